Source: an optimization exercise on an open RTL-to-GDS flow (aim: small area). Production flows keep margins and buffers that such runs may drop. Where RTL was checked, it was by simulation tests only, not by an equivalence proof against the original. Order is by start time. A run may have started before the one above it ended, and the first run may already hold edits. Not every run is shown, and edits may drop behaviour that the tests do not exercise. Function not checked in runs 2, 3, 16, 18, 19, 22, 23 and 26: the RTL went through the layout flow alone. The clock cells of runs 14 to 26 come from the design's own scripts or RTL, not from TritonCTS. The flow treats the clock pin as an ideal source. Dropping or thinning the clock tree relies on that and would not hold on a real chip. Power figures rest on the tool's default switching activity, not on a simulated workload.

File: run.sh
#!/bin/bash
# synth_recipe.tcl (not shown) runs the flow's synth.tcl, then flattens the netlist and writes it again
# the make line also repeats each setting of config.mk as NAME=value (left out here)
make -C /OpenROAD-flow-scripts/flow DESIGN_CONFIG=/design/flow/config.mk WORK_HOME=/design/flow/orfs CLKGATE_MAP_FILE= SYNTH_SCRIPT=/design/flow/synth_recipe.tcl finish
File: config.mk
export PLATFORM = sky130hd
export DESIGN_NAME = MemoryGameTopLvl
export DESIGN_NICKNAME = MemoryGameTopLvl
export VERILOG_FILES = /design/flow/design.v
export SDC_FILE = /design/flow/constraint.sdc
export NUM_CORES = 4
export LEC_CHECK = 0
export CAP_MARGIN = 20
export CORE_MARGIN = 2
export CORE_UTILIZATION = 40
export SLEW_MARGIN = 20
File: constraint.sdc
create_clock -name core_clock -period 10.0 [get_ports {i_clk}]
set_input_delay 2.0000 -clock core_clock [delete_from_list [all_inputs] [get_ports {i_clk}]]
set_output_delay 2.0000 -clock core_clock [all_outputs]
set_load 0.01 [all_outputs]
File: design.v
module Lfsr22(
	input i_clk,
	input i_rst,
	output reg [21:0] o_data);
	wire w_xnor;
	always @(posedge i_clk)
		if (i_rst)
			o_data <= 22'h3A5C96;
		else
			o_data <= {o_data[20:0], w_xnor};
	assign w_xnor = o_data[21] ^~ o_data[20];
endmodule
module CountAndToggle #(parameter COUNT_LIMIT = 1000000)(
	input i_clk,
	input i_rst,
	input i_en,
	output reg o_toggle);
	reg [$clog2(COUNT_LIMIT):0] r_count;
	always @(posedge i_clk)
	begin
		if (i_rst)
		begin
			r_count <= 0;
			o_toggle <= 1'b0;
		end
		else if (i_en)
		begin
			if (r_count < COUNT_LIMIT)
				r_count <= r_count + 1;
			else
				begin
					o_toggle <= ~o_toggle;
					r_count <= 0;
				end
		end
		else
			r_count <= 0;
	end
endmodule
module DebounceFilter #(parameter DEBOUNCE_LIMIT = 5000000)(
	input i_clk,
	input i_rst,
	input i_bouncy,
	output o_debounced);
	reg [$clog2(DEBOUNCE_LIMIT):0] r_count;
	reg r_state;
	always @(posedge i_clk)
	begin
		if (i_rst)
		begin
			r_count <= 0;
			r_state <= 1'b0;
		end
		else if (i_bouncy != r_state && r_count < DEBOUNCE_LIMIT - 1)
			r_count <= r_count + 1;
		else if (r_count == DEBOUNCE_LIMIT - 1)
		begin
			r_state <= i_bouncy;
			r_count <= 0;
		end
		else
			r_count <= 0;
	end
	assign o_debounced = r_state;
endmodule
module BinaryToSevSeg(
	input i_clk,
	input i_rst,
	input [3:0] i_bin_num,
	output reg [6:0] o_sevseg);
	always @(posedge i_clk)
	begin
		if (i_rst)
			o_sevseg <= ~(7'b0000000);
		else
		case (i_bin_num)
		4'd0:
			o_sevseg <= ~(7'b0111111);
		4'd1:
			o_sevseg <= ~(7'b0000110);
		4'd2:
			o_sevseg <= ~(7'b1011011);
		4'd3:
			o_sevseg <= ~(7'b1001111);
		4'd4:
			o_sevseg <= ~(7'b1100110);
		4'd5:
			o_sevseg <= ~(7'b1101101);
		4'd6:
			o_sevseg <= ~(7'b1111101);
		4'd7:
			o_sevseg <= ~(7'b0000111);
		4'd8:
			o_sevseg <= ~(7'b1111111);
		4'd9:
			o_sevseg <= ~(7'b1101111);
		4'hA:
			o_sevseg <= ~(7'b1110111);
		4'hF:
			o_sevseg <= ~(7'b1110001);
		default:
			o_sevseg <= ~(7'b0000000);
		endcase
	end
endmodule
module StateMachineGame #(parameter CLK_PER_SEC = 50000000, parameter GAME_LIMIT = 7)(
	input i_clk,
	input i_rst,
	input [4:0] i_sw,
	output [3:0] o_led,
	output reg [3:0] o_score);
	localparam START = 3'd0;
	localparam PATTERN_OFF = 3'd1;
	localparam SHOW_STEP = 3'd2;
	localparam WAIT_PLAYER = 3'd3;
	localparam LOSE = 3'd4;
	localparam WIN = 3'd5;
	reg [2:0] r_state;
	reg r_toggle, r_dv;
	reg [4:0] r_sw;
	reg [1:0] r_pattern [10:0];
	wire [21:0] w_lfsr;
	reg [$clog2(GAME_LIMIT):0] r_step_index;
	reg [1:0] r_sw_id;
	wire w_count_en, w_toggle;
	always @(posedge i_clk)
	begin
		if (i_rst)
		begin
			r_state <= START;
			o_score <= 0;
			r_step_index <= 0;
		end
		else if (i_sw[4])
			r_state <= START;
		else
		begin
			case (r_state)
			START:
			begin
				r_state <= PATTERN_OFF;
				o_score <= 0;
				r_step_index <= 0;
			end
			PATTERN_OFF:
			begin
				if (r_toggle & !w_toggle)
					r_state <= SHOW_STEP;
			end
			SHOW_STEP:
			begin
				if (r_toggle & !w_toggle)
				begin
					if (o_score == r_step_index)
					begin
						r_state <= WAIT_PLAYER;
						r_step_index <= 0;
					end
					else
					begin
						r_step_index <= r_step_index  + 1;
						r_state <= PATTERN_OFF;
					end
				end
			end
			WAIT_PLAYER:
			begin
				if (r_dv)
				begin
					if (r_sw_id != r_pattern[r_step_index])
						r_state <= LOSE;
					else if (o_score == r_step_index)
					begin
						r_state <= PATTERN_OFF;
						if (o_score == GAME_LIMIT)
							r_state <= WIN;
						else
						begin
							o_score <= o_score + 1;
							r_step_index <= 0;
						end
					end
					else
						r_step_index <= r_step_index + 1;
				end
			end
			LOSE:
				o_score <= 4'hF;
			WIN:
				o_score <= 4'hA;
			default:
				r_state <= START;
			endcase
		end
	end
	integer i;
	always @(posedge i_clk)
	begin
		if (r_state == START)
		begin
		for (i = 0; i < 2 * (GAME_LIMIT + 1); i = i + 2)
			r_pattern[i / 2] <= {w_lfsr[i], w_lfsr[i + 1]};
		end
	end
	always @(posedge i_clk)
	begin
		if (i_rst)
		begin
			r_toggle <= 1'b0;
			r_sw <= 5'b0;
			r_dv <= 1'b0;
			r_sw_id <= 2'b00;
		end
		else
		begin
		r_toggle <= w_toggle;
		r_sw[0] <= i_sw[0];
		r_sw[1] <= i_sw[1];
		r_sw[2] <= i_sw[2];
		r_sw[3] <= i_sw[3];
		r_sw[4] <= i_sw[4];
		if (!i_sw[0] & r_sw[0])
		begin
			r_dv <= 1'b1;
			r_sw_id <= 2'b00;
		end
		else if (!i_sw[1] & r_sw[1])
		begin
			r_dv <= 1'b1;
			r_sw_id <= 2'b01;
		end
		else if (!i_sw[2] & r_sw[2])
		begin
			r_dv <= 1'b1;
			r_sw_id <= 2'b10;
		end
		else if (!i_sw[3] & r_sw[3])
		begin
			r_dv <= 1'b1;
			r_sw_id <= 2'b11;
		end
		else
			r_dv <= 1'b0;
		end
	end
	assign w_count_en = (r_state == PATTERN_OFF || r_state == SHOW_STEP );
	CountAndToggle #(.COUNT_LIMIT(CLK_PER_SEC/4)) cat_inst(
		.i_clk(i_clk),
		.i_rst(i_rst),
		.i_en(w_count_en),
		.o_toggle(w_toggle));
	Lfsr22 lfsr_inst(
		.i_clk(i_clk),
		.i_rst(i_rst),
		.o_data(w_lfsr));
	assign o_led[0] = (SHOW_STEP == r_state && r_pattern[r_step_index] == 2'b00) ? 1'b1 : i_sw[0];
	assign o_led[1] = (SHOW_STEP == r_state && r_pattern[r_step_index] == 2'b01) ? 1'b1 : i_sw[1];
	assign o_led[2] = (SHOW_STEP == r_state && r_pattern[r_step_index] == 2'b10) ? 1'b1 : i_sw[2];
	assign o_led[3] = (SHOW_STEP == r_state && r_pattern[r_step_index] == 2'b11) ? 1'b1 : i_sw[3]; 	
endmodule
module MemoryGameTopLvl(
	input i_clk,
	input i_rst,
	input [4:0] i_sw,
	output [3:0] o_led,
	output [6:0] o_sevseg);
	localparam GAME_LIMIT = 7;
	localparam CLK_PER_SEC = 50000;
	localparam DEBOUNCE_LIMIT = 5000;
	wire [4:0] w_sw;
	wire [6:0] w_sevseg;
	wire [3:0] w_score;
	DebounceFilter #(.DEBOUNCE_LIMIT(DEBOUNCE_LIMIT)) debounce_sw0(
		.i_clk(i_clk),
		.i_rst(i_rst),
		.i_bouncy(i_sw[0]),
		.o_debounced(w_sw[0]));
	DebounceFilter #(.DEBOUNCE_LIMIT(DEBOUNCE_LIMIT)) debounce_sw1(
		.i_clk(i_clk),
		.i_rst(i_rst),
		.i_bouncy(i_sw[1]),
		.o_debounced(w_sw[1]));
	DebounceFilter #(.DEBOUNCE_LIMIT(DEBOUNCE_LIMIT)) debounce_sw2(
		.i_clk(i_clk),
		.i_rst(i_rst),
		.i_bouncy(i_sw[2]),
		.o_debounced(w_sw[2]));
	DebounceFilter #(.DEBOUNCE_LIMIT(DEBOUNCE_LIMIT)) debounce_sw3(
		.i_clk(i_clk),
		.i_rst(i_rst),
		.i_bouncy(i_sw[3]),
		.o_debounced(w_sw[3]));
	DebounceFilter #(.DEBOUNCE_LIMIT(DEBOUNCE_LIMIT)) debounce_sw4(
		.i_clk(i_clk),
		.i_rst(i_rst),
		.i_bouncy(i_sw[4]),
		.o_debounced(w_sw[4]));
	StateMachineGame #(.CLK_PER_SEC(CLK_PER_SEC), .GAME_LIMIT(GAME_LIMIT)) state_machine_inst(
		.i_clk(i_clk),
		.i_rst(i_rst),
		.i_sw(w_sw),
		.o_led(o_led),
		.o_score(w_score));
	BinaryToSevSeg sevseg_inst(
		.i_clk(i_clk),
		.i_rst(i_rst),
		.i_bin_num(w_score),
		.o_sevseg(w_sevseg));
	assign o_sevseg[0] = w_sevseg[0];
	assign o_sevseg[1] = w_sevseg[1];
	assign o_sevseg[2] = w_sevseg[2];
	assign o_sevseg[3] = w_sevseg[3];
	assign o_sevseg[4] = w_sevseg[4];
	assign o_sevseg[5] = w_sevseg[5];
	assign o_sevseg[6] = w_sevseg[6];
endmodule
==> impl_metrics.toml, run 1 <==
[power_and_ir_drop]
cell_internal_pwr_mw = 1.17
ir_drop_mv = 0.126
power_density_mw_per_mm2 = 203
clockPowerShare = 0.443
combPwrFrac = 0.094
p_leak_nw = 2.74
p_seq_frac = 0.462
finalPower_mw = 1.54
swShare = 0.237
switchingPower_mw = 0.364

[setup_path]
cp_data_arrival_time_ns = 2.88
worstSetupPathType = "flop to output port"
critPathMaxStageDelay_ns = 0.56
endpoint = "o_led[0]"
r2r_slack_ns = 7.19
r2r_start = "state_machine_inst.r_step_index[0]$_SDFFE_PP0P_"
crit_required_ns = 8.00
reg2reg_depth = 9
crit_start = "state_machine_inst.r_step_index[0]$_SDFFE_PP0P_"
cp-end-kind = "output port"
cp-start-kind = "flop"
crit_fanout = 7
slowest_stage = "clkdlybuf4s50_1"
reg2reg_to = "state_machine_inst.o_score[3]$_SDFFE_PP0P_"
crit_chain = "inv_1, ha_1, a222oi_1, nor2b_1, or3_1, and2_1, nand2_1, o21ai_0, clkdlybuf4s50_1"

[cts]
cts_sinks = 155
hold_buffers = 0
cts.path.max_buffers = 2
cts.clk_slew.worst_paths_ns = 0.06
cts_resized = 0
cts_made_buffers = 17
cts_tree = "yes"
worstSkewPairLatency_ns = 0.42
ctsRootBufferMaster = "clkbuf_16"
post_cts_buffers = 0
h-tree-depth = 4

[grt]
grt_start_max_net_pins = 49
grt_antenna_before_repair = 0
grt_pass1_vias = 4652
grt_overflow = 0
track_usage = 0.148
grt_pass1_wl_mm = 21.1

[detailed_routing]
wl_mm = 12.3
dr.pass1.iters = 4
drtAntennaViolNets = 0
drcViolationCount = 0
vias = 4852
viasPerCell = 5.02
drt_iter0_markers = 230
routed_wire_length_per_instance_microns = 12.8

[flow_run]
max_cap_viol_count = 0

[layout]
fin_area_sq_mm = 0.00755
post-route-util = 0.474
nets = 761
n_antenna_cell = 0
drive_gt1_frac = 0.0640
syn_to_final_growth_pct = 15.5

[sta]
fin_tns_setup_ns = 0
report.final.slew_viol_count = 0
grt_setup_unrepaired = "no"
worstMarginPinSlew_ns = 0.873
whs_ns = 0.414
min_period_over_period = 0.488
hold_viol = 0
finalClockSkew_ns = 0.00931
setup_viol = 0
relSlewSlack = 0.414
period_needed_ns = 4.88
max_freq_mhz = 205

[yosys]
ys_types = 58
synth_seq_area_share = 0.499
yosys.area_share.simple = 0.240
yosys.area_share.xor_xnor = 0.103
syn_area_per_cell_sq_um = 9.12
synth_cells = 717
ys_ff_latch = 155
synthArstFlopShare = 0
synth_compound_area_frac = 0.0936
synth_area_sq_mm = 0.00654
synth_enable_flop_cells = 16
yosysWarnings = 12
synthAdderAreaFrac = 0.0325
synth_top_family_by_area = "simple AND/OR/NAND/NOR gates"
synthMuxAreaShare = 0.00765
synth_ff_type = "dfxtp_1"

[placed_design]
place_area_sq_mm = 0.00693
portBuffers = 17
place.gp.congestion = 0.773
hpwl_mm = 8.52

[floorplan]
ios = 18
row_count = 46
core_sq_mm = 0.0159
initial_core_util = 0.410
die_area_sq_mm = 0.0174
chipWidth_microns = 132
dieHeight_microns = 132

[min_path]
min_path_type = "flop to flop"
hp-start = "state_machine_inst.lfsr_inst.o_data[18]$_SDFF_PP0_"

[run_status]
status = "no timing/DRC/antenna violations"
==> cell usage after synthesis (8+ instances only) <==
cell type    n  area (sq um)
a21oi_1     20           100
and3_1      14          87.6
clkbuf_1    18          67.6
dfxtp_1    139          2780
edfxtp_1    16           480
ha_1        17           213
inv_1       18          67.6
nand2_1     73           274
nand2b_1     9          56.3
nand3_1     39           195
nand4_1     13          81.3
nor2_1     124           465
nor2b_1     16           100
nor3_1      14          70.1
o21ai_0      8          40.0
or2_2       13          81.3
xnor2_1     37           324
xor2_1      40           350
==> layer usage <==
layer  track usage  share of wire  up-vias
met4        0.0761          0.018        0
met1         0.175           0.46     2285
met3        0.0346          0.024       18
li1              -              -     2480
met2         0.250           0.50       69
met5             0              0        -
==> worst min path at each step <==
| stage | depth (start not counted) | to |
|---|---|---|
| after floorplan | 1 | state_machine_inst.lfsr_inst.o_data[17]$_SDFF_PP1_ |
| after global placement | 1 | state_machine_inst.lfsr_inst.o_data[20]$_SDFF_PP1_ |
| after detailed placement | 1 | state_machine_inst.lfsr_inst.o_data[17]$_SDFF_PP1_ |
| after CTS | 0 | state_machine_inst.r_pattern[6][1]$_DFFE_PP_ |
| after global routing | 1 | state_machine_inst.lfsr_inst.o_data[20]$_SDFF_PP1_ |
| final | 1 | state_machine_inst.lfsr_inst.o_data[19]$_SDFF_PP1_ |
==> worst max-delay path, delay by kind of cell, from the launching register on <==
kind | cells | cell delay [ns]
AO/OA/AOI/OAI | 2 | 0.41
AND/OR/NAND/NOR | 4 | 0.65
adder cells (fa/ha/maj) | 1 | 0.27
buffers and inverters | 2 | 0.68
flip-flops | 1 | 0.46
==> flip-flops by register name (all words and copies together) (netlist names), 2 cells and up <==
register and count:
state_machine_inst.o_score 4, debounce_sw0.r_count 14, debounce_sw2.r_count 14, state_machine_inst.r_pattern 16
state_machine_inst.lfsr_inst.o_data 22, debounce_sw1.r_count 14, debounce_sw3.r_count 14, state_machine_inst.r_sw_id 2
state_machine_inst.r_step_index 4, state_machine_inst.cat_inst.r_count 15, state_machine_inst.r_state 3, sevseg_inst.o_sevseg 7
state_machine_inst.r_sw 4, debounce_sw4.r_count 14
==> logic make-up after synthesis <==
logic type	Yosys count
AOI/OAI and AO/OA	86
DFF	155
adders and majority gates	17
xor gates and xnor gates	77
other	1
buffers and inverters	40
muxes	5
and+or+nand+nor	336
==> power groups by stage <==
stage / Clock (mW) / Combinational [mW] / Sequential, mW
2_1_floorplan: 0 / 0.108 / 0.709
3_3_place_gp: 0 / 0.139 / 0.723
3_5_place_dp: 0 / 0.145 / 0.724
4_1_cts: 0.698 / 0.145 / 0.710
5_1_grt: 0.723 / 0.161 / 0.715
6_report: 0.681 / 0.145 / 0.710
==> layout make-up <==
class                   count  area, sq um
fillers                  1507         8390
flip-flops and latches    155         3260
multi-input cells         527         3150
clock buffers              21          462
well taps                 216          270
repair buffers             18          173
clock inverters            11          166
inverters                  18         67.6
==> layout by cell type, fill, tap and decap left out, types with 3 or more instances in the layout <==
cell,n
mux2i_1,5
nand3_1,39
clkbuf_1,3
edfxtp_1,16
nor2_1,124
a22oi_1,3
nand2b_1,9
xor2_1,40
or3_1,6
nand4_1,13
dfxtp_1,139
clkbuf_16,18
conb_1,6
a21oi_1,20
o21ai_0,8
inv_1,18
a211o_1,4
nor3_1,13
and3_1,14
xnor2_1,37
or2_2,13
o21ai_1,6
a2111oi_0,5
nor2b_1,16
ha_1,17
a21o_1,3
o211ai_1,6
a31oi_1,6
nand2_1,73
nor4b_1,4
clkdlybuf4s50_1,16
bufinv_16,4
==> per-stage QoR <==
| stage | worst slack (ns) | std cells |
|---|---|---|
| 2_1_floorplan | 6.20 | 722 |
| 3_3_place_gp | 5.65 | 934 |
| 3_5_place_dp | 5.55 | 934 |
| 4_1_cts | 5.10 | 966 |
| 5_1_grt | 4.85 | 966 |
| 6_report | 5.12 | 966 |
==> run 2, diff against run 1 <==
==> design.v (replaced) <==
module Lfsr22(
	input i_clk,
	input i_rst,
	output [21:0] o_data);
	localparam [21:0] POL = 22'b1010101010101010101010;
	localparam [21:0] INIT = 22'h3A5C96;
	reg [21:0] r_data;
	wire [21:0] w_q = r_data ^ POL;
	always @(posedge i_clk)
		if (i_rst)
			r_data <= INIT ^ POL;
		else
			r_data <= {w_q[20:0], w_q[21] ~^ w_q[20]} ^ POL;
	assign o_data = r_data;
endmodule
module CountAndToggle(
	input i_clk,
	input i_rst,
	input i_en,
	output o_fall);
	localparam [13:0] Z     = 14'b11101011011100;
	localparam [13:0] TMASK = 14'b00011111111111;
	localparam [13:0] T     = 14'b00000011100011;
	reg [13:0] r_count;
	reg r_toggle, r_toggle_d;
	wire w_det = ((r_count & TMASK) == T);
	always @(posedge i_clk)
	begin
		if (!i_en | w_det)
			r_count <= Z;
		else
			r_count <= {~r_count[12:0], r_count[0] ^ r_count[4] ^ r_count[13]};
		if (i_rst)
			r_toggle <= 1'b0;
		else if (i_en & w_det)
			r_toggle <= ~r_toggle;
		r_toggle_d <= r_toggle;
	end
	assign o_fall = r_toggle_d & ~r_toggle;
endmodule
module DebounceFilter(
	input i_clk,
	input i_rst,
	input i_bouncy,
	output o_debounced,
	output o_fall);
	localparam [12:0] Z     = 13'b0101011010111;
	localparam [12:0] TMASK = 13'b0101110011111;
	localparam [12:0] T     = 13'b0101100011100;
	reg [12:0] r_count;
	reg r_state;
	wire w_det = ((r_count & TMASK) == T);
	wire w_clr = i_rst | (i_bouncy == r_state) | w_det;
	always @(posedge i_clk)
	begin
		if (w_clr)
			r_count <= Z;
		else
			r_count <= {~r_count[11:0], r_count[9] ^ r_count[12]};
		if (i_rst)
			r_state <= 1'b0;
		else if (w_det)
			r_state <= i_bouncy;
	end
	assign o_debounced = r_state;
	assign o_fall = r_state & w_det & ~i_bouncy;
endmodule
module BinaryToSevSeg(
	input [3:0] i_code,
	output reg [6:0] o_sevseg);
	always @(*)
		case (i_code)
		4'd0: o_sevseg = ~(7'b0111111);
		4'd1: o_sevseg = ~(7'b0000110);
		4'd2: o_sevseg = ~(7'b1011011);
		4'd3: o_sevseg = ~(7'b1001111);
		4'd4: o_sevseg = ~(7'b1100110);
		4'd5: o_sevseg = ~(7'b1101101);
		4'd6: o_sevseg = ~(7'b1111101);
		4'd7: o_sevseg = ~(7'b0000111);
		4'b1010: o_sevseg = ~(7'b1110111);
		4'b1111: o_sevseg = ~(7'b1110001);
		4'b1000: o_sevseg = ~(7'b0000000);
		default: o_sevseg = 7'bxxxxxxx;
		endcase
endmodule
module StateMachineGame(
	input i_clk,
	input i_rst,
	input [4:0] i_sw,
	input [3:0] i_fall,
	input i_tfall,
	input [21:0] i_lfsr,
	output o_count_en,
	output [3:0] o_led,
	output [3:0] o_disp);
	localparam START = 3'd0;
	localparam PATTERN_OFF = 3'd1;
	localparam SHOW_STEP = 3'd2;
	localparam WAIT_PLAYER = 3'd3;
	localparam LOSE = 3'd4;
	localparam WIN = 3'd5;
	localparam [3:0] D_F = 4'b1111;
	localparam [3:0] D_A = 4'b1010;
	localparam [3:0] D_BLANK = 4'b1000;
	reg [2:0] r_state;
	reg [2:0] r_step;
	reg [3:0] r_disp;
	reg r_wr;
	reg r_pdv, r_dv;
	reg [1:0] r_pid, r_id;
	reg [15:0] r_pattern;
	wire [2:0] w_score = r_disp[2:0];
	wire w_start = (r_state == START);
	wire w_show = (r_state == SHOW_STEP);
	wire w_off = (r_state == PATTERN_OFF);
	wire w_wait = (r_state == WAIT_PLAYER);
	wire w_lose = (r_state == LOSE);
	wire w_win = (r_state == WIN);
	reg [1:0] w_entry;
	always @(*)
		case (r_step)
		3'd0: w_entry = {r_pattern[0], ~r_pattern[1]};
		3'd1: w_entry = {r_pattern[2], ~r_pattern[3]};
		3'd2: w_entry = {r_pattern[4], ~r_pattern[5]};
		3'd3: w_entry = {r_pattern[6], ~r_pattern[7]};
		3'd4: w_entry = {r_pattern[8], ~r_pattern[9]};
		3'd5: w_entry = {r_pattern[10], ~r_pattern[11]};
		3'd6: w_entry = {r_pattern[12], ~r_pattern[13]};
		default: w_entry = {r_pattern[14], ~r_pattern[15]};
		endcase
	wire w_last = (w_score == r_step);
	wire w_correct = (r_id == w_entry);
	always @(posedge i_clk)
	begin
		if (i_rst)
			r_state <= START;
		else if (i_sw[4])
			r_state <= START;
		else
			case (r_state)
			START: r_state <= PATTERN_OFF;
			PATTERN_OFF: if (i_tfall) r_state <= SHOW_STEP;
			SHOW_STEP: if (i_tfall) r_state <= w_last ? WAIT_PLAYER : PATTERN_OFF;
			WAIT_PLAYER:
				if (r_dv)
				begin
					if (!w_correct)
						r_state <= LOSE;
					else if (w_last)
						r_state <= (w_score == 3'd7) ? WIN : PATTERN_OFF;
				end
			LOSE: r_state <= LOSE;
			WIN: r_state <= WIN;
			default: r_state <= 3'bxxx;
			endcase
		if (i_rst)
			r_wr <= 1'b1;
		else if (i_sw[4])
			r_wr <= 1'b0;
		else
			r_wr <= w_start | w_lose | w_win |
				(w_wait & r_dv & w_correct & w_last & (w_score != 3'd7));
		if (i_rst)
			r_disp <= D_BLANK;
		else if (r_wr)
			r_disp <= w_lose ? D_F : w_win ? D_A : {1'b0, r_step + 3'd1};
		if (i_rst | w_start)
			r_step <= 3'd7;
		else if (w_off & r_wr)
			r_step <= 3'd0;
		else if (w_show & i_tfall)
			r_step <= w_last ? 3'd0 : r_step + 3'd1;
		else if (w_wait & r_dv & w_correct & !w_last)
			r_step <= r_step + 3'd1;
		if (w_start)
			r_pattern <= i_lfsr[15:0];
		r_pdv <= |i_fall;
		r_pid <= i_fall[0] ? 2'd0 : i_fall[1] ? 2'd1 : i_fall[2] ? 2'd2 : 2'd3;
		r_dv <= r_pdv;
		r_id <= r_pid;
	end
	assign o_count_en = w_off | w_show;
	assign o_led[0] = (w_show & (w_entry == 2'd0)) | i_sw[0];
	assign o_led[1] = (w_show & (w_entry == 2'd1)) | i_sw[1];
	assign o_led[2] = (w_show & (w_entry == 2'd2)) | i_sw[2];
	assign o_led[3] = (w_show & (w_entry == 2'd3)) | i_sw[3];
	assign o_disp = r_disp;
endmodule
module MemoryGameTopLvl(
	input i_clk,
	input i_rst,
	input [4:0] i_sw,
	output [3:0] o_led,
	output [6:0] o_sevseg);
	wire [4:0] w_sw;
	wire [4:0] w_fall;
	wire [21:0] w_lfsr;
	wire [3:0] w_disp;
	wire w_count_en, w_tfall;
	genvar g;
	generate
		for (g = 0; g < 5; g = g + 1)
		begin : debounce
			DebounceFilter debounce_sw(
				.i_clk(i_clk),
				.i_rst(i_rst),
				.i_bouncy(i_sw[g]),
				.o_debounced(w_sw[g]),
				.o_fall(w_fall[g]));
		end
	endgenerate
	Lfsr22 lfsr_inst(
		.i_clk(i_clk),
		.i_rst(i_rst),
		.o_data(w_lfsr));
	CountAndToggle cat_inst(
		.i_clk(i_clk),
		.i_rst(i_rst),
		.i_en(w_count_en),
		.o_fall(w_tfall));
	StateMachineGame state_machine_inst(
		.i_clk(i_clk),
		.i_rst(i_rst),
		.i_sw(w_sw),
		.i_fall(w_fall[3:0]),
		.i_tfall(w_tfall),
		.i_lfsr(w_lfsr),
		.o_count_en(w_count_en),
		.o_led(o_led),
		.o_disp(w_disp));
	BinaryToSevSeg sevseg_inst(
		.i_code(w_disp),
		.o_sevseg(o_sevseg));
endmodule
==> impl_metrics.toml, run 2 <==
[detailed_routing]
drcViolationCount = 0
viasPerCell = 4.75
routed_wire_length_per_instance_microns = 12.5
dr.pass1.iters = 4
wl_mm = 8.56
drt_iter0_markers = 129
drtAntennaViolNets = 0
vias = 3248

[yosys]
synth_area_sq_mm = 0.00505
syn_area_per_cell_sq_um = 10.7
synth_enable_flop_cells = 16
synth_top_area_share = 0.523
ys_ff_latch = 148
synth_top_area_cell = "dfxtp_1"
yosys.cell_count.top_type = "dfxtp_1"
ys_types = 65
synthTopCellsByCount = "dfxtp_1, nor2_1, nand2_1"
synth_cells = 472
synth_seq_area_share = 0.618
synth_ff_type = "dfxtp_1"
synthArstFlopShare = 0
yosysWarnings = 5
synth_area_leaders = "dfxtp_1, edfxtp_1, nor2_1"

[layout]
n_antenna_cell = 0
multi_input_area_sq_mm = 0.00183
instances_no_fill = 684
fill_cells = 1164
largest_reg_flops = 65
biggestRegsByFlops = "debounce.debounce_sw.r_count x65, lfsr_inst.r_data x22, state_machine_inst.r_pattern x16"
ff_latch_area_sq_mm = 0.00312
final_cell_mix = "dfxtp_1, nor2_1, nand2_1, clkbuf_16, clkdlybuf4s50_1"
nets = 516
largest_register = "debounce.debounce_sw.r_count"
drive_gt1_frac = 0.0996
mostFrequentLayoutCell = "dfxtp_1"
post-route-util = 0.479
syn_to_final_growth_pct = 18.2

[setup_path]
crit_fanout = 9
critPathMaxStageDelay_ns = 0.59
crit_buf_inv = 2
cp-end-kind = "output port"
worstSetupPathType = "flop to output port"
critPathTopFamily = "simple AND/OR/NAND/NOR gates"
cp-start-kind = "flop"
crit_chain = "inv_1, ha_1, or4_1, nor2_2, a21oi_1, o31ai_1, clkdlybuf4s50_1"
crit_required_ns = 8.00
slowest_stage = "or4_1"
cp_data_arrival_time_ns = 3.11

[run_status]
status = "no timing/DRC/antenna violations"

[grt]
grt_overflow = 0
grt_pass1_vias = 3181
grt_pass1_wl_mm = 14.4
grt_start_max_net_pins = 48
grt_antenna_before_repair = 0
track_usage = 0.140

[floorplan]
core_sq_mm = 0.0125
chipWidth_microns = 116
ios = 18
row_count = 41
die_area_sq_mm = 0.0135
dieHeight_microns = 116
initial_core_util = 0.405

[power_and_ir_drop]
p_leak_nw = 2.28
power_density_mw_per_mm2 = 219
ir_drop_mv = 0.115

[sta]
hold_viol = 0
setup_viol = 0
relSlewSlack = 0.440
min_period_over_period = 0.511
fin_tns_setup_ns = 0
max_freq_mhz = 196
period_needed_ns = 5.11
finalClockSkew_ns = 0.00609
worstMarginPinSlew_ns = 0.834
report.final.slew_viol_count = 0
grt_setup_unrepaired = "no"

[placed_design]
portBuffers = 17
hpwl_mm = 5.87
place_inst = 652
place.gp.congestion = 0.808

[cts]
hold_buffers = 0
cts_made_buffers = 17
post_cts_buffers = 0
cts.clk_slew.worst_paths_ns = 0.06
cts_tree = "yes"
worstSkewPairLatency_ns = 0.41
h-tree-depth = 4
cts_resized = 0
ctsRootBufferMaster = "clkbuf_16"
cts_sinks = 148
cts.path.max_buffers = 2

[flow_run]
max_cap_viol_count = 0

[min_path]
min_path_type = "flop to flop"
run 2: changes by cell type in the layout (fill, tap and decap cells not counted), sizes merged, moves of 8 or more:
cell / previous run / this run
nor2: 124 / 68
xor2: 40 / 6
nand3: 39 / 8
xnor2: 37 / 12
and3: 14 / 1
a21oi: 21 / 9
nand4: 13 / 2
nor2b: 16 / 5
mux2i: 5 / 15
or2: 13 / 3
nand2: 73 / 65
run 2: through the flow:
step | power (mW) | setup slack (ns) | cell area [sq um] | hold slack, ns
2_1_floorplan | 0.702 | 6.02 | 5050 | 0.310
6_report | 1.31 | 4.89 | 5970 | 0.333
3_5_place_dp | 0.729 | 5.35 | 5410 | 0.325
4_1_cts | 1.32 | 4.86 | 5970 | 0.337
5_1_grt | 1.36 | 4.73 | 5970 | 0.336
3_3_place_gp | 0.727 | 5.42 | 5410 | 0.314
run 2: layer usage:
layer	global-route usage	up-vias	wire length (microns)
li1	-	1659	-
met3	0.0555	16	292
met1	0.168	1530	4100
met5	0	-	0
met4	0.0722	0	184
met2	0.217	43	3980
run 2: cell type report:
| type | instances | area share |
|---|---|---|
| clock buffer | 20 | 0.0767 |
| clock inverter | 12 | 0.0176 |
| inverter | 14 | 0.00880 |
| multi-input combinational | 298 | 0.306 |
| sequential | 148 | 0.523 |
| tap | 172 | 0.0360 |
| timing repair buffer | 20 | 0.0323 |
run 2: path summary, 6_finish.rpt:
kind	cells past startpoint	startpoint	slack [ns]	to
setup reg to reg	8	state_machine_inst.r_step[2]$_SDFFE_PP1P_	7.39	state_machine_inst.r_wr$_SDFF_PP1_
hold / removal	0	state_machine_inst.r_pid[1]$_SDFF_PP0_	0.33	state_machine_inst.r_id[1]$_DFF_P_
setup / recovery	7	state_machine_inst.r_step[2]$_SDFFE_PP1P_	4.89	o_led[1]
hold reg to reg	0	state_machine_inst.r_pid[1]$_SDFF_PP0_	0.33	state_machine_inst.r_id[1]$_DFF_P_
run 2: cells by family (layout without fill, tap and decap cells):
family / after synthesis / count (layout) / synth area share
simple gates: 201 / 201 / 0.189
compound gates: 53 / 53 / 0.0840
xor+xnor: 18 / 18 / 0.0312
buf+inv: 26 / 66 / 0.0213
mux: 16 / 16 / 0.0320
fa+ha+maj: 10 / 10 / 0.0248
flops: 148 / 148 / 0.618
run 2: power by group:
| group | internal, mW | total [mW] | switching [mW] |
|---|---|---|---|
| Combinational | 0.0344 | 0.0761 | 0.0417 |
| Sequential | 0.626 | 0.640 | 0.0136 |
| Clock | 0.356 | 0.591 | 0.235 |
| Total | 1.02 | 1.31 | 0.290 |
==> run 3, diff against run 2 <==
--- a/config.mk
+++ b/config.mk
@@ -9,3 +9,6 @@
 export CORE_MARGIN = 2
 export CORE_UTILIZATION = 40
+export CTS_BUF_LIST = sky130_fd_sc_hd__clkbuf_8
+export CTS_CLUSTER_DIAMETER = 100
+export CTS_CLUSTER_SIZE = 30
 export SLEW_MARGIN = 20
==> impl_metrics.toml, run 3 <==
[cts]
h-tree-depth = 4
cts.clk_slew.worst_paths_ns = 0.08
cts_sinks = 148
hold_buffers = 0
cts.path.max_buffers = 2
cts_resized = 0
cts_tree = "yes"
post_cts_buffers = 0
ctsRootBufferMaster = "clkbuf_8"
cts_made_buffers = 17
worstSkewPairLatency_ns = 0.44

[placed_design]
place_area_sq_mm = 0.00541
hpwl_mm = 5.87
portBuffers = 17
place.gp.congestion = 0.808

[yosys]
synth_top_area_share = 0.523
synthTopCellsByCount = "dfxtp_1, nor2_1, nand2_1"
ys_ff_latch = 148
yosys.cell_count.top_type = "dfxtp_1"
synth_ff_type = "dfxtp_1"
syn_area_per_cell_sq_um = 10.7
synth_area_sq_mm = 0.00505
yosysWarnings = 5
synth_enable_flop_cells = 16
ys_types = 65
synth_seq_area_share = 0.618
synth_cells = 472
synthArstFlopShare = 0
synth_top_area_cell = "dfxtp_1"
synth_area_leaders = "dfxtp_1, edfxtp_1, nor2_1"

[setup_path]
crit_required_ns = 8.00
critPathTopFamily = "simple AND/OR/NAND/NOR gates"
slowest_stage = "or4_1"
r2r_start = "state_machine_inst.r_step[2]$_SDFFE_PP1P_"
cp-start-kind = "flop"
crit_chain = "inv_1, ha_1, or4_1, nor2_2, a21oi_1, o31ai_1, clkdlybuf4s50_1"
cp_data_arrival_time_ns = 3.16
crit_fanout = 9
worstSetupPathType = "flop to output port"
crit_start = "state_machine_inst.r_step[2]$_SDFFE_PP1P_"
critPathMaxStageDelay_ns = 0.59
cp-end-kind = "output port"
crit_buf_inv = 2

[floorplan]
core_sq_mm = 0.0125
dieHeight_microns = 116
row_count = 41
initial_core_util = 0.405
chipWidth_microns = 116
ios = 18
die_area_sq_mm = 0.0135

[layout]
mostFrequentLayoutCell = "dfxtp_1"
largest_reg_flops = 65
fill_cells = 1186
final_cell_mix = "dfxtp_1, nor2_1, nand2_1, clkbuf_8, clkdlybuf4s50_1"
syn_to_final_growth_pct = 14.5
drive_gt1_frac = 0.0996
largest_register = "debounce.debounce_sw.r_count"
biggestRegsByFlops = "debounce.debounce_sw.r_count x65, lfsr_inst.r_data x22, state_machine_inst.r_pattern x16"
post-route-util = 0.464
n_antenna_cell = 0
fin_area_sq_mm = 0.00579
nets = 516

[sta]
setup_viol = 0
grt_setup_unrepaired = "no"
min_period_over_period = 0.516
fin_tns_setup_ns = 0
worstMarginPinSlew_ns = 0.831
period_needed_ns = 5.16
finalClockSkew_ns = 0.00556
hold_viol = 0
report.final.slew_viol_count = 0
max_freq_mhz = 194
whs_ns = 0.335
relSlewSlack = 0.441

[grt]
grt_start_max_net_pins = 48
grt_pass1_vias = 3167
grt_pass1_wl_mm = 14.2
grt_antenna_before_repair = 0
grt_overflow = 0
track_usage = 0.138

[detailed_routing]
drt_iter0_markers = 102
viasPerCell = 4.74
drcViolationCount = 0
vias = 3242
routed_wire_length_per_instance_microns = 12.4
wl_mm = 8.49
dr.pass1.iters = 5
drtAntennaViolNets = 0

[power_and_ir_drop]
power_density_mw_per_mm2 = 198
p_leak_nw = 2.20
ir_drop_mv = 0.121

[min_path]
min_path_type = "flop to flop"
hp-start = "state_machine_inst.r_pdv$_DFF_P_"

[run_status]
status = "no timing/DRC/antenna violations"

[flow_run]
max_cap_viol_count = 0
run 3: cell counts after synthesis:
Identical to the previous run, type by type.
run 3: layer usage:
layer	share of wire	up-vias	track usage
li1	-	1656	-
met1	0.47	1525	0.164
met2	0.47	41	0.219
met3	0.033	20	0.0472
met4	0.029	0	0.0786
met5	0	-	0
run 3: final cells by class:
type                            instances  area, sq um  area share
Clock buffer                           17          234      0.0404
Tap cell                              172          215      0.0372
Clock inverter                         15          143      0.0247
Inverter                               14         52.6     0.00908
Timing Repair Buffer                   20          193      0.0333
Multi-Input combinational cell        298         1830       0.316
Sequential cell                       148         3120       0.540
run 3: cell families after synthesis:
group,Yosys count,share of synthesized area
compound gates,53,0.0840
flops,148,0.618
buf+inv,26,0.0213
fa+ha+maj,10,0.0248
xor+xnor,18,0.0312
simple gates,201,0.189
mux,16,0.0320
run 3: path summary, 6_finish.rpt:
kind,slack (ns),depth (start not counted),to
max,4.84,7,o_led[1]
max reg2reg,7.38,8,state_machine_inst.r_wr$_SDFF_PP1_
min,0.33,0,state_machine_inst.r_dv$_DFF_P_
min reg2reg,0.33,0,state_machine_inst.r_dv$_DFF_P_
run 3: power by group:
part	internal, mW	switching, mW
Clock	0.218	0.213
Combinational	0.0344	0.0418
Sequential	0.625	0.0137
run 3: worst reg2reg max path: stages (launching register included):
cell	delay, ns
dfxtp_1	0.57
inv_1	0.12
ha_1	0.27
nor4_4	0.43
a2111oi_0	0.16
a31oi_2	0.25
o311ai_4	0.19
or3_4	0.44
o21ai_2	0.13
run 3: stage by stage:
step                power, mW  instances  setup WS (ns)
global route             1.20        684           4.67
global placement        0.727        652           5.42
finish                   1.15        684           4.84
detailed placement      0.729        652           5.35
floorplan               0.702        472           6.02
CTS                      1.16        684           4.82
==> run 4, diff against run 3 <==
--- a/design.v
+++ b/design.v
@@ -68,20 +68,12 @@
 module BinaryToSevSeg(
 	input [3:0] i_code,
-	output reg [6:0] o_sevseg);
-	always @(*)
-		case (i_code)
-		4'd0: o_sevseg = ~(7'b0111111);
-		4'd1: o_sevseg = ~(7'b0000110);
-		4'd2: o_sevseg = ~(7'b1011011);
-		4'd3: o_sevseg = ~(7'b1001111);
-		4'd4: o_sevseg = ~(7'b1100110);
-		4'd5: o_sevseg = ~(7'b1101101);
-		4'd6: o_sevseg = ~(7'b1111101);
-		4'd7: o_sevseg = ~(7'b0000111);
-		4'b1010: o_sevseg = ~(7'b1110111);
-		4'b1111: o_sevseg = ~(7'b1110001);
-		4'b1000: o_sevseg = ~(7'b0000000);
-		default: o_sevseg = 7'bxxxxxxx;
-		endcase
+	output [6:0] o_sevseg);
+	assign o_sevseg[0] = (~i_code[0] & ~i_code[1] & i_code[2]) | (i_code[0] & ~i_code[1] & ~i_code[2]);
+	assign o_sevseg[1] = (~i_code[0] & i_code[1] & i_code[2] & ~i_code[3]) | (i_code[0] & ~i_code[1] & i_code[2]) | (~i_code[2] & i_code[3]);
+	assign o_sevseg[2] = (~i_code[0] & i_code[1] & ~i_code[2]) | (i_code[0] & i_code[3]);
+	assign o_sevseg[3] = (~i_code[0] & ~i_code[1] & i_code[2]) | (i_code[0] & ~i_code[1] & ~i_code[2]) | (i_code[0] & i_code[1] & i_code[2]) | (i_code[3]);
+	assign o_sevseg[4] = (i_code[0]) | (~i_code[1] & i_code[2]);
+	assign o_sevseg[5] = (i_code[0] & i_code[1]) | (i_code[0] & ~i_code[2]) | (i_code[1] & ~i_code[2] & ~i_code[3]);
+	assign o_sevseg[6] = (i_code[0] & i_code[1] & i_code[2]) | (~i_code[1] & ~i_code[2]);
 endmodule
 module StateMachineGame(
@@ -101,7 +93,7 @@
 	localparam LOSE = 3'd4;
 	localparam WIN = 3'd5;
-	localparam [3:0] D_F = 4'b1111;
-	localparam [3:0] D_A = 4'b1010;
-	localparam [3:0] D_BLANK = 4'b1000;
+	localparam [3:0] D_F = 4'b1010;
+	localparam [3:0] D_A = 4'b1110;
+	localparam [3:0] D_BLANK = 4'b1001;
 	reg [2:0] r_state;
 	reg [2:0] r_step;
--- a/config.mk
+++ b/config.mk
@@ -9,6 +9,6 @@
 export CORE_MARGIN = 2
 export CORE_UTILIZATION = 40
-export CTS_BUF_LIST = sky130_fd_sc_hd__clkbuf_8
-export CTS_CLUSTER_DIAMETER = 100
-export CTS_CLUSTER_SIZE = 30
+export CTS_BUF_LIST = sky130_fd_sc_hd__clkbuf_16
+export CTS_CLUSTER_DIAMETER = 200
+export CTS_CLUSTER_SIZE = 50
 export SLEW_MARGIN = 20
==> impl_metrics.toml, run 4 <==
[sta]
max_freq_mhz = 191
min_period_over_period = 0.525
period_needed_ns = 5.25
setup_viol = 0
relSlewSlack = 0.430
worstMarginPinSlew_ns = 0.849
finalClockSkew_ns = 0.0216
report.final.slew_viol_count = 0
fin_tns_setup_ns = 0
grt_setup_unrepaired = "no"
hold_viol = 0

[min_path]
hold_depth = 0
min_path_type = "flop to flop"
hp-start = "state_machine_inst.r_pid[1]$_SDFF_PP0_"
holdPathEnd = "state_machine_inst.r_id[1]$_DFF_P_"

[layout]
fill_cells = 1071
largest_reg_flops = 65
syn_to_final_growth_pct = 18.7
n_antenna_cell = 0
nets = 475
mostFrequentLayoutCell = "dfxtp_1"
biggestRegsByFlops = "debounce.debounce_sw.r_count x65, lfsr_inst.r_data x22, state_machine_inst.r_pattern x16"
final_cell_mix = "dfxtp_1, nor2_1, nand2_1, nand2b_1"
largest_register = "debounce.debounce_sw.r_count"
drive_gt1_frac = 0.0966

[yosys]
synth_cells = 438
yosys.area_share.simple = 0.207
ys_types = 49
synthArstFlopShare = 0
synthAdderAreaFrac = 0.0134
yosysWarnings = 4
syn_area_per_cell_sq_um = 10.7
ys_ff_latch = 141
synth_area_sq_mm = 0.00467
synth_area_leaders = "dfxtp_1, edfxtp_1, nor2_1"
synthTopCellsByCount = "dfxtp_1, nor2_1, nand2_1"
synthMuxAreaShare = 0.0220
synth_compound_area_frac = 0.0597
synth_top_area_share = 0.536
synth_ff_type = "dfxtp_1"
synth_top_family_by_area = "simple AND/OR/NAND/NOR gates"
yosys.area_share.xor_xnor = 0.0391
synth_enable_flop_cells = 16
yosys.cell_count.top_type = "dfxtp_1"
synth_seq_area_share = 0.639
synth_top_area_cell = "dfxtp_1"

[cts]
hold_buffers = 0
h-tree-depth = 4
cts.clk_slew.worst_paths_ns = 0.06
ctsRootBufferMaster = "clkbuf_16"
cts.path.max_buffers = 2
cts_resized = 0
worstSkewPairLatency_ns = 0.42
cts_made_buffers = 17
post_cts_buffers = 0
cts_tree = "yes"
cts_sinks = 141

[floorplan]
row_count = 39
dieHeight_microns = 112
die_area_sq_mm = 0.0126
core_sq_mm = 0.0114
initial_core_util = 0.409
chipWidth_microns = 112
ios = 18

[grt]
track_usage = 0.134
grt_pass1_vias = 2877
grt_pass1_wl_mm = 13.2
grt_antenna_before_repair = 0
grt_overflow = 0
grt_start_max_net_pins = 46

[setup_path]
critPathTopFamily = "simple AND/OR/NAND/NOR gates"
reg2reg_depth = 9
r2r_start = "state_machine_inst.r_step[2]$_SDFFE_PP1P_"
crit_required_ns = 8.00
crit_buf_inv = 2
crit_start = "state_machine_inst.r_step[2]$_SDFFE_PP1P_"
r2r_slack_ns = 7.03
worstSetupPathType = "flop to output port"
slowest_stage = "nor4_2"
critPathMaxStageDelay_ns = 0.56
crit_chain = "inv_1, ha_1, nor4_2, a21oi_1, a32oi_1, nand2_1, o21bai_1, clkdlybuf4s50_1"
cp-end-kind = "output port"
reg2reg_to = "state_machine_inst.r_step[2]$_SDFFE_PP1P_"
cp_data_arrival_time_ns = 3.25
cp-start-kind = "flop"
crit_fanout = 11

[detailed_routing]
drt_iter0_markers = 171
routed-wl-met2_mm = 3.53
dr.pass1.iters = 5
drcViolationCount = 0
viasPerCell = 4.81
wl_met3_microns = 290
met1_length_mm = 3.84
dr.max_layer_used = "met4"
drtAntennaViolNets = 0
wl_mm = 7.72
routed_wire_length_per_instance_microns = 12.5
vias = 2980

[placed_design]
hpwl_mm = 5.22
place.gp.congestion = 0.784
portBuffers = 17

[power_and_ir_drop]
p_leak_nw = 2.11
finalPower_mw = 1.26
power_density_mw_per_mm2 = 226
ir_drop_mv = 0.159

[run_status]
status = "no timing/DRC/antenna violations"

[flow_run]
max_cap_viol_count = 0
run 4: cells by family (layout without fill, tap and decap cells):
kind of cell / Yosys count / after routing
adder cells (fa/ha/maj): 5 / 5
multiplexers: 10 / 10
XOR/XNOR: 20 / 20
AO/OA/AOI/OAI: 37 / 37
AND/OR/NAND/NOR: 202 / 202
buffers and inverters: 23 / 61
flip-flops: 141 / 141
run 4: power by group:
group / leakage, nW / internal [mW] / switching [mW]
Combinational: 0.662 / 0.0282 / 0.0311
Clock: 0.273 / 0.345 / 0.243
Sequential: 1.18 / 0.594 / 0.0145
run 4: stage by stage:
stage | std cells | setup slack [ns] | util | area (sq um) | hold WS, ns
after floorplan | 438 | 6.05 | - | 4670 | 0.310
after global placement | 587 | 5.41 | 0.436 | 4980 | 0.315
after detailed placement | 587 | 5.24 | 0.436 | 4980 | 0.316
after CTS | 619 | 4.77 | 0.486 | 5550 | 0.328
after global routing | 619 | 4.59 | 0.486 | 5550 | 0.331
final | 619 | 4.75 | 0.486 | 5550 | 0.327
run 4: per-layer routing:
metal  up-vias  global-route usage
met5         -                   0
met4         0              0.0634
met3         5              0.0508
met2        57               0.201
met1      1401               0.172
li1       1517                   -
run 4: worst max-delay path by stage:
stage               endpoint  slack [ns]  cells past startpoint
global placement    o_led[2]        5.41                      8
detailed placement  o_led[3]        5.24                      8
floorplan           o_led[0]        6.05                      7
global route        o_led[3]        4.59                      8
CTS                 o_led[3]        4.77                      8
finish              o_led[3]        4.75                      8
run 4: cell type report:
type	count	area [sq um]	share of cell area
sequential	141	2980	0.538
multi-input combinational	274	1600	0.288
clock buffer	17	425	0.0767
timing repair buffer	19	185	0.0334
tap	143	179	0.0323
clock inverter	15	136	0.0246
inverter	10	37.5	0.00677
==> run 5, diff against run 4 <==
==> flow/run.sh (new file) <==
#!/bin/bash
# Standard ORFS layout with port buffers of the smallest buffer and a clock
# tree without dummy loads; each tool's output is in ORFS's logs, make's in
# standard.log.
export BUFFER_PORTS_ARGS="-buffer_cell sky130_fd_sc_hd__buf_1"
export CTS_ARGS="-sink_clustering_enable -repair_clock_nets -dont_use_dummy_load -buf_list sky130_fd_sc_hd__clkbuf_4 -sink_clustering_size 20 -sink_clustering_max_diameter 60"
bash standard.sh > standard.log 2>&1
==> standard.sh (new file) <==
#!/bin/bash
# synth_recipe.tcl (not shown) runs the flow's synth.tcl, then flattens the netlist and writes it again
# the make line also repeats each setting of config.mk as NAME=value (left out here)
make -C /OpenROAD-flow-scripts/flow DESIGN_CONFIG=/design/flow/config.mk WORK_HOME=/design/flow/orfs CLKGATE_MAP_FILE= SYNTH_SCRIPT=/design/flow/synth_recipe.tcl "${@:-finish}"
--- a/config.mk
+++ b/config.mk
@@ -9,6 +9,3 @@
 export CORE_MARGIN = 2
 export CORE_UTILIZATION = 40
-export CTS_BUF_LIST = sky130_fd_sc_hd__clkbuf_16
-export CTS_CLUSTER_DIAMETER = 200
-export CTS_CLUSTER_SIZE = 50
 export SLEW_MARGIN = 20
removed: run.sh
==> impl_metrics.toml, run 5 <==
[detailed_routing]
viasPerCell = 4.82
drtAntennaViolNets = 0
vias = 2911
drt_iter0_markers = 146
routed_wire_length_per_instance_microns = 12.0
drcViolationCount = 0
dr.pass1.iters = 5
wl_mm = 7.27

[sta]
min_period_over_period = 0.483
relSlewSlack = 0.426
period_needed_ns = 4.83
grt_setup_unrepaired = "no"
worstMarginPinSlew_ns = 0.855
hold_viol = 0
max_freq_mhz = 207
fin_tns_setup_ns = 0
setup_viol = 0
finalClockSkew_ns = 0.0518
report.final.slew_viol_count = 0
whs_ns = 0.341

[grt]
grt_pass1_wl_mm = 12.7
grt_overflow = 0
grt_antenna_before_repair = 0
grt_pass1_vias = 2821
track_usage = 0.128
grt_start_max_net_pins = 46

[placed_design]
hpwl_mm = 5.11
place.gp.congestion = 0.765
portBuffers = 17

[setup_path]
critPathMaxStageDelay_ns = 0.54
slowest_stage = "dfxtp_1"
cp_data_arrival_time_ns = 2.83
crit_buf_inv = 2
crit_chain = "inv_1, ha_1, nor4_2, a21oi_1, a32oi_1, nand2_1, o21bai_1, buf_1"
cp-start-kind = "flop"
crit_fanout = 11
cp-end-kind = "output port"
crit_required_ns = 8.00
worstSetupPathType = "flop to output port"
critPathTopFamily = "simple AND/OR/NAND/NOR gates"

[layout]
fill_cells = 1121
biggestRegsByFlops = "debounce.debounce_sw.r_count x65, lfsr_inst.r_data x22, state_machine_inst.r_pattern x16"
final_cell_mix = "dfxtp_1, nor2_1, nand2_1, nand2b_1, clkbuf_4"
n_antenna_cell = 0
mostFrequentLayoutCell = "dfxtp_1"
drive_gt1_frac = 0.0694
nets = 475
syn_to_final_growth_pct = 7.18
largest_reg_flops = 65
post-route-util = 0.438
largest_register = "debounce.debounce_sw.r_count"

[power_and_ir_drop]
cell_internal_pwr_mw = 0.693
power_density_mw_per_mm2 = 178
p_leak_nw = 1.87
switchingPower_mw = 0.200
clockPowerShare = 0.260
combPwrFrac = 0.059
ir_drop_mv = 0.0919
swShare = 0.224
p_seq_frac = 0.680

[yosys]
synth_area_leaders = "dfxtp_1, edfxtp_1, nor2_1"
synth_ff_type = "dfxtp_1"
synth_area_sq_mm = 0.00467
ys_ff_latch = 141
synthArstFlopShare = 0
syn_area_per_cell_sq_um = 10.7
synth_enable_flop_cells = 16
yosys.cell_count.top_type = "dfxtp_1"
yosysWarnings = 4
synth_seq_area_share = 0.639
synthTopCellsByCount = "dfxtp_1, nor2_1, nand2_1"
ys_types = 49
synth_top_area_cell = "dfxtp_1"
synth_cells = 438
synth_top_area_share = 0.536

[cts]
cts_sinks = 141
ctsRootBufferMaster = "clkbuf_4"
cts_resized = 0
cts.path.max_buffers = 2
hold_buffers = 0
worstSkewPairLatency_ns = 0.53
post_cts_buffers = 0
cts_tree = "yes"
cts.clk_slew.worst_paths_ns = 0.09
cts_made_buffers = 17
h-tree-depth = 4

[floorplan]
dieHeight_microns = 112
row_count = 39
initial_core_util = 0.409
core_sq_mm = 0.0114
die_area_sq_mm = 0.0126
chipWidth_microns = 112
ios = 18

[min_path]
min_path_type = "flop to flop"

[flow_run]
max_cap_viol_count = 0

[run_status]
status = "no timing/DRC/antenna violations"
==> run 5: final timing paths <==
kind                                             start                                        end  slack (ns)  cells after the start
max          state_machine_inst.r_step[2]$_SDFFE_PP1P_                                   o_led[2]        5.17                      8
min reg2reg     state_machine_inst.r_pid[0]$_SDFF_PP0_         state_machine_inst.r_id[0]$_DFF_P_        0.34                      0
min             state_machine_inst.r_pid[0]$_SDFF_PP0_         state_machine_inst.r_id[0]$_DFF_P_        0.34                      0
max reg2reg  state_machine_inst.r_step[2]$_SDFFE_PP1P_  state_machine_inst.r_step[2]$_SDFFE_PP1P_        7.09                      9
==> run 5: metal layers <==
layer / wire length, microns / global-route usage / share of wire / up-vias
met5: 0 / 0 / 0 / -
met4: 149 / 0.0683 / 0.020 / 0
met3: 338 / 0.0443 / 0.046 / 12
met2: 3160 / 0.192 / 0.43 / 40
met1: 3620 / 0.165 / 0.50 / 1347
li1: - / - / - / 1512
==> run 5: final cells by class <==
| cell class | instances | area [sq um] | share of cell area |
|---|---|---|---|
| sequential | 141 | 2980 | 0.596 |
| tap | 143 | 179 | 0.0357 |
| multi-input combinational | 274 | 1600 | 0.319 |
| inverter | 10 | 37.5 | 0.00750 |
| timing repair buffer | 19 | 80.1 | 0.0160 |
| clock buffer | 17 | 128 | 0.0255 |
==> run 5: kinds of logic after synthesis <==
| family | synth area share |
|---|---|
| simple gates | 0.207 |
| flops | 0.639 |
| compound gates | 0.0597 |
| buf+inv | 0.0201 |
| xor+xnor | 0.0391 |
| mux | 0.0220 |
| fa+ha+maj | 0.0134 |
==> run 5: power by group through the flow <==
stage                     Combinational [mW]  Sequential (mW)  Clock (mW)
after global routing                  0.0603            0.611       0.266
after CTS                             0.0538            0.608       0.244
final                                 0.0529            0.607       0.232
after global placement                0.0523            0.620           0
after floorplan                       0.0445            0.613           0
after detailed placement              0.0535            0.621           0
==> run 5: per-stage QoR <==
step	area (sq um)	power (mW)	setup WS (ns)	std cells
5_1_grt	5010	0.937	4.92	604
3_3_place_gp	4880	0.673	5.79	587
3_5_place_dp	4880	0.674	5.67	587
2_1_floorplan	4670	0.658	6.05	438
4_1_cts	5010	0.906	5.11	604
6_report	5010	0.893	5.17	604
==> run 6, diff against run 5 <==
==> flow/run.sh (replaced) <==
#!/bin/bash
# Standard ORFS layout with port buffers of the smallest buffer and a clock
# tree without dummy loads; each tool's output is in ORFS's logs, make's in
# standard.log.
export BUFFER_PORTS_ARGS="-buffer_cell sky130_fd_sc_hd__buf_1"
export CTS_ARGS="-sink_clustering_enable -repair_clock_nets -dont_use_dummy_load -buf_list sky130_fd_sc_hd__clkbuf_8 -sink_clustering_size 30 -sink_clustering_max_diameter 100"
bash standard.sh > standard.log 2>&1
==> impl_metrics.toml, run 6 <==
[setup_path]
crit_required_ns = 8.00
crit_fanout = 11
cp-end-kind = "output port"
r2r_slack_ns = 7.07
cp-start-kind = "flop"
worstSetupPathType = "flop to output port"
reg2reg_depth = 9
reg2reg_to = "state_machine_inst.r_step[2]$_SDFFE_PP1P_"
r2r_start = "state_machine_inst.r_step[2]$_SDFFE_PP1P_"
cp_data_arrival_time_ns = 2.78

[detailed_routing]
routed_wire_length_per_instance_microns = 12.1
drcViolationCount = 0
drtAntennaViolNets = 0
dr.pass1.iters = 4
viasPerCell = 4.83
vias = 2915
wl_mm = 7.32
drt_iter0_markers = 148

[yosys]
synth_top_area_share = 0.536
synthArstFlopShare = 0
syn_area_per_cell_sq_um = 10.7
synth_area_leaders = "dfxtp_1, edfxtp_1, nor2_1"
yosys.cell_count.top_type = "dfxtp_1"
ys_types = 49
yosysWarnings = 4
synth_ff_type = "dfxtp_1"
ys_ff_latch = 141
synthTopCellsByCount = "dfxtp_1, nor2_1, nand2_1"
synth_enable_flop_cells = 16
synth_area_sq_mm = 0.00467
synth_cells = 438
synth_top_area_cell = "dfxtp_1"
synth_seq_area_share = 0.639

[layout]
n_antenna_cell = 0
largest_reg_flops = 65
syn_to_final_growth_pct = 9.46
final_cell_mix = "dfxtp_1, nor2_1, nand2_1, nand2b_1, clkbuf_8"
fill_cells = 1122
nets = 475
mostFrequentLayoutCell = "dfxtp_1"
drive_gt1_frac = 0.0694
largest_register = "debounce.debounce_sw.r_count"
biggestRegsByFlops = "debounce.debounce_sw.r_count x65, lfsr_inst.r_data x22, state_machine_inst.r_pattern x16"
fin_area_sq_mm = 0.00511

[min_path]
holdPathEnd = "state_machine_inst.r_id[0]$_DFF_P_"
min_path_type = "flop to flop"
hold_depth = 0
hp-start = "state_machine_inst.r_pid[0]$_SDFF_PP0_"

[power_and_ir_drop]
p_leak_nw = 1.92
power_density_mw_per_mm2 = 191
ir_drop_mv = 0.106

[floorplan]
die_area_sq_mm = 0.0126
row_count = 39
ios = 18
initial_core_util = 0.409
dieHeight_microns = 112
chipWidth_microns = 112
core_sq_mm = 0.0114

[grt]
grt_start_max_net_pins = 46
track_usage = 0.130
grt_pass1_wl_mm = 12.8
grt_overflow = 0
grt_antenna_before_repair = 0
grt_pass1_vias = 2840

[run_status]
status = "no timing/DRC/antenna violations"

[sta]
fin_tns_setup_ns = 0
period_needed_ns = 4.78
worstMarginPinSlew_ns = 0.843
hold_viol = 0
grt_setup_unrepaired = "no"
relSlewSlack = 0.434
max_freq_mhz = 209
report.final.slew_viol_count = 0
finalClockSkew_ns = 0.0290
setup_viol = 0
min_period_over_period = 0.478

[cts]
cts_resized = 0
h-tree-depth = 4
cts_tree = "yes"
cts_made_buffers = 17
cts_sinks = 141
ctsRootBufferMaster = "clkbuf_8"
hold_buffers = 0
cts.clk_slew.worst_paths_ns = 0.06
worstSkewPairLatency_ns = 0.44
post_cts_buffers = 0
cts.path.max_buffers = 2

[placed_design]
place.gp.congestion = 0.765
place_area_sq_mm = 0.00488
portBuffers = 17
hpwl_mm = 5.11

[flow_run]
max_cap_viol_count = 0
run 6: cell counts after synthesis:
No cell type changed its count.
run 6: per-stage QoR:
step / cells / worst slack [ns] / total power, mW / utilization / hold slack (ns)
2_1_floorplan: 438 / 6.05 / 0.658 / - / 0.310
3_3_place_gp: 587 / 5.79 / 0.673 / 0.427 / 0.312
3_5_place_dp: 587 / 5.67 / 0.674 / 0.427 / 0.320
4_1_cts: 604 / 5.20 / 0.992 / 0.448 / 0.334
5_1_grt: 604 / 5.02 / 1.02 / 0.448 / 0.335
6_report: 604 / 5.22 / 0.975 / 0.448 / 0.330
run 6: critical path, cell delays in order (launching register included):
cell and delay (ns):
dfxtp_1 0.53, inv_1 0.11, ha_1 0.24, nor4_2 0.55, a21oi_1 0.09, a32oi_1 0.40
nand2_1 0.12, o21bai_1 0.16, buf_1 0.17
run 6: logic make-up (layout without fill, tap and decap cells):
kind of cell / count (synthesis) / count (layout) / share of synthesized area
AOI/OAI and AO/OA: 37 / 37 / 0.0597
xor gates and xnor gates: 20 / 20 / 0.0391
adders and majority gates: 5 / 5 / 0.0134
buffers and inverters: 23 / 46 / 0.0201
DFF: 141 / 141 / 0.639
muxes: 10 / 10 / 0.0220
and+or+nand+nor: 202 / 202 / 0.207
run 6: how the worst max path moves through the flow:
stage | depth (start not counted) | slack, ns | endpoint | start
after detailed placement | 8 | 5.67 | o_led[2] | state_machine_inst.r_step[2]$_SDFFE_PP1P_
final | 8 | 5.22 | o_led[2] | state_machine_inst.r_step[2]$_SDFFE_PP1P_
after global placement | 8 | 5.79 | o_led[2] | state_machine_inst.r_step[2]$_SDFFE_PP1P_
after floorplan | 7 | 6.05 | o_led[0] | state_machine_inst.r_step[1]$_SDFFE_PP1P_
after global routing | 8 | 5.02 | o_led[2] | state_machine_inst.r_step[2]$_SDFFE_PP1P_
after CTS | 8 | 5.20 | o_led[2] | state_machine_inst.r_step[2]$_SDFFE_PP1P_
run 6: final cells by class:
class | count | area [sq um] | share of cell area
Clock buffer | 17 | 234 | 0.0458
Timing Repair Buffer | 19 | 80.1 | 0.0157
Sequential cell | 141 | 2980 | 0.583
Inverter | 10 | 37.5 | 0.00734
Multi-Input combinational cell | 274 | 1600 | 0.313
Tap cell | 143 | 179 | 0.0350
run 6: per-layer routing:
metal | global-route usage | up-vias | part of all wire
li1 | - | 1508 | -
met1 | 0.166 | 1349 | 0.49
met2 | 0.192 | 45 | 0.44
met3 | 0.0475 | 13 | 0.047
met4 | 0.0707 | 0 | 0.019
met5 | 0 | - | 0
run 6: where the power goes:
part | internal [mW] | leakage [nW] | switching, mW
Sequential | 0.594 | 1.18 | 0.0141
Clock | 0.149 | 0.122 | 0.165
Combinational | 0.0222 | 0.620 | 0.0308
Total | 0.765 | 1.92 | 0.210
==> run 7, diff against run 6 <==
==> flow/run.sh (replaced) <==
#!/bin/bash
export BUFFER_PORTS_ARGS="-buffer_cell sky130_fd_sc_hd__buf_1"
export CTS_ARGS="-sink_clustering_enable -repair_clock_nets -dont_use_dummy_load -buf_list sky130_fd_sc_hd__clkbuf_8 -sink_clustering_size 50 -sink_clustering_max_diameter 300"
bash standard.sh > standard.log 2>&1
==> impl_metrics.toml, run 7 <==
[run_status]
status = "no timing/DRC/antenna violations"

[cts]
cts_tree = "yes"
worstSkewPairLatency_ns = 0.44
hold_buffers = 0
cts_resized = 0
ctsRootBufferMaster = "clkbuf_8"
cts.path.max_buffers = 2
cts_made_buffers = 17
cts_sinks = 141
post_cts_buffers = 0
h-tree-depth = 4
cts.clk_slew.worst_paths_ns = 0.06

[detailed_routing]
drcViolationCount = 0
drtAntennaViolNets = 0
wl_mm = 7.32
dr.pass1.iters = 4
drt_iter0_markers = 148
routed_wire_length_per_instance_microns = 12.1
viasPerCell = 4.83
vias = 2915

[power_and_ir_drop]
ir_drop_mv = 0.106
switchingPower_mw = 0.210
cell_internal_pwr_mw = 0.765
p_seq_frac = 0.624
clockPowerShare = 0.322
swShare = 0.215
finalPower_mw = 0.975
power_density_mw_per_mm2 = 191
combPwrFrac = 0.054
p_leak_nw = 1.92

[layout]
post-route-util = 0.448
biggestRegsByFlops = "debounce.debounce_sw.r_count x65, lfsr_inst.r_data x22, state_machine_inst.r_pattern x16"
final_cell_mix = "dfxtp_1, nor2_1, nand2_1, nand2b_1, clkbuf_8"
syn_to_final_growth_pct = 9.46
fin_area_sq_mm = 0.00511
largest_register = "debounce.debounce_sw.r_count"
instances_no_fill = 604
nets = 475
mostFrequentLayoutCell = "dfxtp_1"
n_antenna_cell = 0
drive_gt1_frac = 0.0694
largest_reg_flops = 65

[floorplan]
row_count = 39
chipWidth_microns = 112
ios = 18
die_area_sq_mm = 0.0126
dieHeight_microns = 112
initial_core_util = 0.409
core_sq_mm = 0.0114

[setup_path]
cp_data_arrival_time_ns = 2.78
slowest_stage = "nor4_2"
critPathTopFamily = "simple AND/OR/NAND/NOR gates"
cp-start-kind = "flop"
crit_required_ns = 8.00
crit_buf_inv = 2
critPathMaxStageDelay_ns = 0.55
crit_chain = "inv_1, ha_1, nor4_2, a21oi_1, a32oi_1, nand2_1, o21bai_1, buf_1"
worstSetupPathType = "flop to output port"
cp-end-kind = "output port"
crit_fanout = 11

[sta]
hold_viol = 0
finalClockSkew_ns = 0.0290
relSlewSlack = 0.434
report.final.slew_viol_count = 0
setup_viol = 0
period_needed_ns = 4.78
worstMarginPinSlew_ns = 0.843
grt_setup_unrepaired = "no"
fin_tns_setup_ns = 0
min_period_over_period = 0.478
max_freq_mhz = 209
layout_setup_ws_ns = 5.22
whs_ns = 0.330

[placed_design]
pre_cts_ws_ns = 5.67
portBuffers = 17
place_inst = 587
place.gp.congestion = 0.765
place_area_sq_mm = 0.00488
hpwl_mm = 5.11

[yosys]
ys_types = 49
synth_top_area_cell = "dfxtp_1"
ys_ff_latch = 141
yosysWarnings = 4
synthTopCellsByCount = "dfxtp_1, nor2_1, nand2_1"
synth_enable_flop_cells = 16
yosys.cell_count.top_type = "dfxtp_1"
synth_seq_area_share = 0.639
synth_area_sq_mm = 0.00467
synth_cells = 438
synth_ff_type = "dfxtp_1"
synth_area_leaders = "dfxtp_1, edfxtp_1, nor2_1"
syn_area_per_cell_sq_um = 10.7
synth_top_area_share = 0.536
synthArstFlopShare = 0

[grt]
grt_pass1_vias = 2840
grt_start_max_net_pins = 46
track_usage = 0.130
grt_pass1_wl_mm = 12.8
grt_antenna_before_repair = 0
grt_overflow = 0

[min_path]
min_path_type = "flop to flop"

[flow_run]
max_cap_viol_count = 0
==> run 7: cell counts in the layout (fill, tap and decap cells not counted) <==
Identical to the previous run, type by type.
==> run 7: worst paths after layout <==
kind / slack, ns / from / cells after the start / to
worst min register to register: 0.33 / state_machine_inst.r_pid[0]$_SDFF_PP0_ / 0 / state_machine_inst.r_id[0]$_DFF_P_
worst max register to register: 7.07 / state_machine_inst.r_step[2]$_SDFFE_PP1P_ / 9 / state_machine_inst.r_step[2]$_SDFFE_PP1P_
worst max-delay path: 5.22 / state_machine_inst.r_step[2]$_SDFFE_PP1P_ / 8 / o_led[2]
worst min-delay path: 0.33 / state_machine_inst.r_pid[0]$_SDFF_PP0_ / 0 / state_machine_inst.r_id[0]$_DFF_P_
==> run 7: worst register-to-register path, delay by kind of cell (launching register included) <==
kind                       cells  cell delay [ns]
AOI/OAI and AO/OA              3             0.72
xor gates and xnor gates       1             0.23
adders and majority gates      1             0.24
buffers and inverters          1             0.11
DFF                            1             0.53
and+or+nand+nor                3             1.03
==> run 7: layer usage <==
metal  part of all wire  up-vias  global-route usage
li1                   -     1508                   -
met1               0.49     1349               0.166
met2               0.44       45               0.192
met3              0.047       13              0.0475
met4              0.019        0              0.0707
met5                  0        -                   0
==> run 7: kinds of logic after synthesis <==
logic type / synth area share
simple gates: 0.207
flops: 0.639
mux: 0.0220
buf+inv: 0.0201
fa+ha+maj: 0.0134
xor+xnor: 0.0391
compound gates: 0.0597
==> run 7: power by group through the flow <==
stage,sequential [mW],combinational [mW],clock (mW)
floorplan,0.613,0.0445,0
global route,0.611,0.0603,0.352
CTS,0.608,0.0538,0.330
finish,0.608,0.0530,0.314
detailed placement,0.621,0.0535,0
global placement,0.620,0.0523,0
==> run 7: final cells by class <==
class,instances,area (sq um)
Fill cell,1122,6310
Sequential cell,141,2980
Multi-Input combinational cell,274,1600
Clock buffer,17,234
Tap cell,143,179
Timing Repair Buffer,19,80.1
Inverter,10,37.5
==> run 8, diff against run 7 <==
==> flow/run.sh (replaced) <==
#!/bin/bash
export BUFFER_PORTS_ARGS="-buffer_cell sky130_fd_sc_hd__buf_1"
export CTS_ARGS="-sink_clustering_enable -repair_clock_nets -dont_use_dummy_load -buf_list sky130_fd_sc_hd__clkbuf_4 -sink_clustering_size 40 -sink_clustering_max_diameter 200"
bash standard.sh > standard.log 2>&1
==> impl_metrics.toml, run 8 <==
[flow_run]
max_cap_viol_count = 0

[floorplan]
dieHeight_microns = 112
core_sq_mm = 0.0114
row_count = 39
chipWidth_microns = 112
initial_core_util = 0.409
die_area_sq_mm = 0.0126
ios = 18

[layout]
syn_to_final_growth_pct = 7.18
drive_gt1_frac = 0.0694
nets = 475
mostFrequentLayoutCell = "dfxtp_1"
biggestRegsByFlops = "debounce.debounce_sw.r_count x65, lfsr_inst.r_data x22, state_machine_inst.r_pattern x16"
fill_cells = 1121
largest_register = "debounce.debounce_sw.r_count"
fin_area_sq_mm = 0.00501
largest_reg_flops = 65
n_antenna_cell = 0
final_cell_mix = "dfxtp_1, nor2_1, nand2_1, nand2b_1, clkbuf_4"

[detailed_routing]
vias = 2911
dr.pass1.iters = 5
routed_wire_length_per_instance_microns = 12.0
drcViolationCount = 0
drtAntennaViolNets = 0
wl_mm = 7.27
viasPerCell = 4.82
drt_iter0_markers = 146

[yosys]
synth_ff_type = "dfxtp_1"
ys_types = 49
yosys.cell_count.top_type = "dfxtp_1"
yosys.area_share.xor_xnor = 0.0391
synth_seq_area_share = 0.639
synth_top_area_cell = "dfxtp_1"
synth_top_family_by_area = "simple AND/OR/NAND/NOR gates"
ys_ff_latch = 141
synth_area_sq_mm = 0.00467
synth_area_leaders = "dfxtp_1, edfxtp_1, nor2_1"
synth_cells = 438
synth_enable_flop_cells = 16
synthArstFlopShare = 0
synthMuxAreaShare = 0.0220
synth_compound_area_frac = 0.0597
synthAdderAreaFrac = 0.0134
syn_area_per_cell_sq_um = 10.7
yosys.area_share.simple = 0.207
yosysWarnings = 4
synth_top_area_share = 0.536
synthTopCellsByCount = "dfxtp_1, nor2_1, nand2_1"

[placed_design]
portBuffers = 17
place.gp.congestion = 0.765
hpwl_mm = 5.11
place_area_sq_mm = 0.00488

[cts]
worstSkewPairLatency_ns = 0.53
cts_made_buffers = 17
cts.clk_slew.worst_paths_ns = 0.09
cts.path.max_buffers = 2
cts_sinks = 141
post_cts_buffers = 0
ctsRootBufferMaster = "clkbuf_4"
h-tree-depth = 4
cts_resized = 0
hold_buffers = 0
cts_tree = "yes"

[sta]
period_needed_ns = 4.83
relSlewSlack = 0.426
min_period_over_period = 0.483
max_freq_mhz = 207
fin_tns_setup_ns = 0
setup_viol = 0
finalClockSkew_ns = 0.0518
worstMarginPinSlew_ns = 0.855
report.final.slew_viol_count = 0
grt_setup_unrepaired = "no"
hold_viol = 0

[setup_path]
cp_data_arrival_time_ns = 2.83
worstSetupPathType = "flop to output port"
reg2reg_depth = 9
cp-start-kind = "flop"
cp-end-kind = "output port"
crit_required_ns = 8.00
crit_fanout = 11

[grt]
grt_antenna_before_repair = 0
grt_overflow = 0
grt_start_max_net_pins = 46
track_usage = 0.128
grt_pass1_wl_mm = 12.7
grt_pass1_vias = 2821

[run_status]
status = "no timing/DRC/antenna violations"

[power_and_ir_drop]
ir_drop_mv = 0.0919
p_leak_nw = 1.87
power_density_mw_per_mm2 = 178

[min_path]
min_path_type = "flop to flop"
hold_depth = 0
## run 8: cell counts after synthesis
No cell type changed its count.
## run 8: cells by family after synthesis
| logic type | Yosys count |
|---|---|
| xor gates and xnor gates | 20 |
| DFF | 141 |
| buffers and inverters | 23 |
| muxes | 10 |
| AOI/OAI and AO/OA | 37 |
| and+or+nand+nor | 202 |
| adders and majority gates | 5 |
## run 8: layer usage
metal | part of all wire | wire [microns] | track usage
met1 | 0.50 | 3620 | 0.165
met2 | 0.43 | 3160 | 0.192
met3 | 0.046 | 338 | 0.0443
met4 | 0.020 | 149 | 0.0683
met5 | 0 | 0 | 0
## run 8: through the flow
stage | hold slack, ns | util | power, mW | std cells | worst slack [ns]
finish | 0.341 | 0.438 | 0.893 | 604 | 5.17
global route | 0.347 | 0.438 | 0.937 | 604 | 4.92
CTS | 0.339 | 0.438 | 0.906 | 604 | 5.11
detailed placement | 0.320 | 0.427 | 0.674 | 587 | 5.67
global placement | 0.312 | 0.427 | 0.673 | 587 | 5.79
floorplan | 0.310 | - | 0.658 | 438 | 6.05
## run 8: cell type report
type                       count  area, sq um  area share
tap                          143          179      0.0357
clock buffer                  17          128      0.0255
inverter                      10         37.5     0.00750
sequential                   141         2980       0.596
timing repair buffer          19         80.1      0.0160
multi-input combinational    274         1600       0.319
## run 8: final timing paths
path | slack (ns) | end | startpoint
setup / recovery | 5.17 | o_led[2] | state_machine_inst.r_step[2]$_SDFFE_PP1P_
hold / removal | 0.34 | state_machine_inst.r_id[0]$_DFF_P_ | state_machine_inst.r_pid[0]$_SDFF_PP0_
setup reg to reg | 7.09 | state_machine_inst.r_step[2]$_SDFFE_PP1P_ | state_machine_inst.r_step[2]$_SDFFE_PP1P_
hold reg to reg | 0.34 | state_machine_inst.r_id[0]$_DFF_P_ | state_machine_inst.r_pid[0]$_SDFF_PP0_
## run 8: worst max-delay path: stages (launching register included)
cell and delay, ns:
dfxtp_1 0.54, inv_1 0.11, ha_1 0.24, nor4_2 0.54
a21oi_1 0.09, a32oi_1 0.39, nand2_1 0.12, o21bai_1 0.15
buf_1 0.17
## run 8: report_power, final
| group | internal [mW] | total [mW] | switching (mW) |
|---|---|---|---|
| logic | 0.0222 | 0.0529 | 0.0307 |
| registers | 0.593 | 0.607 | 0.0142 |
| clock network | 0.0777 | 0.232 | 0.155 |
==> run 9, diff against run 8 <==
==> flow/run.sh (replaced) <==
#!/bin/bash
export BUFFER_PORTS_ARGS="-buffer_cell sky130_fd_sc_hd__buf_1"
export CTS_ARGS="-sink_clustering_enable -repair_clock_nets -dont_use_dummy_load -root_buf sky130_fd_sc_hd__clkbuf_8 -buf_list sky130_fd_sc_hd__clkbuf_4 -sink_clustering_size 25 -sink_clustering_max_diameter 150"
bash standard.sh > standard.log 2>&1
==> impl_metrics.toml, run 9 <==
[setup_path]
critPathMaxStageDelay_ns = 0.55
critPathTopFamily = "simple AND/OR/NAND/NOR gates"
crit_chain = "inv_1, ha_1, nor4_2, a21oi_1, a32oi_1, nand2_1, o21bai_1, buf_1"
crit_fanout = 11
crit_required_ns = 8.00
worstSetupPathType = "flop to output port"
cp-start-kind = "flop"
cp-end-kind = "output port"
crit_buf_inv = 2
cp_data_arrival_time_ns = 2.74
slowest_stage = "dfxtp_1"

[grt]
grt_start_max_net_pins = 46
grt_pass1_vias = 2829
grt_pass1_wl_mm = 12.7
grt_antenna_before_repair = 0
grt_overflow = 0
track_usage = 0.129

[floorplan]
chipWidth_microns = 112
dieHeight_microns = 112
initial_core_util = 0.409
row_count = 39
ios = 18
core_sq_mm = 0.0114
die_area_sq_mm = 0.0126

[layout]
final_cell_mix = "dfxtp_1, nor2_1, nand2_1, nand2b_1"
syn_to_final_growth_pct = 7.31
multi_input_area_sq_mm = 0.00160
ff_latch_area_sq_mm = 0.00298
n_antenna_cell = 0
drive_gt1_frac = 0.0694
largest_register = "debounce.debounce_sw.r_count"
post-route-util = 0.439
nets = 475
biggestRegsByFlops = "debounce.debounce_sw.r_count x65, lfsr_inst.r_data x22, state_machine_inst.r_pattern x16"
mostFrequentLayoutCell = "dfxtp_1"
instances_no_fill = 604
fill_cells = 1123
largest_reg_flops = 65

[yosys]
synth_seq_area_share = 0.639
synth_top_area_cell = "dfxtp_1"
syn_area_per_cell_sq_um = 10.7
synth_compound_area_frac = 0.0597
ys_ff_latch = 141
yosysWarnings = 4
yosys.area_share.simple = 0.207
synth_cells = 438
synth_area_leaders = "dfxtp_1, edfxtp_1, nor2_1"
synth_enable_flop_cells = 16
synthMuxAreaShare = 0.0220
synthArstFlopShare = 0
yosys.area_share.xor_xnor = 0.0391
synth_area_sq_mm = 0.00467
synth_top_area_share = 0.536
synthAdderAreaFrac = 0.0134
synth_top_family_by_area = "simple AND/OR/NAND/NOR gates"
yosys.cell_count.top_type = "dfxtp_1"
ys_types = 49
synth_ff_type = "dfxtp_1"
synthTopCellsByCount = "dfxtp_1, nor2_1, nand2_1"

[sta]
min_period_over_period = 0.474
whs_ns = 0.341
grt_setup_unrepaired = "no"
period_needed_ns = 4.74
fin_tns_setup_ns = 0
setup_viol = 0
finalClockSkew_ns = 0.0517
report.final.slew_viol_count = 0
hold_viol = 0
relSlewSlack = 0.426
max_freq_mhz = 211
worstMarginPinSlew_ns = 0.854

[cts]
post_cts_buffers = 0
ctsRootBufferMaster = "clkbuf_8"
cts_resized = 0
worstSkewPairLatency_ns = 0.42
cts.path.max_buffers = 2
cts_tree = "yes"
hold_buffers = 0
cts_made_buffers = 17
cts_sinks = 141
h-tree-depth = 4
cts.clk_slew.worst_paths_ns = 0.10

[detailed_routing]
viasPerCell = 4.80
dr.pass1.iters = 5
wl_mm = 7.24
drcViolationCount = 0
routed_wire_length_per_instance_microns = 12.0
vias = 2901
drt_iter0_markers = 139
drtAntennaViolNets = 0

[flow_run]
max_cap_viol_count = 0

[placed_design]
hpwl_mm = 5.11
place.gp.congestion = 0.765
place_inst = 587
portBuffers = 17

[power_and_ir_drop]
ir_drop_mv = 0.0922
p_leak_nw = 1.88
finalPower_mw = 0.898
power_density_mw_per_mm2 = 179

[min_path]
min_path_type = "flop to flop"

[run_status]
status = "no timing/DRC/antenna violations"
-- run 9: cell counts after synthesis --
Identical to the previous run, type by type.
-- run 9: per-stage QoR --
step | area (sq um) | setup WS, ns
finish | 5010 | 5.26
CTS | 5010 | 5.24
global placement | 4880 | 5.79
floorplan | 4670 | 6.05
global route | 5010 | 5.04
detailed placement | 4880 | 5.67
-- run 9: cells by family (layout without fill, tap and decap cells) --
family	count (synthesis)	count (layout)
DFF	141	141
AOI/OAI and AO/OA	37	37
adders and majority gates	5	5
muxes	10	10
buffers and inverters	23	46
xor gates and xnor gates	20	20
and+or+nand+nor	202	202
-- run 9: metal layers --
| metal | global-route usage | vias to the layer above | routed length (microns) |
|---|---|---|---|
| met5 | 0 | - | 0 |
| met4 | 0.0732 | 0 | 138 |
| met3 | 0.0427 | 9 | 306 |
| met2 | 0.192 | 41 | 3180 |
| met1 | 0.165 | 1338 | 3610 |
| li1 | - | 1513 | - |
-- run 9: layout make-up --
class | instances | share of cell area
clock buffer | 17 | 0.0267
inverter | 10 | 0.00749
multi-input combinational | 274 | 0.319
sequential | 141 | 0.595
tap | 143 | 0.0357
timing repair buffer | 19 | 0.0160
-- run 9: where the power goes --
| group | internal, mW | leakage [nW] | total, mW | switching (mW) |
|---|---|---|---|---|
| registers | 0.593 | 1.18 | 0.607 | 0.0142 |
| clock network | 0.0834 | 0.0808 | 0.238 | 0.155 |
| logic | 0.0222 | 0.620 | 0.0527 | 0.0305 |
| total | 0.699 | 1.88 | 0.898 | 0.199 |
-- run 9: path summary, 6_finish.rpt --
| path | to | cells after the start | slack (ns) | startpoint |
|---|---|---|---|---|
| max | o_led[2] | 8 | 5.26 | state_machine_inst.r_step[2]$_SDFFE_PP1P_ |
| min | cat_inst.r_count[13]$_SDFF_PP1_ | 1 | 0.34 | cat_inst.r_count[12]$_SDFF_PP1_ |
| max reg2reg | state_machine_inst.r_step[2]$_SDFFE_PP1P_ | 9 | 7.09 | state_machine_inst.r_step[2]$_SDFFE_PP1P_ |
| min reg2reg | cat_inst.r_count[13]$_SDFF_PP1_ | 1 | 0.34 | cat_inst.r_count[12]$_SDFF_PP1_ |
==> run 10, diff against run 9 <==
==> flow/run.sh (replaced) <==
#!/bin/bash
# Layout flow: the standard ORFS flow (standard.sh) with three changes:
#  - synthesis maps the logic with an area-oriented ABC script (the same
#    Yosys script otherwise, so the registers are the standard ones);
#  - ports are buffered with the smallest buffer;
#  - the clock tree uses small buffers and no dummy loads.
# make's output goes to standard.log, each tool's to ORFS's logs/.
set -e
H=$(pwd)
cp flow/abc_area.script "$H/abc_area.script"
{
  echo "proc abc {args} {"
  echo "  set i [lsearch -exact \$args -script]"
  echo "  if {\$i >= 0} { lset args [expr {\$i + 1}] $H/abc_area.script }"
  echo "  yosys abc {*}\$args"
  echo "}"
  cat synth_recipe.tcl
} > my_synth.tcl
sed "s#SYNTH_SCRIPT=[^ ]*#SYNTH_SCRIPT=$H/my_synth.tcl#" standard.sh > my_standard.sh
export BUFFER_PORTS_ARGS="-buffer_cell sky130_fd_sc_hd__buf_1"
export CTS_ARGS="$(cat flow/cts_args.txt)"
bash my_standard.sh > standard.log 2>&1
==> flow/abc_area.script (new file) <==
&get -n
&st
&if -K 6 -a
&mfs
&st
&dch -f
&nf -a -R 1000
&put
&get -n
&st
&dch -f
&nf -a -R 1000
&put
==> flow/cts_args.txt (new file) <==
-sink_clustering_enable -repair_clock_nets -dont_use_dummy_load -root_buf sky130_fd_sc_hd__clkbuf_16 -buf_list sky130_fd_sc_hd__clkbuf_4
==> impl_metrics.toml, run 10 <==
[min_path]
hold_depth = 0
min_path_type = "flop to flop"

[cts]
h-tree-depth = 4
cts_tree = "yes"
worstSkewPairLatency_ns = 0.35
cts_sinks = 141
hold_buffers = 0
post_cts_buffers = 0
cts.path.max_buffers = 2
cts.clk_slew.worst_paths_ns = 0.08
cts_made_buffers = 17
ctsRootBufferMaster = "clkbuf_16"
cts_resized = 0

[setup_path]
cp_data_arrival_time_ns = 2.75
crit_required_ns = 8.00
cp-end-kind = "output port"
crit_fanout = 8
r2r_slack_ns = 6.55
reg2reg_depth = 13
worstSetupPathType = "flop to output port"
cp-start-kind = "flop"

[yosys]
yosys.area_share.simple = 0.197
ys_ff_latch = 141
synthArstFlopShare = 0
synth_enable_flop_cells = 16
synth_area_leaders = "dfxtp_1, edfxtp_1, nand2_1"
synth_ff_type = "dfxtp_1"
syn_area_per_cell_sq_um = 10.6
synth_seq_area_share = 0.668
yosys.cell_count.top_type = "dfxtp_1"
synthAdderAreaFrac = 0.0140
synth_top_family_by_area = "simple AND/OR/NAND/NOR gates"
synth_top_area_share = 0.560
synth_compound_area_frac = 0.0751
ys_types = 39
yosys.area_share.xor_xnor = 0.0353
synth_area_sq_mm = 0.00447
synth_top_area_cell = "dfxtp_1"
synthMuxAreaShare = 0
synthTopCellsByCount = "dfxtp_1, nand2_1, nor2_1"
synth_cells = 421
yosysWarnings = 4

[placed_design]
hpwl_mm = 5.03
place_area_sq_mm = 0.00473
portBuffers = 17
pre_cts_ws_ns = 5.61
place.gp.congestion = 0.876

[sta]
fin_tns_setup_ns = 0
finalClockSkew_ns = 0.0481
setup_viol = 0
period_needed_ns = 4.75
max_freq_mhz = 211
min_period_over_period = 0.475
layout_setup_ws_ns = 5.25
hold_viol = 0
grt_setup_unrepaired = "no"
worstMarginPinSlew_ns = 0.846
relSlewSlack = 0.432
report.final.slew_viol_count = 0

[power_and_ir_drop]
finalPower_mw = 0.937
ir_drop_mv = 0.105
p_leak_nw = 1.76
power_density_mw_per_mm2 = 192

[floorplan]
core_sq_mm = 0.0109
initial_core_util = 0.410
chipWidth_microns = 110
dieHeight_microns = 110
ios = 18
row_count = 38
die_area_sq_mm = 0.0120

[layout]
biggestRegsByFlops = "debounce.debounce_sw.r_count x65, lfsr_inst.r_data x22, state_machine_inst.r_pattern x16"
largest_register = "debounce.debounce_sw.r_count"
drive_gt1_frac = 0.0460
largest_reg_flops = 65
fill_cells = 1053
final_cell_mix = "dfxtp_1, nand2_1, nor2_1, nor3_1"
ff_latch_area_sq_mm = 0.00298
fin_area_sq_mm = 0.00487
syn_to_final_growth_pct = 9.08
n_antenna_cell = 0
nets = 471
mostFrequentLayoutCell = "dfxtp_1"
multi_input_area_sq_mm = 0.00144

[grt]
grt_antenna_before_repair = 0
track_usage = 0.136
grt_use_met3 = 0.0569
use_met2 = 0.212
grt_pass1_vias = 2806
groute.layer.met1.usage = 0.162
grt_overflow = 0
grt_pass1_wl_mm = 12.4
grt_start_max_net_pins = 48
grt_busiest_layer = "met2"

[detailed_routing]
drt_iter0_markers = 99
wl_mm = 7.12
drcViolationCount = 0
dr.pass1.iters = 4
viasPerCell = 4.82
vias = 2876
routed_wire_length_per_instance_microns = 11.9
drtAntennaViolNets = 0

[run_status]
status = "no timing/DRC/antenna violations"

[flow_run]
max_cap_viol_count = 0
==> run 10: cell count changes after synthesis, moves of 5 or more <==
cell | previous run | this run
nor2_1 | 63 | 58
clkinv_1 | 0 | 13
o21ai_0 | 5 | 10
nand2b_1 | 21 | 13
clkbuf_1 | 11 | 0
mux2i_1 | 8 | 0
nor3_1 | 8 | 19
inv_1 | 10 | 0
==> run 10: worst paths after layout <==
path | endpoint | from
max | o_led[0] | state_machine_inst.r_step[2]$_SDFFE_PP1P_
min | state_machine_inst.r_dv$_DFF_P_ | state_machine_inst.r_pdv$_DFF_P_
max reg2reg | state_machine_inst.r_step[0]$_SDFFE_PP1P_ | state_machine_inst.r_step[2]$_SDFFE_PP1P_
min reg2reg | state_machine_inst.r_dv$_DFF_P_ | state_machine_inst.r_pdv$_DFF_P_
==> run 10: per-layer routing <==
| layer | share of wire | vias to the layer above |
|---|---|---|
| met5 | 0 | - |
| met4 | 0.024 | 0 |
| met3 | 0.045 | 15 |
| met2 | 0.44 | 44 |
| met1 | 0.49 | 1314 |
| li1 | - | 1503 |
==> run 10: final cells by class <==
class	count	area share
Sequential cell	141	0.612
Multi-Input combinational cell	267	0.295
Tap cell	140	0.0360
Clock buffer	17	0.0298
Timing Repair Buffer	19	0.0164
Inverter	13	0.0100
==> run 10: power breakdown <==
part	leakage, nW	internal, mW	switching [mW]
registers	1.18	0.603	0.0184
logic	0.495	0.0267	0.0429
clock network	0.0859	0.0928	0.153
==> run 10: through the flow <==
| stage | hold WS (ns) | util | std cells |
|---|---|---|---|
| 5_1_grt | 0.352 | 0.447 | 597 |
| 3_5_place_dp | 0.312 | 0.434 | 580 |
| 2_1_floorplan | 0.310 | - | 421 |
| 4_1_cts | 0.332 | 0.447 | 597 |
| 6_report | 0.331 | 0.447 | 597 |
| 3_3_place_gp | 0.312 | 0.434 | 580 |
==> run 10: critical path, stage by stage (launching register included) <==
cell and delay, ns:
dfxtp_1 0.48, clkinv_1 0.18, ha_1 0.24, or4_1 0.59
o21ai_0 0.11, nor3_1 0.06, a21oi_1 0.36, nor2_1 0.10
a21o_1 0.19, buf_1 0.12
==> run 10: logic make-up after synthesis <==
logic type               after synthesis
AO/OA/AOI/OAI                         52
XOR/XNOR                              18
adder cells (fa/ha/maj)                5
buffers and inverters                 13
flip-flops                           141
AND/OR/NAND/NOR                      192
==> run 11, diff against run 10 <==
--- a/design.v
+++ b/design.v
@@ -3,5 +3,5 @@
 	input i_rst,
 	output [21:0] o_data);
-	localparam [21:0] POL = 22'b1010101010101010101010;
+	localparam [21:0] POL = 22'h2A5494;
 	localparam [21:0] INIT = 22'h3A5C96;
 	reg [21:0] r_data;
@@ -70,9 +70,9 @@
 	output [6:0] o_sevseg);
 	assign o_sevseg[0] = (~i_code[0] & ~i_code[1] & i_code[2]) | (i_code[0] & ~i_code[1] & ~i_code[2]);
-	assign o_sevseg[1] = (~i_code[0] & i_code[1] & i_code[2] & ~i_code[3]) | (i_code[0] & ~i_code[1] & i_code[2]) | (~i_code[2] & i_code[3]);
-	assign o_sevseg[2] = (~i_code[0] & i_code[1] & ~i_code[2]) | (i_code[0] & i_code[3]);
+	assign o_sevseg[1] = ~((~i_code[0] & ~i_code[1]) | (i_code[0] & i_code[1]) | (~i_code[2] & ~i_code[3]));
+	assign o_sevseg[2] = (~i_code[0] & i_code[1] & ~i_code[2]) | (~i_code[1] & i_code[3]);
 	assign o_sevseg[3] = (~i_code[0] & ~i_code[1] & i_code[2]) | (i_code[0] & ~i_code[1] & ~i_code[2]) | (i_code[0] & i_code[1] & i_code[2]) | (i_code[3]);
-	assign o_sevseg[4] = (i_code[0]) | (~i_code[1] & i_code[2]);
-	assign o_sevseg[5] = (i_code[0] & i_code[1]) | (i_code[0] & ~i_code[2]) | (i_code[1] & ~i_code[2] & ~i_code[3]);
+	assign o_sevseg[4] = (i_code[0] & ~i_code[1]) | (i_code[0] & ~i_code[3]) | (~i_code[1] & i_code[2]);
+	assign o_sevseg[5] = (i_code[0] & ~i_code[1] & ~i_code[2]) | (i_code[0] & i_code[1] & i_code[2]) | (i_code[1] & ~i_code[2] & ~i_code[3]);
 	assign o_sevseg[6] = (i_code[0] & i_code[1] & i_code[2]) | (~i_code[1] & ~i_code[2]);
 endmodule
@@ -88,12 +88,12 @@
 	output [3:0] o_disp);
 	localparam START = 3'd0;
-	localparam PATTERN_OFF = 3'd1;
-	localparam SHOW_STEP = 3'd2;
-	localparam WAIT_PLAYER = 3'd3;
+	localparam PATTERN_OFF = 3'd7;
+	localparam SHOW_STEP = 3'd3;
+	localparam WAIT_PLAYER = 3'd1;
 	localparam LOSE = 3'd4;
 	localparam WIN = 3'd5;
-	localparam [3:0] D_F = 4'b1010;
-	localparam [3:0] D_A = 4'b1110;
-	localparam [3:0] D_BLANK = 4'b1001;
+	localparam [3:0] D_F = 4'd10;
+	localparam [3:0] D_A = 4'd11;
+	localparam [3:0] D_BLANK = 4'd9;
 	reg [2:0] r_state;
 	reg [2:0] r_step;
@@ -104,21 +104,23 @@
 	reg [15:0] r_pattern;
 	wire [2:0] w_score = r_disp[2:0];
-	wire w_start = (r_state == START);
-	wire w_show = (r_state == SHOW_STEP);
-	wire w_off = (r_state == PATTERN_OFF);
-	wire w_wait = (r_state == WAIT_PLAYER);
-	wire w_lose = (r_state == LOSE);
-	wire w_win = (r_state == WIN);
+	wire w_start = (~r_state[0] & ~r_state[2]);
+	wire w_off = (r_state[1] & r_state[2]);
+	wire w_show = (r_state[1] & ~r_state[2]);
+	wire w_wait = (r_state[0] & ~r_state[1] & ~r_state[2]);
+	wire w_lose = (~r_state[0] & r_state[2]);
+	wire w_win = (r_state[0] & ~r_state[1] & r_state[2]);
+	localparam [15:0] PPOL = 16'h5494;
+	wire [15:0] w_pat = r_pattern ^ PPOL;
 	reg [1:0] w_entry;
 	always @(*)
 		case (r_step)
-		3'd0: w_entry = {r_pattern[0], ~r_pattern[1]};
-		3'd1: w_entry = {r_pattern[2], ~r_pattern[3]};
-		3'd2: w_entry = {r_pattern[4], ~r_pattern[5]};
-		3'd3: w_entry = {r_pattern[6], ~r_pattern[7]};
-		3'd4: w_entry = {r_pattern[8], ~r_pattern[9]};
-		3'd5: w_entry = {r_pattern[10], ~r_pattern[11]};
-		3'd6: w_entry = {r_pattern[12], ~r_pattern[13]};
-		default: w_entry = {r_pattern[14], ~r_pattern[15]};
+		3'd0: w_entry = {w_pat[0], w_pat[1]};
+		3'd1: w_entry = {w_pat[2], w_pat[3]};
+		3'd2: w_entry = {w_pat[4], w_pat[5]};
+		3'd3: w_entry = {w_pat[6], w_pat[7]};
+		3'd4: w_entry = {w_pat[8], w_pat[9]};
+		3'd5: w_entry = {w_pat[10], w_pat[11]};
+		3'd6: w_entry = {w_pat[12], w_pat[13]};
+		default: w_entry = {w_pat[14], w_pat[15]};
 		endcase
 	wire w_last = (w_score == r_step);
@@ -145,5 +147,5 @@
 			LOSE: r_state <= LOSE;
 			WIN: r_state <= WIN;
-			default: r_state <= 3'bxxx;
+			default: r_state <= START;
 			endcase
 		if (i_rst)
@@ -157,12 +159,10 @@
 			r_disp <= D_BLANK;
 		else if (r_wr)
-			r_disp <= w_lose ? D_F : w_win ? D_A : {1'b0, r_step + 3'd1};
-		if (i_rst | w_start)
-			r_step <= 3'd7;
-		else if (w_off & r_wr)
+			r_disp <= w_lose ? D_F : w_win ? D_A : {1'b0, r_step};
+		if (i_rst | w_start | (w_off & r_wr))
 			r_step <= 3'd0;
 		else if (w_show & i_tfall)
 			r_step <= w_last ? 3'd0 : r_step + 3'd1;
-		else if (w_wait & r_dv & w_correct & !w_last)
+		else if (w_wait & r_dv & w_correct)
 			r_step <= r_step + 3'd1;
 		if (w_start)
@@ -173,5 +173,5 @@
 		r_id <= r_pid;
 	end
-	assign o_count_en = w_off | w_show;
+	assign o_count_en = (r_state[1]);
 	assign o_led[0] = (w_show & (w_entry == 2'd0)) | i_sw[0];
 	assign o_led[1] = (w_show & (w_entry == 2'd1)) | i_sw[1];
--- a/flow/run.sh
+++ b/flow/run.sh
@@ -1,6 +1,7 @@
 #!/bin/bash
 # Layout flow: the standard ORFS flow (standard.sh) with three changes:
-#  - synthesis maps the logic with an area-oriented ABC script (the same
-#    Yosys script otherwise, so the registers are the standard ones);
+#  - synthesis maps the logic with an area-oriented ABC script and without
+#    ORFS's half/full adder extraction (the same Yosys script otherwise, so
+#    the registers are the standard ones);
 #  - ports are buffered with the smallest buffer;
 #  - the clock tree uses small buffers and no dummy loads.
@@ -17,5 +18,5 @@
   cat synth_recipe.tcl
 } > my_synth.tcl
-sed "s#SYNTH_SCRIPT=[^ ]*#SYNTH_SCRIPT=$H/my_synth.tcl#" standard.sh > my_standard.sh
+sed "s#SYNTH_SCRIPT=[^ ]*#SYNTH_SCRIPT=$H/my_synth.tcl ADDER_MAP_FILE=#" standard.sh > my_standard.sh
 export BUFFER_PORTS_ARGS="-buffer_cell sky130_fd_sc_hd__buf_1"
 export CTS_ARGS="$(cat flow/cts_args.txt)"
==> flow/abc_area.script (replaced) <==
&get -n
&st
&synch2
&if -K 6 -a
&mfs
&st
&dch -f
&nf -a -R 1000
&put
&get -n
&st
&dch -f
&nf -a -R 1000
&put
==> impl_metrics.toml, run 11 <==
[run_status]
status = "no timing/DRC/antenna violations"

[power_and_ir_drop]
cell_internal_pwr_mw = 0.792
combPwrFrac = 0.137
ir_drop_mv = 0.112
switchingPower_mw = 0.297
p_seq_frac = 0.635
p_leak_nw = 1.71
clockPowerShare = 0.228
swShare = 0.273
power_density_mw_per_mm2 = 228

[detailed_routing]
drcViolationCount = 0
vias = 2869
viasPerCell = 4.86
wl_mm = 7.44
dr.pass1.iters = 4
drtAntennaViolNets = 0
drt_iter0_markers = 147
routed_wire_length_per_instance_microns = 12.6

[cts]
cts.path.max_buffers = 2
post_cts_buffers = 0
cts.clk_slew.worst_paths_ns = 0.10
hold_buffers = 0
cts_made_buffers = 17
ctsRootBufferMaster = "clkbuf_16"
h-tree-depth = 4
cts_sinks = 141
cts_resized = 0
cts_tree = "yes"
worstSkewPairLatency_ns = 0.36

[placed_design]
hpwl_mm = 5.07
place.gp.congestion = 0.880
portBuffers = 17
pre_cts_ws_ns = 6.02

[setup_path]
crit_buf_inv = 2
cp.depth = 9
worstSetupPathType = "flop to output port"
crit_fanout = 9
crit_required_ns = 8.00
slowest_stage = "dfxtp_1"
critPathMaxStageDelay_ns = 0.51
cp-end-kind = "output port"
critPathTopFamily = "compound AO/OA/AOI/OAI gates"
cp-start-kind = "flop"
cp_data_arrival_time_ns = 2.35
crit_chain = "clkinv_1, nor2_1, a22o_1, a21oi_1, o21ai_0, o21ai_0, nor2_1, a31o_1, buf_1"
reg2reg_depth = 13

[yosys]
synth_top_area_cell = "dfxtp_1"
synth_area_leaders = "dfxtp_1, edfxtp_1, nor2_1"
ys_types = 39
syn_area_per_cell_sq_um = 10.6
synth_cells = 414
yosysWarnings = 4
ys_ff_latch = 141
synth_top_area_share = 0.573
synth_area_sq_mm = 0.00437
synth_enable_flop_cells = 16
yosys.cell_count.top_type = "dfxtp_1"
synth_seq_area_share = 0.683
synth_ff_type = "dfxtp_1"
synthArstFlopShare = 0
synthTopCellsByCount = "dfxtp_1, nor2_1, nand2_1"

[sta]
setup_viol = 0
max_freq_mhz = 230
layout_setup_ws_ns = 5.65
report.final.slew_viol_count = 0
period_needed_ns = 4.35
fin_tns_setup_ns = 0
grt_setup_unrepaired = "no"
min_period_over_period = 0.435
finalClockSkew_ns = 0.0401
relSlewSlack = 0.461
worstMarginPinSlew_ns = 0.802
hold_viol = 0

[grt]
track_usage = 0.143
groute.layer.met1.usage = 0.185
grt_pass1_wl_mm = 12.9
grt_antenna_before_repair = 0
use_met2 = 0.218
grt_use_met3 = 0.0518
grt_busiest_layer = "met2"
grt_start_max_net_pins = 42
grt_overflow = 0
grt_pass1_vias = 2759

[floorplan]
ios = 18
dieHeight_microns = 109
chipWidth_microns = 109
core_sq_mm = 0.0107
die_area_sq_mm = 0.0118
row_count = 38
initial_core_util = 0.407

[flow_run]
max_cap_viol_count = 0

[layout]
syn_to_final_growth_pct = 9.16
mostFrequentLayoutCell = "dfxtp_1"
post-route-util = 0.444
final_cell_mix = "dfxtp_1, nor2_1, nand2_1"
biggestRegsByFlops = "debounce.debounce_sw.r_count x65, lfsr_inst.r_data x22, state_machine_inst.r_pattern x16"
nets = 459
drive_gt1_frac = 0.0444
largest_reg_flops = 65
largest_register = "debounce.debounce_sw.r_count"
n_antenna_cell = 0

[min_path]
min_path_type = "flop to flop"
hold_depth = 0
run 11: cell count changes after synthesis, sizes merged, moves of 8 or more:
cell,change
nor2,+9
nand2b,-11
clkinv,-8
nand3,+8
run 11: power groups by stage:
stage | sequential (mW) | combinational, mW | clock (mW)
2_1_floorplan | 0.686 | 0.110 | 0
5_1_grt | 0.700 | 0.173 | 0.284
3_3_place_gp | 0.702 | 0.147 | 0
6_report | 0.692 | 0.149 | 0.248
4_1_cts | 0.691 | 0.150 | 0.262
3_5_place_dp | 0.704 | 0.149 | 0
run 11: final timing paths:
kind                                             startpoint                                         to  slack, ns
setup / recovery  state_machine_inst.r_step[1]$_SDFFE_PP0P_                                   o_led[3]       5.65
hold / removal       state_machine_inst.r_pid[1]$_SDFF_PP0_         state_machine_inst.r_id[1]$_DFF_P_       0.34
setup reg to reg  state_machine_inst.r_step[1]$_SDFFE_PP0P_  state_machine_inst.r_step[1]$_SDFFE_PP0P_       7.01
hold reg to reg      state_machine_inst.r_pid[1]$_SDFF_PP0_         state_machine_inst.r_id[1]$_DFF_P_       0.34
run 11: per-stage QoR:
stage	power, mW	instance area [sq um]	cells	hold slack [ns]
4_1_cts	1.10	4770	590	0.336
6_report	1.09	4770	590	0.336
3_5_place_dp	0.853	4630	573	0.313
5_1_grt	1.16	4770	590	0.353
3_3_place_gp	0.849	4630	573	0.313
2_1_floorplan	0.796	4370	414	0.310
run 11: kinds of logic (layout without fill, tap and decap cells):
| logic type | Yosys count | count (layout) | synth area share |
|---|---|---|---|
| and+or+nand+nor | 195 | 195 | 0.197 |
| DFF | 141 | 141 | 0.683 |
| AOI/OAI and AO/OA | 55 | 55 | 0.0799 |
| xor gates and xnor gates | 16 | 16 | 0.0321 |
| buffers and inverters | 5 | 41 | 0.00429 |
| muxes | 2 | 2 | 0.00458 |
run 11: area by class of cell:
cell class | instances | area, sq um
Fill cell | 1062 | 5970
Sequential cell | 141 | 2980
Inverter | 5 | 18.8
Tap cell | 140 | 175
Timing Repair Buffer | 19 | 80.1
Clock buffer | 17 | 145
Multi-Input combinational cell | 268 | 1370
run 11: metal layers:
metal	up-vias	routed length, microns	share of wire
li1	1494	-	-
met1	1335	3740	0.50
met2	34	3360	0.45
met3	6	246	0.033
met4	0	102	0.014
met5	-	0	0
run 11: worst register-to-register path: cells and delay by family (launching register included):
kind / cells / cell delay (ns)
compound gates: 10 / 1.93
flops: 1 / 0.51
simple gates: 2 / 0.24
buf+inv: 1 / 0.18
==> run 12, diff against run 11 <==
==> flow/cts_args.txt (replaced) <==
-sink_clustering_enable -repair_clock_nets -dont_use_dummy_load -root_buf sky130_fd_sc_hd__clkbuf_8 -buf_list sky130_fd_sc_hd__clkbuf_4
==> impl_metrics.toml, run 12 <==
[placed_design]
pre_cts_ws_ns = 6.02
portBuffers = 17
place.gp.congestion = 0.880
hpwl_mm = 5.07

[layout]
fill_cells = 1064
biggestRegsByFlops = "debounce.debounce_sw.r_count x65, lfsr_inst.r_data x22, state_machine_inst.r_pattern x16"
mostFrequentLayoutCell = "dfxtp_1"
final_cell_mix = "dfxtp_1, nor2_1, nand2_1"
n_antenna_cell = 0
drive_gt1_frac = 0.0444
multi_input_area_sq_mm = 0.00137
syn_to_final_growth_pct = 8.90
ff_latch_area_sq_mm = 0.00298
nets = 459
largest_register = "debounce.debounce_sw.r_count"
largest_reg_flops = 65

[floorplan]
ios = 18
die_area_sq_mm = 0.0118
core_sq_mm = 0.0107
row_count = 38
dieHeight_microns = 109
initial_core_util = 0.407
chipWidth_microns = 109

[power_and_ir_drop]
cell_internal_pwr_mw = 0.783
swShare = 0.275
p_leak_nw = 1.70
ir_drop_mv = 0.112
power_density_mw_per_mm2 = 227
clockPowerShare = 0.221
switchingPower_mw = 0.297
p_seq_frac = 0.641
combPwrFrac = 0.138

[sta]
setup_viol = 0
hold_viol = 0
layout_setup_ws_ns = 5.59
report.final.slew_viol_count = 0
relSlewSlack = 0.461
finalClockSkew_ns = 0.0393
fin_tns_setup_ns = 0
grt_setup_unrepaired = "no"
max_freq_mhz = 227
min_period_over_period = 0.441
period_needed_ns = 4.41
worstMarginPinSlew_ns = 0.802

[cts]
worstSkewPairLatency_ns = 0.40
cts_sinks = 141
ctsRootBufferMaster = "clkbuf_8"
h-tree-depth = 4
cts.path.max_buffers = 2
cts.clk_slew.worst_paths_ns = 0.10
hold_buffers = 0
cts_made_buffers = 17
cts_tree = "yes"
post_cts_buffers = 0
cts_resized = 0

[setup_path]
crit_fanout = 9
cp-start-kind = "flop"
cp_data_arrival_time_ns = 2.41
crit_required_ns = 8.00
worstSetupPathType = "flop to output port"
cp-end-kind = "output port"

[detailed_routing]
drtAntennaViolNets = 0
routed_wire_length_per_instance_microns = 12.6
vias = 2874
drt_iter0_markers = 148
drcViolationCount = 0
wl_mm = 7.46
dr.pass1.iters = 5
viasPerCell = 4.87

[run_status]
status = "no timing/DRC/antenna violations"

[grt]
grt_overflow = 0
grt_pass1_vias = 2761
grt_antenna_before_repair = 0
grt_pass1_wl_mm = 12.9
grt_start_max_net_pins = 42
track_usage = 0.143

[yosys]
synth_area_sq_mm = 0.00437
yosys.cell_count.top_type = "dfxtp_1"
syn_area_per_cell_sq_um = 10.6
ys_ff_latch = 141
synth_ff_type = "dfxtp_1"
synth_enable_flop_cells = 16
synthArstFlopShare = 0
ys_types = 39
synth_cells = 414
synth_top_area_cell = "dfxtp_1"
synth_seq_area_share = 0.683
synth_top_area_share = 0.573
synth_area_leaders = "dfxtp_1, edfxtp_1, nor2_1"
synthTopCellsByCount = "dfxtp_1, nor2_1, nand2_1"
yosysWarnings = 4

[flow_run]
max_cap_viol_count = 0

[min_path]
min_path_type = "flop to flop"
[run 12: cell count changes in the layout (fill, tap and decap cells not counted)]
cell       change
clkbuf_8       +1
clkbuf_16      -1
[run 12: area by class of cell]
class / count / area share
Clock buffer: 17 / 0.0281
Inverter: 5 / 0.00394
Multi-Input combinational cell: 268 / 0.288
Sequential cell: 141 / 0.627
Tap cell: 140 / 0.0368
Timing Repair Buffer: 19 / 0.0168
[run 12: cell families (layout without fill, tap and decap cells)]
| group | after synthesis | count (layout) | synth area share |
|---|---|---|---|
| flip-flops | 141 | 141 | 0.683 |
| AND/OR/NAND/NOR | 195 | 195 | 0.197 |
| buffers and inverters | 5 | 41 | 0.00429 |
| AO/OA/AOI/OAI | 55 | 55 | 0.0799 |
| XOR/XNOR | 16 | 16 | 0.0321 |
| multiplexers | 2 | 2 | 0.00458 |
[run 12: power by group through the flow]
stage / sequential, mW / clock [mW] / combinational, mW
3_3_place_gp: 0.702 / 0 / 0.147
5_1_grt: 0.700 / 0.275 / 0.173
2_1_floorplan: 0.686 / 0 / 0.110
6_report: 0.692 / 0.239 / 0.149
4_1_cts: 0.691 / 0.252 / 0.150
3_5_place_dp: 0.704 / 0 / 0.149
[run 12: worst paths after layout]
check | start | end | slack, ns | depth (start not counted)
min | state_machine_inst.r_pid[1]$_SDFF_PP0_ | state_machine_inst.r_id[1]$_DFF_P_ | 0.34 | 0
max reg2reg | state_machine_inst.r_step[1]$_SDFFE_PP0P_ | state_machine_inst.r_step[1]$_SDFFE_PP0P_ | 6.99 | 13
max | state_machine_inst.r_step[1]$_SDFFE_PP0P_ | o_led[3] | 5.59 | 9
min reg2reg | state_machine_inst.r_pid[1]$_SDFF_PP0_ | state_machine_inst.r_id[1]$_DFF_P_ | 0.34 | 0
[run 12: stage by stage]
stage / hold slack [ns] / total power [mW] / area, sq um / instances / utilization
finish: 0.336 / 1.08 / 4760 / 590 / 0.443
floorplan: 0.310 / 0.796 / 4370 / 414 / -
global route: 0.353 / 1.15 / 4760 / 590 / 0.443
global placement: 0.313 / 0.849 / 4630 / 573 / 0.430
CTS: 0.336 / 1.09 / 4760 / 590 / 0.443
detailed placement: 0.313 / 0.853 / 4630 / 573 / 0.430
[run 12: routing by layer]
layer | wire length [microns] | vias to the layer above | global-route usage
met1 | 3770 | 1339 | 0.185
li1 | - | 1494 | -
met3 | 245 | 6 | 0.0536
met5 | 0 | - | 0
met2 | 3340 | 35 | 0.218
met4 | 104 | 0 | 0.0549
[run 12: critical path, stage by stage (launching register included)]
cell	delay, ns
dfxtp_1	0.53
clkinv_1	0.18
nor2_1	0.17
a22o_1	0.16
a21oi_1	0.06
o21ai_0	0.11
o21ai_0	0.27
nor2_1	0.21
a31o_1	0.19
buf_1	0.16
==> run 13, diff against run 12 <==
==> flow/cts_args.txt (replaced) <==
-sink_clustering_enable -repair_clock_nets -dont_use_dummy_load -root_buf sky130_fd_sc_hd__clkbuf_16 -buf_list {sky130_fd_sc_hd__clkbuf_2 sky130_fd_sc_hd__clkbuf_4 sky130_fd_sc_hd__clkbuf_8}
==> impl_metrics.toml, run 13 <==
[floorplan]
core_sq_mm = 0.0107
row_count = 38
chipWidth_microns = 109
dieHeight_microns = 109
ios = 18
initial_core_util = 0.407
die_area_sq_mm = 0.0118

[placed_design]
portBuffers = 17
place_inst = 573
place.gp.congestion = 0.880
hpwl_mm = 5.07

[cts]
post_cts_buffers = 0
worstSkewPairLatency_ns = 0.36
cts.path.max_buffers = 2
cts_sinks = 141
ctsRootBufferMaster = "clkbuf_16"
hold_buffers = 0
h-tree-depth = 4
cts_resized = 0
cts.clk_slew.worst_paths_ns = 0.06
cts_tree = "yes"
cts_made_buffers = 17

[yosys]
synth_cells = 414
synth_seq_area_share = 0.683
ys_ff_latch = 141
yosys.cell_count.top_type = "dfxtp_1"
synthTopCellsByCount = "dfxtp_1, nor2_1, nand2_1"
synth_enable_flop_cells = 16
synth_top_area_share = 0.573
synth_top_area_cell = "dfxtp_1"
synth_area_leaders = "dfxtp_1, edfxtp_1, nor2_1"
syn_area_per_cell_sq_um = 10.6
synthArstFlopShare = 0
synth_ff_type = "dfxtp_1"
synth_area_sq_mm = 0.00437
ys_types = 39
yosysWarnings = 4

[detailed_routing]
dr.pass1.iters = 4
vias = 2870
drt_iter0_markers = 143
routed_wire_length_per_instance_microns = 12.7
viasPerCell = 4.86
drcViolationCount = 0
wl_mm = 7.49
drtAntennaViolNets = 0

[sta]
worstMarginPinSlew_ns = 0.797
min_period_over_period = 0.436
setup_viol = 0
finalClockSkew_ns = 0.0237
whs_ns = 0.327
hold_viol = 0
period_needed_ns = 4.36
grt_setup_unrepaired = "no"
fin_tns_setup_ns = 0
max_freq_mhz = 229
relSlewSlack = 0.465
report.final.slew_viol_count = 0

[min_path]
min_path_type = "flop to flop"
hold_depth = 0

[setup_path]
reg2reg_depth = 13
worstSetupPathType = "flop to output port"
crit_fanout = 9
cp-end-kind = "output port"
cp_data_arrival_time_ns = 2.36
cp-start-kind = "flop"
crit_required_ns = 8.00

[flow_run]
max_cap_viol_count = 0

[grt]
grt_antenna_before_repair = 0
track_usage = 0.146
grt_pass1_vias = 2764
grt_pass1_wl_mm = 13.0
grt_start_max_net_pins = 42
grt_overflow = 0

[power_and_ir_drop]
clockPowerShare = 0.280
p_leak_nw = 1.75
ir_drop_mv = 0.108
combPwrFrac = 0.128
p_seq_frac = 0.593
switchingPower_mw = 0.309
power_density_mw_per_mm2 = 240
cell_internal_pwr_mw = 0.860
swShare = 0.265

[layout]
largest_register = "debounce.debounce_sw.r_count"
multi_input_area_sq_mm = 0.00137
nets = 459
mostFrequentLayoutCell = "dfxtp_1"
drive_gt1_frac = 0.0444
largest_reg_flops = 65
ff_latch_area_sq_mm = 0.00298
biggestRegsByFlops = "debounce.debounce_sw.r_count x65, lfsr_inst.r_data x22, state_machine_inst.r_pattern x16"
syn_to_final_growth_pct = 11.5
fill_cells = 1048
instances_no_fill = 590
n_antenna_cell = 0
final_cell_mix = "dfxtp_1, nor2_1, nand2_1"

[run_status]
status = "no timing/DRC/antenna violations"
## run 13: cell count changes in the layout (fill, tap and decap cells not counted)
cell       before  now
clkbuf_16       0    1
clkbuf_4       16    0
clkbuf_8        1   16
## run 13: per-layer routing
| layer | global-route usage | part of all wire | up-vias | routed length, microns |
|---|---|---|---|---|
| li1 | - | - | 1490 | - |
| met1 | 0.186 | 0.50 | 1346 | 3750 |
| met2 | 0.218 | 0.46 | 30 | 3420 |
| met3 | 0.0609 | 0.035 | 4 | 265 |
| met4 | 0.0577 | 0.0085 | 0 | 64 |
| met5 | 0 | 0 | - | 0 |
## run 13: worst paths after layout
path | slack (ns) | from | end
worst max-delay path | 5.64 | state_machine_inst.r_step[1]$_SDFFE_PP0P_ | o_led[3]
worst min-delay path | 0.33 | state_machine_inst.r_pid[0]$_SDFF_PP0_ | state_machine_inst.r_id[0]$_DFF_P_
worst max register to register | 6.99 | state_machine_inst.r_step[1]$_SDFFE_PP0P_ | state_machine_inst.r_step[1]$_SDFFE_PP0P_
worst min register to register | 0.33 | state_machine_inst.r_pid[0]$_SDFF_PP0_ | state_machine_inst.r_id[0]$_DFF_P_
## run 13: critical path, stage by stage, from the launching register on
cell	delay, ns
dfxtp_1	0.51
clkinv_1	0.18
nor2_1	0.17
a22o_1	0.16
a21oi_1	0.06
o21ai_0	0.11
o21ai_0	0.27
nor2_1	0.21
a31o_1	0.19
buf_1	0.16
## run 13: layout make-up
type                            instances  area share
Tap cell                              140      0.0360
Timing Repair Buffer                   19      0.0164
Clock buffer                           17      0.0503
Inverter                                5     0.00385
Multi-Input combinational cell        268       0.281
Sequential cell                       141       0.612
## run 13: cell families after synthesis
group           share of synthesized area
mux                               0.00458
buf+inv                           0.00429
simple gates                        0.197
xor+xnor                           0.0321
flops                               0.683
compound gates                     0.0799
## run 13: power groups by stage
| stage | registers (mW) | clock network [mW] | logic [mW] |
|---|---|---|---|
| 2_1_floorplan | 0.686 | 0 | 0.110 |
| 3_3_place_gp | 0.702 | 0 | 0.147 |
| 3_5_place_dp | 0.704 | 0 | 0.149 |
| 4_1_cts | 0.692 | 0.341 | 0.150 |
| 5_1_grt | 0.701 | 0.364 | 0.173 |
| 6_report | 0.693 | 0.327 | 0.149 |
## run 13: metrics by stage
stage / worst slack, ns / util / cell area, sq um / power, mW
after floorplan: 6.48 / - / 4370 / 0.796
after global placement: 6.18 / 0.430 / 4630 / 0.849
after detailed placement: 6.02 / 0.430 / 4630 / 0.853
after CTS: 5.66 / 0.453 / 4870 / 1.18
after global routing: 5.37 / 0.453 / 4870 / 1.24
final: 5.64 / 0.453 / 4870 / 1.17
==> run 14, diff against run 13 <==
==> flow/run.sh (replaced) <==
#!/bin/bash
# Layout flow: the standard ORFS flow (standard.sh) with these changes:
#  - synthesis maps the logic with an area-oriented ABC script and without
#    ORFS's half/full adder extraction (the same Yosys script otherwise, so
#    the registers are the standard ones);
#  - ports are buffered with the smallest buffer;
#  - the clock tree is built by cts_manual.tcl (a few clock buffers, one per
#    group of nearby flip-flops) instead of TritonCTS.
# make's output goes to standard.log and finish.log, the clock tree step's
# to cts_manual.log, each ORFS tool's to ORFS's logs/.
set -e
H=$(pwd)
cp flow/abc_area.script "$H/abc_area.script"
{
  echo "proc abc {args} {"
  echo "  set i [lsearch -exact \$args -script]"
  echo "  if {\$i >= 0} { lset args [expr {\$i + 1}] $H/abc_area.script }"
  echo "  yosys abc {*}\$args"
  echo "}"
  cat synth_recipe.tcl
} > my_synth.tcl
sed "s#SYNTH_SCRIPT=[^ ]*#SYNTH_SCRIPT=$H/my_synth.tcl ADDER_MAP_FILE=#" standard.sh > my_standard.sh
export BUFFER_PORTS_ARGS="-buffer_cell sky130_fd_sc_hd__buf_1"
bash my_standard.sh place > standard.log 2>&1
RESULTS=$H/orfs/results/sky130hd/MemoryGameTopLvl/base PLATFORM_DIR=$FLOW_HOME/platforms/sky130hd \
  NCLUSTER=$(cat flow/ncluster.txt) CLKBUF=$(cat flow/clkbuf.txt) CLKPORT=i_clk \
  openroad -no_init -exit flow/cts_manual.tcl > cts_manual.log 2>&1
bash my_standard.sh finish > finish.log 2>&1
==> flow/clkbuf.txt (new file) <==
sky130_fd_sc_hd__clkbuf_16
==> flow/cts_manual.tcl (new file) <==
# Clock tree for a small design: the flip-flops are split into NCLUSTER
# groups of equal size by position (k-means), each driven by one clock buffer placed at
# the group's centre; the clock port drives the group buffers directly.
# Reads 3_place.odb, writes 4_1_cts.odb and 4_cts.sdc like ORFS's cts step.
set R $::env(RESULTS)
set P $::env(PLATFORM_DIR)
read_lef $P/lef/sky130_fd_sc_hd.tlef
read_lef $P/lef/sky130_fd_sc_hd_merged.lef
read_liberty $P/lib/sky130_fd_sc_hd__tt_025C_1v80.lib
read_db $R/3_place.odb
read_sdc $R/3_place.sdc
source $P/setRC.tcl

set k $::env(NCLUSTER)
set bufname $::env(CLKBUF)
set block [ord::get_db_block]
set clknet [$block findNet $::env(CLKPORT)]
set sinks {}
foreach it [$clknet getITerms] {
  set inst [$it getInst]
  lassign [$inst getLocation] x y
  set m [$inst getMaster]
  lappend sinks [list $it [expr {$x + [$m getWidth] / 2}] [expr {$y + [$m getHeight] / 2}]]
}
set n [llength $sinks]
puts "manual cts: $n sinks, $k clusters of $bufname"

# k-means on sink positions, seeded deterministically along the sorted x order
set sorted [lsort -real -index 1 $sinks]
set cent {}
for {set c 0} {$c < $k} {incr c} {
  set s [lindex $sorted [expr {int(($c + 0.5) * $n / $k)}]]
  lappend cent [list [lindex $s 1] [lindex $s 2]]
}
# capacity-limited k-means: every group gets at most ceil(n / k) sinks
set cap [expr {($n + $k - 1) / $k}]
for {set iter 0} {$iter < 50} {incr iter} {
  set pairs {}
  for {set i 0} {$i < $n} {incr i} {
    set s [lindex $sinks $i]
    for {set c 0} {$c < $k} {incr c} {
      lassign [lindex $cent $c] cx cy
      lappend pairs [list [expr {abs([lindex $s 1] - $cx) + abs([lindex $s 2] - $cy)}] $i $c]
    }
  }
  set pairs [lsort -real -index 0 $pairs]
  set assigned [lrepeat $n -1]
  set count [lrepeat $k 0]
  foreach p $pairs {
    lassign $p d i c
    if {[lindex $assigned $i] >= 0 || [lindex $count $c] >= $cap} continue
    lset assigned $i $c
    lset count $c [expr {[lindex $count $c] + 1}]
  }
  set groups {}
  for {set c 0} {$c < $k} {incr c} { lappend groups {} }
  for {set i 0} {$i < $n} {incr i} {
    set c [lindex $assigned $i]
    lset groups $c [concat [lindex $groups $c] [list [lindex $sinks $i]]]
  }
  set new {}
  for {set c 0} {$c < $k} {incr c} {
    set g [lindex $groups $c]
    if {[llength $g] == 0} { lappend new [lindex $cent $c]; continue }
    set sx 0; set sy 0
    foreach s $g { set sx [expr {$sx + [lindex $s 1]}]; set sy [expr {$sy + [lindex $s 2]}] }
    lappend new [list [expr {$sx / [llength $g]}] [expr {$sy / [llength $g]}]]
  }
  if {$new eq $cent} break
  set cent $new
}
set master [[ord::get_db] findMaster $bufname]
for {set c 0} {$c < $k} {incr c} {
  set g [lindex $groups $c]
  if {[llength $g] == 0} continue
  set buf [odb::dbInst_create $block $master "clkbuf_manual_$c"]
  set net [odb::dbNet_create $block "clknet_manual_$c"]
  $net setSigType CLOCK
  lassign [lindex $cent $c] cx cy
  $buf setLocation [expr {int($cx)}] [expr {int($cy)}]
  $buf setPlacementStatus PLACED
  [$buf findITerm A] connect $clknet
  [$buf findITerm X] connect $net
  foreach s $g {
    set it [lindex $s 0]
    $it disconnect
    $it connect $net
  }
  puts "cluster $c: [llength $g] sinks at ([expr {int($cx)}], [expr {int($cy)}])"
}
$clknet setSigType CLOCK

detailed_placement
set_propagated_clock [all_clocks]
estimate_parasitics -placement
report_clock_skew
repair_timing -hold -verbose
detailed_placement
check_placement -verbose
estimate_parasitics -placement
report_worst_slack -min
report_worst_slack -max
write_db $R/4_1_cts.odb
write_sdc $R/4_cts.sdc
==> flow/ncluster.txt (new file) <==
4
--- a/config.mk
+++ b/config.mk
@@ -8,4 +8,4 @@
 export CAP_MARGIN = 20
 export CORE_MARGIN = 2
-export CORE_UTILIZATION = 40
+export CORE_UTILIZATION = 70
 export SLEW_MARGIN = 20
removed: flow/cts_args.txt
==> impl_metrics.toml, run 14 <==
[layout]
n_antenna_cell = 0
final_cell_mix = "dfxtp_1, nor2_1, nand2_1"
largest_reg_flops = 65
syn_to_final_growth_pct = 6.10
nets = 445
post-route-util = 0.774
mostFrequentLayoutCell = "dfxtp_1"
biggestRegsByFlops = "debounce.debounce_sw.r_count x65, lfsr_inst.r_data x22, state_machine_inst.r_pattern x16"
largest_register = "debounce.debounce_sw.r_count"
drive_gt1_frac = 0.0138

[yosys]
yosys.cell_count.top_type = "dfxtp_1"
synth_top_area_cell = "dfxtp_1"
ys_types = 39
syn_area_per_cell_sq_um = 10.6
synthTopCellsByCount = "dfxtp_1, nor2_1, nand2_1"
synth_seq_area_share = 0.683
synth_enable_flop_cells = 16
synth_area_leaders = "dfxtp_1, edfxtp_1, nor2_1"
synth_ff_type = "dfxtp_1"
synth_area_sq_mm = 0.00437
ys_ff_latch = 141
synthArstFlopShare = 0
synth_top_area_share = 0.573
synth_cells = 414
yosysWarnings = 4

[floorplan]
row_count = 28
core_sq_mm = 0.00599
initial_core_util = 0.730
dieHeight_microns = 83.0
die_area_sq_mm = 0.00689
chipWidth_microns = 83.0
ios = 18

[power_and_ir_drop]
power_density_mw_per_mm2 = 225
p_leak_nw = 1.66
ir_drop_mv = 0.165
finalPower_mw = 1.04

[setup_path]
cp_data_arrival_time_ns = 2.12
crit_chain = "clkinv_1, nor2_1, a22o_1, a21oi_1, o21ai_0, o21ai_0, nor2_1, a31o_1, buf_1"
r2r_slack_ns = 7.17
critPathMaxStageDelay_ns = 0.53
slowest_stage = "dfxtp_1"
worstSetupPathType = "flop to output port"
crit_fanout = 9
crit_required_ns = 8.00
cp-end-kind = "output port"
cp-start-kind = "flop"

[detailed_routing]
drt_iter0_markers = 166
drtAntennaViolNets = 0
viasPerCell = 5.57
vias = 2844
drcViolationCount = 0
wl_mm = 7.12
dr.pass1.iters = 4
routed_wire_length_per_instance_microns = 13.9

[sta]
relSlewSlack = 0.445
setup_viol = 0
report.final.slew_viol_count = 0
hold_viol = 0
worstMarginPinSlew_ns = 0.826
period_needed_ns = 4.12
max_freq_mhz = 243
grt_setup_unrepaired = "no"
fin_tns_setup_ns = 0
min_period_over_period = 0.412
finalClockSkew_ns = 0.00958

[cts]
worstSkewPairLatency_ns = 0.18
cts.clk_slew.worst_paths_ns = 0.12

[min_path]
min_path_type = "flop to flop"

[placed_design]
hpwl_mm = 4.86
portBuffers = 17
place.gp.congestion = 0.786

[grt]
track_usage = 0.204
grt_overflow = 0
grt_pass1_wl_mm = 12.0
grt_pass1_vias = 2616
grt_start_max_net_pins = 42
grt_antenna_before_repair = 0

[run_status]
status = "no timing/DRC/antenna violations"

[flow_run]
max_cap_viol_count = 0
-- run 14: cell count changes in the layout (fill, tap and decap cells not counted) --
cell       previous run  this run
clkbuf_8             16         0
clkbuf_16             1         4
buf_4                 2         1
-- run 14: worst paths after layout --
check                                            startpoint                                        end  cells past startpoint
setup reg to reg  state_machine_inst.r_step[1]$_SDFFE_PP0P_  state_machine_inst.r_step[2]$_SDFFE_PP0P_                     14
hold reg to reg      state_machine_inst.r_pid[1]$_SDFF_PP0_         state_machine_inst.r_id[1]$_DFF_P_                      0
hold / removal       state_machine_inst.r_pid[1]$_SDFF_PP0_         state_machine_inst.r_id[1]$_DFF_P_                      0
setup / recovery  state_machine_inst.r_step[1]$_SDFFE_PP0P_                                   o_led[3]                      9
-- run 14: cell type report --
cell class	instances	area (sq um)
Buffer	4	100
Fill cell	406	1350
Inverter	5	18.8
Multi-Input combinational cell	268	1370
Sequential cell	141	2980
Tap cell	75	93.8
Timing Repair Buffer	18	72.6
-- run 14: kinds of logic (layout without fill, tap and decap cells) --
| kind of cell | Yosys count | count (layout) | synth area share |
|---|---|---|---|
| AO/OA/AOI/OAI | 55 | 55 | 0.0799 |
| XOR/XNOR | 16 | 16 | 0.0321 |
| buffers and inverters | 5 | 27 | 0.00429 |
| flip-flops | 141 | 141 | 0.683 |
| multiplexers | 2 | 2 | 0.00458 |
| AND/OR/NAND/NOR | 195 | 195 | 0.197 |
-- run 14: critical path, delay by kind of cell, from the launching register on --
kind	cells	cell delay, ns
flops	1	0.53
simple gates	2	0.36
compound gates	5	0.73
buf+inv	2	0.33
-- run 14: power by group --
part / internal (mW) / total (mW) / switching [mW]
Clock: 0.0750 / 0.207 / 0.132
Sequential: 0.640 / 0.689 / 0.0488
Combinational: 0.0582 / 0.149 / 0.0904
-- run 14: metal layers --
layer / vias up / GRT usage / part of all wire
li1: 1469 / - / -
met1: 1316 / 0.305 / 0.48
met2: 49 / 0.339 / 0.47
met3: 10 / 0.0129 / 0.032
met4: 0 / 0.0298 / 0.018
met5: - / 0 / 0
-- run 14: per-stage QoR --
stage,worst slack [ns],area [sq um],cells,hold WS (ns)
after floorplan,6.48,4370,414,0.310
after global placement,6.16,4540,507,0.310
after detailed placement,6.13,4540,507,0.312
after global routing,5.64,4640,511,0.333
final,5.88,4640,511,0.329
==> run 15, diff against run 14 <==
--- a/config.mk
+++ b/config.mk
@@ -8,4 +8,4 @@
 export CAP_MARGIN = 20
 export CORE_MARGIN = 2
-export CORE_UTILIZATION = 70
+export CORE_UTILIZATION = 60
 export SLEW_MARGIN = 20
==> impl_metrics.toml, run 15 <==
[yosys]
synth_area_sq_mm = 0.00437
ys_ff_latch = 141
synth_top_area_cell = "dfxtp_1"
synth_enable_flop_cells = 16
yosysWarnings = 4
yosys.cell_count.top_type = "dfxtp_1"
synth_seq_area_share = 0.683
synth_area_leaders = "dfxtp_1, edfxtp_1, nor2_1"
synth_ff_type = "dfxtp_1"
syn_area_per_cell_sq_um = 10.6
synthTopCellsByCount = "dfxtp_1, nor2_1, nand2_1"
ys_types = 39
synth_cells = 414
synthArstFlopShare = 0
synth_top_area_share = 0.573

[setup_path]
cp-end-kind = "output port"
crit_buf_inv = 2
crit_required_ns = 8.00
worstSetupPathType = "flop to output port"
crit_chain = "clkinv_1, nor2_1, a22o_1, a21oi_1, o21ai_0, o21ai_0, nor2_1, a31o_1, buf_1"
slowest_stage = "dfxtp_1"
critPathTopFamily = "compound AO/OA/AOI/OAI gates"
cp-start-kind = "flop"
critPathMaxStageDelay_ns = 0.52
cp_data_arrival_time_ns = 2.10
crit_fanout = 9

[sta]
period_needed_ns = 4.10
fin_tns_setup_ns = 0
min_period_over_period = 0.410
layout_setup_ws_ns = 5.90
report.final.slew_viol_count = 0
hold_viol = 0
max_freq_mhz = 244
relSlewSlack = 0.427
grt_setup_unrepaired = "no"
finalClockSkew_ns = 0.00760
setup_viol = 0
worstMarginPinSlew_ns = 0.853
whs_ns = 0.341

[layout]
post-route-util = 0.654
mostFrequentLayoutCell = "dfxtp_1"
drive_gt1_frac = 0.0138
syn_to_final_growth_pct = 6.79
largest_register = "debounce.debounce_sw.r_count"
ff_latch_area_sq_mm = 0.00298
biggestRegsByFlops = "debounce.debounce_sw.r_count x65, lfsr_inst.r_data x22, state_machine_inst.r_pattern x16"
nets = 445
fill_cells = 628
n_antenna_cell = 0
multi_input_area_sq_mm = 0.00137
final_cell_mix = "dfxtp_1, nor2_1, nand2_1"
largest_reg_flops = 65

[placed_design]
place.gp.congestion = 0.835
portBuffers = 17
hpwl_mm = 4.83
pre_cts_ws_ns = 6.08

[floorplan]
ios = 18
dieHeight_microns = 89.3
row_count = 31
chipWidth_microns = 89.3
initial_core_util = 0.612
die_area_sq_mm = 0.00798
core_sq_mm = 0.00714

[power_and_ir_drop]
p_leak_nw = 1.66
ir_drop_mv = 0.165
power_density_mw_per_mm2 = 224
finalPower_mw = 1.04

[run_status]
status = "no timing/DRC/antenna violations"

[detailed_routing]
drcViolationCount = 0
dr.pass1.iters = 4
wl_mm = 6.85
drtAntennaViolNets = 0
routed_wire_length_per_instance_microns = 12.8
viasPerCell = 5.27
drt_iter0_markers = 72
vias = 2817

[grt]
grt_pass1_vias = 2604
grt_pass1_wl_mm = 11.5
grt_start_max_net_pins = 42
grt_antenna_before_repair = 0
track_usage = 0.175
grt_overflow = 0

[cts]
cts.clk_slew.worst_paths_ns = 0.12
worstSkewPairLatency_ns = 0.18

[flow_run]
max_cap_viol_count = 0

[min_path]
min_path_type = "flop to flop"
[run 15: cell counts after synthesis]
Identical to the previous run, type by type.
[run 15: power breakdown]
part / total (mW) / internal, mW / switching [mW]
clock: 0.209 / 0.0751 / 0.134
combinational: 0.147 / 0.0581 / 0.0886
sequential: 0.689 / 0.640 / 0.0483
[run 15: layout make-up]
cell class	instances	area share
sequential	141	0.639
tap	99	0.0265
buffer	4	0.0214
inverter	5	0.00402
multi-input combinational	268	0.293
timing repair buffer	18	0.0155
[run 15: routing by layer]
layer  up-vias  track usage  wire (microns)
met4         0       0.0244              78
li1       1472            -               -
met5         -            0               0
met1      1314        0.246            3410
met3         7       0.0185             172
met2        24        0.304            3190
[run 15: worst paths after layout]
path	startpoint	to	slack, ns	cells after the start
max	state_machine_inst.r_step[1]$_SDFFE_PP0P_	o_led[3]	5.90	9
min	state_machine_inst.r_pid[0]$_SDFF_PP0_	state_machine_inst.r_id[0]$_DFF_P_	0.34	0
max reg2reg	state_machine_inst.r_step[1]$_SDFFE_PP0P_	state_machine_inst.r_step[1]$_SDFFE_PP0P_	7.19	13
min reg2reg	state_machine_inst.r_pid[0]$_SDFF_PP0_	state_machine_inst.r_id[0]$_DFF_P_	0.34	0
[run 15: logic make-up after synthesis]
group                  after synthesis  share of synthesized area
AND/OR/NAND/NOR                    195                      0.197
flip-flops                         141                      0.683
AO/OA/AOI/OAI                       55                     0.0799
XOR/XNOR                            16                     0.0321
buffers and inverters                5                    0.00429
multiplexers                         2                    0.00458
[run 15: per-stage QoR]
| stage | std cells | area (sq um) |
|---|---|---|
| 2_1_floorplan | 414 | 4370 |
| 3_3_place_gp | 531 | 4570 |
| 3_5_place_dp | 531 | 4570 |
| 5_1_grt | 535 | 4670 |
| 6_report | 535 | 4670 |
==> run 16, diff against run 15 <==
--- a/design.v
+++ b/design.v
@@ -69,11 +69,11 @@
 	input [3:0] i_code,
 	output [6:0] o_sevseg);
-	assign o_sevseg[0] = (~i_code[0] & ~i_code[1] & i_code[2]) | (i_code[0] & ~i_code[1] & ~i_code[2]);
-	assign o_sevseg[1] = ~((~i_code[0] & ~i_code[1]) | (i_code[0] & i_code[1]) | (~i_code[2] & ~i_code[3]));
-	assign o_sevseg[2] = (~i_code[0] & i_code[1] & ~i_code[2]) | (~i_code[1] & i_code[3]);
-	assign o_sevseg[3] = (~i_code[0] & ~i_code[1] & i_code[2]) | (i_code[0] & ~i_code[1] & ~i_code[2]) | (i_code[0] & i_code[1] & i_code[2]) | (i_code[3]);
-	assign o_sevseg[4] = (i_code[0] & ~i_code[1]) | (i_code[0] & ~i_code[3]) | (~i_code[1] & i_code[2]);
-	assign o_sevseg[5] = (i_code[0] & ~i_code[1] & ~i_code[2]) | (i_code[0] & i_code[1] & i_code[2]) | (i_code[1] & ~i_code[2] & ~i_code[3]);
-	assign o_sevseg[6] = (i_code[0] & i_code[1] & i_code[2]) | (~i_code[1] & ~i_code[2]);
+	assign o_sevseg[0] = ~((i_code[1]) | (~i_code[2] & ~i_code[3]));
+	assign o_sevseg[1] = (~i_code[0] & i_code[1]) | (~i_code[1] & i_code[3]);
+	assign o_sevseg[2] = (~i_code[0] & i_code[3]) | (i_code[0] & i_code[1] & i_code[2]) | (~i_code[1] & i_code[3]);
+	assign o_sevseg[3] = ~((~i_code[0] & ~i_code[1] & ~i_code[2]) | (i_code[1] & ~i_code[3]));
+	assign o_sevseg[4] = (~i_code[0] & i_code[2]) | (i_code[0] & ~i_code[1]) | (i_code[0] & ~i_code[2] & ~i_code[3]);
+	assign o_sevseg[5] = ~((~i_code[0]) | (i_code[1] & i_code[3]));
+	assign o_sevseg[6] = ~((~i_code[0] & i_code[2]) | (i_code[1]));
 endmodule
 module StateMachineGame(
@@ -93,4 +93,12 @@
 	localparam LOSE = 3'd4;
 	localparam WIN = 3'd5;
+	localparam [2:0] E0 = 3'd0;
+	localparam [2:0] E1 = 3'd5;
+	localparam [2:0] E2 = 3'd7;
+	localparam [2:0] E3 = 3'd3;
+	localparam [2:0] E4 = 3'd4;
+	localparam [2:0] E5 = 3'd6;
+	localparam [2:0] E6 = 3'd2;
+	localparam [2:0] E7 = 3'd1;
 	localparam [3:0] D_F = 4'd10;
 	localparam [3:0] D_A = 4'd11;
@@ -115,13 +123,17 @@
 	always @(*)
 		case (r_step)
-		3'd0: w_entry = {w_pat[0], w_pat[1]};
-		3'd1: w_entry = {w_pat[2], w_pat[3]};
-		3'd2: w_entry = {w_pat[4], w_pat[5]};
-		3'd3: w_entry = {w_pat[6], w_pat[7]};
-		3'd4: w_entry = {w_pat[8], w_pat[9]};
-		3'd5: w_entry = {w_pat[10], w_pat[11]};
-		3'd6: w_entry = {w_pat[12], w_pat[13]};
+		E0: w_entry = {w_pat[0], w_pat[1]};
+		E1: w_entry = {w_pat[2], w_pat[3]};
+		E2: w_entry = {w_pat[4], w_pat[5]};
+		E3: w_entry = {w_pat[6], w_pat[7]};
+		E4: w_entry = {w_pat[8], w_pat[9]};
+		E5: w_entry = {w_pat[10], w_pat[11]};
+		E6: w_entry = {w_pat[12], w_pat[13]};
 		default: w_entry = {w_pat[14], w_pat[15]};
 		endcase
+	wire [2:0] w_step_inc;
+	assign w_step_inc[0] = (~r_step[0] & ~r_step[2]) | (r_step[0] & r_step[2]);
+	assign w_step_inc[1] = (r_step[2]);
+	assign w_step_inc[2] = (~r_step[0] & ~r_step[1]) | (r_step[0] & r_step[1] & ~r_step[2]) | (~r_step[1] & r_step[2]);
 	wire w_last = (w_score == r_step);
 	wire w_correct = (r_id == w_entry);
@@ -143,5 +155,5 @@
 						r_state <= LOSE;
 					else if (w_last)
-						r_state <= (w_score == 3'd7) ? WIN : PATTERN_OFF;
+						r_state <= (w_score == E7) ? WIN : PATTERN_OFF;
 				end
 			LOSE: r_state <= LOSE;
@@ -155,5 +167,5 @@
 		else
 			r_wr <= w_start | w_lose | w_win |
-				(w_wait & r_dv & w_correct & w_last & (w_score != 3'd7));
+				(w_wait & r_dv & w_correct & w_last & (w_score != E7));
 		if (i_rst)
 			r_disp <= D_BLANK;
@@ -161,9 +173,9 @@
 			r_disp <= w_lose ? D_F : w_win ? D_A : {1'b0, r_step};
 		if (i_rst | w_start | (w_off & r_wr))
-			r_step <= 3'd0;
+			r_step <= E0;
 		else if (w_show & i_tfall)
-			r_step <= w_last ? 3'd0 : r_step + 3'd1;
+			r_step <= w_last ? E0 : w_step_inc;
 		else if (w_wait & r_dv & w_correct)
-			r_step <= r_step + 3'd1;
+			r_step <= w_step_inc;
 		if (w_start)
 			r_pattern <= i_lfsr[15:0];
==> impl_metrics.toml, run 16 <==
[run_status]
status = "no timing/DRC/antenna violations"

[setup_path]
critPathMaxStageDelay_ns = 0.60
cp_data_arrival_time_ns = 2.25
reg2reg_depth = 12
crit_fanout = 12
cp-start-kind = "flop"
cp-end-kind = "output port"
slowest_stage = "dfxtp_1"
crit_chain = "nand2_1, o21ai_0, a21oi_1, a21oi_1, clkinv_1, a31o_1, buf_1"
crit_required_ns = 8.00
worstSetupPathType = "flop to output port"
cpMostUsedCell = "a21oi_1"

[yosys]
synthAdderAreaFrac = 0
synth_top_area_cell = "dfxtp_1"
synthTopCellsByCount = "dfxtp_1, nor2_1, nand2_1"
synth_ff_type = "dfxtp_1"
synth_compound_area_frac = 0.0745
synth_top_family_by_area = "simple AND/OR/NAND/NOR gates"
syn_area_per_cell_sq_um = 10.7
synth_seq_area_share = 0.683
yosys.area_share.xor_xnor = 0.0361
yosysWarnings = 4
synthArstFlopShare = 0
ys_types = 39
synthMuxAreaShare = 0.0103
synth_area_leaders = "dfxtp_1, edfxtp_1, nor2_1"
synth_top_area_share = 0.573
synth_cells = 408
ys_ff_latch = 141
yosys.area_share.simple = 0.190
synth_area_sq_mm = 0.00436
yosys.cell_count.top_type = "dfxtp_1"
synth_enable_flop_cells = 16

[detailed_routing]
dr.max_layer_used = "met4"
routed-wl-met2_mm = 3.23
drtAntennaViolNets = 0
wl_met3_microns = 202
dr.pass1.iters = 4
viasPerCell = 5.17
drcViolationCount = 0
drt_iter0_markers = 62
vias = 2734
met1_length_mm = 3.34
routed_wire_length_per_instance_microns = 12.9
wl_mm = 6.82

[layout]
syn_to_final_growth_pct = 6.79
largest_reg_flops = 65
fill_cells = 626
n_antenna_cell = 0
nets = 439
final_cell_mix = "dfxtp_1, nor2_1, nand2_1, nor3_1"
mostFrequentLayoutCell = "dfxtp_1"
fin_area_sq_mm = 0.00466
drive_gt1_frac = 0.0163
largest_register = "debounce.debounce_sw.r_count"
biggestRegsByFlops = "debounce.debounce_sw.r_count x65, lfsr_inst.r_data x22, state_machine_inst.r_pattern x16"

[sta]
fin_tns_setup_ns = 0
min_period_over_period = 0.425
setup_viol = 0
grt_setup_unrepaired = "no"
report.final.slew_viol_count = 0
layout_setup_ws_ns = 5.75
period_needed_ns = 4.25
max_freq_mhz = 235
hold_viol = 0
worstMarginPinSlew_ns = 0.847
finalClockSkew_ns = 0.0113
relSlewSlack = 0.431

[floorplan]
dieHeight_microns = 89.3
ios = 18
die_area_sq_mm = 0.00797
initial_core_util = 0.612
chipWidth_microns = 89.3
core_sq_mm = 0.00714
row_count = 31

[grt]
track_usage = 0.172
grt_antenna_before_repair = 0
grt_overflow = 0
grt_pass1_wl_mm = 11.3
grt_start_max_net_pins = 43
grt_pass1_vias = 2464

[power_and_ir_drop]
p_leak_nw = 1.67
combPwrFrac = 0.149
ir_drop_mv = 0.111
switchingPower_mw = 0.272
cell_internal_pwr_mw = 0.777
p_seq_frac = 0.657
swShare = 0.259
power_density_mw_per_mm2 = 225
finalPower_mw = 1.05
clockPowerShare = 0.195

[placed_design]
pre_cts_ws_ns = 5.96
portBuffers = 17
hpwl_mm = 4.82
place.gp.congestion = 0.847
place_area_sq_mm = 0.00456

[flow_run]
max_cap_viol_count = 0

[min_path]
hold_depth = 0
min_path_type = "flop to flop"

[cts]
cts.clk_slew.worst_paths_ns = 0.11
worstSkewPairLatency_ns = 0.18
==> run 16: changes by cell type in the layout (fill, tap and decap cells not counted), moves of 3 or more <==
cell	previous run	this run
a211oi_1	1	4
a21oi_1	16	12
nand2_1	66	62
nand3_1	12	3
nor2_1	67	71
nor2b_1	10	13
nor3_1	14	18
nor4_1	6	3
o21ai_0	15	12
xnor2_1	15	12
xor2_1	1	6
==> run 16: power groups by stage <==
| stage | combinational [mW] | sequential (mW) | clock, mW |
|---|---|---|---|
| 2_1_floorplan | 0.116 | 0.685 | 0 |
| 6_report | 0.156 | 0.688 | 0.204 |
| 3_5_place_dp | 0.157 | 0.701 | 0 |
| 3_3_place_gp | 0.154 | 0.702 | 0 |
| 5_1_grt | 0.180 | 0.697 | 0.226 |
==> run 16: logic make-up (layout without fill, tap and decap cells) <==
kind of cell              count (synthesis)  count (layout)
buffers and inverters                     7              29
AOI/OAI and AO/OA                        50              50
and+or+nand+nor                         189             189
DFF                                     141             141
xor gates and xnor gates                 18              18
muxes                                     3               3
==> run 16: path summary, 6_finish.rpt <==
path,end,slack [ns],startpoint
setup / recovery,o_led[2],5.75,state_machine_inst.r_step[0]$_SDFFE_PP0P_
hold / removal,state_machine_inst.r_id[1]$_DFF_P_,0.34,state_machine_inst.r_pid[1]$_SDFF_PP0_
hold reg to reg,state_machine_inst.r_id[1]$_DFF_P_,0.34,state_machine_inst.r_pid[1]$_SDFF_PP0_
setup reg to reg,state_machine_inst.r_state[2]$_SDFFE_PP0P_,7.22,state_machine_inst.r_step[0]$_SDFFE_PP0P_
==> run 16: layout make-up <==
type | instances | area, sq um | area share
well taps | 99 | 124 | 0.0266
flip-flops and latches | 141 | 2980 | 0.640
plain buffers | 4 | 100 | 0.0215
repair buffers | 18 | 72.6 | 0.0156
multi-input cells | 260 | 1360 | 0.291
inverters | 7 | 26.3 | 0.00564
==> run 16: worst max-delay path, delay by kind of cell, from the launching register on <==
family / cells / cell delay [ns]
AOI/OAI and AO/OA: 4 / 1.03
DFF: 1 / 0.60
buffers and inverters: 2 / 0.26
and+or+nand+nor: 1 / 0.19
==> run 16: per-stage QoR <==
stage,cells,hold slack (ns),util
floorplan,408,0.310,-
global placement,525,0.314,0.639
detailed placement,525,0.318,0.639
global route,529,0.352,0.653
finish,529,0.341,0.653
==> run 16: metal layers <==
layer | track usage | up-vias
met5 | 0 | -
li1 | - | 1427
met3 | 0.0203 | 5
met4 | 0.0149 | 0
met1 | 0.237 | 1277
met2 | 0.307 | 25
==> run 17, diff against run 16 <==
--- a/design.v
+++ b/design.v
@@ -88,9 +88,11 @@
 	output [3:0] o_disp);
 	localparam START = 3'd0;
-	localparam PATTERN_OFF = 3'd7;
-	localparam SHOW_STEP = 3'd3;
-	localparam WAIT_PLAYER = 3'd1;
-	localparam LOSE = 3'd4;
-	localparam WIN = 3'd5;
+	localparam START_W = 3'd1;
+	localparam PATTERN_OFF_W = 3'd3;
+	localparam PATTERN_OFF = 3'd6;
+	localparam SHOW_STEP = 3'd4;
+	localparam WAIT_PLAYER = 3'd5;
+	localparam END = 3'd7;
+	localparam END_W = 3'd2;
 	localparam [2:0] E0 = 3'd0;
 	localparam [2:0] E1 = 3'd5;
@@ -107,15 +109,16 @@
 	reg [2:0] r_step;
 	reg [3:0] r_disp;
-	reg r_wr;
 	reg r_pdv, r_dv;
 	reg [1:0] r_pid, r_id;
 	reg [15:0] r_pattern;
 	wire [2:0] w_score = r_disp[2:0];
-	wire w_start = (~r_state[0] & ~r_state[2]);
-	wire w_off = (r_state[1] & r_state[2]);
-	wire w_show = (r_state[1] & ~r_state[2]);
-	wire w_wait = (r_state[0] & ~r_state[1] & ~r_state[2]);
-	wire w_lose = (~r_state[0] & r_state[2]);
-	wire w_win = (r_state[0] & ~r_state[1] & r_state[2]);
+	wire w_start = (~r_state[0] & ~r_state[1] & ~r_state[2]);
+	wire w_start_w = (r_state[0] & ~r_state[1] & ~r_state[2]);
+	wire w_off_w = (r_state[0] & r_state[1] & ~r_state[2]);
+	wire w_off = (~r_state[0] & r_state[1] & r_state[2]);
+	wire w_show = (~r_state[0] & ~r_state[1] & r_state[2]);
+	wire w_wait = (r_state[0] & ~r_state[1] & r_state[2]);
+	wire w_end = (r_state[0] & r_state[1] & r_state[2]);
+	wire w_end_w = (~r_state[0] & r_state[1] & ~r_state[2]);
 	localparam [15:0] PPOL = 16'h5494;
 	wire [15:0] w_pat = r_pattern ^ PPOL;
@@ -136,4 +139,5 @@
 	assign w_step_inc[1] = (r_step[2]);
 	assign w_step_inc[2] = (~r_step[0] & ~r_step[1]) | (r_step[0] & r_step[1] & ~r_step[2]) | (~r_step[1] & r_step[2]);
+	localparam [2:0] MARK = E0 ^ 3'd1;
 	wire w_last = (w_score == r_step);
 	wire w_correct = (r_id == w_entry);
@@ -141,10 +145,12 @@
 	begin
 		if (i_rst)
-			r_state <= START;
+			r_state <= START_W;
 		else if (i_sw[4])
 			r_state <= START;
 		else
 			case (r_state)
-			START: r_state <= PATTERN_OFF;
+			START: r_state <= PATTERN_OFF_W;
+			START_W: r_state <= PATTERN_OFF_W;
+			PATTERN_OFF_W: r_state <= PATTERN_OFF;
 			PATTERN_OFF: if (i_tfall) r_state <= SHOW_STEP;
 			SHOW_STEP: if (i_tfall) r_state <= w_last ? WAIT_PLAYER : PATTERN_OFF;
@@ -153,30 +159,24 @@
 				begin
 					if (!w_correct)
-						r_state <= LOSE;
+						r_state <= END;
 					else if (w_last)
-						r_state <= (w_score == E7) ? WIN : PATTERN_OFF;
+						r_state <= (w_score == E7) ? END : PATTERN_OFF_W;
 				end
-			LOSE: r_state <= LOSE;
-			WIN: r_state <= WIN;
-			default: r_state <= START;
+			END: r_state <= END_W;
+			default: r_state <= END_W;
 			endcase
 		if (i_rst)
-			r_wr <= 1'b1;
-		else if (i_sw[4])
-			r_wr <= 1'b0;
-		else
-			r_wr <= w_start | w_lose | w_win |
-				(w_wait & r_dv & w_correct & w_last & (w_score != E7));
-		if (i_rst)
 			r_disp <= D_BLANK;
-		else if (r_wr)
-			r_disp <= w_lose ? D_F : w_win ? D_A : {1'b0, r_step};
-		if (i_rst | w_start | (w_off & r_wr))
+		else if (w_start_w | w_off_w)
+			r_disp <= {1'b0, r_step};
+		else if (w_end_w)
+			r_disp <= (r_step[0] == E0[0]) ? D_A : D_F;
+		if (i_rst | w_start | w_start_w | w_off_w)
 			r_step <= E0;
 		else if (w_show & i_tfall)
 			r_step <= w_last ? E0 : w_step_inc;
-		else if (w_wait & r_dv & w_correct)
-			r_step <= w_step_inc;
-		if (w_start)
+		else if (w_wait & r_dv)
+			r_step <= w_correct ? w_step_inc : MARK;
+		if (w_start | w_start_w)
 			r_pattern <= i_lfsr[15:0];
 		r_pdv <= |i_fall;
@@ -185,5 +185,5 @@
 		r_id <= r_pid;
 	end
-	assign o_count_en = (r_state[1]);
+	assign o_count_en = (~r_state[0] & r_state[2]) | (r_state[0] & r_state[1] & ~r_state[2]);
 	assign o_led[0] = (w_show & (w_entry == 2'd0)) | i_sw[0];
 	assign o_led[1] = (w_show & (w_entry == 2'd1)) | i_sw[1];
==> impl_metrics.toml, run 17 <==
[layout]
mostFrequentLayoutCell = "dfxtp_1"
final_cell_mix = "dfxtp_1, nor2_1, nand2_1, nor3_1"
largest_reg_flops = 65
ff_latch_area_sq_mm = 0.00296
multi_input_area_sq_mm = 0.00138
drive_gt1_frac = 0.0212
nets = 433
biggestRegsByFlops = "debounce.debounce_sw.r_count x65, lfsr_inst.r_data x22, state_machine_inst.r_pattern x16"
largest_register = "debounce.debounce_sw.r_count"
n_antenna_cell = 0
syn_to_final_growth_pct = 6.98
fill_cells = 621

[grt]
groute.layer.met1.usage = 0.245
grt_overflow = 0
grt_busiest_layer = "met2"
track_usage = 0.174
grt_start_max_net_pins = 47
grt_antenna_before_repair = 0
grt_pass1_wl_mm = 11.3
use_met2 = 0.307
grt_use_met3 = 0.0102
grt_pass1_vias = 2464

[sta]
report.final.slew_viol_count = 0
hold_viol = 0
worstMarginPinSlew_ns = 0.834
setup_viol = 0
layout_setup_ws_ns = 5.88
fin_tns_setup_ns = 0
finalClockSkew_ns = 0.0171
relSlewSlack = 0.440
period_needed_ns = 4.12
grt_setup_unrepaired = "no"
max_freq_mhz = 242
min_period_over_period = 0.412

[yosys]
yosys.cell_count.top_type = "dfxtp_1"
synth_seq_area_share = 0.680
synth_area_sq_mm = 0.00435
synth_ff_type = "dfxtp_1"
synth_enable_flop_cells = 16
synthArstFlopShare = 0
synth_cells = 401
yosysWarnings = 4
synthTopCellsByCount = "dfxtp_1, nor2_1, nand2_1"
ys_types = 36
synth_area_leaders = "dfxtp_1, edfxtp_1, nor2_1"
syn_area_per_cell_sq_um = 10.9
ys_ff_latch = 140
synth_top_area_share = 0.570
synth_top_area_cell = "dfxtp_1"

[detailed_routing]
routed_wire_length_per_instance_microns = 13.1
viasPerCell = 5.13
drt_iter0_markers = 92
drtAntennaViolNets = 0
dr.pass1.iters = 4
vias = 2685
wl_mm = 6.83
drcViolationCount = 0

[floorplan]
initial_core_util = 0.610
ios = 18
dieHeight_microns = 89.2
chipWidth_microns = 89.2
core_sq_mm = 0.00714
die_area_sq_mm = 0.00795
row_count = 31

[min_path]
min_path_type = "flop to flop"

[setup_path]
crit_fanout = 10
crit_required_ns = 8.00
worstSetupPathType = "flop to output port"
cp-start-kind = "flop"
crit_start = "state_machine_inst.r_step[1]$_SDFFE_PP0P_"
cp_data_arrival_time_ns = 2.12
endpoint = "o_led[3]"
reg2reg_to = "state_machine_inst.r_state[2]$_SDFFE_PP0P_"
cp-end-kind = "output port"
r2r_slack_ns = 7.56
r2r_start = "state_machine_inst.r_step[2]$_SDFFE_PP0P_"
reg2reg_depth = 9

[placed_design]
pre_cts_ws_ns = 6.06
hpwl_mm = 4.90
portBuffers = 17
place.gp.congestion = 0.790

[power_and_ir_drop]
ir_drop_mv = 0.136
p_leak_nw = 1.69
power_density_mw_per_mm2 = 190

[run_status]
status = "no timing/DRC/antenna violations"

[flow_run]
max_cap_viol_count = 0

[cts]
worstSkewPairLatency_ns = 0.19
cts.clk_slew.worst_paths_ns = 0.12
[run 17: how the worst min path moves through the flow]
stage | start | end | slack [ns] | cells past startpoint
6_report | state_machine_inst.r_pid[0]$_SDFF_PP0_ | state_machine_inst.r_id[0]$_DFF_P_ | 0.32 | 0
5_1_grt | state_machine_inst.r_pid[0]$_SDFF_PP0_ | state_machine_inst.r_id[0]$_DFF_P_ | 0.33 | 0
3_5_place_dp | state_machine_inst.r_pid[1]$_SDFF_PP0_ | state_machine_inst.r_id[1]$_DFF_P_ | 0.31 | 0
3_3_place_gp | state_machine_inst.r_pid[1]$_SDFF_PP0_ | state_machine_inst.r_id[1]$_DFF_P_ | 0.31 | 0
2_1_floorplan | state_machine_inst.r_pdv$_DFF_P_ | state_machine_inst.r_dv$_DFF_P_ | 0.31 | 0
[run 17: cell families (layout without fill, tap and decap cells)]
kind of cell,Yosys count,in the layout,synth area share
buf+inv,4,27,0.00345
simple gates,193,193,0.198
compound gates,36,36,0.0540
mux,7,7,0.0221
flops,140,140,0.680
xor+xnor,21,21,0.0422
[run 17: worst max-delay path: stages (launching register included)]
cell and delay [ns]:
dfxtp_1 0.56, mux4_2 0.55, mux2i_1 0.31, clkinv_1 0.14, a41o_1 0.26, buf_1 0.13
[run 17: area by class of cell]
| class | count | share of cell area |
|---|---|---|
| repair buffers | 19 | 0.0172 |
| well taps | 99 | 0.0266 |
| inverters | 4 | 0.00322 |
| plain buffers | 4 | 0.0215 |
| flip-flops and latches | 140 | 0.636 |
| multi-input cells | 257 | 0.295 |
[run 17: layer usage]
layer	up-vias	part of all wire
li1	1403	-
met5	-	0
met1	1247	0.49
met2	27	0.47
met3	8	0.019
met4	0	0.015
[run 17: through the flow]
stage               hold WS [ns]  area (sq um)  total power [mW]  cells   util
global placement           0.314          4560             0.693    519  0.639
finish                     0.324          4660             0.887    523  0.653
floorplan                  0.310          4350             0.671    401      -
global route               0.328          4660             0.925    523  0.653
detailed placement         0.314          4560             0.695    519  0.639
[run 17: power breakdown]
| part | internal [mW] | leakage, nW | switching [mW] |
|---|---|---|---|
| logic | 0.0249 | 0.473 | 0.0382 |
| registers | 0.599 | 1.17 | 0.0192 |
| clock network | 0.0749 | 0.0493 | 0.130 |
==> run 18, diff against run 17 <==
--- a/design.v
+++ b/design.v
@@ -90,7 +90,7 @@
 	localparam START_W = 3'd1;
 	localparam PATTERN_OFF_W = 3'd3;
-	localparam PATTERN_OFF = 3'd6;
+	localparam PATTERN_OFF = 3'd5;
 	localparam SHOW_STEP = 3'd4;
-	localparam WAIT_PLAYER = 3'd5;
+	localparam WAIT_PLAYER = 3'd6;
 	localparam END = 3'd7;
 	localparam END_W = 3'd2;
@@ -116,7 +116,7 @@
 	wire w_start_w = (r_state[0] & ~r_state[1] & ~r_state[2]);
 	wire w_off_w = (r_state[0] & r_state[1] & ~r_state[2]);
-	wire w_off = (~r_state[0] & r_state[1] & r_state[2]);
+	wire w_off = (r_state[0] & ~r_state[1] & r_state[2]);
 	wire w_show = (~r_state[0] & ~r_state[1] & r_state[2]);
-	wire w_wait = (r_state[0] & ~r_state[1] & r_state[2]);
+	wire w_wait = (~r_state[0] & r_state[1] & r_state[2]);
 	wire w_end = (r_state[0] & r_state[1] & r_state[2]);
 	wire w_end_w = (~r_state[0] & r_state[1] & ~r_state[2]);
@@ -185,5 +185,5 @@
 		r_id <= r_pid;
 	end
-	assign o_count_en = (~r_state[0] & r_state[2]) | (r_state[0] & r_state[1] & ~r_state[2]);
+	assign o_count_en = (r_state[0] & r_state[1] & ~r_state[2]) | (~r_state[1] & r_state[2]);
 	assign o_led[0] = (w_show & (w_entry == 2'd0)) | i_sw[0];
 	assign o_led[1] = (w_show & (w_entry == 2'd1)) | i_sw[1];
==> impl_metrics.toml, run 18 <==
[run_status]
status = "no timing/DRC/antenna violations"

[grt]
grt_overflow = 0
grt_start_max_net_pins = 47
grt_pass1_wl_mm = 11.6
grt_antenna_before_repair = 0
grt_pass1_vias = 2520
track_usage = 0.177

[yosys]
synth_ff_type = "dfxtp_1"
synth_seq_area_share = 0.677
synth_area_leaders = "dfxtp_1, edfxtp_1, nor2_1"
ys_types = 36
synth_area_sq_mm = 0.00438
yosys.area_share.simple = 0.198
synthMuxAreaShare = 0.00714
synthArstFlopShare = 0
synth_top_area_share = 0.567
synthTopCellsByCount = "dfxtp_1, nor2_1, nand2_1"
yosysWarnings = 4
synth_top_area_cell = "dfxtp_1"
synth_cells = 417
ys_ff_latch = 140
yosys.area_share.xor_xnor = 0.0360
syn_area_per_cell_sq_um = 10.5
synth_top_family_by_area = "simple AND/OR/NAND/NOR gates"
yosys.cell_count.top_type = "dfxtp_1"
synthAdderAreaFrac = 0
synth_enable_flop_cells = 16
synth_compound_area_frac = 0.0760

[sta]
worstMarginPinSlew_ns = 0.822
max_freq_mhz = 237
report.final.slew_viol_count = 0
fin_tns_setup_ns = 0
relSlewSlack = 0.448
grt_setup_unrepaired = "no"
min_period_over_period = 0.421
finalClockSkew_ns = 0.00999
setup_viol = 0
period_needed_ns = 4.21
hold_viol = 0

[layout]
syn_to_final_growth_pct = 6.94
largest_register = "debounce.debounce_sw.r_count"
largest_reg_flops = 65
drive_gt1_frac = 0.0159
instances_no_fill = 539
final_cell_mix = "dfxtp_1, nor2_1, nand2_1, nor3_1, xnor2_1"
n_antenna_cell = 0
nets = 449
mostFrequentLayoutCell = "dfxtp_1"
biggestRegsByFlops = "debounce.debounce_sw.r_count x65, lfsr_inst.r_data x22, state_machine_inst.r_pattern x16"
fill_cells = 567

[setup_path]
cp-start-kind = "flop"
crit_start = "state_machine_inst.r_step[2]$_SDFFE_PP0P_"
crit_buf_inv = 2
cp-end-kind = "output port"
critPathTopFamily = "compound AO/OA/AOI/OAI gates"
critPathMaxStageDelay_ns = 0.60
cp_data_arrival_time_ns = 2.21
r2r_slack_ns = 7.31
crit_chain = "clkinv_1, o21ai_0, o211ai_1, o32a_1, o41ai_1, buf_1"
crit_fanout = 12
worstSetupPathType = "flop to output port"
r2r_start = "state_machine_inst.r_step[2]$_SDFFE_PP0P_"
reg2reg_depth = 12
crit_required_ns = 8.00
slowest_stage = "dfxtp_1"
reg2reg_to = "state_machine_inst.r_state[0]$_SDFFE_PP1P_"

[power_and_ir_drop]
p_seq_frac = 0.694
ir_drop_mv = 0.132
clockPowerShare = 0.222
cell_internal_pwr_mw = 0.714
switchingPower_mw = 0.200
power_density_mw_per_mm2 = 195
finalPower_mw = 0.914
swShare = 0.219
combPwrFrac = 0.083
p_leak_nw = 1.69

[placed_design]
place_inst = 535
place.gp.congestion = 0.882
portBuffers = 17
hpwl_mm = 4.94

[detailed_routing]
drt_iter0_markers = 54
wl_mm = 7.01
viasPerCell = 5.25
dr.pass1.iters = 4
drcViolationCount = 0
routed_wire_length_per_instance_microns = 13.0
drtAntennaViolNets = 0
vias = 2831

[floorplan]
ios = 18
die_area_sq_mm = 0.00800
chipWidth_microns = 89.4
initial_core_util = 0.610
row_count = 31
dieHeight_microns = 89.4
core_sq_mm = 0.00718

[min_path]
holdPathEnd = "state_machine_inst.r_id[0]$_DFF_P_"
hold_depth = 0
hp-start = "state_machine_inst.r_pid[0]$_SDFF_PP0_"
min_path_type = "flop to flop"

[cts]
cts.clk_slew.worst_paths_ns = 0.12
worstSkewPairLatency_ns = 0.18

[flow_run]
max_cap_viol_count = 0
==> run 18: cell types whose count changed after synthesis, sizes merged, moves of 3 or more <==
cell,delta
a21o,+3
clkinv,+3
nand2b,+6
nor2,+4
nor2b,-3
o21ai,+4
xor2,-5
==> run 18: layer usage <==
metal  global-route usage  vias to the layer above  wire length, microns
met4               0.0204                        0                    84
met3               0.0129                        9                   173
li1                     -                     1453                     -
met1                0.248                     1337                  3470
met5                    0                        -                     0
met2                0.313                       32                  3280
==> run 18: how the worst max path moves through the flow <==
stage          endpoint  slack [ns]  depth (start not counted)
2_1_floorplan  o_led[0]        6.28                          5
3_3_place_gp   o_led[0]        6.17                          6
3_5_place_dp   o_led[0]        6.07                          6
5_1_grt        o_led[0]        5.56                          7
6_report       o_led[0]        5.79                          6
==> run 18: cells by family after synthesis <==
logic type | Yosys count
DFF | 140
AOI/OAI and AO/OA | 52
muxes | 3
xor gates and xnor gates | 18
and+or+nand+nor | 197
buffers and inverters | 7
==> run 18: power by group through the flow <==
stage	Sequential, mW	Clock [mW]	Combinational [mW]
6_report	0.635	0.203	0.0761
5_1_grt	0.640	0.226	0.0873
3_5_place_dp	0.647	0	0.0772
3_3_place_gp	0.647	0	0.0754
2_1_floorplan	0.639	0	0.0558
==> run 18: final cells by class <==
| cell class | count | area, sq um | area share |
|---|---|---|---|
| multi-input cells | 270 | 1390 | 0.297 |
| inverters | 7 | 26.3 | 0.00561 |
| well taps | 99 | 124 | 0.0265 |
| repair buffers | 19 | 80.1 | 0.0171 |
| plain buffers | 4 | 100 | 0.0214 |
| flip-flops and latches | 140 | 2960 | 0.633 |
==> run 18: worst register-to-register path: stages, from the launching register on <==
cell and delay [ns]:
dfxtp_1 0.60, clkinv_1 0.27, nand2_1 0.21, nor2_1 0.08, a22oi_1 0.43, xnor2_1 0.21, nand3_1 0.12, a21oi_1 0.16
a21oi_1 0.10, nor2_1 0.12, a21oi_1 0.07, o21ai_0 0.16, o21bai_1 0.07
==> run 18: metrics by stage <==
step	util	setup WS [ns]	cell area, sq um	hold slack [ns]
after floorplan	-	6.28	4380	0.310
after global placement	0.639	6.17	4580	0.312
after detailed placement	0.639	6.07	4580	0.314
after global routing	0.652	5.56	4680	0.339
final	0.652	5.79	4680	0.336
==> run 19, diff against run 18 <==
--- a/config.mk
+++ b/config.mk
@@ -6,6 +6,6 @@
 export NUM_CORES = 4
 export LEC_CHECK = 0
-export CAP_MARGIN = 20
+export CAP_MARGIN = 0
 export CORE_MARGIN = 2
 export CORE_UTILIZATION = 60
-export SLEW_MARGIN = 20
+export SLEW_MARGIN = 0
==> impl_metrics.toml, run 19 <==
[run_status]
status = "no timing/DRC/antenna violations"

[layout]
ff_latch_area_sq_mm = 0.00296
n_antenna_cell = 0
multi_input_area_sq_mm = 0.00139
fill_cells = 567
biggestRegsByFlops = "debounce.debounce_sw.r_count x65, lfsr_inst.r_data x22, state_machine_inst.r_pattern x16"
final_cell_mix = "dfxtp_1, nor2_1, nand2_1, nor3_1, xnor2_1"
largest_reg_flops = 65
mostFrequentLayoutCell = "dfxtp_1"
nets = 449
syn_to_final_growth_pct = 6.94
drive_gt1_frac = 0.0159
largest_register = "debounce.debounce_sw.r_count"

[grt]
grt_use_met3 = 0.0129
groute.layer.met1.usage = 0.248
grt_overflow = 0
grt_start_max_net_pins = 47
use_met2 = 0.313
grt_antenna_before_repair = 0
track_usage = 0.177
grt_busiest_layer = "met2"
grt_pass1_vias = 2520
grt_pass1_wl_mm = 11.6

[power_and_ir_drop]
combPwrFrac = 0.083
clockPowerShare = 0.222
p_seq_frac = 0.694
ir_drop_mv = 0.132
swShare = 0.219
finalPower_mw = 0.914
switchingPower_mw = 0.200
cell_internal_pwr_mw = 0.714
power_density_mw_per_mm2 = 195
p_leak_nw = 1.69

[sta]
hold_viol = 0
worstMarginPinSlew_ns = 0.822
setup_viol = 0
min_period_over_period = 0.421
report.final.slew_viol_count = 0
relSlewSlack = 0.448
fin_tns_setup_ns = 0
grt_setup_unrepaired = "no"
period_needed_ns = 4.21
finalClockSkew_ns = 0.00999
max_freq_mhz = 237

[detailed_routing]
drcViolationCount = 0
dr.pass1.iters = 4
vias = 2831
routed_wire_length_per_instance_microns = 13.0
drt_iter0_markers = 54
drtAntennaViolNets = 0
viasPerCell = 5.25
wl_mm = 7.01

[yosys]
yosys.area_share.xor_xnor = 0.0360
ys_types = 36
yosys.cell_count.top_type = "dfxtp_1"
yosysWarnings = 4
synth_cells = 417
synth_area_sq_mm = 0.00438
synth_compound_area_frac = 0.0760
synth_top_family_by_area = "simple AND/OR/NAND/NOR gates"
synth_top_area_cell = "dfxtp_1"
synth_enable_flop_cells = 16
synthAdderAreaFrac = 0
synth_ff_type = "dfxtp_1"
synthMuxAreaShare = 0.00714
synth_seq_area_share = 0.677
syn_area_per_cell_sq_um = 10.5
synth_area_leaders = "dfxtp_1, edfxtp_1, nor2_1"
synth_top_area_share = 0.567
ys_ff_latch = 140
synthArstFlopShare = 0
synthTopCellsByCount = "dfxtp_1, nor2_1, nand2_1"
yosys.area_share.simple = 0.198

[setup_path]
worstSetupPathType = "flop to output port"
crit_fanout = 12
cp_data_arrival_time_ns = 2.21
cp-start-kind = "flop"
crit_required_ns = 8.00
cp-end-kind = "output port"

[cts]
worstSkewPairLatency_ns = 0.18
cts.clk_slew.worst_paths_ns = 0.12

[floorplan]
die_area_sq_mm = 0.00800
ios = 18
dieHeight_microns = 89.4
initial_core_util = 0.610
chipWidth_microns = 89.4
core_sq_mm = 0.00718
row_count = 31

[placed_design]
place.gp.congestion = 0.882
hpwl_mm = 4.94
portBuffers = 17

[min_path]
min_path_type = "flop to flop"

[flow_run]
max_cap_viol_count = 0
==> run 19: cell counts after synthesis <==
No cell type changed its count.
==> run 19: worst max-delay path, stage by stage (launching register included) <==
cell,delay [ns]
dfxtp_1,0.60
clkinv_1,0.26
o21ai_0,0.24
o211ai_1,0.13
o32a_1,0.26
o41ai_1,0.35
buf_1,0.19
==> run 19: worst paths after layout <==
check | endpoint | slack, ns | startpoint | depth (start not counted)
setup / recovery | o_led[0] | 5.79 | state_machine_inst.r_step[2]$_SDFFE_PP0P_ | 6
hold / removal | state_machine_inst.r_id[0]$_DFF_P_ | 0.34 | state_machine_inst.r_pid[0]$_SDFF_PP0_ | 0
setup reg to reg | state_machine_inst.r_state[0]$_SDFFE_PP1P_ | 7.31 | state_machine_inst.r_step[2]$_SDFFE_PP0P_ | 12
hold reg to reg | state_machine_inst.r_id[0]$_DFF_P_ | 0.34 | state_machine_inst.r_pid[0]$_SDFF_PP0_ | 0
==> run 19: stage by stage <==
stage | instances | area, sq um | utilization | hold slack (ns) | setup slack, ns
after floorplan | 417 | 4380 | - | 0.310 | 6.28
after global placement | 535 | 4580 | 0.639 | 0.312 | 6.17
after detailed placement | 535 | 4580 | 0.639 | 0.314 | 6.07
after global routing | 539 | 4680 | 0.652 | 0.339 | 5.56
final | 539 | 4680 | 0.652 | 0.336 | 5.79
==> run 19: area by class of cell <==
| class | instances | share of cell area |
|---|---|---|
| buffer | 4 | 0.0214 |
| sequential | 140 | 0.633 |
| inverter | 7 | 0.00561 |
| multi-input combinational | 270 | 0.297 |
| tap | 99 | 0.0265 |
| timing repair buffer | 19 | 0.0171 |
==> run 19: cell families (layout without fill, tap and decap cells) <==
family	count (synthesis)	after routing
compound gates	52	52
flops	140	140
xor+xnor	18	18
mux	3	3
buf+inv	7	30
simple gates	197	197
==> run 19: power groups by stage <==
stage	registers, mW	logic [mW]	clock network (mW)
after floorplan	0.639	0.0558	0
after global placement	0.647	0.0754	0
after detailed placement	0.647	0.0772	0
after global routing	0.640	0.0873	0.226
final	0.635	0.0761	0.203
==> run 19: per-layer routing <==
metal / part of all wire / vias up
met5: 0 / -
met4: 0.012 / 0
met3: 0.025 / 9
met2: 0.47 / 32
met1: 0.50 / 1337
li1: - / 1453
==> run 20, diff against run 19 <==
--- a/design.v
+++ b/design.v
@@ -90,7 +90,7 @@
 	localparam START_W = 3'd1;
 	localparam PATTERN_OFF_W = 3'd3;
-	localparam PATTERN_OFF = 3'd5;
+	localparam PATTERN_OFF = 3'd6;
 	localparam SHOW_STEP = 3'd4;
-	localparam WAIT_PLAYER = 3'd6;
+	localparam WAIT_PLAYER = 3'd5;
 	localparam END = 3'd7;
 	localparam END_W = 3'd2;
@@ -116,7 +116,7 @@
 	wire w_start_w = (r_state[0] & ~r_state[1] & ~r_state[2]);
 	wire w_off_w = (r_state[0] & r_state[1] & ~r_state[2]);
-	wire w_off = (r_state[0] & ~r_state[1] & r_state[2]);
+	wire w_off = (~r_state[0] & r_state[1] & r_state[2]);
 	wire w_show = (~r_state[0] & ~r_state[1] & r_state[2]);
-	wire w_wait = (~r_state[0] & r_state[1] & r_state[2]);
+	wire w_wait = (r_state[0] & ~r_state[1] & r_state[2]);
 	wire w_end = (r_state[0] & r_state[1] & r_state[2]);
 	wire w_end_w = (~r_state[0] & r_state[1] & ~r_state[2]);
@@ -185,5 +185,5 @@
 		r_id <= r_pid;
 	end
-	assign o_count_en = (r_state[0] & r_state[1] & ~r_state[2]) | (~r_state[1] & r_state[2]);
+	assign o_count_en = (~r_state[0] & r_state[2]) | (r_state[0] & r_state[1] & ~r_state[2]);
 	assign o_led[0] = (w_show & (w_entry == 2'd0)) | i_sw[0];
 	assign o_led[1] = (w_show & (w_entry == 2'd1)) | i_sw[1];
==> impl_metrics.toml, run 20 <==
[layout]
mostFrequentLayoutCell = "dfxtp_1"
biggestRegsByFlops = "debounce.debounce_sw.r_count x65, lfsr_inst.r_data x22, state_machine_inst.r_pattern x16"
n_antenna_cell = 0
nets = 433
post-route-util = 0.653
drive_gt1_frac = 0.0212
final_cell_mix = "dfxtp_1, nor2_1, nand2_1, nor3_1"
largest_register = "debounce.debounce_sw.r_count"
syn_to_final_growth_pct = 6.98
largest_reg_flops = 65
instances_no_fill = 523
fill_cells = 621

[yosys]
yosys.area_share.xor_xnor = 0.0422
synth_area_leaders = "dfxtp_1, edfxtp_1, nor2_1"
synth_area_sq_mm = 0.00435
synth_top_family_by_area = "simple AND/OR/NAND/NOR gates"
synthArstFlopShare = 0
synth_top_area_cell = "dfxtp_1"
yosys.cell_count.top_type = "dfxtp_1"
yosys.area_share.simple = 0.198
synth_top_area_share = 0.570
synth_enable_flop_cells = 16
synth_compound_area_frac = 0.0540
synth_cells = 401
ys_types = 36
syn_area_per_cell_sq_um = 10.9
synthAdderAreaFrac = 0
synth_ff_type = "dfxtp_1"
ys_ff_latch = 140
synthTopCellsByCount = "dfxtp_1, nor2_1, nand2_1"
yosysWarnings = 4
synthMuxAreaShare = 0.0221
synth_seq_area_share = 0.680

[grt]
track_usage = 0.174
grt_pass1_vias = 2464
grt_start_max_net_pins = 47
grt_pass1_wl_mm = 11.3
grt_overflow = 0
grt_antenna_before_repair = 0

[min_path]
hold_depth = 0
min_path_type = "flop to flop"

[setup_path]
crit_fanout = 10
critPathTopFamily = "multiplexers"
cp_data_arrival_time_ns = 2.12
cp.depth = 5
slowest_stage = "dfxtp_1"
cp-start-kind = "flop"
reg2reg_depth = 9
worstSetupPathType = "flop to output port"
critPathMaxStageDelay_ns = 0.56
cp-end-kind = "output port"
crit_required_ns = 8.00
crit_buf_inv = 2
crit_chain = "mux4_2, mux2i_1, clkinv_1, a41o_1, buf_1"

[detailed_routing]
routed_wire_length_per_instance_microns = 13.1
wl_mm = 6.83
dr.pass1.iters = 4
viasPerCell = 5.13
drt_iter0_markers = 92
drtAntennaViolNets = 0
vias = 2685
drcViolationCount = 0

[placed_design]
portBuffers = 17
place.gp.congestion = 0.790
hpwl_mm = 4.90
place_inst = 519

[power_and_ir_drop]
swShare = 0.212
clockPowerShare = 0.231
p_seq_frac = 0.698
power_density_mw_per_mm2 = 190
p_leak_nw = 1.69
switchingPower_mw = 0.188
combPwrFrac = 0.071
ir_drop_mv = 0.136
cell_internal_pwr_mw = 0.699
finalPower_mw = 0.887

[sta]
max_freq_mhz = 242
whs_ns = 0.324
period_needed_ns = 4.12
grt_setup_unrepaired = "no"
worstMarginPinSlew_ns = 0.834
setup_viol = 0
min_period_over_period = 0.412
relSlewSlack = 0.440
fin_tns_setup_ns = 0
hold_viol = 0
finalClockSkew_ns = 0.0171
report.final.slew_viol_count = 0

[floorplan]
ios = 18
row_count = 31
chipWidth_microns = 89.2
core_sq_mm = 0.00714
initial_core_util = 0.610
dieHeight_microns = 89.2
die_area_sq_mm = 0.00795

[flow_run]
max_cap_viol_count = 0

[cts]
worstSkewPairLatency_ns = 0.19
cts.clk_slew.worst_paths_ns = 0.12

[run_status]
status = "no timing/DRC/antenna violations"
[run 20: cell types whose count changed in the layout (fill, tap and decap cells not counted), moves of 3 or more]
cell      before  now
nand2b_1       9    3
nor2b_1        8   11
o21ai_0       10    6
nor2_1        76   72
clkinv_1       7    4
a21o_1         3    0
xor2_1         1    6
[run 20: power groups by stage]
stage,Combinational (mW),Sequential [mW],Clock [mW]
detailed placement,0.0638,0.632,0
global placement,0.0626,0.631,0
finish,0.0631,0.619,0.205
floorplan,0.0459,0.625,0
global route,0.0719,0.623,0.230
[run 20: final timing paths]
check,slack [ns],start,endpoint
hold / removal,0.32,state_machine_inst.r_pid[0]$_SDFF_PP0_,state_machine_inst.r_id[0]$_DFF_P_
setup reg to reg,7.56,state_machine_inst.r_step[2]$_SDFFE_PP0P_,state_machine_inst.r_state[2]$_SDFFE_PP0P_
setup / recovery,5.88,state_machine_inst.r_step[1]$_SDFFE_PP0P_,o_led[3]
hold reg to reg,0.32,state_machine_inst.r_pid[0]$_SDFF_PP0_,state_machine_inst.r_id[0]$_DFF_P_
[run 20: cell type report]
class	count	area (sq um)	share of cell area
flip-flops and latches	140	2960	0.636
multi-input cells	257	1380	0.295
well taps	99	124	0.0266
plain buffers	4	100	0.0215
repair buffers	19	80.1	0.0172
inverters	4	15.0	0.00322
[run 20: worst reg2reg max path, delay by kind of cell, from the launching register on]
kind / cells / cell delay, ns
AO/OA/AOI/OAI: 4 / 0.88
XOR/XNOR: 1 / 0.13
flip-flops: 1 / 0.63
AND/OR/NAND/NOR: 3 / 0.48
multiplexers: 1 / 0.24
[run 20: cells by family (layout without fill, tap and decap cells)]
kind of cell | after synthesis | count (layout)
XOR/XNOR | 21 | 21
flip-flops | 140 | 140
multiplexers | 7 | 7
AND/OR/NAND/NOR | 193 | 193
AO/OA/AOI/OAI | 36 | 36
buffers and inverters | 4 | 27
[run 20: per-stage QoR]
| step | setup slack [ns] | cell area [sq um] |
|---|---|---|
| floorplan | 6.30 | 4350 |
| global placement | 6.04 | 4560 |
| detailed placement | 6.06 | 4560 |
| global route | 5.68 | 4660 |
| finish | 5.88 | 4660 |
[run 20: routing by layer]
metal  track usage  wire (microns)  vias to the layer above
met2         0.307            3230                       27
met3        0.0102             129                        8
met4        0.0231             105                        0
li1              -               -                     1403
met5             0               0                        -
met1         0.245            3370                     1247
==> run 21, diff against run 20 <==
--- a/config.mk
+++ b/config.mk
@@ -6,6 +6,7 @@
 export NUM_CORES = 4
 export LEC_CHECK = 0
-export CAP_MARGIN = 0
+export CAP_MARGIN = 20
 export CORE_MARGIN = 2
 export CORE_UTILIZATION = 60
-export SLEW_MARGIN = 0
+export PLACE_DENSITY = 0.9
+export SLEW_MARGIN = 20
==> impl_metrics.toml, run 21 <==
[min_path]
holdPathEnd = "state_machine_inst.r_dv$_DFF_P_"
min_path_type = "flop to flop"
hold_depth = 0
hp-start = "state_machine_inst.r_pdv$_DFF_P_"

[grt]
grt_pass1_wl_mm = 11.4
grt_pass1_vias = 2550
grt_overflow = 0
track_usage = 0.175
grt_antenna_before_repair = 0
grt_start_max_net_pins = 47

[floorplan]
ios = 18
initial_core_util = 0.610
chipWidth_microns = 89.2
dieHeight_microns = 89.2
core_sq_mm = 0.00714
die_area_sq_mm = 0.00795
row_count = 31

[detailed_routing]
routed_wire_length_per_instance_microns = 13.2
drt_iter0_markers = 136
wl_mm = 6.92
viasPerCell = 5.26
drcViolationCount = 0
vias = 2745
dr.pass1.iters = 4
drtAntennaViolNets = 0

[sta]
hold_viol = 0
whs_ns = 0.335
report.final.slew_viol_count = 0
min_period_over_period = 0.418
period_needed_ns = 4.18
grt_setup_unrepaired = "no"
fin_tns_setup_ns = 0
setup_viol = 0
max_freq_mhz = 239
finalClockSkew_ns = 0.00988
worstMarginPinSlew_ns = 0.843
relSlewSlack = 0.438

[setup_path]
critPathMaxStageDelay_ns = 0.67
crit_fanout = 13
r2r_slack_ns = 7.39
worstSetupPathType = "flop to output port"
slowest_stage = "dfxtp_1"
cp-start-kind = "flop"
r2r_start = "state_machine_inst.r_step[2]$_SDFFE_PP0P_"
reg2reg_depth = 9
reg2reg_to = "state_machine_inst.r_state[2]$_SDFFE_PP0P_"
crit_chain = "mux2i_1, a21oi_1, o21ai_0, nor3_1, a31o_1, buf_1"
cp-end-kind = "output port"
crit_required_ns = 8.00
cp_data_arrival_time_ns = 2.18

[layout]
mostFrequentLayoutCell = "dfxtp_1"
syn_to_final_growth_pct = 6.81
fill_cells = 558
largest_register = "debounce.debounce_sw.r_count"
final_cell_mix = "dfxtp_1, nor2_1, nand2_1, nor3_1"
n_antenna_cell = 0
biggestRegsByFlops = "debounce.debounce_sw.r_count x65, lfsr_inst.r_data x22, state_machine_inst.r_pattern x16"
largest_reg_flops = 65
nets = 432
drive_gt1_frac = 0.0189

[cts]
worstSkewPairLatency_ns = 0.18
cts.clk_slew.worst_paths_ns = 0.12

[yosys]
yosys.cell_count.top_type = "dfxtp_1"
synth_compound_area_frac = 0.0540
synthArstFlopShare = 0
synth_top_area_share = 0.570
ys_types = 36
synth_top_family_by_area = "simple AND/OR/NAND/NOR gates"
synth_area_leaders = "dfxtp_1, edfxtp_1, nor2_1"
synth_enable_flop_cells = 16
synthTopCellsByCount = "dfxtp_1, nor2_1, nand2_1"
synth_ff_type = "dfxtp_1"
synthAdderAreaFrac = 0
syn_area_per_cell_sq_um = 10.9
synth_cells = 401
ys_ff_latch = 140
synth_area_sq_mm = 0.00435
yosysWarnings = 4
synth_top_area_cell = "dfxtp_1"
yosys.area_share.simple = 0.198
yosys.area_share.xor_xnor = 0.0422
synth_seq_area_share = 0.680
synthMuxAreaShare = 0.0221

[power_and_ir_drop]
p_leak_nw = 1.69
ir_drop_mv = 0.110
power_density_mw_per_mm2 = 191

[placed_design]
hpwl_mm = 4.85
place.gp.congestion = 0.846
portBuffers = 17

[flow_run]
max_cap_viol_count = 0

[run_status]
status = "no timing/DRC/antenna violations"
[run 21: cell counts after synthesis]
Identical to the previous run, type by type.
[run 21: worst max-delay path by stage]
stage | start | endpoint | slack, ns | cells past startpoint
detailed placement | state_machine_inst.r_step[1]$_SDFFE_PP0P_ | o_led[3] | 6.05 | 5
global route | state_machine_inst.r_step[2]$_SDFFE_PP0P_ | o_led[1] | 5.63 | 6
finish | state_machine_inst.r_step[2]$_SDFFE_PP0P_ | o_led[0] | 5.82 | 6
floorplan | state_machine_inst.r_step[1]$_SDFFE_PP0P_ | o_led[3] | 6.30 | 4
global placement | state_machine_inst.r_step[1]$_SDFFE_PP0P_ | o_led[3] | 6.12 | 5
[run 21: metrics by stage]
step / cell area [sq um] / worst slack (ns) / power, mW / util / std cells
finish: 4650 / 5.82 / 0.889 / 0.652 / 522
global placement: 4550 / 6.12 / 0.692 / 0.638 / 518
global route: 4650 / 5.63 / 0.926 / 0.652 / 522
floorplan: 4350 / 6.30 / 0.671 / - / 401
detailed placement: 4550 / 6.05 / 0.696 / 0.638 / 518
[run 21: metal layers]
| metal | up-vias | track usage | share of wire |
|---|---|---|---|
| li1 | 1398 | - | - |
| met1 | 1276 | 0.254 | 0.48 |
| met2 | 66 | 0.294 | 0.46 |
| met3 | 5 | 0.0129 | 0.048 |
| met4 | 0 | 0.0299 | 0.0081 |
| met5 | - | 0 | 0 |
[run 21: critical path: cells and delay by family (launching register included)]
family | cells | cell delay [ns]
AND/OR/NAND/NOR | 1 | 0.14
buffers and inverters | 1 | 0.12
flip-flops | 1 | 0.67
multiplexers | 1 | 0.25
AO/OA/AOI/OAI | 3 | 0.82
[run 21: where the power goes]
part / internal [mW] / switching, mW
logic: 0.0247 / 0.0397
registers: 0.599 / 0.0200
clock network: 0.0750 / 0.130
total: 0.699 / 0.190
[run 21: area by class of cell]
class / count / area (sq um) / area share
Timing Repair Buffer: 18 / 72.6 / 0.0156
Tap cell: 99 / 124 / 0.0266
Buffer: 4 / 100 / 0.0215
Inverter: 4 / 15.0 / 0.00323
Sequential cell: 140 / 2960 / 0.637
Multi-Input combinational cell: 257 / 1380 / 0.296
[run 21: cell families (layout without fill, tap and decap cells)]
kind of cell / Yosys count / after routing
simple gates: 193 / 193
flops: 140 / 140
xor+xnor: 21 / 21
buf+inv: 4 / 26
compound gates: 36 / 36
mux: 7 / 7
==> run 22, diff against run 21 <==
--- a/design.v
+++ b/design.v
@@ -69,9 +69,9 @@
 	input [3:0] i_code,
 	output [6:0] o_sevseg);
-	assign o_sevseg[0] = ~((i_code[1]) | (~i_code[2] & ~i_code[3]));
-	assign o_sevseg[1] = (~i_code[0] & i_code[1]) | (~i_code[1] & i_code[3]);
-	assign o_sevseg[2] = (~i_code[0] & i_code[3]) | (i_code[0] & i_code[1] & i_code[2]) | (~i_code[1] & i_code[3]);
-	assign o_sevseg[3] = ~((~i_code[0] & ~i_code[1] & ~i_code[2]) | (i_code[1] & ~i_code[3]));
-	assign o_sevseg[4] = (~i_code[0] & i_code[2]) | (i_code[0] & ~i_code[1]) | (i_code[0] & ~i_code[2] & ~i_code[3]);
+	assign o_sevseg[0] = (~i_code[0] & i_code[1] & i_code[2]) | (i_code[0] & ~i_code[1] & ~i_code[2]);
+	assign o_sevseg[1] = (~i_code[0] & ~i_code[1] & i_code[2]) | (~i_code[0] & i_code[1] & ~i_code[2]) | (~i_code[1] & i_code[3]);
+	assign o_sevseg[2] = (~i_code[0] & i_code[3]) | (i_code[0] & i_code[1] & ~i_code[2] & ~i_code[3]) | (~i_code[1] & i_code[3]);
+	assign o_sevseg[3] = (~i_code[0] & i_code[1] & i_code[2]) | (i_code[0] & ~i_code[1]) | (i_code[3]);
+	assign o_sevseg[4] = (i_code[0] & ~i_code[1]) | (i_code[2]);
 	assign o_sevseg[5] = ~((~i_code[0]) | (i_code[1] & i_code[3]));
 	assign o_sevseg[6] = ~((~i_code[0] & i_code[2]) | (i_code[1]));
@@ -96,11 +96,11 @@
 	localparam END_W = 3'd2;
 	localparam [2:0] E0 = 3'd0;
-	localparam [2:0] E1 = 3'd5;
-	localparam [2:0] E2 = 3'd7;
-	localparam [2:0] E3 = 3'd3;
-	localparam [2:0] E4 = 3'd4;
-	localparam [2:0] E5 = 3'd6;
+	localparam [2:0] E1 = 3'd1;
+	localparam [2:0] E2 = 3'd3;
+	localparam [2:0] E3 = 3'd7;
+	localparam [2:0] E4 = 3'd6;
+	localparam [2:0] E5 = 3'd4;
 	localparam [2:0] E6 = 3'd2;
-	localparam [2:0] E7 = 3'd1;
+	localparam [2:0] E7 = 3'd5;
 	localparam [3:0] D_F = 4'd10;
 	localparam [3:0] D_A = 4'd11;
@@ -136,7 +136,7 @@
 		endcase
 	wire [2:0] w_step_inc;
-	assign w_step_inc[0] = (~r_step[0] & ~r_step[2]) | (r_step[0] & r_step[2]);
-	assign w_step_inc[1] = (r_step[2]);
-	assign w_step_inc[2] = (~r_step[0] & ~r_step[1]) | (r_step[0] & r_step[1] & ~r_step[2]) | (~r_step[1] & r_step[2]);
+	assign w_step_inc[0] = (~r_step[2]);
+	assign w_step_inc[1] = (~r_step[0] & ~r_step[1] & r_step[2]) | (r_step[0] & r_step[1]) | (r_step[0] & ~r_step[2]);
+	assign w_step_inc[2] = (r_step[1]);
 	localparam [2:0] MARK = E0 ^ 3'd1;
 	wire w_last = (w_score == r_step);
==> impl_metrics.toml, run 22 <==
[run_status]
status = "no timing/DRC/antenna violations"

[power_and_ir_drop]
p_leak_nw = 1.68
finalPower_mw = 0.915
ir_drop_mv = 0.104
power_density_mw_per_mm2 = 197

[yosys]
ys_ff_latch = 140
ys_types = 39
synth_seq_area_share = 0.682
synth_cells = 403
synthArstFlopShare = 0
synth_enable_flop_cells = 16
yosys.cell_count.top_type = "dfxtp_1"
synth_area_sq_mm = 0.00435
syn_area_per_cell_sq_um = 10.8
synth_top_area_cell = "dfxtp_1"
synth_ff_type = "dfxtp_1"
yosysWarnings = 4
synthTopCellsByCount = "dfxtp_1, nand2_1, nor2_1"
synth_area_leaders = "dfxtp_1, edfxtp_1, nand2_1"
synth_top_area_share = 0.571

[placed_design]
place.gp.congestion = 0.933
place_inst = 521
pre_cts_ws_ns = 5.93
hpwl_mm = 5.13
portBuffers = 17
place_area_sq_mm = 0.00455

[setup_path]
cp_data_arrival_time_ns = 2.34
reg2reg_depth = 10
cp-end-kind = "output port"
crit_fanout = 15
endpoint = "o_led[1]"
reg2reg_to = "state_machine_inst.r_state[1]$_SDFFE_PP0P_"
cp-start-kind = "flop"
crit_required_ns = 8.00
worstSetupPathType = "flop to output port"
r2r_start = "state_machine_inst.r_step[2]$_SDFFE_PP0P_"
r2r_slack_ns = 7.05
crit_start = "state_machine_inst.r_step[2]$_SDFFE_PP0P_"

[layout]
final_cell_mix = "dfxtp_1, nand2_1, nor2_1, nor3_1, buf_1"
instances_no_fill = 525
mostFrequentLayoutCell = "dfxtp_1"
nets = 435
ff_latch_area_sq_mm = 0.00296
n_antenna_cell = 0
fin_area_sq_mm = 0.00465
fill_cells = 567
post-route-util = 0.651
largest_reg_flops = 65
drive_gt1_frac = 0.0164
multi_input_area_sq_mm = 0.00136
syn_to_final_growth_pct = 6.97
largest_register = "debounce.debounce_sw.r_count"
biggestRegsByFlops = "debounce.debounce_sw.r_count x65, lfsr_inst.r_data x22, state_machine_inst.r_pattern x16"

[sta]
grt_setup_unrepaired = "no"
hold_viol = 0
max_freq_mhz = 230
finalClockSkew_ns = 0.0190
setup_viol = 0
layout_setup_ws_ns = 5.66
period_needed_ns = 4.34
relSlewSlack = 0.413
whs_ns = 0.349
fin_tns_setup_ns = 0
worstMarginPinSlew_ns = 0.874
report.final.slew_viol_count = 0
min_period_over_period = 0.434

[grt]
grt_pass1_vias = 2617
use_met2 = 0.310
grt_antenna_before_repair = 0
grt_busiest_layer = "met2"
grt_start_max_net_pins = 43
grt_use_met3 = 0.0157
grt_overflow = 0
grt_pass1_wl_mm = 11.7
groute.layer.met1.usage = 0.253
track_usage = 0.181

[detailed_routing]
drt_iter0_markers = 214
drcViolationCount = 0
routed_wire_length_per_instance_microns = 13.4
viasPerCell = 5.31
drtAntennaViolNets = 0
wl_mm = 7.06
dr.pass1.iters = 5
vias = 2787

[cts]
cts.clk_slew.worst_paths_ns = 0.12
worstSkewPairLatency_ns = 0.18

[floorplan]
core_sq_mm = 0.00714
die_area_sq_mm = 0.00794
chipWidth_microns = 89.1
ios = 18
row_count = 31
initial_core_util = 0.609
dieHeight_microns = 89.1

[min_path]
min_path_type = "flop to flop"
hp-start = "state_machine_inst.r_pid[1]$_SDFF_PP0_"

[flow_run]
max_cap_viol_count = 0
run 22: cell families (layout without fill, tap and decap cells):
| group | count (synthesis) | in the layout | share of synthesized area |
|---|---|---|---|
| AND/OR/NAND/NOR | 190 | 190 | 0.195 |
| AO/OA/AOI/OAI | 44 | 44 | 0.0688 |
| flip-flops | 140 | 140 | 0.682 |
| multiplexers | 2 | 2 | 0.00748 |
| XOR/XNOR | 21 | 21 | 0.0423 |
| buffers and inverters | 6 | 29 | 0.00518 |
run 22: metal layers:
metal,up-vias,share of wire
met3,14,0.028
met2,56,0.47
li1,1418,-
met1,1299,0.47
met5,-,0
met4,0,0.024
run 22: critical path: stages (launching register included):
cell and delay (ns):
dfxtp_1 0.63, nand2_1 0.18, o21ai_0 0.19, a21oi_1 0.07, a311oi_1 0.65, nor3_1 0.12
a21o_1 0.20, buf_1 0.12
run 22: power by group:
part / internal [mW] / switching, mW
registers: 0.605 / 0.0237
clock network: 0.0749 / 0.130
logic: 0.0309 / 0.0502
run 22: worst min path at each step:
| stage | end | cells past startpoint | slack, ns |
|---|---|---|---|
| 5_1_grt | state_machine_inst.r_dv$_DFF_P_ | 0 | 0.36 |
| 6_report | state_machine_inst.r_id[1]$_DFF_P_ | 0 | 0.35 |
| 2_1_floorplan | state_machine_inst.r_dv$_DFF_P_ | 0 | 0.31 |
| 3_3_place_gp | state_machine_inst.r_dv$_DFF_P_ | 0 | 0.31 |
| 3_5_place_dp | state_machine_inst.r_id[1]$_DFF_P_ | 0 | 0.32 |
run 22: final cells by class:
cell class / count / share of cell area
buffer: 4 / 0.0215
inverter: 6 / 0.00484
multi-input combinational: 257 / 0.293
sequential: 140 / 0.637
tap: 99 / 0.0266
timing repair buffer: 19 / 0.0170
==> run 23, diff against run 22 <==
--- a/flow/cts_manual.tcl
+++ b/flow/cts_manual.tcl
@@ -1,4 +1,4 @@
 # Clock tree for a small design: the flip-flops are split into NCLUSTER
-# groups of equal size by position (k-means), each driven by one clock buffer placed at
+# groups of about equal load by position (k-means), each driven by one clock buffer placed at
 # the group's centre; the clock port drives the group buffers directly.
 # Reads 3_place.odb, writes 4_1_cts.odb and 4_cts.sdc like ORFS's cts step.
@@ -33,23 +33,39 @@
   lappend cent [list [lindex $s 1] [lindex $s 2]]
 }
-# capacity-limited k-means: every group gets at most ceil(n / k) sinks
-set cap [expr {($n + $k - 1) / $k}]
-for {set iter 0} {$iter < 50} {incr iter} {
+# load-balanced k-means: a sink's load is its pin (about 1.8 fF) plus an
+# estimate of the wire it adds (0.076 fF per um of distance to its group's
+# centre); every group takes at most 1/k of the total load (plus 1%), so
+# that no group buffer drives much more than the others.
+set dbu [$block getDbUnitsPerMicron]
+for {set iter 0} {$iter < 60} {incr iter} {
   set pairs {}
+  set total 0.0
   for {set i 0} {$i < $n} {incr i} {
     set s [lindex $sinks $i]
     for {set c 0} {$c < $k} {incr c} {
       lassign [lindex $cent $c] cx cy
-      lappend pairs [list [expr {abs([lindex $s 1] - $cx) + abs([lindex $s 2] - $cy)}] $i $c]
+      set d [expr {(abs([lindex $s 1] - $cx) + abs([lindex $s 2] - $cy)) / double($dbu)}]
+      lappend pairs [list $d $i $c]
     }
   }
+  # total load with each sink at its nearest centre
+  set near [lrepeat $n 1e30]
+  foreach p $pairs { lassign $p d i c; if {$d < [lindex $near $i]} { lset near $i $d } }
+  foreach d $near { set total [expr {$total + 1.8 + 0.076 * $d}] }
+  set cap [expr {1.01 * $total / $k}]
   set pairs [lsort -real -index 0 $pairs]
   set assigned [lrepeat $n -1]
-  set count [lrepeat $k 0]
-  foreach p $pairs {
-    lassign $p d i c
-    if {[lindex $assigned $i] >= 0 || [lindex $count $c] >= $cap} continue
-    lset assigned $i $c
-    lset count $c [expr {[lindex $count $c] + 1}]
+  set load [lrepeat $k 0.0]
+  set left $n
+  # pass 1 within the load cap, pass 2 places any sink left to its nearest open group
+  foreach pass {1 2} {
+    foreach p $pairs {
+      lassign $p d i c
+      if {[lindex $assigned $i] >= 0} continue
+      set l [expr {[lindex $load $c] + 1.8 + 0.076 * $d}]
+      if {$pass == 1 && $l > $cap} continue
+      lset assigned $i $c
+      lset load $c $l
+    }
   }
   set groups {}
@@ -70,4 +86,5 @@
   set cent $new
 }
+puts "group loads (fF, estimated): $load"
 set master [[ord::get_db] findMaster $bufname]
 for {set c 0} {$c < $k} {incr c} {
==> impl_metrics.toml, run 23 <==
[run_status]
status = "no timing/DRC/antenna violations"

[sta]
grt_setup_unrepaired = "no"
fin_tns_setup_ns = 0
period_needed_ns = 4.32
report.final.slew_viol_count = 0
worstMarginPinSlew_ns = 0.866
hold_viol = 0
finalClockSkew_ns = 0.0102
whs_ns = 0.346
min_period_over_period = 0.432
relSlewSlack = 0.418
max_freq_mhz = 232
setup_viol = 0

[setup_path]
worstSetupPathType = "flop to output port"
r2r_slack_ns = 7.07
cp-start-kind = "flop"
slowest_stage = "a311oi_1"
crit_fanout = 15
critPathMaxStageDelay_ns = 0.63
crit_required_ns = 8.00
cp-end-kind = "output port"
r2r_start = "state_machine_inst.r_step[2]$_SDFFE_PP0P_"
crit_start = "state_machine_inst.r_step[2]$_SDFFE_PP0P_"
cp_data_arrival_time_ns = 2.32
reg2reg_to = "state_machine_inst.r_state[1]$_SDFFE_PP0P_"
crit_chain = "nand2_1, o21ai_0, a21oi_1, a311oi_1, nor3_1, a21o_1, buf_1"
reg2reg_depth = 10

[grt]
grt_start_max_net_pins = 43
grt_pass1_vias = 2596
grt_pass1_wl_mm = 11.6
grt_antenna_before_repair = 0
grt_overflow = 0
track_usage = 0.179

[yosys]
yosysWarnings = 4
synth_area_leaders = "dfxtp_1, edfxtp_1, nand2_1"
yosys.cell_count.top_type = "dfxtp_1"
synth_top_area_share = 0.571
ys_ff_latch = 140
synthTopCellsByCount = "dfxtp_1, nand2_1, nor2_1"
synth_top_area_cell = "dfxtp_1"
synth_enable_flop_cells = 16
ys_types = 39
synthArstFlopShare = 0
syn_area_per_cell_sq_um = 10.8
synth_seq_area_share = 0.682
synth_ff_type = "dfxtp_1"
synth_area_sq_mm = 0.00435
synth_cells = 403

[layout]
largest_reg_flops = 65
syn_to_final_growth_pct = 6.97
final_cell_mix = "dfxtp_1, nand2_1, nor2_1, nor3_1, buf_1"
largest_register = "debounce.debounce_sw.r_count"
fill_cells = 568
post-route-util = 0.651
drive_gt1_frac = 0.0164
mostFrequentLayoutCell = "dfxtp_1"
biggestRegsByFlops = "debounce.debounce_sw.r_count x65, lfsr_inst.r_data x22, state_machine_inst.r_pattern x16"
n_antenna_cell = 0
nets = 435

[floorplan]
core_sq_mm = 0.00714
die_area_sq_mm = 0.00794
initial_core_util = 0.609
ios = 18
row_count = 31
chipWidth_microns = 89.1
dieHeight_microns = 89.1

[placed_design]
portBuffers = 17
place.gp.congestion = 0.933
hpwl_mm = 5.13

[detailed_routing]
routed_wire_length_per_instance_microns = 13.4
dr.pass1.iters = 4
drcViolationCount = 0
vias = 2767
viasPerCell = 5.27
drt_iter0_markers = 174
wl_mm = 7.02
drtAntennaViolNets = 0

[flow_run]
max_cap_viol_count = 0

[cts]
worstSkewPairLatency_ns = 0.18
cts.clk_slew.worst_paths_ns = 0.11

[min_path]
hp-start = "state_machine_inst.r_pid[1]$_SDFF_PP0_"
min_path_type = "flop to flop"
holdPathEnd = "state_machine_inst.r_id[1]$_DFF_P_"
hold_depth = 0

[power_and_ir_drop]
p_leak_nw = 1.68
ir_drop_mv = 0.109
finalPower_mw = 0.912
power_density_mw_per_mm2 = 196
[run 23: worst max-delay path, delay by kind of cell (launching register included)]
family	cells	cell delay, ns
buf+inv	1	0.12
flops	1	0.62
simple gates	2	0.30
compound gates	4	1.09
[run 23: power by group]
group	internal [mW]	total [mW]	leakage (nW)	switching, mW
Sequential	0.605	0.629	1.17	0.0237
Clock	0.0748	0.202	0.0493	0.127
Combinational	0.0309	0.0811	0.454	0.0503
Total	0.711	0.912	1.68	0.201
[run 23: per-stage QoR]
| stage | setup slack, ns | area (sq um) | cells |
|---|---|---|---|
| floorplan | 6.20 | 4350 | 403 |
| global placement | 6.07 | 4550 | 521 |
| detailed placement | 5.93 | 4550 | 521 |
| global route | 5.49 | 4650 | 525 |
| finish | 5.68 | 4650 | 525 |
[run 23: layout make-up]
cell class | count | area (sq um) | area share
plain buffers | 4 | 100 | 0.0215
repair buffers | 19 | 78.8 | 0.0170
inverters | 6 | 22.5 | 0.00484
multi-input cells | 257 | 1360 | 0.293
flip-flops and latches | 140 | 2960 | 0.637
well taps | 99 | 124 | 0.0266
[run 23: logic make-up (layout without fill, tap and decap cells)]
logic type / after synthesis / in the layout / share of synthesized area
simple gates: 190 / 190 / 0.195
flops: 140 / 140 / 0.682
compound gates: 44 / 44 / 0.0688
xor+xnor: 21 / 21 / 0.0423
buf+inv: 6 / 29 / 0.00518
mux: 2 / 2 / 0.00748
[run 23: worst max-delay path by stage]
stage / endpoint / slack (ns) / cells past startpoint
finish: o_led[1] / 5.68 / 7
global route: o_led[1] / 5.49 / 7
floorplan: o_led[0] / 6.20 / 4
detailed placement: o_led[1] / 5.93 / 7
global placement: o_led[1] / 6.07 / 7
[run 23: per-layer routing]
layer / global-route usage / wire [microns] / vias up
li1: - / - / 1418
met1: 0.251 / 3330 / 1284
met2: 0.304 / 3330 / 52
met3: 0.0157 / 190 / 13
met4: 0.0393 / 164 / 0
met5: 0 / 0 / -
==> run 24, diff against run 23 <==
--- a/design.v
+++ b/design.v
@@ -69,9 +69,9 @@
 	input [3:0] i_code,
 	output [6:0] o_sevseg);
-	assign o_sevseg[0] = (~i_code[0] & i_code[1] & i_code[2]) | (i_code[0] & ~i_code[1] & ~i_code[2]);
-	assign o_sevseg[1] = (~i_code[0] & ~i_code[1] & i_code[2]) | (~i_code[0] & i_code[1] & ~i_code[2]) | (~i_code[1] & i_code[3]);
-	assign o_sevseg[2] = (~i_code[0] & i_code[3]) | (i_code[0] & i_code[1] & ~i_code[2] & ~i_code[3]) | (~i_code[1] & i_code[3]);
-	assign o_sevseg[3] = (~i_code[0] & i_code[1] & i_code[2]) | (i_code[0] & ~i_code[1]) | (i_code[3]);
-	assign o_sevseg[4] = (i_code[0] & ~i_code[1]) | (i_code[2]);
+	assign o_sevseg[0] = ~((i_code[1]) | (~i_code[2] & ~i_code[3]));
+	assign o_sevseg[1] = (~i_code[0] & i_code[1]) | (~i_code[1] & i_code[3]);
+	assign o_sevseg[2] = (~i_code[0] & i_code[3]) | (i_code[0] & i_code[1] & i_code[2]) | (~i_code[1] & i_code[3]);
+	assign o_sevseg[3] = ~((~i_code[0] & ~i_code[1] & ~i_code[2]) | (i_code[1] & ~i_code[3]));
+	assign o_sevseg[4] = (~i_code[0] & i_code[2]) | (i_code[0] & ~i_code[1]) | (i_code[0] & ~i_code[2] & ~i_code[3]);
 	assign o_sevseg[5] = ~((~i_code[0]) | (i_code[1] & i_code[3]));
 	assign o_sevseg[6] = ~((~i_code[0] & i_code[2]) | (i_code[1]));
@@ -96,11 +96,11 @@
 	localparam END_W = 3'd2;
 	localparam [2:0] E0 = 3'd0;
-	localparam [2:0] E1 = 3'd1;
-	localparam [2:0] E2 = 3'd3;
-	localparam [2:0] E3 = 3'd7;
-	localparam [2:0] E4 = 3'd6;
-	localparam [2:0] E5 = 3'd4;
+	localparam [2:0] E1 = 3'd5;
+	localparam [2:0] E2 = 3'd7;
+	localparam [2:0] E3 = 3'd3;
+	localparam [2:0] E4 = 3'd4;
+	localparam [2:0] E5 = 3'd6;
 	localparam [2:0] E6 = 3'd2;
-	localparam [2:0] E7 = 3'd5;
+	localparam [2:0] E7 = 3'd1;
 	localparam [3:0] D_F = 4'd10;
 	localparam [3:0] D_A = 4'd11;
@@ -136,7 +136,7 @@
 		endcase
 	wire [2:0] w_step_inc;
-	assign w_step_inc[0] = (~r_step[2]);
-	assign w_step_inc[1] = (~r_step[0] & ~r_step[1] & r_step[2]) | (r_step[0] & r_step[1]) | (r_step[0] & ~r_step[2]);
-	assign w_step_inc[2] = (r_step[1]);
+	assign w_step_inc[0] = (~r_step[0] & ~r_step[2]) | (r_step[0] & r_step[2]);
+	assign w_step_inc[1] = (r_step[2]);
+	assign w_step_inc[2] = (~r_step[0] & ~r_step[1]) | (r_step[0] & r_step[1] & ~r_step[2]) | (~r_step[1] & r_step[2]);
 	localparam [2:0] MARK = E0 ^ 3'd1;
 	wire w_last = (w_score == r_step);
==> impl_metrics.toml, run 24 <==
[run_status]
status = "no timing/DRC/antenna violations"

[grt]
grt_pass1_vias = 2539
grt_overflow = 0
grt_start_max_net_pins = 47
grt_antenna_before_repair = 0
grt_pass1_wl_mm = 11.3
track_usage = 0.173

[yosys]
synth_area_leaders = "dfxtp_1, edfxtp_1, nor2_1"
ys_types = 36
synth_area_sq_mm = 0.00435
synth_top_area_cell = "dfxtp_1"
ys_ff_latch = 140
synth_enable_flop_cells = 16
yosys.cell_count.top_type = "dfxtp_1"
synthTopCellsByCount = "dfxtp_1, nor2_1, nand2_1"
synthArstFlopShare = 0
synth_top_area_share = 0.570
syn_area_per_cell_sq_um = 10.9
synth_ff_type = "dfxtp_1"
yosysWarnings = 4
synth_seq_area_share = 0.680
synth_cells = 401

[setup_path]
critPathMaxStageDelay_ns = 0.58
cp-start-kind = "flop"
cp_data_arrival_time_ns = 2.16
r2r_start = "state_machine_inst.r_step[2]$_SDFFE_PP0P_"
crit_required_ns = 8.00
r2r_slack_ns = 7.40
crit_chain = "mux4_2, mux2i_1, clkinv_1, a41o_1, buf_1"
reg2reg_depth = 9
reg2reg_to = "state_machine_inst.r_state[2]$_SDFFE_PP0P_"
cp-end-kind = "output port"
slowest_stage = "dfxtp_1"
worstSetupPathType = "flop to output port"
crit_fanout = 10

[layout]
largest_reg_flops = 65
nets = 432
fin_area_sq_mm = 0.00465
mostFrequentLayoutCell = "dfxtp_1"
fill_cells = 565
post-route-util = 0.652
n_antenna_cell = 0
final_cell_mix = "dfxtp_1, nor2_1, nand2_1, nor3_1"
instances_no_fill = 522
biggestRegsByFlops = "debounce.debounce_sw.r_count x65, lfsr_inst.r_data x22, state_machine_inst.r_pattern x16"
syn_to_final_growth_pct = 6.81
multi_input_area_sq_mm = 0.00138
largest_register = "debounce.debounce_sw.r_count"
ff_latch_area_sq_mm = 0.00296
drive_gt1_frac = 0.0189

[floorplan]
core_sq_mm = 0.00714
die_area_sq_mm = 0.00795
ios = 18
row_count = 31
chipWidth_microns = 89.2
dieHeight_microns = 89.2
initial_core_util = 0.610

[min_path]
min_path_type = "flop to flop"
holdPathEnd = "state_machine_inst.r_id[0]$_DFF_P_"
hold_depth = 0
hp-start = "state_machine_inst.r_pid[0]$_SDFF_PP0_"

[power_and_ir_drop]
finalPower_mw = 0.889
p_leak_nw = 1.69
ir_drop_mv = 0.109
power_density_mw_per_mm2 = 191

[detailed_routing]
routed_wire_length_per_instance_microns = 13.2
vias = 2737
drt_iter0_markers = 125
dr.pass1.iters = 4
viasPerCell = 5.24
drtAntennaViolNets = 0
drcViolationCount = 0
wl_mm = 6.87

[sta]
report.final.slew_viol_count = 0
relSlewSlack = 0.443
hold_viol = 0
fin_tns_setup_ns = 0
finalClockSkew_ns = 0.0144
grt_setup_unrepaired = "no"
max_freq_mhz = 240
worstMarginPinSlew_ns = 0.828
min_period_over_period = 0.416
setup_viol = 0
period_needed_ns = 4.16

[placed_design]
place.gp.congestion = 0.846
portBuffers = 17
place_inst = 518
hpwl_mm = 4.85
place_area_sq_mm = 0.00455

[cts]
cts.clk_slew.worst_paths_ns = 0.12
worstSkewPairLatency_ns = 0.18

[flow_run]
max_cap_viol_count = 0
run 24: worst max path at each step:
stage	start	endpoint	slack, ns	depth (start not counted)
6_report	state_machine_inst.r_step[1]$_SDFFE_PP0P_	o_led[3]	5.84	5
5_1_grt	state_machine_inst.r_step[2]$_SDFFE_PP0P_	o_led[1]	5.64	6
3_5_place_dp	state_machine_inst.r_step[1]$_SDFFE_PP0P_	o_led[3]	6.05	5
3_3_place_gp	state_machine_inst.r_step[1]$_SDFFE_PP0P_	o_led[3]	6.12	5
2_1_floorplan	state_machine_inst.r_step[1]$_SDFFE_PP0P_	o_led[3]	6.30	4
run 24: critical path: cells and delay by family (launching register included):
family | cells | cell delay, ns
DFF | 1 | 0.58
AOI/OAI and AO/OA | 1 | 0.26
buffers and inverters | 2 | 0.27
muxes | 2 | 0.88
run 24: where the power goes:
part | internal, mW | switching, mW | total [mW] | leakage [nW]
Clock | 0.0749 | 0.130 | 0.205 | 0.0493
Combinational | 0.0247 | 0.0396 | 0.0644 | 0.468
Sequential | 0.599 | 0.0202 | 0.620 | 1.17
run 24: routing by layer:
metal,GRT usage,up-vias,wire (microns)
met5,0,-,0
met4,0.0299,0,89
met3,0.0120,7,217
met2,0.293,47,3170
met1,0.250,1291,3390
li1,-,1392,-
run 24: per-stage QoR:
step                      hold WS, ns  worst slack [ns]
after floorplan                 0.310              6.30
after global placement          0.311              6.12
after detailed placement        0.312              6.05
after global routing            0.345              5.64
final                           0.336              5.84
run 24: kinds of logic after synthesis:
kind of cell           synth area share
AO/OA/AOI/OAI                    0.0540
XOR/XNOR                         0.0422
AND/OR/NAND/NOR                   0.198
multiplexers                     0.0221
flip-flops                        0.680
buffers and inverters           0.00345
run 24: layout make-up:
class / instances / area share
buffer: 4 / 0.0215
inverter: 4 / 0.00323
multi-input combinational: 257 / 0.296
sequential: 140 / 0.637
tap: 99 / 0.0266
timing repair buffer: 18 / 0.0156
==> run 25, diff against run 24 <==
--- a/design.v
+++ b/design.v
@@ -69,11 +69,11 @@
 	input [3:0] i_code,
 	output [6:0] o_sevseg);
-	assign o_sevseg[0] = ~((i_code[1]) | (~i_code[2] & ~i_code[3]));
+	assign o_sevseg[0] = (i_code[0] & ~i_code[1]);
 	assign o_sevseg[1] = (~i_code[0] & i_code[1]) | (~i_code[1] & i_code[3]);
-	assign o_sevseg[2] = (~i_code[0] & i_code[3]) | (i_code[0] & i_code[1] & i_code[2]) | (~i_code[1] & i_code[3]);
-	assign o_sevseg[3] = ~((~i_code[0] & ~i_code[1] & ~i_code[2]) | (i_code[1] & ~i_code[3]));
-	assign o_sevseg[4] = (~i_code[0] & i_code[2]) | (i_code[0] & ~i_code[1]) | (i_code[0] & ~i_code[2] & ~i_code[3]);
-	assign o_sevseg[5] = ~((~i_code[0]) | (i_code[1] & i_code[3]));
-	assign o_sevseg[6] = ~((~i_code[0] & i_code[2]) | (i_code[1]));
+	assign o_sevseg[2] = (~i_code[0] & i_code[3]) | (i_code[0] & i_code[1] & ~i_code[2] & ~i_code[3]) | (~i_code[1] & i_code[3]);
+	assign o_sevseg[3] = ~((~i_code[0] & ~i_code[3]) | (i_code[1] & ~i_code[2] & ~i_code[3]));
+	assign o_sevseg[4] = (i_code[0] & ~i_code[1]) | (i_code[2]);
+	assign o_sevseg[5] = (i_code[0] & i_code[1] & ~i_code[3]) | (~i_code[1] & i_code[2]) | (~i_code[1] & i_code[3]);
+	assign o_sevseg[6] = (~i_code[0] & ~i_code[1] & ~i_code[2]) | (i_code[0] & i_code[2]) | (~i_code[1] & i_code[3]);
 endmodule
 module StateMachineGame(
@@ -97,10 +97,10 @@
 	localparam [2:0] E0 = 3'd0;
 	localparam [2:0] E1 = 3'd5;
-	localparam [2:0] E2 = 3'd7;
-	localparam [2:0] E3 = 3'd3;
-	localparam [2:0] E4 = 3'd4;
+	localparam [2:0] E2 = 3'd3;
+	localparam [2:0] E3 = 3'd4;
+	localparam [2:0] E4 = 3'd1;
 	localparam [2:0] E5 = 3'd6;
 	localparam [2:0] E6 = 3'd2;
-	localparam [2:0] E7 = 3'd1;
+	localparam [2:0] E7 = 3'd7;
 	localparam [3:0] D_F = 4'd10;
 	localparam [3:0] D_A = 4'd11;
@@ -136,7 +136,7 @@
 		endcase
 	wire [2:0] w_step_inc;
-	assign w_step_inc[0] = (~r_step[0] & ~r_step[2]) | (r_step[0] & r_step[2]);
-	assign w_step_inc[1] = (r_step[2]);
-	assign w_step_inc[2] = (~r_step[0] & ~r_step[1]) | (r_step[0] & r_step[1] & ~r_step[2]) | (~r_step[1] & r_step[2]);
+	assign w_step_inc[0] = (~r_step[0] & ~r_step[2]) | (~r_step[1] & r_step[2]);
+	assign w_step_inc[1] = (~r_step[0] & r_step[1]) | (r_step[0] & ~r_step[1]);
+	assign w_step_inc[2] = (~r_step[2]);
 	localparam [2:0] MARK = E0 ^ 3'd1;
 	wire w_last = (w_score == r_step);
==> impl_metrics.toml, run 25 <==
[layout]
drive_gt1_frac = 0.0161
n_antenna_cell = 0
largest_register = "debounce.debounce_sw.r_count"
biggestRegsByFlops = "debounce.debounce_sw.r_count x65, lfsr_inst.r_data x22, state_machine_inst.r_pattern x16"
mostFrequentLayoutCell = "dfxtp_1"
largest_reg_flops = 65
syn_to_final_growth_pct = 6.90
final_cell_mix = "dfxtp_1, nor2_1, nand2_1, buf_1, edfxtp_1"
nets = 443

[power_and_ir_drop]
clockPowerShare = 0.225
p_seq_frac = 0.688
switchingPower_mw = 0.204
combPwrFrac = 0.088
swShare = 0.222
ir_drop_mv = 0.135
power_density_mw_per_mm2 = 197
p_leak_nw = 1.69
cell_internal_pwr_mw = 0.711

[yosys]
synth_enable_flop_cells = 16
synth_cells = 411
yosys.area_share.xor_xnor = 0.0404
synthMuxAreaShare = 0.0101
synth_compound_area_frac = 0.0649
ys_types = 36
yosys.area_share.simple = 0.197
synth_ff_type = "dfxtp_1"
synth_area_leaders = "dfxtp_1, edfxtp_1, nor2_1"
synthTopCellsByCount = "dfxtp_1, nor2_1, nand2_1"
yosysWarnings = 4
yosys.cell_count.top_type = "dfxtp_1"
synthAdderAreaFrac = 0
synth_top_family_by_area = "simple AND/OR/NAND/NOR gates"
syn_area_per_cell_sq_um = 10.5
synth_seq_area_share = 0.683
synth_top_area_cell = "dfxtp_1"
synth_top_area_share = 0.573
synth_area_sq_mm = 0.00434
synthArstFlopShare = 0
ys_ff_latch = 140

[detailed_routing]
dr.pass1.iters = 4
vias = 2819
wl_mm = 7.00
routed_wire_length_per_instance_microns = 13.2
viasPerCell = 5.32
drt_iter0_markers = 113
drtAntennaViolNets = 0
drcViolationCount = 0

[cts]
cts.clk_slew.worst_paths_ns = 0.12
worstSkewPairLatency_ns = 0.18

[sta]
layout_setup_ws_ns = 5.79
relSlewSlack = 0.397
hold_viol = 0
worstMarginPinSlew_ns = 0.897
min_period_over_period = 0.421
report.final.slew_viol_count = 0
fin_tns_setup_ns = 0
grt_setup_unrepaired = "no"
period_needed_ns = 4.21
finalClockSkew_ns = 0.0136
setup_viol = 0
max_freq_mhz = 237

[setup_path]
slowest_stage = "dfxtp_1"
critPathTopFamily = "flip-flops"
crit_required_ns = 8.00
cp_data_arrival_time_ns = 2.21
crit_buf_inv = 1
cp-end-kind = "output port"
cp-start-kind = "flop"
crit_fanout = 15
worstSetupPathType = "flop to output port"
critPathMaxStageDelay_ns = 0.65
crit_chain = "mux4_2, a21oi_1, nor2_1, a21o_1, buf_1"
r2r_slack_ns = 7.27

[floorplan]
die_area_sq_mm = 0.00792
chipWidth_microns = 89.0
dieHeight_microns = 89.0
ios = 18
core_sq_mm = 0.00691
initial_core_util = 0.628
row_count = 30

[grt]
grt_pass1_wl_mm = 11.7
grt_pass1_vias = 2791
track_usage = 0.179
grt_start_max_net_pins = 41
grt_antenna_before_repair = 0
grt_overflow = 0

[placed_design]
portBuffers = 17
hpwl_mm = 5.07
pre_cts_ws_ns = 6.02
place.gp.congestion = 0.797

[min_path]
min_path_type = "flop to flop"

[flow_run]
max_cap_viol_count = 0

[run_status]
status = "no timing/DRC/antenna violations"
==> run 25: worst reg2reg max path: cells and delay by family (launching register included) <==
family	cells	cell delay, ns
mux	1	0.56
xor+xnor	1	0.16
simple gates	1	0.14
compound gates	5	1.15
flops	1	0.65
==> run 25: logic make-up (layout without fill, tap and decap cells) <==
| logic type | count (synthesis) | after routing |
|---|---|---|
| xor+xnor | 20 | 20 |
| flops | 140 | 140 |
| simple gates | 197 | 197 |
| compound gates | 46 | 46 |
| buf+inv | 5 | 28 |
| mux | 3 | 3 |
==> run 25: layout make-up <==
cell class                      count  area, sq um
Sequential cell                   140         2960
Fill cell                         545         2270
Multi-Input combinational cell    266         1350
Tap cell                           96          120
Buffer                              4          100
Timing Repair Buffer               19         78.8
Inverter                            5         18.8
==> run 25: power groups by stage <==
stage          sequential [mW]  combinational [mW]  clock [mW]
2_1_floorplan            0.635              0.0578           0
3_3_place_gp             0.641              0.0764           0
3_5_place_dp             0.642              0.0807           0
5_1_grt                  0.634              0.0914       0.225
6_report                 0.629              0.0802       0.206
==> run 25: worst paths after layout <==
| check | depth (start not counted) | startpoint | endpoint |
|---|---|---|---|
| worst max-delay path | 5 | state_machine_inst.r_step[1]$_SDFFE_PP0P_ | o_led[1] |
| worst min-delay path | 0 | state_machine_inst.r_pdv$_DFF_P_ | state_machine_inst.r_dv$_DFF_P_ |
| worst max register to register | 8 | state_machine_inst.r_step[1]$_SDFFE_PP0P_ | state_machine_inst.r_state[1]$_SDFFE_PP0P_ |
| worst min register to register | 0 | state_machine_inst.r_pdv$_DFF_P_ | state_machine_inst.r_dv$_DFF_P_ |
==> run 25: routing by layer <==
| metal | wire [microns] | GRT usage | vias up |
|---|---|---|---|
| met1 | 3140 | 0.211 | 1324 |
| met3 | 236 | 0.0148 | 18 |
| met4 | 210 | 0.0570 | 0 |
| li1 | - | - | 1425 |
| met2 | 3420 | 0.344 | 52 |
| met5 | 0 | 0 | - |
==> run 25: stage by stage <==
stage | instances | area (sq um) | utilization | hold WS [ns] | power [mW]
finish | 530 | 4630 | 0.671 | 0.341 | 0.915
global route | 530 | 4630 | 0.671 | 0.352 | 0.950
detailed placement | 526 | 4530 | 0.657 | 0.312 | 0.723
global placement | 526 | 4530 | 0.657 | 0.312 | 0.717
floorplan | 411 | 4340 | - | 0.310 | 0.693
==> run 26, diff against run 25 <==
--- a/design.v
+++ b/design.v
@@ -69,11 +69,11 @@
 	input [3:0] i_code,
 	output [6:0] o_sevseg);
-	assign o_sevseg[0] = (i_code[0] & ~i_code[1]);
-	assign o_sevseg[1] = (~i_code[0] & i_code[1]) | (~i_code[1] & i_code[3]);
-	assign o_sevseg[2] = (~i_code[0] & i_code[3]) | (i_code[0] & i_code[1] & ~i_code[2] & ~i_code[3]) | (~i_code[1] & i_code[3]);
-	assign o_sevseg[3] = ~((~i_code[0] & ~i_code[3]) | (i_code[1] & ~i_code[2] & ~i_code[3]));
-	assign o_sevseg[4] = (i_code[0] & ~i_code[1]) | (i_code[2]);
-	assign o_sevseg[5] = (i_code[0] & i_code[1] & ~i_code[3]) | (~i_code[1] & i_code[2]) | (~i_code[1] & i_code[3]);
-	assign o_sevseg[6] = (~i_code[0] & ~i_code[1] & ~i_code[2]) | (i_code[0] & i_code[2]) | (~i_code[1] & i_code[3]);
+	assign o_sevseg[0] = (i_code[0] & i_code[1] & ~i_code[3]) | (~i_code[1] & i_code[3]);
+	assign o_sevseg[1] = (~i_code[0] & i_code[2]) | (~i_code[0] & i_code[3]) | (~i_code[1] & i_code[3]);
+	assign o_sevseg[2] = ~((~i_code[0] & i_code[2]) | (i_code[0] & i_code[1]) | (~i_code[2] & ~i_code[3]));
+	assign o_sevseg[3] = ~((~i_code[0] & ~i_code[3]) | (~i_code[1] & i_code[2]));
+	assign o_sevseg[4] = (i_code[0] & ~i_code[1] & ~i_code[2]) | (i_code[1] & ~i_code[3]);
+	assign o_sevseg[5] = (i_code[0] & ~i_code[1]) | (i_code[1] & ~i_code[2] & ~i_code[3]);
+	assign o_sevseg[6] = (i_code[0] & ~i_code[2] & ~i_code[3]) | (~i_code[1] & ~i_code[2]);
 endmodule
 module StateMachineGame(
@@ -90,17 +90,17 @@
 	localparam START_W = 3'd1;
 	localparam PATTERN_OFF_W = 3'd3;
-	localparam PATTERN_OFF = 3'd6;
-	localparam SHOW_STEP = 3'd4;
-	localparam WAIT_PLAYER = 3'd5;
-	localparam END = 3'd7;
-	localparam END_W = 3'd2;
+	localparam PATTERN_OFF = 3'd4;
+	localparam SHOW_STEP = 3'd5;
+	localparam WAIT_PLAYER = 3'd6;
+	localparam END = 3'd2;
+	localparam END_W = 3'd7;
 	localparam [2:0] E0 = 3'd0;
-	localparam [2:0] E1 = 3'd5;
-	localparam [2:0] E2 = 3'd3;
-	localparam [2:0] E3 = 3'd4;
-	localparam [2:0] E4 = 3'd1;
+	localparam [2:0] E1 = 3'd3;
+	localparam [2:0] E2 = 3'd5;
+	localparam [2:0] E3 = 3'd2;
+	localparam [2:0] E4 = 3'd7;
 	localparam [2:0] E5 = 3'd6;
-	localparam [2:0] E6 = 3'd2;
-	localparam [2:0] E7 = 3'd7;
+	localparam [2:0] E6 = 3'd4;
+	localparam [2:0] E7 = 3'd1;
 	localparam [3:0] D_F = 4'd10;
 	localparam [3:0] D_A = 4'd11;
@@ -116,9 +116,9 @@
 	wire w_start_w = (r_state[0] & ~r_state[1] & ~r_state[2]);
 	wire w_off_w = (r_state[0] & r_state[1] & ~r_state[2]);
-	wire w_off = (~r_state[0] & r_state[1] & r_state[2]);
-	wire w_show = (~r_state[0] & ~r_state[1] & r_state[2]);
-	wire w_wait = (r_state[0] & ~r_state[1] & r_state[2]);
-	wire w_end = (r_state[0] & r_state[1] & r_state[2]);
-	wire w_end_w = (~r_state[0] & r_state[1] & ~r_state[2]);
+	wire w_off = (~r_state[0] & ~r_state[1] & r_state[2]);
+	wire w_show = (r_state[0] & ~r_state[1] & r_state[2]);
+	wire w_wait = (~r_state[0] & r_state[1] & r_state[2]);
+	wire w_end = (~r_state[0] & r_state[1] & ~r_state[2]);
+	wire w_end_w = (r_state[0] & r_state[1] & r_state[2]);
 	localparam [15:0] PPOL = 16'h5494;
 	wire [15:0] w_pat = r_pattern ^ PPOL;
@@ -136,7 +136,7 @@
 		endcase
 	wire [2:0] w_step_inc;
-	assign w_step_inc[0] = (~r_step[0] & ~r_step[2]) | (~r_step[1] & r_step[2]);
-	assign w_step_inc[1] = (~r_step[0] & r_step[1]) | (r_step[0] & ~r_step[1]);
-	assign w_step_inc[2] = (~r_step[2]);
+	assign w_step_inc[0] = (~r_step[0] & ~r_step[1]) | (r_step[1] & ~r_step[2]);
+	assign w_step_inc[1] = (~r_step[0] & ~r_step[2]) | (r_step[0] & r_step[2]);
+	assign w_step_inc[2] = (r_step[1]);
 	localparam [2:0] MARK = E0 ^ 3'd1;
 	wire w_last = (w_score == r_step);
@@ -185,5 +185,5 @@
 		r_id <= r_pid;
 	end
-	assign o_count_en = (~r_state[0] & r_state[2]) | (r_state[0] & r_state[1] & ~r_state[2]);
+	assign o_count_en = (r_state[0] & r_state[1] & ~r_state[2]) | (~r_state[1] & r_state[2]);
 	assign o_led[0] = (w_show & (w_entry == 2'd0)) | i_sw[0];
 	assign o_led[1] = (w_show & (w_entry == 2'd1)) | i_sw[1];
==> impl_metrics.toml, run 26 <==
[yosys]
synth_ff_type = "dfxtp_1"
synth_cells = 409
synthArstFlopShare = 0
synth_seq_area_share = 0.681
synth_enable_flop_cells = 16
ys_types = 34
synthTopCellsByCount = "dfxtp_1, nand2_1, nor2_1"
syn_area_per_cell_sq_um = 10.6
yosysWarnings = 4
synth_area_sq_mm = 0.00435
synth_top_area_cell = "dfxtp_1"
yosys.cell_count.top_type = "dfxtp_1"
synth_top_area_share = 0.571
ys_ff_latch = 140
synth_area_leaders = "dfxtp_1, edfxtp_1, nand2_1"

[grt]
grt_start_max_net_pins = 46
track_usage = 0.179
grt_pass1_vias = 2693
grt_antenna_before_repair = 0
grt_overflow = 0
grt_pass1_wl_mm = 11.7

[detailed_routing]
drtAntennaViolNets = 0
routed_wire_length_per_instance_microns = 13.2
viasPerCell = 5.36
drt_iter0_markers = 138
wl_mm = 6.98
vias = 2845
dr.pass1.iters = 4
drcViolationCount = 0

[floorplan]
row_count = 31
die_area_sq_mm = 0.00794
dieHeight_microns = 89.1
ios = 18
chipWidth_microns = 89.1
initial_core_util = 0.609
core_sq_mm = 0.00714

[flow_run]
max_cap_viol_count = 0

[sta]
worstMarginPinSlew_ns = 0.837
period_needed_ns = 4.19
report.final.slew_viol_count = 0
hold_viol = 0
whs_ns = 0.342
finalClockSkew_ns = 0.00732
relSlewSlack = 0.438
fin_tns_setup_ns = 0
max_freq_mhz = 239
min_period_over_period = 0.419
grt_setup_unrepaired = "no"
setup_viol = 0
layout_setup_ws_ns = 5.81

[setup_path]
crit_chain = "mux4_2, a21oi_1, nand2_1, o21bai_1, buf_1"
cp-end-kind = "output port"
reg2reg_to = "state_machine_inst.r_state[0]$_SDFFE_PP1P_"
crit_fanout = 10
endpoint = "o_led[3]"
cp_data_arrival_time_ns = 2.19
crit_buf_inv = 1
cp.depth = 5
reg2reg_depth = 6
r2r_start = "state_machine_inst.r_step[2]$_SDFFE_PP0P_"
r2r_slack_ns = 7.43
critPathMaxStageDelay_ns = 0.56
cp-start-kind = "flop"
slowest_stage = "dfxtp_1"
worstSetupPathType = "flop to output port"
crit_required_ns = 8.00
critPathTopFamily = "compound AO/OA/AOI/OAI gates"
crit_start = "state_machine_inst.r_step[1]$_SDFFE_PP0P_"

[layout]
biggestRegsByFlops = "debounce.debounce_sw.r_count x65, lfsr_inst.r_data x22, state_machine_inst.r_pattern x16"
syn_to_final_growth_pct = 6.99
fin_area_sq_mm = 0.00465
ff_latch_area_sq_mm = 0.00296
n_antenna_cell = 0
instances_no_fill = 531
mostFrequentLayoutCell = "dfxtp_1"
multi_input_area_sq_mm = 0.00137
fill_cells = 579
largest_reg_flops = 65
largest_register = "debounce.debounce_sw.r_count"
drive_gt1_frac = 0.0208
nets = 441
final_cell_mix = "dfxtp_1, nand2_1, nor2_1, nor3_1, xnor2_1"

[power_and_ir_drop]
ir_drop_mv = 0.132
power_density_mw_per_mm2 = 195
p_leak_nw = 1.66

[min_path]
min_path_type = "flop to flop"
hp-start = "state_machine_inst.r_pdv$_DFF_P_"

[run_status]
status = "no timing/DRC/antenna violations"

[cts]
worstSkewPairLatency_ns = 0.17
cts.clk_slew.worst_paths_ns = 0.11

[placed_design]
portBuffers = 17
pre_cts_ws_ns = 6.04
place.gp.congestion = 0.868
place_inst = 527
hpwl_mm = 4.98
place_area_sq_mm = 0.00455
## run 26: how the worst min path moves through the flow
| stage | endpoint | cells after the start | slack, ns |
|---|---|---|---|
| 6_report | state_machine_inst.r_dv$_DFF_P_ | 0 | 0.34 |
| 2_1_floorplan | state_machine_inst.r_dv$_DFF_P_ | 0 | 0.31 |
| 3_3_place_gp | state_machine_inst.r_dv$_DFF_P_ | 0 | 0.31 |
| 5_1_grt | state_machine_inst.r_id[1]$_DFF_P_ | 0 | 0.35 |
| 3_5_place_dp | state_machine_inst.r_id[1]$_DFF_P_ | 0 | 0.32 |
## run 26: metrics by stage
step,utilization,power [mW]
finish,0.652,0.908
global route,0.652,0.944
floorplan,-,0.691
detailed placement,0.638,0.721
global placement,0.638,0.715
## run 26: report_power, final
group,switching (mW),internal [mW],leakage (nW),total (mW)
logic,0.0501,0.0299,0.438,0.0801
clock network,0.125,0.0747,0.0493,0.200
registers,0.0225,0.606,1.18,0.628
## run 26: routing by layer
layer / GRT usage / wire, microns
met1: 0.238 / 3140
met3: 0.0166 / 304
met2: 0.321 / 3410
met5: 0 / 0
met4: 0.0366 / 124
## run 26: kinds of logic (layout without fill, tap and decap cells)
family	count (synthesis)	in the layout	share of synthesized area
AO/OA/AOI/OAI	39	39	0.0570
XOR/XNOR	20	20	0.0403
AND/OR/NAND/NOR	202	202	0.204
flip-flops	140	140	0.681
buffers and inverters	5	28	0.00432
multiplexers	3	3	0.0127
## run 26: layout make-up
type                       count  area share
inverter                       5     0.00403
multi-input combinational    264       0.294
buffer                         4      0.0215
tap                           99      0.0266
sequential                   140       0.637
timing repair buffer          19      0.0172
## run 26: worst register-to-register path, stage by stage, from the launching register on
cell and delay (ns):
dfxtp_1 0.61, mux4_2 0.55, a21oi_1 0.42, xnor2_1 0.17, o41a_1 0.40, nor4_1 0.24
or3_1 0.13

==> re-timing with driven ports <==
The results above use ideal ports. As a check the final layouts listed here were re-extracted and re-timed, cells and wires unchanged. Step 1: set_driving_cell puts a clkbuf_16 on i_clk and a buf_2 on each other input, an assumption about the parent block. Step 2 adds t to the input delays and takes it off the output delays; t is the mean of the earliest and latest rising clock arrival at the registers after step 1. Input paths then give back, and output paths get back, about the clock's delay inside the block. Slacks: ideal / step 1 / step 2; pairs: ideal / step 1.
| run | t, ns | slack for setup (ns) | clock arrival spread, ns |
|---|---|---|---|
| run 1 | 0.455 | 5.121 / 5.083 / 5.538 | 0.010 / 0.010 |
| run 2 | 0.449 | 4.894 / 4.854 / 5.303 | 0.007 / 0.007 |
| run 3 | 0.473 | 4.844 / 4.812 / 5.285 | 0.007 / 0.007 |
| run 4 | 0.450 | 4.754 / 4.715 / 5.165 | 0.023 / 0.022 |
| run 5 | 0.534 | 5.172 / 5.140 / 5.674 | 0.053 / 0.054 |
| run 6 | 0.456 | 5.219 / 5.186 / 5.642 | 0.031 / 0.030 |
| run 7 | 0.456 | 5.219 / 5.186 / 5.642 | 0.031 / 0.030 |
| run 8 | 0.534 | 5.172 / 5.140 / 5.674 | 0.053 / 0.054 |
| run 9 | 0.427 | 5.262 / 5.231 / 5.658 | 0.054 / 0.053 |
| run 10 | 0.372 | 5.250 / 5.214 / 5.585 | 0.059 / 0.059 |
| run 11 | 0.373 | 5.654 / 5.617 / 5.990 | 0.043 / 0.043 |
| run 12 | 0.413 | 5.593 / 5.560 / 5.973 | 0.041 / 0.042 |
| run 13 | 0.386 | 5.637 / 5.600 / 5.986 | 0.024 / 0.024 |
| run 14 | 0.251 | 5.884 / 5.807 / 6.058 | 0.010 / 0.010 |
| run 15 | 0.251 | 5.898 / 5.821 / 6.072 | 0.009 / 0.008 |
| run 16 | 0.249 | 5.752 / 5.675 / 5.924 | 0.014 / 0.013 |
| run 17 | 0.252 | 5.876 / 5.801 / 6.053 | 0.018 / 0.018 |
| run 18 | 0.247 | 5.786 / 5.710 / 5.957 | 0.012 / 0.012 |
| run 19 | 0.247 | 5.786 / 5.710 / 5.957 | 0.012 / 0.012 |
| run 20 | 0.252 | 5.876 / 5.801 / 6.053 | 0.018 / 0.018 |
| run 21 | 0.248 | 5.816 / 5.741 / 5.990 | 0.016 / 0.015 |
| run 22 | 0.256 | 5.656 / 5.575 / 5.831 | 0.020 / 0.021 |
| run 23 | 0.251 | 5.681 / 5.602 / 5.853 | 0.013 / 0.013 |
| run 24 | 0.256 | 5.838 / 5.757 / 6.013 | 0.015 / 0.015 |
| run 25 | 0.252 | 5.787 / 5.709 / 5.961 | 0.013 / 0.014 |
| run 26 | 0.243 | 5.811 / 5.737 / 5.981 | 0.009 / 0.009 |
After both steps every run listed still meets setup and hold.
